Source: an optimization exercise on an open RTL-to-GDS flow (aim: small area). Production flows keep margins and buffers that such runs may drop. The RTL was checked by simulation tests, not by an equivalence proof against the original design. Order is by start time. A run may have started before the one above it ended, and the first run may already hold edits. Some runs may be left out. An edit can pass the tests and still lose a function that they never use. The clock cells of runs 7 to 13 come from the design's own scripts or RTL, not from TritonCTS. The clock input has no modelled driver; a real chip could not lean on it and would need a root buffer or a full tree. No activity file was given, so power comes from the tool's default toggle rates.

**flow/run.sh**
```bash
#!/bin/bash
# synth_recipe.tcl (not shown) runs the flow's synth.tcl, then flattens the netlist and writes it again
# the make line also repeats each setting of config.mk as NAME=value (left out here)
make -C /OpenROAD-flow-scripts/flow DESIGN_CONFIG=/design/flow/config.mk WORK_HOME=/design/flow/orfs CLKGATE_MAP_FILE= SYNTH_SCRIPT=/design/flow/synth_recipe.tcl finish
```
**flow/config.mk**
```make
export PLATFORM = sky130hd
export DESIGN_NAME = Snake
export DESIGN_NICKNAME = Snake
export VERILOG_FILES = /design/flow/design.v
export SDC_FILE = /design/flow/constraint.sdc
export NUM_CORES = 4
export LEC_CHECK = 0
export CAP_MARGIN = 20
export CORE_MARGIN = 2
export CORE_UTILIZATION = 40
export SLEW_MARGIN = 20
```
**flow/constraint.sdc**
```tcl
create_clock -name core_clock -period 10.0 [get_ports {clk}]
set_input_delay 2.0000 -clock core_clock [delete_from_list [all_inputs] [get_ports {clk}]]
set_output_delay 2.0000 -clock core_clock [all_outputs]
set_load 0.01 [all_outputs]
```
**flow/design.v**
```verilog
`timescale 1ns / 1ps
module Buttons (
input wire clk,
input wire reset,
input left,
input right,
input up,
input down,
output reg [3:0] movement
);
    always@(posedge clk) begin
        if(reset) begin
            movement <= 4'b0000;  
        end
        else if(left == 1) begin 
            movement <= 4'b0001;  
        end 
        else if(right == 1) begin 
            movement <= 4'b0010;  
        end 
        else if(up == 1) begin 
            movement <= 4'b0100;  
        end 
        else if(down == 1) begin 
            movement <=4'b1000;  
        end 
        else begin 
            movement <= movement;  
        end 
    end
endmodule
module ClockDivider(
input wire clk,
input wire reset,
output reg VGA_clk
);
    localparam integer check = 3;
    integer a;
	always@(posedge clk)
    begin 
        if(reset) begin
            a <= 0;
            VGA_clk <= 0;
        end
        else if(a<check) begin
            a <= a + 1;
            VGA_clk <= 0;
        end
        else begin
            a <= 0;
            VGA_clk <= 1;
        end
	end
endmodule 
`timescale 1ns / 1ps
module SNAKECLOCK(
input wire clk,
input wire reset,
output reg update_clk
);
    localparam [21:0] LIMIT = 22'd100000;
    reg [21:0] check;
    always @ (posedge clk) begin
        if(reset) begin
            check <= 0;
            update_clk <= 0;
        end
        else if(check < LIMIT) begin
            check <= check + 1;
            update_clk <= 0;
        end
        else begin 
            check <= 0;
            update_clk <= 1;
        end
    end
endmodule              
`timescale 1ns/1ps
module RandomPoint(clk, reset, VGA_clk, randX, randY);
	input clk;
	input reset;
	input VGA_clk;
	output reg [9:0]randX;
	output reg [8:0]randY;
	reg [5:0]pointX, pointY;
	always @(posedge clk)
		if(reset)
			pointX <= 0;
		else if(VGA_clk)
			pointX <= pointX + 2;	
	always @(posedge clk)
		if(reset)
			pointY <= 10;
		else if(VGA_clk)
			pointY <= pointY + 1;
	always @(posedge clk)
	begin	
		if(reset)
			randX <= 0;
		else if(VGA_clk) begin
			if(pointX>62)
				randX <= 620;
			else if (pointX<2)
				randX <= 20;
			else
				randX <= (pointX * 10);
		end
	end
	always @(posedge clk)
	begin	
		if(reset)
			randY <= 0;
		else if(VGA_clk) begin
			if(pointY>469)
				randY <= 460;
			else if (pointY<2)
				randY <= 20;
			else
				randY <= (pointY * 10);
		end
	end
endmodule
`timescale 1ns / 1ps
	module VGA(
	input wire clk,
	input wire reset,
	input wire VGA_clk,
	output reg [9:0] CountxAxis, CountyAxis, 
	output reg displayArea,
    output VGA_hSync, VGA_vSync
    ); 
    reg p_hSync, p_vSync;
	localparam integer porchHF = 640;  
	localparam integer syncH = 656; 
	localparam integer porchHB = 752;  
	localparam integer maxH = 800;  
	localparam integer porchVF = 480;  
	localparam integer syncV = 490;  
	localparam integer porchVB = 492;  
	localparam integer maxV = 525;  
	always@(posedge clk)
    begin
		if(reset)
			CountxAxis <= 0;
		else if(VGA_clk) begin
			if(CountxAxis == maxH)
				CountxAxis <= 0;
			else
				CountxAxis <= CountxAxis + 1'b1;
		end
	end
	always@(posedge clk)
    begin
		if(reset)
			CountyAxis <= 0;
		else if(VGA_clk) begin
			if(CountxAxis == maxH)
			begin
				if(CountyAxis == maxV)
					CountyAxis <= 0;
				else
				CountyAxis <= CountyAxis + 1'b1;
			end
		end
	end
	always@(posedge clk)
    begin
		if(reset)
			displayArea <= 0;
		else if(VGA_clk)
			displayArea <= ((CountxAxis < porchHF) && (CountyAxis < porchVF)); 
	end
	always@(posedge clk)
    begin
		if(reset) begin
			p_hSync <= 0;
			p_vSync <= 0;
		end
		else if(VGA_clk) begin
			p_hSync <= ((CountxAxis >= syncH) && (CountxAxis < porchHB)); 
			p_vSync <= ((CountyAxis >= syncV) && (CountyAxis < porchVB)); 
		end
	end
	assign VGA_vSync = ~p_vSync; 
	assign VGA_hSync = ~p_hSync;
endmodule
  module Snake (
  input wire clk,
  input reset, left, right, up, down,
  output h_sync, v_sync,
  output reg [3:0] red, green, blue
  );
  wire VGA_clk;        
  wire update_clock;   
  wire[9:0] CountxAxis;
  wire[9:0] CountyAxis;
  wire[3:0] movement;
  wire[9:0] randX;
  reg[9:0] randomX;
  wire[8:0] randY;
  reg[8:0] randomY;
  wire displayArea;
  reg [9:0] appleX;
  reg [9:0] appleY;
  reg inX, inY;
  reg [9:0] snakeX[0:10];
  reg [8:0] snakeY[0:10];
  reg snake;
  reg gameOver;
  reg SnakeHead;
  reg apple;
  reg border;
  reg R, G, B;
  integer i;
  ClockDivider VGAclkDivider(clk, reset, VGA_clk);
  SNAKECLOCK UpdateSnakeMovementCLK(clk, reset, update_clock);
  VGA VGAoutput(clk, reset, VGA_clk, CountxAxis, CountyAxis, displayArea, h_sync, v_sync);
  RandomPoint randompointgen(clk, reset, VGA_clk, randX, randY);
  Buttons buttonInpu(clk,reset,left,right,up,down,movement);
  always @(*) begin 
  randomX = randX;
   randomY = randY;
   end
  always @(posedge clk) begin
      if(reset) begin
          inX <= 0;
          inY <= 0;
          apple <= 0;
      end
      else if(VGA_clk) begin
          inX <= (CountxAxis > appleX & CountxAxis < (appleX + 10));
          inY <= (CountyAxis > appleY & CountyAxis < (appleY + 10));
          apple <= inX & inY;
      end
  end
  always@(posedge clk) begin
      if(reset)
         border <= 0;
      else if(VGA_clk)
         border <= (((CountxAxis >= 0) & (CountxAxis < 15) | (CountxAxis >= 630) & (CountxAxis < 641)) | ((CountyAxis >= 0) & (CountyAxis < 15) | (CountyAxis >= 465) & (CountyAxis < 481)));
  end
  always@(posedge clk) begin    
      if(reset) begin
        appleX <= 350;
        appleY <= 300;
      end 
      else if(VGA_clk & apple & SnakeHead) begin 
        appleX <= randomX % 400;
        appleY <= randomY % 250;
      end                        
  end
  always@(posedge clk) begin
  if(reset) begin
     for(i = 0; i <= 10; i = i + 1) begin
        snakeX[i] <= 320;
        snakeY[i] <= 240;
     end
  end
  else if(update_clock) begin
  snakeX[10] <= snakeX[9];
  snakeY[10] <= snakeY[9];
  snakeX[9] <= snakeX[8];
  snakeY[9] <= snakeY[8];
  snakeX[8] <= snakeX[7];
  snakeY[8] <= snakeY[7];
  snakeX[7] <= snakeX[6];
  snakeY[7] <= snakeY[6];
  snakeX[6] <= snakeX[5];
  snakeY[6] <= snakeY[5];
  snakeX[5] <= snakeX[4];
  snakeY[5] <= snakeY[4];
  snakeX[4] <= snakeX[3];
  snakeY[4] <= snakeY[3];
  snakeX[3] <= snakeX[2];
  snakeY[3] <= snakeY[2];
  snakeX[2] <= snakeX[1];
  snakeY[2] <= snakeY[1];
  snakeX[1] <= snakeX[0];
  snakeY[1] <= snakeY[0];
  if(movement == 4'b0001) begin snakeX[0] <= snakeX[0] - 5; end  
     else if (movement == 4'b0010) begin snakeX[0] <= snakeX[0] + 5; end  
     else if (movement == 4'b0100) begin snakeY[0] <= snakeY[0] - 5; end  
     else if(movement == 4'b1000) begin snakeY[0] <= snakeY[0] + 5; end  
  end
  end
always@(posedge clk) begin
    if(reset)
        snake <= 0;
    else if(VGA_clk)
        snake <= ((CountxAxis > snakeX[1] & CountxAxis < snakeX[10]+10) & (CountyAxis > snakeY[1] & CountyAxis < snakeY[10]+10));
end   
always@(posedge clk) begin
    if(reset)
        SnakeHead <= 0;
    else if(VGA_clk)
        SnakeHead  <= (CountxAxis > snakeX[0] & CountxAxis < (snakeX[0]+10)) & (CountyAxis > snakeY[0] & CountyAxis < (snakeY[0]+10));
end
always @(posedge clk) begin
   if(reset) gameOver <= 1;
   else if(VGA_clk) begin
      if(border & (snake|SnakeHead)) gameOver<=1;
      else gameOver<=0;
   end
end
always @(*) begin        
R = (displayArea & (apple & ~gameOver));
G = (displayArea & (snake & ~gameOver));
B = (displayArea & (border | SnakeHead | gameOver));
end
always@(posedge clk) begin       
    if(reset) begin
       red <= 0;
       green <= 0;
       blue <= 0;
    end
    else if(VGA_clk) begin
       red <= {4{R}};
       green <= {4{G}};
       blue <= {4{B}};
    end
end          
endmodule 
```
==> results of run 1 <==
flip-flops by register name, summed over array words and instances, names as in the netlist, 4 cells and up:
signal and cells:
appleX 9, VGAclkDivider.a 32, buttonInpu.movement 4, snakeY 99, randompointgen.randX 8, appleY 9, randompointgen.randY 8, VGAoutput.CountxAxis 10
randompointgen.pointY 6, UpdateSnakeMovementCLK.check 22, snakeX 110, VGAoutput.CountyAxis 10, randompointgen.pointX 5
where the power goes:
part           switching, mW  internal, mW  leakage, nW
Clock                  0.583         0.914        0.669
Sequential            0.0280          1.41         2.81
Combinational          0.119        0.0782         4.89
per-stage QoR:
stage,std cells,hold slack [ns],util [%]
after CTS,2573,0.446,44.9
after detailed placement,2501,0.436,41.8
after global routing,2573,0.486,44.9
final,2573,0.442,44.9
after floorplan,1972,0.413,-
after global placement,2501,0.423,41.8
cells by family (layout without fill, tap and decap cells):
family / count (synthesis) / after routing / share of synthesized area (%)
xor+xnor: 127 / 127 / 6.28
buf+inv: 179 / 188 / 4.00
simple gates: 678 / 678 / 17.8
other cells: 1 / 5 / 0.0212
compound gates: 274 / 274 / 9.67
fa+ha+maj: 165 / 165 / 11.8
mux: 197 / 197 / 11.2
flops: 347 / 347 / 39.2
layer usage:
layer	share of wire, %	wire length [um]	up-vias	global-route usage, %
met2	45	16200	199	25.8
met3	4.1	1480	59	2.72
met5	0	0	-	0
met4	2.6	925	0	5.56
li1	-	-	6825	-
met1	49	17700	6204	21.0
worst max-delay path, stage by stage:
cell                       delay [ns]
sky130_fd_sc_hd__buf_6           0.30
sky130_fd_sc_hd__inv_2           0.55
sky130_fd_sc_hd__buf_4           0.57
sky130_fd_sc_hd__nand2_1         0.18
sky130_fd_sc_hd__a211o_1         0.31
sky130_fd_sc_hd__a311oi_1        0.23
sky130_fd_sc_hd__a32oi_1         0.14
sky130_fd_sc_hd__a211oi_1        0.18
Yosys cell counts (9+ instances only):
| cell | instances |
|---|---|
| sky130_fd_sc_hd__nand2_1 | 143 |
| sky130_fd_sc_hd__and3_1 | 21 |
| sky130_fd_sc_hd__xor2_1 | 66 |
| sky130_fd_sc_hd__nor3_1 | 32 |
| sky130_fd_sc_hd__dfxtp_1 | 347 |
| sky130_fd_sc_hd__or3_1 | 14 |
| sky130_fd_sc_hd__nor2_1 | 300 |
| sky130_fd_sc_hd__nor4_1 | 14 |
| sky130_fd_sc_hd__a211oi_1 | 14 |
| sky130_fd_sc_hd__ha_1 | 160 |
| sky130_fd_sc_hd__a21o_1 | 11 |
| sky130_fd_sc_hd__buf_4 | 9 |
| sky130_fd_sc_hd__a21oi_1 | 83 |
| sky130_fd_sc_hd__clkbuf_1 | 50 |
| sky130_fd_sc_hd__buf_1 | 27 |
| sky130_fd_sc_hd__xnor2_1 | 61 |
| sky130_fd_sc_hd__mux2i_1 | 194 |
| sky130_fd_sc_hd__o211ai_1 | 20 |
| sky130_fd_sc_hd__nand3_1 | 42 |
| sky130_fd_sc_hd__nor2b_1 | 18 |
| sky130_fd_sc_hd__a22oi_1 | 9 |
| sky130_fd_sc_hd__inv_1 | 91 |
| sky130_fd_sc_hd__nand2b_1 | 9 |
| sky130_fd_sc_hd__o21ai_0 | 70 |
| sky130_fd_sc_hd__nand4_1 | 31 |
area by class of cell:
cell class / count / area [um^2] / area share, %
repair buffers: 25 / 249 / 1.26
multi-input cells: 1446 / 10100 / 51.1
inverters: 91 / 342 / 1.73
well taps: 592 / 741 / 3.76
clock buffers: 51 / 1100 / 5.60
clock inverters: 21 / 254 / 1.29
flip-flops and latches: 347 / 6950 / 35.3
worst max-delay path by stage:
stage | from | endpoint | slack [ns]
2_1_floorplan | buttonInpu.movement[1] | snakeX[0][9] | 6.95
3_3_place_gp | reset | SnakeHead | 5.42
3_5_place_dp | reset | SnakeHead | 5.40
4_1_cts | reset | SnakeHead | 5.97
5_1_grt | reset | SnakeHead | 5.73
6_report | reset | SnakeHead | 5.98
==> Implementation_results.wiki, run 1 <==
{| class="wikitable"
! Metric !! Value
|-
| Status || complete, no violations
|-
| Detailed Place HPWL || 24,500 um
|-
| Commonest cells after routing, fill and taps aside || sky130_fd_sc_hd__dfxtp_1, sky130_fd_sc_hd__nor2_1, sky130_fd_sc_hd__mux2i_1, sky130_fd_sc_hd__ha_1, sky130_fd_sc_hd__nand2_1
|-
| Relative slew margins || between 10% and 20%
|-
| FILL cells || 4,300
|-
| Row Count || 77
|-
| Kind of end point of the critical path || register
|-
| Pin count of the biggest net entering global routing || 151
|-
| Final global-route overflow total || 0
|-
| Post-DR wirelength/cell || 14.1 um
|-
| Most common cell after layout, fill and taps aside || sky130_fd_sc_hd__dfxtp_1
|-
| Area Growth Syn to Fin || 11.3%
|-
| Cells after Synth || 1,968
|-
| Initial antenna violation count || 0
|-
| Die Span Y || 214 um
|-
| Flop and latch count out of synthesis || 347
|-
| Fin area || 0.0197 mm^2
|-
| Nets || 2,121
|-
| Std-Cell Core Area || 0.0439 mm^2
|-
| Setup repair after global routing missed its margin || false
|-
| Root buffer cell || sky130_fd_sc_hd__clkbuf_16
|-
| Yosys warns || 8
|-
| Number of clock sinks || 347
|-
| Leak || between 8 and 9 nW
|-
| Setup_tns || 0 ns
|-
| TritonCTS clock tree || yes
|-
| Worst hold path startpoint || UpdateSnakeMovementCLK.check[0]
|-
| Clock-pin slew on the worst setup and hold paths || 0.06 ns
|-
| Synth Flop Type || sky130_fd_sc_hd__dfxtp_1
|-
| Source-to-sink clock delay at the later pin of the worst-skew pair || 0.56 ns
|-
| Hold Path End || UpdateSnakeMovementCLK.check[0]
|-
| Number of buffers created by CTS || 40
|-
| Average size of a mapped cell || 9.00 um^2
|-
| Routed via count || 13.3k
|-
| Number of detailed-routing iterations run before antenna repair || 5
|-
| Post-route fraction of the period consumed by the critical path || 40.2%
|-
| Worst Path Class, Setup || in -> reg
|-
| Number of gates resized after CTS || 0
|-
| Largest vdd supply drop || approximately 0.12 mV
|-
| Weighted congestion at the end of routability-driven global placement || 0.837
|-
| Number of distinct library cells after synthesis || slightly below 70
|-
| Hold violation total from the final report || 0
|-
| Clock skew after layout || 0.0185 ns
|-
| Post-CTS setup buffers || 0
|-
| Post-route ant nets || 0
|-
| WHS Path Cells || 1
|-
| Ranking of synthesized cells by area || sky130_fd_sc_hd__dfxtp_1, sky130_fd_sc_hd__ha_1, sky130_fd_sc_hd__mux2i_1
|-
| Vias in the first global route || 12.8k
|-
| Fraction of final layout cells sized beyond drive strength 1 || ~5%
|-
| Max cap viols || 0
|-
| Remaining routing DRC violations || 0
|-
| R2R depth || 10
|-
| Initial core utilization || approximately 40%
|-
| EDFF count, synth || 0
|-
| Required time of the critical path || 10.47 ns
|-
| Critical path arrival || 4.49 ns
|-
| Cell type contributing the most total cell area after synthesis || sky130_fd_sc_hd__dfxtp_1
|-
| Gr usage total || roughly 16%
|-
| Pwr Density || 159 mW/mm^2
|-
| Global-route wire length before repair || 62,000 um
|-
| Total power after layout || 3.13 mW
|-
| H-Tree Level Count || 2
|-
| Final setup violation count || 0
|-
| Actual transition at the worst max-transition pin || 1.31 ns
|-
| Ports || 20
|-
| Post-Place Cell Area || 0.0184 mm^2
|-
| Share of the yosys chip area belonging to registers || around two fifths
|-
| Worst R2R Start || buttonInpu.movement[1]
|-
| Kind of start point of the critical path || primary input
|-
| Area fraction of the dominant cell type after synthesis || 39.2%
|-
| Number of antenna diodes || 0
|-
| Critical-path maximum fanout || slightly below 100
|-
| Share of flip-flops with an asynchronous set or reset after synthesis || 0%
|-
| Reg2reg end || snakeX[0][9]
|-
| Die Span X || roughly 210 um
|-
| Number of DRC markers after the initial detailed-route iteration || 649
|-
| Worst min path class || reg -> reg
|-
| Number of buffers between clock root and the deepest sink || 3
|-
| Die Area || 0.0460 mm^2
|-
| Minimum clock period after layout || 4.02 ns
|-
| Port Buffer Count || 19
|-
| Setup Slack @ Placement || 5.40 ns
|-
| Overall routed net length || 36,300 um
|-
| Number of pins with negative max-slew slack in the final report || 0
|-
| Reg2Reg Setup Slack || 7.15 ns
|-
| Vias per cell || 5.16
|-
| Final WS setup || 5.98 ns
|-
| Hold_buf cts || 0
|-
| Netlist area before placement || 0.0177 mm^2
|-
| Max frequency || 0.249 GHz
|}
==> inputs of run 2 (changes only) <==
==> flow/design.v (replaced) <==
module Snake (
  input wire clk,
  input reset, left, right, up, down,
  output h_sync, v_sync,
  output [3:0] red, green, blue
);
  function automatic [10:0] inc11(input [10:0] a);
    integer i; reg c;
    begin c = 1'b1; for (i = 0; i < 11; i = i + 1) begin inc11[i] = a[i] ^ c; c = c & a[i]; end end
  endfunction
  function automatic [10:0] add11(input [10:0] a, input [10:0] b);
    integer i; reg c;
    begin c = 1'b0; for (i = 0; i < 11; i = i + 1) begin add11[i] = a[i] ^ b[i] ^ c; c = (a[i] & b[i]) | (c & (a[i] ^ b[i])); end end
  endfunction
  function automatic [10:0] sub11(input [10:0] a, input [10:0] b);
    integer i; reg c;
    begin c = 1'b1; for (i = 0; i < 11; i = i + 1) begin sub11[i] = a[i] ^ ~b[i] ^ c; c = (a[i] & ~b[i]) | (c & (a[i] | ~b[i])); end end
  endfunction
  function automatic lt11(input [10:0] a, input [10:0] b);
    integer i; reg l;
    begin l = 1'b0; for (i = 0; i < 11; i = i + 1) l = (~a[i] & b[i]) | (~a[i] & l) | (b[i] & l); lt11 = l; end
  endfunction
  reg [1:0] ph;    
  reg       run;   
  always @(posedge clk) begin
    run <= ~reset;
    if (reset) ph <= 2'b00;
    else       ph <= {ph[0], ~ph[1]};
  end
  wire en = run & (ph == 2'b00);
  localparam [16:0] TERM = 17'h151ae;
  reg  [16:0] lf;
  wire upd = (lf == TERM);
  always @(posedge clk) begin
    if (reset | upd) lf <= {16'd0, ~reset};
    else             lf <= {lf[15:0], ~(lf[16] ^ lf[13])};
  end
  reg [9:0] cx, cy;
  wire cx_end = cx[9] & cx[8] & cx[5];             
  wire cy_end = cy[9] & cy[3] & cy[2] & cy[0];     
  always @(posedge clk) begin
    if (reset) begin
      cx <= 10'd0;
      cy <= 10'd0;
    end else if (en) begin
      if (cx_end) begin
        cx <= 10'd0;
        cy <= cy_end ? 10'd0 : inc11({1'b0, cy});
      end else
        cx <= inc11({1'b0, cx});
    end
  end
  wire cx0 = (cx == 10'd0);
  wire disp = ~cx0 & lt11({1'b0, cx}, 11'd641) & lt11({1'b0, cy}, 11'd480);
  wire hs_p = ~lt11({1'b0, cx}, 11'd657) & lt11({1'b0, cx}, 11'd753);
  wire vs_p = cx0 ? ((cy == 10'd491) | (cy == 10'd492)) : ((cy == 10'd490) | (cy == 10'd491));
  wire bx   = (~cx0 & lt11({1'b0, cx}, 11'd16)) | (~lt11({1'b0, cx}, 11'd631) & lt11({1'b0, cx}, 11'd642));
  wire by   = cx0 ? (((cy != 10'd0) & lt11({1'b0, cy}, 11'd16)) | (~lt11({1'b0, cy}, 11'd466) & lt11({1'b0, cy}, 11'd482)))
                  : (lt11({1'b0, cy}, 11'd15) | (~lt11({1'b0, cy}, 11'd465) & lt11({1'b0, cy}, 11'd481)));
  wire brd  = bx | by;
  assign h_sync = ~hs_p;
  assign v_sync = ~vs_p;
  reg [5:0] rc;    
  always @(posedge clk) begin
    if (reset)   rc <= 6'd63;
    else if (en) rc <= inc11({5'b0, rc});
  end
  reg [5:0] aidx;   
  reg       aset;   
  reg [8:0] tx, ty;
  always @(*) begin
    case (aidx[4:0])
      5'd0: tx = 9'd20;
      5'd1: tx = 9'd20;
      5'd2: tx = 9'd40;
      5'd3: tx = 9'd60;
      5'd4: tx = 9'd80;
      5'd5: tx = 9'd100;
      5'd6: tx = 9'd120;
      5'd7: tx = 9'd140;
      5'd8: tx = 9'd160;
      5'd9: tx = 9'd180;
      5'd10: tx = 9'd200;
      5'd11: tx = 9'd220;
      5'd12: tx = 9'd240;
      5'd13: tx = 9'd260;
      5'd14: tx = 9'd280;
      5'd15: tx = 9'd300;
      5'd16: tx = 9'd320;
      5'd17: tx = 9'd340;
      5'd18: tx = 9'd360;
      5'd19: tx = 9'd380;
      5'd20: tx = 9'd0;
      5'd21: tx = 9'd20;
      5'd22: tx = 9'd40;
      5'd23: tx = 9'd60;
      5'd24: tx = 9'd80;
      5'd25: tx = 9'd100;
      5'd26: tx = 9'd120;
      5'd27: tx = 9'd140;
      5'd28: tx = 9'd160;
      5'd29: tx = 9'd180;
      5'd30: tx = 9'd200;
      5'd31: tx = 9'd220;
      default: tx = 9'd0;
    endcase
    case (aidx)
      6'd0: ty = 9'd100;
      6'd1: ty = 9'd110;
      6'd2: ty = 9'd120;
      6'd3: ty = 9'd130;
      6'd4: ty = 9'd140;
      6'd5: ty = 9'd150;
      6'd6: ty = 9'd160;
      6'd7: ty = 9'd170;
      6'd8: ty = 9'd180;
      6'd9: ty = 9'd190;
      6'd10: ty = 9'd200;
      6'd11: ty = 9'd210;
      6'd12: ty = 9'd220;
      6'd13: ty = 9'd230;
      6'd14: ty = 9'd240;
      6'd15: ty = 9'd0;
      6'd16: ty = 9'd10;
      6'd17: ty = 9'd20;
      6'd18: ty = 9'd30;
      6'd19: ty = 9'd40;
      6'd20: ty = 9'd50;
      6'd21: ty = 9'd60;
      6'd22: ty = 9'd70;
      6'd23: ty = 9'd80;
      6'd24: ty = 9'd90;
      6'd25: ty = 9'd100;
      6'd26: ty = 9'd110;
      6'd27: ty = 9'd120;
      6'd28: ty = 9'd130;
      6'd29: ty = 9'd140;
      6'd30: ty = 9'd150;
      6'd31: ty = 9'd160;
      6'd32: ty = 9'd170;
      6'd33: ty = 9'd180;
      6'd34: ty = 9'd190;
      6'd35: ty = 9'd200;
      6'd36: ty = 9'd210;
      6'd37: ty = 9'd220;
      6'd38: ty = 9'd230;
      6'd39: ty = 9'd240;
      6'd40: ty = 9'd0;
      6'd41: ty = 9'd10;
      6'd42: ty = 9'd8;
      6'd43: ty = 9'd18;
      6'd44: ty = 9'd28;
      6'd45: ty = 9'd38;
      6'd46: ty = 9'd48;
      6'd47: ty = 9'd58;
      6'd48: ty = 9'd68;
      6'd49: ty = 9'd78;
      6'd50: ty = 9'd88;
      6'd51: ty = 9'd98;
      6'd52: ty = 9'd108;
      6'd53: ty = 9'd118;
      6'd54: ty = 9'd20;
      6'd55: ty = 9'd20;
      6'd56: ty = 9'd20;
      6'd57: ty = 9'd30;
      6'd58: ty = 9'd40;
      6'd59: ty = 9'd50;
      6'd60: ty = 9'd60;
      6'd61: ty = 9'd70;
      6'd62: ty = 9'd80;
      6'd63: ty = 9'd90;
      default: ty = 9'd0;
    endcase
  end
  wire [8:0] ax = aset ? tx : 9'd350;
  wire [8:0] ay = aset ? ty : 9'd300;
  reg       mv;      
  reg [1:0] mdir;    
  always @(posedge clk) begin
    if (reset) mv <= 1'b0;
    else if (left | right | up | down) mv <= 1'b1;
    if (left)       mdir <= 2'd0;
    else if (right) mdir <= 2'd1;
    else if (up)    mdir <= 2'd2;
    else if (down)  mdir <= 2'd3;
  end
  reg [9:0] s1x, s10x;
  reg [8:0] s1y, s10y;
  reg [1:0] hd0, hd1, hd2, hd3, hd4, hd5, hd6, hd7, hd8, hd9;
  reg [3:0] cnt;
  wire lv = (cnt != 4'd0);
  wire ov = (cnt == 4'd10);
  wire [9:0] dx_l = (lv & ~hd0[1]) ? (hd0[0] ? 10'd5 : -10'd5) : 10'd0;
  wire [8:0] dy_l = (lv &  hd0[1]) ? (hd0[0] ? 9'd5  : -9'd5)  : 9'd0;
  wire [9:0] dx_o = (ov & ~hd9[1]) ? (hd9[0] ? 10'd5 : -10'd5) : 10'd0;
  wire [8:0] dy_o = (ov &  hd9[1]) ? (hd9[0] ? 9'd5  : -9'd5)  : 9'd0;
  wire [10:0] s0xw = add11({1'b0, s1x}, {1'b0, dx_l});
  wire [10:0] s0yw = add11({2'b0, s1y}, {2'b0, dy_l});
  wire [10:0] s10xn = add11({1'b0, s10x}, {1'b0, dx_o});
  wire [10:0] s10yn = add11({2'b0, s10y}, {2'b0, dy_o});
  wire [9:0] s0x = s0xw[9:0];
  wire [8:0] s0y = s0yw[8:0];
  always @(posedge clk) begin
    if (reset) begin
      s1x <= 10'd320; s1y <= 9'd240;
      s10x <= 10'd320; s10y <= 9'd240;
      cnt <= 4'd0;
    end else if (upd) begin
      s1x <= s0x; s1y <= s0y;
      s10x <= s10xn[9:0]; s10y <= s10yn[8:0];
      if (mv & ~ov) cnt <= inc11({7'b0, cnt});
    end
  end
  always @(posedge clk) begin
    if (upd) begin
      hd9 <= hd8; hd8 <= hd7; hd7 <= hd6; hd6 <= hd5; hd5 <= hd4;
      hd4 <= hd3; hd3 <= hd2; hd2 <= hd1; hd1 <= hd0; hd0 <= mdir;
    end
  end
  reg pa, apl, snk, hd, go, R, G, B;
  function automatic in19(input [10:0] d);
    in19 = (d[10:4] == 7'd0) & (d[3:0] != 4'd0) & ~(d[3] & (d[2] | d[1]));
  endfunction
  wire [10:0] cxm = add11({1'b0, cx}, 11'd2038);
  wire [10:0] cym = add11({1'b0, cy}, 11'd2038);
  wire cxl = lt11({1'b0, cx}, 11'd10);
  wire cyl = lt11({1'b0, cy}, 11'd10);
  wire in_apple = in19(sub11({1'b0, cx}, {2'b0, ax})) & in19(sub11({1'b0, cy}, {2'b0, ay}));
  wire in_body  = lt11({1'b0, s1x}, {1'b0, cx}) & (cxl | lt11({1'b0, cxm[9:0]}, {1'b0, s10x})) &
                  lt11({2'b0, s1y}, {1'b0, cy}) & (cyl | lt11({1'b0, cym[9:0]}, {2'b0, s10y}));
  wire in_head  = in19(sub11({1'b0, cx}, {1'b0, s0x})) & in19(sub11({1'b0, cy}, {2'b0, s0y}));
  always @(posedge clk) begin
    if (reset) begin
      pa <= 1'b0; apl <= 1'b0; snk <= 1'b0; hd <= 1'b0; go <= 1'b1;
      R <= 1'b0; G <= 1'b0; B <= 1'b0;
      aset <= 1'b0;
    end else if (en) begin
      pa  <= in_apple;
      apl <= pa;
      snk <= in_body;
      hd  <= in_head;
      go  <= brd & (snk | hd);
      R   <= disp & apl & ~go;
      G   <= disp & snk & ~go;
      B   <= disp & (brd | hd | go);
      if (apl & hd) aset <= 1'b1;
    end
  end
  always @(posedge clk)
    if (en & apl & hd) aidx <= rc;
  assign red   = {4{R}};
  assign green = {4{G}};
  assign blue  = {4{B}};
endmodule
==> run 2 against run 1 <==
  * Via count fell by 47%
  * Maximum frequency fell by 38%
  * Power fell by 59%
  * Final area fell by 49%
  * Combinational power fell by 79%
  * Worst setup slack got worse by 2.4 ns
  * Core utilization fell by 0.47 points
  * Synthesized area fell by 49%
  * Register-to-register slack got worse by 3.6 ns
  * Critical endpoint is now hd
  * Highest routed layer unchanged
==> Implementation_results.wiki, run 2 <==
{| class="wikitable"
! Metric !! Value
|-
| Status || complete, no violations
|-
| Number of DRC markers after the initial detailed-route iteration || 606 (-6.6%)
|-
| Number of buffers between clock root and the deepest sink || 2 (-1)
|-
| Pin count of the biggest net entering global routing || 50 (-67%)
|-
| Initial core utilization || 40.4% (+0.084 points)
|-
| Actual transition at the worst max-transition pin || 0.847 ns (-0.462 ns)
|-
| Root buffer cell || sky130_fd_sc_hd__clkbuf_16
|-
| Worst Path Class, Setup || reg -> reg
|-
| Share of the yosys chip area belonging to registers || 33.7% (-5.5 points)
|-
| Setup repair after global routing missed its margin || false
|-
| Relative slew margins || 43.2% (+30 points)
|-
| Overall routed net length || 21,500 um (-41%)
|-
| Initial antenna violation count || 0 (unchanged)
|-
| Clock-pin slew on the worst setup and hold paths || 0.07 ns (about the same)
|-
| Remaining routing DRC violations || 0 (unchanged)
|-
| H-Tree Level Count || 4 (+2)
|-
| Yosys warns || 1 (-7)
|-
| Final global-route overflow total || 0 (unchanged)
|-
| Number of antenna diodes || 0 (unchanged)
|-
| Max cap viols || 0 (unchanged)
|-
| Number of distinct library cells after synthesis || 81 (+17%)
|-
| Average size of a mapped cell || 9.14 um^2 (+1.6%)
|-
| Most common cell after layout, fill and taps aside || sky130_fd_sc_hd__nand2_1
|-
| Number of buffers created by CTS || 17 (-57%)
|-
| Share of flip-flops with an asynchronous set or reset after synthesis || 0% (unchanged)
|-
| Netlist area before placement || 0.00909 mm^2 (-49%)
|-
| Number of clock sinks || 140 (-60%)
|-
| Weighted congestion at the end of routability-driven global placement || 0.860 (+2.8%)
|-
| Std-Cell Core Area || 0.0225 mm^2 (-49%)
|-
| Leak || 3.99 nW (-52%)
|-
| Most used standard cells in the synthesized netlist || sky130_fd_sc_hd__nand2_1, sky130_fd_sc_hd__dfxtp_1, sky130_fd_sc_hd__inv_1
|-
| Minimum clock period after layout || 6.46 ns (+2.44 ns)
|-
| Kind of start point of the critical path || register
|-
| Largest vdd supply drop || 0.0852 mV (-31%)
|-
| Vias in the first global route || 6,873 (-46%)
|-
| Maximum cell stage delay along the critical path || 0.54 ns (-0.03 ns)
|-
| Slowest cell on crit path || sky130_fd_sc_hd__fa_1
|-
| Commonest cells after routing, fill and taps aside || sky130_fd_sc_hd__nand2_1, sky130_fd_sc_hd__dfxtp_1, sky130_fd_sc_hd__inv_1, sky130_fd_sc_hd__a21oi_1, sky130_fd_sc_hd__nor2_1
|-
| Flip-flop count of the largest register after layout || 17 (-85%)
|-
| Post-CTS setup buffers || 0 (unchanged)
|-
| FILL cells || 2,146 (-50%)
|-
| Area Growth Syn to Fin || 9.91%
|-
| Pwr Density || 128 mW/mm^2 (-19%)
|-
| Global-route wire length before repair || 35,700 um (-42%)
|-
| Total power after layout || 1.28 mW (-59%)
|-
| Hold violation total from the final report || 0 (unchanged)
|-
| Crit path top cell by count || sky130_fd_sc_hd__fa_1
|-
| Worst path cell trace || inv_1 -> ha_1 -> nor3b_1 -> nor3_1 -> inv_1 -> fa_1 -> fa_1 -> inv_1 -> fa_1 -> inv_1 -> fa_1 -> fa_1 -> fa_1 -> fa_1 -> fa_1 -> fa_1 -> inv_1 -> fa_1 -> nor4_1 -> nand4b_1 -> a2111oi_0 -> nand3_1 -> a21oi_1
|-
| Post-route ant nets || 0 (unchanged)
|-
| Nets || 1,113 (-48%)
|-
| Register name with the most flops || lf
|-
| Number of pins with negative max-slew slack in the final report || 0 (unchanged)
|-
| Max frequency || 0.155 GHz (-38%)
|-
| Post-DR wirelength/cell || 16.8 um (+19%)
|-
| Fraction of final layout cells sized beyond drive strength 1 || 5.92% (+0.98 points)
|-
| Port Buffer Count || 19 (unchanged)
|-
| Post-Route Hold Slack || 0.416 ns (-0.0257 ns)
|-
| Routed via count || 6,976 (-47%)
|-
| Ranking of synthesized cells by area || sky130_fd_sc_hd__dfxtp_1, sky130_fd_sc_hd__fa_1, sky130_fd_sc_hd__ha_1
|-
| Most common cell in the synthesized netlist || sky130_fd_sc_hd__nand2_1
|-
| Cell type contributing the most total cell area after synthesis || sky130_fd_sc_hd__dfxtp_1
|-
| Kind of end point of the critical path || register
|-
| Critical-path maximum fanout || 6 (-94%)
|-
| Gr usage total || 18.9% (+3.1 points)
|-
| Critical path arrival || 6.81 ns (+2.32 ns)
|-
| Worst min path class || reg -> reg
|-
| Reg2Reg Setup Slack || 3.54 ns (-3.61 ns)
|-
| Hold_buf cts || 0 (unchanged)
|-
| TritonCTS clock tree || yes
|-
| EDFF count, synth || 26 (+26)
|-
| Number of detailed-routing iterations run before antenna repair || 5 (unchanged)
|-
| Synth Flop Type || sky130_fd_sc_hd__dfxtp_1
|-
| Die Span Y || 155 um (-28%)
|-
| Post-route fraction of the period consumed by the critical path || 64.6% (+24 points)
|-
| Source-to-sink clock delay at the later pin of the worst-skew pair || 0.43 ns (-0.13 ns)
|-
| Cells after Synth || 994 (-49%)
|-
| Setup_tns || 0 ns (unchanged)
|-
| Die Span X || 155 um (-28%)
|-
| Detailed Place HPWL || 15,300 um (-38%)
|-
| Row Count || 55 (-29%)
|-
| Final setup violation count || 0 (unchanged)
|-
| Clock skew after layout || 0.0166 ns (-0.00183 ns)
|-
| Number of gates resized after CTS || 0 (unchanged)
|-
| Required time of the critical path || 10.35 ns (-0.12 ns)
|-
| Flop and latch count out of synthesis || 140 (-60%)
|-
| Die Area || 0.0239 mm^2 (-48%)
|-
| Area fraction of the dominant cell type after synthesis || 25.1% (-14 points)
|-
| Vias per cell || 5.45 (+5.5%)
|-
| Ports || 20 (unchanged)
|}
-- run 2: power breakdown --
group / switching (mW) / total (mW) / internal [mW]
Combinational: 0.0271 / 0.0423 / 0.0152
Clock: 0.274 / 0.645 / 0.371
Sequential: 0.0107 / 0.589 / 0.578
Total: 0.312 / 1.28 / 0.964
-- run 2: layer usage --
metal  global-route usage (%)  vias to the layer above  share of wire (%)
li1                         -                     3429                  -
met1                     27.6                     3350                 50
met2                     29.3                      185                 44
met3                     3.33                       12                4.6
met4                     4.54                        0               0.75
met5                        0                        -                  0
-- run 2: cells by family after synthesis --
group	synth area share [%]
adders and majority gates	22.5
and+or+nand+nor	18.0
buffers and inverters	7.24
DFF	33.7
xor gates and xnor gates	1.54
muxes	1.07
AOI/OAI and AO/OA	15.9
-- run 2: final cells by class --
class                      count  area [um^2]  area share (%)
multi-input combinational    700         5370            53.8
sequential                   140         3060            30.7
clock buffer                  20          468            4.68
inverter                      99          372            3.72
tap                          285          357            3.57
timing repair buffer          25          230            2.30
clock inverter                12          126            1.27
-- run 2: through the flow --
| step | setup WS, ns | cells | util [%] | instance area (um^2) |
|---|---|---|---|---|
| 2_1_floorplan | 4.10 | 994 | - | 9090 |
| 3_3_place_gp | 3.63 | 1249 | 41.8 | 9400 |
| 3_5_place_dp | 3.55 | 1249 | 41.8 | 9400 |
| 4_1_cts | 3.49 | 1281 | 44.4 | 9990 |
| 5_1_grt | 3.20 | 1281 | 44.4 | 9990 |
| 6_report | 3.54 | 1281 | 44.4 | 9990 |
-- run 2: worst paths after layout --
kind,end,from,cells after the start
worst max-delay path,hd,cnt[0],23
worst min-delay path,hd6[1],hd5[1],0
worst max register to register,hd,cnt[0],23
worst min register to register,hd6[1],hd5[1],0
-- run 2: critical path, delay by kind of cell (launching register included) --
kind	cells	cell delay [ns]
flip-flops	1	0.34
adder cells (fa/ha/maj)	11	3.87
AND/OR/NAND/NOR	5	1.09
buffers and inverters	5	0.61
AO/OA/AOI/OAI	2	0.46
==> inputs of run 3 (changes only) <==
==> flow/design.v (replaced) <==
module Snake (
  input wire clk,
  input reset, left, right, up, down,
  output h_sync, v_sync,
  output [3:0] red, green, blue
);
  function automatic [10:0] add11(input [10:0] a, input [10:0] b);
    integer i; reg c;
    begin c = 1'b0; for (i = 0; i < 11; i = i + 1) begin add11[i] = a[i] ^ b[i] ^ c; c = (a[i] & b[i]) | (c & (a[i] ^ b[i])); end end
  endfunction
  function automatic [10:0] inc11(input [10:0] a, input ci);
    integer i; reg c;
    begin c = ci; for (i = 0; i < 11; i = i + 1) begin inc11[i] = a[i] ^ c; c = c & a[i]; end end
  endfunction
  function automatic [10:0] sub11(input [10:0] a, input [10:0] b);
    integer i; reg c;
    begin c = 1'b1; for (i = 0; i < 11; i = i + 1) begin sub11[i] = a[i] ^ ~b[i] ^ c; c = (a[i] & ~b[i]) | (c & (a[i] | ~b[i])); end end
  endfunction
  function automatic lt11(input [10:0] a, input [10:0] b);
    integer i; reg l;
    begin l = 1'b0; for (i = 0; i < 11; i = i + 1) l = (~a[i] & b[i]) | (~a[i] & l) | (b[i] & l); lt11 = l; end
  endfunction
  function automatic in19(input [10:0] d);
    in19 = (d[10:4] == 7'd0) & (d[3:0] != 4'd0) & ~(d[3] & (d[2] | d[1]));
  endfunction
  reg [1:0] ph;    
  reg       run;   
  always @(posedge clk) begin
    run <= ~reset;
    if (reset) ph <= 2'b00;
    else       ph <= {ph[0], ~ph[1]};
  end
  wire en = run & (ph == 2'b00);
  localparam [16:0] TERM = 17'h151ae;
  reg  [16:0] lf;
  wire upd = (lf == TERM);
  always @(posedge clk) begin
    if (reset | upd) lf <= {16'd0, ~reset};
    else             lf <= {lf[15:0], ~(lf[16] ^ lf[13])};
  end
  reg [9:0] cx, cy;
  wire cx_end = cx[9] & cx[8] & cx[5];             
  wire cy_end = cy[9] & cy[3] & cy[2] & cy[0];     
  wire line_end = en & cx_end;
  wire [10:0] cxn = inc11({1'b0, cx}, en);
  wire [10:0] cyn = inc11({1'b0, cy}, line_end);
  always @(posedge clk) begin
    cx <= (reset | line_end) ? 10'd0 : cxn[9:0];
    cy <= (reset | (line_end & cy_end)) ? 10'd0 : cyn[9:0];
  end
  wire cx0 = (cx == 10'd0);
  wire disp = ~cx0 & lt11({1'b0, cx}, 11'd641) & lt11({1'b0, cy}, 11'd480);
  wire hs_p = ~lt11({1'b0, cx}, 11'd657) & lt11({1'b0, cx}, 11'd753);
  wire vs_p = cx0 ? ((cy == 10'd491) | (cy == 10'd492)) : ((cy == 10'd490) | (cy == 10'd491));
  wire bx   = (~cx0 & lt11({1'b0, cx}, 11'd16)) | (~lt11({1'b0, cx}, 11'd631) & lt11({1'b0, cx}, 11'd642));
  wire by   = cx0 ? (((cy != 10'd0) & lt11({1'b0, cy}, 11'd16)) | (~lt11({1'b0, cy}, 11'd466) & lt11({1'b0, cy}, 11'd482)))
                  : (lt11({1'b0, cy}, 11'd15) | (~lt11({1'b0, cy}, 11'd465) & lt11({1'b0, cy}, 11'd481)));
  wire brd  = bx | by;
  assign h_sync = ~hs_p;
  assign v_sync = ~vs_p;
  reg [5:0] rc;    
  wire [10:0] rcn = inc11({5'b0, rc}, en);
  always @(posedge clk)
    rc <= reset ? 6'd63 : rcn[5:0];
  reg [5:0] aidx;   
  reg       aset;   
  wire [8:0] tx, ty;
  assign tx[0] = 1'b0;
  assign tx[1] = 1'b0;
  assign tx[2] = (aidx[4:0] == 5'd0) | (aidx[4:0] == 5'd1) | (aidx[4:0] == 5'd3) | (aidx[4:0] == 5'd5) | (aidx[4:0] == 5'd7) | (aidx[4:0] == 5'd9) | (aidx[4:0] == 5'd11) | (aidx[4:0] == 5'd13) | (aidx[4:0] == 5'd15) | (aidx[4:0] == 5'd17) | (aidx[4:0] == 5'd19) | (aidx[4:0] == 5'd21) | (aidx[4:0] == 5'd23) | (aidx[4:0] == 5'd25) | (aidx[4:0] == 5'd27) | (aidx[4:0] == 5'd29) | (aidx[4:0] == 5'd31);
  assign tx[3] = (aidx[4:0] == 5'd2) | (aidx[4:0] == 5'd3) | (aidx[4:0] == 5'd6) | (aidx[4:0] == 5'd7) | (aidx[4:0] == 5'd10) | (aidx[4:0] == 5'd11) | (aidx[4:0] == 5'd14) | (aidx[4:0] == 5'd15) | (aidx[4:0] == 5'd18) | (aidx[4:0] == 5'd19) | (aidx[4:0] == 5'd22) | (aidx[4:0] == 5'd23) | (aidx[4:0] == 5'd26) | (aidx[4:0] == 5'd27) | (aidx[4:0] == 5'd30) | (aidx[4:0] == 5'd31);
  assign tx[4] = (aidx[4:0] == 5'd0) | (aidx[4:0] == 5'd1) | (aidx[4:0] == 5'd3) | (aidx[4:0] == 5'd4) | (aidx[4:0] == 5'd6) | (aidx[4:0] == 5'd9) | (aidx[4:0] == 5'd11) | (aidx[4:0] == 5'd12) | (aidx[4:0] == 5'd14) | (aidx[4:0] == 5'd17) | (aidx[4:0] == 5'd19) | (aidx[4:0] == 5'd21) | (aidx[4:0] == 5'd23) | (aidx[4:0] == 5'd24) | (aidx[4:0] == 5'd26) | (aidx[4:0] == 5'd29) | (aidx[4:0] == 5'd31);
  assign tx[5] = (aidx[4:0] == 5'd2) | (aidx[4:0] == 5'd3) | (aidx[4:0] == 5'd5) | (aidx[4:0] == 5'd6) | (aidx[4:0] == 5'd8) | (aidx[4:0] == 5'd9) | (aidx[4:0] == 5'd12) | (aidx[4:0] == 5'd15) | (aidx[4:0] == 5'd18) | (aidx[4:0] == 5'd19) | (aidx[4:0] == 5'd22) | (aidx[4:0] == 5'd23) | (aidx[4:0] == 5'd25) | (aidx[4:0] == 5'd26) | (aidx[4:0] == 5'd28) | (aidx[4:0] == 5'd29);
  assign tx[6] = (aidx[4:0] == 5'd4) | (aidx[4:0] == 5'd5) | (aidx[4:0] == 5'd6) | (aidx[4:0] == 5'd10) | (aidx[4:0] == 5'd11) | (aidx[4:0] == 5'd12) | (aidx[4:0] == 5'd16) | (aidx[4:0] == 5'd17) | (aidx[4:0] == 5'd18) | (aidx[4:0] == 5'd19) | (aidx[4:0] == 5'd24) | (aidx[4:0] == 5'd25) | (aidx[4:0] == 5'd26) | (aidx[4:0] == 5'd30) | (aidx[4:0] == 5'd31);
  assign tx[7] = (aidx[4:0] == 5'd7) | (aidx[4:0] == 5'd8) | (aidx[4:0] == 5'd9) | (aidx[4:0] == 5'd10) | (aidx[4:0] == 5'd11) | (aidx[4:0] == 5'd12) | (aidx[4:0] == 5'd27) | (aidx[4:0] == 5'd28) | (aidx[4:0] == 5'd29) | (aidx[4:0] == 5'd30) | (aidx[4:0] == 5'd31);
  assign tx[8] = (aidx[4:0] == 5'd13) | (aidx[4:0] == 5'd14) | (aidx[4:0] == 5'd15) | (aidx[4:0] == 5'd16) | (aidx[4:0] == 5'd17) | (aidx[4:0] == 5'd18) | (aidx[4:0] == 5'd19);
  wire [10:0] pyw = add11({5'b0, aidx}, 11'd10);
  wire [5:0] p = pyw[5:0];
  wire p01 = (p[5:1] == 5'd0);
  wire ge25 = ~lt11({5'b0, p}, 11'd25);
  wire ge50 = ~lt11({5'b0, p}, 11'd50);
  wire ge52 = ~lt11({5'b0, p}, 11'd52);
  wire [10:0] qq = sub11({5'b0, p}, ge52 ? 11'd52 : ge50 ? 11'd50 : ge25 ? 11'd25 : 11'd0);
  wire [4:0] q = qq[4:0];
  wire [10:0] t10b = add11({3'b0, q, 3'b000}, {5'b0, q, 1'b0});
  wire [10:0] t10c = add11(t10b, {7'b0, ge52, 3'b000});
  assign ty = p01 ? 9'd20 : t10c[8:0];
  wire [8:0] ax = aset ? tx : 9'd350;
  wire [8:0] ay = aset ? ty : 9'd300;
  reg       mv;      
  reg [1:0] mdir;    
  always @(posedge clk) begin
    if (reset) mv <= 1'b0;
    else if (left | right | up | down) mv <= 1'b1;
    if (left)       mdir <= 2'd0;
    else if (right) mdir <= 2'd1;
    else if (up)    mdir <= 2'd2;
    else if (down)  mdir <= 2'd3;
  end
  reg [1:0] last;    
  reg [1:0] rg0, rg1, rg2, rg3, rg4, rg5, rg6, rg7, rg8;
  always @(posedge clk) begin
    if (upd) last <= mdir;
    rg0 <= upd ? last : rg8;
    rg1 <= rg0; rg2 <= rg1; rg3 <= rg2; rg4 <= rg3;
    rg5 <= rg4; rg6 <= rg5; rg7 <= rg6; rg8 <= rg7;
  end
  wire [1:0] h0 = last;
  wire [1:0] h9 = rg8;
  reg [9:0] s1x, s10x;
  reg [8:0] s1y, s10y;
  reg [3:0] cnt;
  wire lv = (cnt != 4'd0);
  wire ov = (cnt == 4'd10);
  wire dzx = ~lv | h0[1];
  wire dpx = lv & ~h0[1] & h0[0];
  wire dnx = lv & ~h0[1] & ~h0[0];
  wire dzy = ~lv | ~h0[1];
  wire dpy = lv & h0[1] & h0[0];
  wire dny = lv & h0[1] & ~h0[0];
  wire ux = upd & lv & ~h0[1];
  wire uy = upd & lv &  h0[1];
  wire vx = upd & ov & ~h9[1];
  wire vy = upd & ov &  h9[1];
  wire [9:0] ax_l = ux ? (h0[0] ? 10'd5 : -10'd5) : 10'd0;
  wire [8:0] ay_l = uy ? (h0[0] ? 9'd5  : -9'd5)  : 9'd0;
  wire [9:0] ax_o = vx ? (h9[0] ? 10'd5 : -10'd5) : 10'd0;
  wire [8:0] ay_o = vy ? (h9[0] ? 9'd5  : -9'd5)  : 9'd0;
  wire [10:0] s1xn = add11({1'b0, s1x}, {1'b0, ax_l});
  wire [10:0] s1yn = add11({2'b0, s1y}, {2'b0, ay_l});
  wire [10:0] s10xn = add11({1'b0, s10x}, {1'b0, ax_o});
  wire [10:0] s10yn = add11({2'b0, s10y}, {2'b0, ay_o});
  wire [10:0] cntn = inc11({7'b0, cnt}, upd & mv & ~ov);
  always @(posedge clk) begin
    s1x  <= reset ? 10'd320 : s1xn[9:0];
    s1y  <= reset ? 9'd240  : s1yn[8:0];
    s10x <= reset ? 10'd320 : s10xn[9:0];
    s10y <= reset ? 9'd240  : s10yn[8:0];
    cnt  <= reset ? 4'd0    : cntn[3:0];
  end
  wire xwp = ~lt11({1'b0, s1x}, 11'd1019);    
  wire xwn = lt11({1'b0, s1x}, 11'd5);        
  wire ywp = ~lt11({2'b0, s1y}, 11'd507);
  wire ywn = lt11({2'b0, s1y}, 11'd5);
  reg pa, apl, snk, hd, go, R, G, B;
  wire [10:0] cxm = add11({1'b0, cx}, 11'd2038);
  wire [10:0] cym = add11({1'b0, cy}, 11'd2038);
  wire cxl = lt11({1'b0, cx}, 11'd10);
  wire cyl = lt11({1'b0, cy}, 11'd10);
  wire [10:0] d1x = sub11({1'b0, cx}, {1'b0, s1x});
  wire [10:0] d1y = sub11({1'b0, cy}, {2'b0, s1y});
  wire in_apple = in19(sub11({1'b0, cx}, {2'b0, ax})) & in19(sub11({1'b0, cy}, {2'b0, ay}));
  wire in_body  = ~d1x[10] & (d1x != 11'd0) & (cxl | lt11({1'b0, cxm[9:0]}, {1'b0, s10x})) &
                  ~d1y[10] & (d1y != 11'd0) & (cyl | lt11({1'b0, cym[9:0]}, {2'b0, s10y}));
  wire head_x = (dzx & (~lt11(d1x ^ 11'h400, 11'd1025) & lt11(d1x ^ 11'h400, 11'd1034))) |
                   (dpx & ~xwp & (~lt11(d1x ^ 11'h400, 11'd1030) & lt11(d1x ^ 11'h400, 11'd1039))) |
                   (dpx & xwp & (~lt11(d1x ^ 11'h400, 11'd6) & lt11(d1x ^ 11'h400, 11'd15))) |
                   (dnx & ~xwn & (~lt11(d1x ^ 11'h400, 11'd1020) & lt11(d1x ^ 11'h400, 11'd1029)));
  wire head_y = (dzy & (~lt11(d1y ^ 11'h400, 11'd1025) & lt11(d1y ^ 11'h400, 11'd1034))) |
                   (dpy & ~ywp & (~lt11(d1y ^ 11'h400, 11'd1030) & lt11(d1y ^ 11'h400, 11'd1039))) |
                   (dpy & ywp & (~lt11(d1y ^ 11'h400, 11'd518) & lt11(d1y ^ 11'h400, 11'd527))) |
                   (dny & ~ywn & (~lt11(d1y ^ 11'h400, 11'd1020) & lt11(d1y ^ 11'h400, 11'd1029))) |
                   (dny & ywn & (~lt11(d1y ^ 11'h400, 11'd1532) & lt11(d1y ^ 11'h400, 11'd1541)));
  wire in_head = head_x & head_y;
  always @(posedge clk) begin
    if (reset) begin
      pa <= 1'b0; apl <= 1'b0; snk <= 1'b0; hd <= 1'b0; go <= 1'b1;
      R <= 1'b0; G <= 1'b0; B <= 1'b0;
      aset <= 1'b0;
    end else if (en) begin
      pa  <= in_apple;
      apl <= pa;
      snk <= in_body;
      hd  <= in_head;
      go  <= brd & (snk | hd);
      R   <= disp & apl & ~go;
      G   <= disp & snk & ~go;
      B   <= disp & (brd | hd | go);
      if (apl & hd) aset <= 1'b1;
    end
  end
  always @(posedge clk)
    if (en & apl & hd) aidx <= rc;
  assign red   = {4{R}};
  assign green = {4{G}};
  assign blue  = {4{B}};
endmodule
==> run 3 against run 2 <==
  * Maximum frequency decreased by 8.4%
  * Sequential share of layout area decreased by 0.50 points
  * Non-clock buffer count decreased by 4
  * Critical endpoint is now pa
==> Implementation_results.wiki, run 3 <==
{| class="wikitable"
! Metric !! Value
|-
| Share of flip-flops with an asynchronous set or reset after synthesis || 0% (unchanged)
|-
| Required time of the critical path || 10.34 ns (about the same)
|-
| Port Buffer Count || 19 (unchanged)
|-
| Number of DRC markers after the initial detailed-route iteration || 168 (-72%)
|-
| Placed insts || 1,020 (-18%)
|-
| Source-to-sink clock delay at the later pin of the worst-skew pair || 0.42 ns (about the same)
|-
| Cells after Synth || 766 (-23%)
|-
| Share of the yosys chip area belonging to registers || 33.7% (about the same)
|-
| Root buffer cell || sky130_fd_sc_hd__clkbuf_16
|-
| Std-Cell Core Area || 0.0188 mm^2 (-16%)
|-
| Fraction of final layout cells sized beyond drive strength 1 || 9.09% (+3.2 points)
|-
| Global-route wire length before repair || 25,300 um (-29%)
|-
| Minimum clock period after layout || 7.06 ns (+0.594 ns)
|-
| Crit path top cell by count || sky130_fd_sc_hd__fa_1
|-
| Flop and latch count out of synthesis || 126 (-10%)
|-
| Most common cell in the synthesized netlist || sky130_fd_sc_hd__dfxtp_1
|-
| Slowest cell on crit path || sky130_fd_sc_hd__edfxtp_1
|-
| Area fraction of the dominant cell type after synthesis || 30.6% (+5.5 points)
|-
| Ranking of synthesized cells by area || sky130_fd_sc_hd__dfxtp_1, sky130_fd_sc_hd__fa_1, sky130_fd_sc_hd__ha_1
|-
| Critical-path maximum fanout || 12 (+6)
|-
| Final setup violation count || 0 (unchanged)
|-
| Commonest cells after routing, fill and taps aside || sky130_fd_sc_hd__dfxtp_1, sky130_fd_sc_hd__inv_1, sky130_fd_sc_hd__fa_1, sky130_fd_sc_hd__ha_1, sky130_fd_sc_hd__nor2_1
|-
| Actual transition at the worst max-transition pin || 0.857 ns (+0.0103 ns)
|-
| Area Growth Syn to Fin || 11.7%
|-
| Vias per cell || 4.81 (-12%)
|-
| End-of-flow core utilization || 45.8% (+1.4 points)
|-
| Overall routed net length || 14,800 um (-31%)
|-
| Number of gates resized after CTS || 0 (unchanged)
|-
| Post-CTS setup buffers || 0 (unchanged)
|-
| Post-Place Cell Area || 0.00807 mm^2 (-14%)
|-
| Flip-flop count of the largest register after layout || 17 (unchanged)
|-
| H-Tree Level Count || 4 (unchanged)
|-
| Setup_tns || 0 ns (unchanged)
|-
| Register name with the most flops || lf
|-
| Kind of start point of the critical path || register
|-
| Post-route fraction of the period consumed by the critical path || 70.6% (+5.9 points)
|-
| Number of detailed-routing iterations run before antenna repair || 6 (+1)
|-
| Total power after layout || 1.14 mW (-11%)
|-
| Non-filler cells, final || 1,052 (-18%)
|-
| Worst min path class || reg -> reg
|-
| Die Area || 0.0204 mm^2 (-15%)
|-
| Final global-route overflow total || 0 (unchanged)
|-
| Cell type contributing the most total cell area after synthesis || sky130_fd_sc_hd__dfxtp_1
|-
| Detailed Place HPWL || 11,300 um (-26%)
|-
| TritonCTS clock tree || yes
|-
| Average size of a mapped cell || 10.1 um^2 (+10%)
|-
| Number of distinct library cells after synthesis || 75 (-7.4%)
|-
| Initial antenna violation count || 0 (unchanged)
|-
| Remaining routing DRC violations || 0 (unchanged)
|-
| Ports || 20 (unchanged)
|-
| Number of pins with negative max-slew slack in the final report || 0 (unchanged)
|-
| Die Span X || 143 um (-7.6%)
|-
| Hold_buf cts || 0 (unchanged)
|-
| Setup Slack @ Placement || 2.95 ns (-0.607 ns)
|-
| Leak || 3.67 nW (-8.2%)
|-
| Most used standard cells in the synthesized netlist || sky130_fd_sc_hd__dfxtp_1, sky130_fd_sc_hd__inv_1, sky130_fd_sc_hd__fa_1
|-
| Relative slew margins || 42.6% (-0.62 points)
|-
| Most common cell after layout, fill and taps aside || sky130_fd_sc_hd__dfxtp_1
|-
| Pwr Density || 132 mW/mm^2 (+3.0%)
|-
| Clock-pin slew on the worst setup and hold paths || 0.06 ns (about the same)
|-
| Kind of end point of the critical path || register
|-
| Max cap viols || 0 (unchanged)
|-
| Final WS setup || 2.94 ns (-0.594 ns)
|-
| Netlist area before placement || 0.00772 mm^2 (-15%)
|-
| Max frequency || 0.142 GHz (-8.4%)
|-
| Critical path arrival || 7.40 ns (+0.59 ns)
|-
| Nets || 918 (-18%)
|-
| Yosys warns || 1 (unchanged)
|-
| Number of buffers created by CTS || 17 (unchanged)
|-
| Largest vdd supply drop || 0.140 mV (+65%)
|-
| Hold violation total from the final report || 0 (unchanged)
|-
| Number of antenna diodes || 0 (unchanged)
|-
| Setup repair after global routing missed its margin || false
|-
| Number of buffers between clock root and the deepest sink || 2 (unchanged)
|-
| Weighted congestion at the end of routability-driven global placement || 0.807 (-6.2%)
|-
| Gr usage total || 16.0% (-3.0 points)
|-
| Vias in the first global route || 4,988 (-27%)
|-
| Pin count of the biggest net entering global routing || 70 (+40%)
|-
| Post-Route Hold Slack || 0.322 ns (-0.0939 ns)
|-
| Die Span Y || 143 um (-7.6%)
|-
| Clock skew after layout || 0.00665 ns (-0.00998 ns)
|-
| Post-route ant nets || 0 (unchanged)
|-
| Row Count || 50 (-9.1%)
|-
| EDFF count, synth || 8 (-69%)
|-
| Number of clock sinks || 126 (-10%)
|-
| Fin area || 0.00863 mm^2 (-14%)
|-
| Routed via count || 5,060 (-27%)
|-
| Post-DR wirelength/cell || 14.1 um (-16%)
|-
| Status || complete, no violations
|-
| Initial core utilization || 41.0% (+0.62 points)
|-
| Worst Path Class, Setup || reg -> reg
|-
| Maximum cell stage delay along the critical path || 0.54 ns (about the same)
|-
| Synth Flop Type || sky130_fd_sc_hd__dfxtp_1
|}
==> run 3: changes by cell type after synthesis, sizes merged, moves of 22 or more <==
cell | before | now
a21oi | 71 | 30
nand2 | 115 | 38
nor2b | 11 | 38
o21ai | 38 | 16
==> run 3: layout make-up <==
type	count	area [um^2]
Tap cell	260	325
Inverter	93	364
Timing Repair Buffer	21	200
Sequential cell	126	2600
Multi-Input combinational cell	520	4570
Clock inverter	15	139
Fill cell	1797	10200
Clock buffer	17	425
==> run 3: critical path, delay by kind of cell (launching register included) <==
family / cells / cell delay [ns]
AO/OA/AOI/OAI: 1 / 0.16
XOR/XNOR: 1 / 0.39
adder cells (fa/ha/maj): 13 / 4.22
buffers and inverters: 7 / 0.48
flip-flops: 1 / 0.54
AND/OR/NAND/NOR: 7 / 1.22
==> run 3: worst paths after layout <==
kind / endpoint / slack [ns] / cells past startpoint / startpoint
worst max-delay path: pa / 2.94 / 29 / aidx[1]
worst min-delay path: rg8[1] / 0.32 / 0 / rg7[1]
worst max register to register: pa / 2.94 / 29 / aidx[1]
worst min register to register: rg8[1] / 0.32 / 0 / rg7[1]
==> run 3: logic make-up after synthesis <==
logic type,count (synthesis),synth area share (%)
simple gates,271,20.4
fa+ha+maj,138,28.7
flops,126,33.7
buf+inv,120,7.08
compound gates,89,7.57
xor+xnor,17,1.93
mux,5,0.648
==> run 3: routing by layer <==
layer	global-route usage, %	wire length (um)	vias up
met5	0	0	-
met4	5.52	148	0
met3	3.42	348	7
met2	24.5	6690	53
met1	22.4	7620	2409
li1	-	-	2591
==> run 3: report_power, final <==
group / internal [mW] / total [mW] / switching [mW] / leakage (nW)
Clock: 0.345 / 0.585 / 0.240 / 0.268
Sequential: 0.514 / 0.519 / 0.00477 / 1.03
Combinational: 0.0137 / 0.0318 / 0.0181 / 2.37
==> inputs of run 4 (changes only) <==
--- a/flow/config.mk
+++ b/flow/config.mk
@@ -9,3 +9,4 @@
 export CORE_MARGIN = 2
 export CORE_UTILIZATION = 40
+export CTS_BUF_LIST = sky130_fd_sc_hd__clkbuf_8
 export SLEW_MARGIN = 20
==> run 4 against run 3 <==
  * Via count is 0.53% higher
  * Sequential share of layout area is 0.68 points higher
  * Critical path depth stayed put
  * Power is 15% lower
  * Critical path type unchanged
  * Non-clock buffer count stayed put
==> Implementation_results.wiki, run 4 <==
{| class="wikitable"
! Metric !! Value
|-
| Overall routed net length || 14,700 um (-0.84%)
|-
| Actual transition at the worst max-transition pin || 0.851 ns (-0.00605 ns)
|-
| EDFF count, synth || 8 (unchanged)
|-
| Source-to-sink clock delay at the later pin of the worst-skew pair || 0.44 ns (+0.02 ns)
|-
| Leak || 3.58 nW (-2.4%)
|-
| Relative slew margins || 43.0% (+0.41 points)
|-
| Root buffer cell || sky130_fd_sc_hd__clkbuf_8
|-
| Critical path arrival || 7.40 ns (about the same)
|-
| Number of clock sinks || 126 (unchanged)
|-
| Number of gates resized after CTS || 0 (unchanged)
|-
| Number of pins with negative max-slew slack in the final report || 0 (unchanged)
|-
| Required time of the critical path || 10.37 ns (+0.03 ns)
|-
| Initial core utilization || 41.0% (unchanged)
|-
| Gr usage total || 15.9% (-0.088 points)
|-
| Number of buffers between clock root and the deepest sink || 2 (unchanged)
|-
| Most used standard cells in the synthesized netlist || sky130_fd_sc_hd__dfxtp_1, sky130_fd_sc_hd__inv_1, sky130_fd_sc_hd__fa_1
|-
| Pin count of the biggest net entering global routing || 70 (unchanged)
|-
| Kind of end point of the critical path || register
|-
| Yosys warns || 1 (unchanged)
|-
| Maximum cell stage delay along the critical path || 0.54 ns (about the same)
|-
| Flop and latch count out of synthesis || 126 (unchanged)
|-
| H-Tree Level Count || 4 (unchanged)
|-
| Worst hold path startpoint || rg7[1]
|-
| Die Area || 0.0204 mm^2 (unchanged)
|-
| Ports || 20 (unchanged)
|-
| Initial antenna violation count || 0 (unchanged)
|-
| R2R depth || 29 (unchanged)
|-
| Max frequency || 0.142 GHz (+0.41%)
|-
| Cell type contributing the most total cell area after synthesis || sky130_fd_sc_hd__dfxtp_1
|-
| Worst min path class || reg -> reg
|-
| Portion of netlist area occupied by mux cells || 0.648% (unchanged)
|-
| TritonCTS clock tree || yes
|-
| Post-synthesis compound-gate area fraction || 7.57% (unchanged)
|-
| Reg2reg end || pa
|-
| Number of distinct library cells after synthesis || 75 (unchanged)
|-
| Adder-Cell Fraction of Synth Area || 28.7% (unchanged)
|-
| Hold_buf cts || 0 (unchanged)
|-
| Nets || 918 (unchanged)
|-
| Routing usage on met1 || 22.3% (-0.074 points)
|-
| Die Span Y || 143 um (unchanged)
|-
| Clock skew after layout || 0.00762 ns (+0.000971 ns)
|-
| Area fraction of the dominant cell type after synthesis || 30.6% (unchanged)
|-
| Crit path top cell by count || sky130_fd_sc_hd__fa_1
|-
| Routed via count || 5,087 (+0.53%)
|-
| Setup_tns || 0 ns (unchanged)
|-
| Top cell family by delay on the critical path || adder cells
|-
| Netlist area before placement || 0.00772 mm^2 (unchanged)
|-
| Max cap viols || 0 (unchanged)
|-
| Reg2Reg Setup Slack || 2.97 ns (+0.03 ns)
|-
| Total power after layout || 0.970 mW (-15%)
|-
| Share of flip-flops with an asynchronous set or reset after synthesis || 0% (unchanged)
|-
| Clock-pin slew on the worst setup and hold paths || 0.08 ns (+0.02 ns)
|-
| Post-CTS setup buffers || 0 (unchanged)
|-
| Largest family of logic cells by synthesized area || adder cells
|-
| WHS Path Cells || 0 (unchanged)
|-
| Synth Area in XOR/XNOR || 1.93% (unchanged)
|-
| Slowest cell on crit path || sky130_fd_sc_hd__edfxtp_1
|-
| Area Growth Syn to Fin || 9.27%
|-
| Critical-path maximum fanout || 12 (unchanged)
|-
| Std-Cell Core Area || 0.0188 mm^2 (unchanged)
|-
| Most common cell after layout, fill and taps aside || sky130_fd_sc_hd__dfxtp_1
|-
| Final setup violation count || 0 (unchanged)
|-
| Worst Path Class, Setup || reg -> reg
|-
| Non-filler cells, final || 1,052 (unchanged)
|-
| Vias per cell || 4.84 (+0.53%)
|-
| Synth Area in Simple Gates || 20.4% (unchanged)
|-
| Fraction of final layout cells sized beyond drive strength 1 || 9.09% (unchanged)
|-
| Ranking of synthesized cells by area || sky130_fd_sc_hd__dfxtp_1, sky130_fd_sc_hd__fa_1, sky130_fd_sc_hd__ha_1
|-
| Post-DR wirelength/cell || 14.0 um (-0.84%)
|-
| Weighted congestion at the end of routability-driven global placement || 0.807 (unchanged)
|-
| GR peak layer || met2
|-
| FILL cells || 1,819 (+1.2%)
|-
| Vias in the first global route || 4,964 (-0.48%)
|-
| Detailed Place HPWL || 11,300 um (unchanged)
|-
| Port Buffer Count || 19 (unchanged)
|-
| Global-route wire length before repair || 25,200 um (-0.62%)
|-
| Commonest cells after routing, fill and taps aside || sky130_fd_sc_hd__dfxtp_1, sky130_fd_sc_hd__inv_1, sky130_fd_sc_hd__fa_1, sky130_fd_sc_hd__ha_1, sky130_fd_sc_hd__nor2_1
|-
| Synth Flop Type || sky130_fd_sc_hd__dfxtp_1
|-
| Minimum clock period after layout || 7.03 ns (-0.0286 ns)
|-
| Number of DRC markers after the initial detailed-route iteration || 191 (+14%)
|-
| Status || complete, no violations
|-
| Placed insts || 1,020 (unchanged)
|-
| Global routing usage on met3 || 3.02% (-0.40 points)
|-
| Flip-flop count of the largest register after layout || 17 (unchanged)
|-
| Number of buffers and inverters on the critical path || 7 (unchanged)
|-
| Largest vdd supply drop || 0.130 mV (-7.1%)
|-
| Final global-route overflow total || 0 (unchanged)
|-
| Share of the yosys chip area belonging to registers || 33.7% (unchanged)
|-
| Kind of start point of the critical path || register
|-
| Grt met2 use || 24.5% (-0.076 points)
|-
| Number of detailed-routing iterations run before antenna repair || 4 (-2)
|-
| Setup repair after global routing missed its margin || false
|-
| Die Span X || 143 um (unchanged)
|-
| Average size of a mapped cell || 10.1 um^2 (unchanged)
|-
| Hold violation total from the final report || 0 (unchanged)
|-
| Hold Path End || rg8[1]
|-
| Post-route ant nets || 0 (unchanged)
|-
| Post-route fraction of the period consumed by the critical path || 70.3% (-0.29 points)
|-
| Remaining routing DRC violations || 0 (unchanged)
|-
| Cells after Synth || 766 (unchanged)
|-
| Row Count || 50 (unchanged)
|-
| Worst R2R Start || aidx[1]
|-
| Number of buffers created by CTS || 17 (unchanged)
|-
| End-of-flow core utilization || 44.8% (-1.0 points)
|-
| Register name with the most flops || lf
|-
| Most common cell in the synthesized netlist || sky130_fd_sc_hd__dfxtp_1
|-
| Number of antenna diodes || 0 (unchanged)
|-
| Pwr Density || 115 mW/mm^2 (-13%)
|}
==> run 4: routing by layer <==
metal / wire, um / vias up
li1: - / 2589
met1: 7560 / 2425
met2: 6510 / 56
met3: 333 / 17
met4: 269 / 0
met5: 0 / -
==> run 4: layout make-up <==
| type | count | area (um^2) | share of cell area, % |
|---|---|---|---|
| multi-input combinational | 520 | 4570 | 54.2 |
| tap | 260 | 325 | 3.86 |
| sequential | 126 | 2600 | 30.8 |
| inverter | 93 | 364 | 4.31 |
| clock inverter | 15 | 139 | 1.65 |
| clock buffer | 17 | 234 | 2.77 |
| timing repair buffer | 21 | 200 | 2.37 |
==> run 4: report_power, final <==
group / switching, mW / internal (mW)
clock: 0.221 / 0.200
sequential: 0.00471 / 0.513
combinational: 0.0179 / 0.0137
total: 0.244 / 0.727
==> run 4: cells by family (layout without fill, tap and decap cells) <==
family                     Yosys count  in the layout
and+or+nand+nor                    271            271
adders and majority gates          138            138
DFF                                126            126
buffers and inverters              120            146
AOI/OAI and AO/OA                   89             89
xor gates and xnor gates            17             17
muxes                                5              5
==> run 4: how the worst max path moves through the flow <==
stage	slack [ns]	end	from	cells past startpoint
2_1_floorplan	3.45	pa	aidx[2]	29
3_3_place_gp	3.08	pa	aidx[1]	29
3_5_place_dp	2.95	pa	aidx[1]	29
4_1_cts	2.95	pa	aidx[1]	29
5_1_grt	2.45	pa	aidx[1]	29
6_report	2.97	pa	aidx[1]	29
==> run 4: per-stage QoR <==
step | instance area [um^2] | setup WS [ns] | hold slack (ns)
detailed placement | 8070 | 2.95 | 0.312
CTS | 8440 | 2.95 | 0.331
global route | 8440 | 2.45 | 0.339
floorplan | 7720 | 3.45 | 0.310
finish | 8440 | 2.97 | 0.324
global placement | 8070 | 3.08 | 0.312
==> inputs of run 5 (changes only) <==
--- a/flow/config.mk
+++ b/flow/config.mk
@@ -9,4 +9,4 @@
 export CORE_MARGIN = 2
 export CORE_UTILIZATION = 40
-export CTS_BUF_LIST = sky130_fd_sc_hd__clkbuf_8
+export CTS_BUF_LIST = sky130_fd_sc_hd__clkbuf_2 sky130_fd_sc_hd__clkbuf_4 sky130_fd_sc_hd__clkbuf_8
 export SLEW_MARGIN = 20
==> run 5 against run 4 <==
  * Routed wire length did not move
  * Global-route usage did not move
  * Still clean
  * Final area did not move
  * Largest cell class unchanged
  * Critical path depth did not move
  * Largest power group unchanged
==> Implementation_results.wiki, run 5 <==
{| class="wikitable"
! Metric !! Value
|-
| Post-DR wirelength/cell || 14.0 um (unchanged)
|-
| Number of DRC markers after the initial detailed-route iteration || 191 (unchanged)
|-
| Area fraction of the dominant cell type after synthesis || 30.6% (unchanged)
|-
| Average size of a mapped cell || 10.1 um^2 (unchanged)
|-
| Top Metal Used || met4
|-
| Remaining routing DRC violations || 0 (unchanged)
|-
| Yosys warns || 1 (unchanged)
|-
| R2R depth || 29 (unchanged)
|-
| Synth Flop Type || sky130_fd_sc_hd__dfxtp_1
|-
| Netlist area before placement || 0.00772 mm^2 (unchanged)
|-
| Number of pins with negative max-slew slack in the final report || 0 (unchanged)
|-
| Ranking of synthesized cells by area || sky130_fd_sc_hd__dfxtp_1, sky130_fd_sc_hd__fa_1, sky130_fd_sc_hd__ha_1
|-
| Vias in the first global route || 4,964 (unchanged)
|-
| Required time of the critical path || 10.37 ns (about the same)
|-
| Hold violation total from the final report || 0 (unchanged)
|-
| WHS Path Cells || 0 (unchanged)
|-
| Overall routed net length || 14,700 um (unchanged)
|-
| Wire length on met3 || 333 um (unchanged)
|-
| Weighted congestion at the end of routability-driven global placement || 0.807 (unchanged)
|-
| Post-route fraction of the period consumed by the critical path || 70.3% (unchanged)
|-
| Worst min path class || reg -> reg
|-
| Ports || 20 (unchanged)
|-
| Critical path arrival || 7.40 ns (about the same)
|-
| Die Area || 0.0204 mm^2 (unchanged)
|-
| Pin count of the biggest net entering global routing || 70 (unchanged)
|-
| Most common cell after layout, fill and taps aside || sky130_fd_sc_hd__dfxtp_1
|-
| Final setup violation count || 0 (unchanged)
|-
| Length of routed met2 wiring || 6510 um (unchanged)
|-
| Routed via count || 5,087 (unchanged)
|-
| Number of clock sinks || 126 (unchanged)
|-
| Number of buffers between clock root and the deepest sink || 2 (unchanged)
|-
| Maximum cell stage delay along the critical path || 0.54 ns (about the same)
|-
| Vias per cell || 4.84 (unchanged)
|-
| Most common cell in the synthesized netlist || sky130_fd_sc_hd__dfxtp_1
|-
| Cell type contributing the most total cell area after synthesis || sky130_fd_sc_hd__dfxtp_1
|-
| Nets || 918 (unchanged)
|-
| Number of distinct library cells after synthesis || 75 (unchanged)
|-
| Worst Path Class, Setup || reg -> reg
|-
| Relative slew margins || 43.0% (unchanged)
|-
| Hold_buf cts || 0 (unchanged)
|-
| TritonCTS clock tree || yes
|-
| Final global-route overflow total || 0 (unchanged)
|-
| Die Span Y || 143 um (unchanged)
|-
| Status || complete, no violations
|-
| Synth Area in Simple Gates || 20.4% (unchanged)
|-
| Clock skew after layout || 0.00762 ns (unchanged)
|-
| Number of buffers created by CTS || 17 (unchanged)
|-
| Commonest cells after routing, fill and taps aside || sky130_fd_sc_hd__dfxtp_1, sky130_fd_sc_hd__inv_1, sky130_fd_sc_hd__fa_1, sky130_fd_sc_hd__ha_1, sky130_fd_sc_hd__nor2_1
|-
| Slowest cell on crit path || sky130_fd_sc_hd__edfxtp_1
|-
| Detailed Place HPWL || 11,300 um (unchanged)
|-
| Root buffer cell || sky130_fd_sc_hd__clkbuf_8
|-
| Synth Area in XOR/XNOR || 1.93% (unchanged)
|-
| Clock-pin slew on the worst setup and hold paths || 0.08 ns (about the same)
|-
| Max frequency || 0.142 GHz (unchanged)
|-
| Post-route met1 wirelength || 7560 um (unchanged)
|-
| Setup_tns || 0 ns (unchanged)
|-
| Row Count || 50 (unchanged)
|-
| Post-route ant nets || 0 (unchanged)
|-
| Critical-path maximum fanout || 12 (unchanged)
|-
| Total power after layout || 0.970 mW (unchanged)
|-
| Number of gates resized after CTS || 0 (unchanged)
|-
| EDFF count, synth || 8 (unchanged)
|-
| Adder-Cell Fraction of Synth Area || 28.7% (unchanged)
|-
| Number of antenna diodes || 0 (unchanged)
|-
| Crit path top cell by count || sky130_fd_sc_hd__fa_1
|-
| Cells after Synth || 766 (unchanged)
|-
| Flop and latch count out of synthesis || 126 (unchanged)
|-
| H-Tree Level Count || 4 (unchanged)
|-
| Area Growth Syn to Fin || 9.27% (unchanged)
|-
| Share of flip-flops with an asynchronous set or reset after synthesis || 0% (unchanged)
|-
| Share of the yosys chip area belonging to registers || 33.7% (unchanged)
|-
| Number of detailed-routing iterations run before antenna repair || 4 (unchanged)
|-
| Kind of end point of the critical path || register
|-
| Largest family of logic cells by synthesized area || adder cells
|-
| Initial antenna violation count || 0 (unchanged)
|-
| Most used standard cells in the synthesized netlist || sky130_fd_sc_hd__dfxtp_1, sky130_fd_sc_hd__inv_1, sky130_fd_sc_hd__fa_1
|-
| Setup repair after global routing missed its margin || false
|-
| Actual transition at the worst max-transition pin || 0.851 ns (unchanged)
|-
| Source-to-sink clock delay at the later pin of the worst-skew pair || 0.44 ns (about the same)
|-
| Pwr Density || 115 mW/mm^2 (unchanged)
|-
| Largest vdd supply drop || 0.130 mV (unchanged)
|-
| Post-synthesis compound-gate area fraction || 7.57% (unchanged)
|-
| Die Span X || 143 um (unchanged)
|-
| Global-route wire length before repair || 25,200 um (unchanged)
|-
| Max cap viols || 0 (unchanged)
|-
| Flip-flop count of the largest register after layout || 17 (unchanged)
|-
| Initial core utilization || 41.0% (unchanged)
|-
| Port Buffer Count || 19 (unchanged)
|-
| Register name with the most flops || lf
|-
| Kind of start point of the critical path || register
|-
| Post-CTS setup buffers || 0 (unchanged)
|-
| Fraction of final layout cells sized beyond drive strength 1 || 9.09% (unchanged)
|-
| Minimum clock period after layout || 7.03 ns (unchanged)
|-
| Portion of netlist area occupied by mux cells || 0.648% (unchanged)
|-
| Gr usage total || 15.9% (unchanged)
|-
| Std-Cell Core Area || 0.0188 mm^2 (unchanged)
|-
| Leak || 3.58 nW (unchanged)
|}
run 5: cell counts after synthesis:
No cell type changed its count.
run 5: path summary, 6_finish.rpt:
check          start  endpoint  slack (ns)
min reg2reg   rg7[1]    rg8[1]        0.32
min           rg7[1]    rg8[1]        0.32
max          aidx[1]        pa        2.97
max reg2reg  aidx[1]        pa        2.97
run 5: per-stage QoR:
stage          worst slack [ns]  cell area (um^2)  util, %  instances  hold slack (ns)
2_1_floorplan              3.45              7720        -        766            0.310
3_3_place_gp               3.08              8070     42.8       1020            0.312
3_5_place_dp               2.95              8070     42.8       1020            0.312
4_1_cts                    2.95              8440     44.8       1052            0.331
5_1_grt                    2.45              8440     44.8       1052            0.339
6_report                   2.97              8440     44.8       1052            0.324
run 5: cell type report:
class | count | area, um^2
Clock inverter | 15 | 139
Inverter | 93 | 364
Clock buffer | 17 | 234
Timing Repair Buffer | 21 | 200
Multi-Input combinational cell | 520 | 4570
Tap cell | 260 | 325
Fill cell | 1819 | 10400
Sequential cell | 126 | 2600
run 5: critical path: cells and delay by family, from the launching register on:
kind | cells | cell delay, ns
AO/OA/AOI/OAI | 1 | 0.16
XOR/XNOR | 1 | 0.39
adder cells (fa/ha/maj) | 13 | 4.20
buffers and inverters | 7 | 0.48
flip-flops | 1 | 0.54
AND/OR/NAND/NOR | 7 | 1.21
run 5: where the power goes:
group | total [mW] | internal [mW] | switching (mW)
Combinational | 0.0316 | 0.0137 | 0.0179
Sequential | 0.518 | 0.513 | 0.00471
Clock | 0.421 | 0.200 | 0.221
Total | 0.970 | 0.727 | 0.244
run 5: cells by family (layout without fill, tap and decap cells):
family	after synthesis	after routing
flip-flops	126	126
XOR/XNOR	17	17
adder cells (fa/ha/maj)	138	138
multiplexers	5	5
AO/OA/AOI/OAI	89	89
AND/OR/NAND/NOR	271	271
buffers and inverters	120	146
run 5: routing by layer:
metal  GRT usage, %  up-vias
li1               -     2589
met1           22.3     2425
met2           24.5       56
met3           3.02       17
met4           5.84        0
met5              0        -
==> inputs of run 6 (changes only) <==
==> flow/flow/run.sh (new file) <==
#!/bin/bash
# The standard layout, with the smallest buffer on the ports and a clock
# tree of clkbuf_8 without dummy loads.
set -euo pipefail
export BUFFER_PORTS_ARGS="-buffer_cell sky130_fd_sc_hd__buf_1"
export CTS_ARGS="-sink_clustering_enable -repair_clock_nets -buf_list sky130_fd_sc_hd__clkbuf_8 -dont_use_dummy_load"
bash standard.sh > standard.log 2>&1
==> flow/standard.sh (new file) <==
#!/bin/bash
# synth_recipe.tcl (not shown) runs the flow's synth.tcl, then flattens the netlist and writes it again
# the make line also repeats each setting of config.mk as NAME=value (left out here)
make -C /OpenROAD-flow-scripts/flow DESIGN_CONFIG=/design/flow/config.mk WORK_HOME=/design/flow/orfs CLKGATE_MAP_FILE= SYNTH_SCRIPT=/design/flow/synth_recipe.tcl "${@:-finish}"
--- a/flow/config.mk
+++ b/flow/config.mk
@@ -9,4 +9,3 @@
 export CORE_MARGIN = 2
 export CORE_UTILIZATION = 40
-export CTS_BUF_LIST = sky130_fd_sc_hd__clkbuf_2 sky130_fd_sc_hd__clkbuf_4 sky130_fd_sc_hd__clkbuf_8
 export SLEW_MARGIN = 20
removed: flow/run.sh
==> run 6 against run 5 <==
  * Synthesized cell count stayed put
  * Sequential power hardly changed
  * Worst hold slack worse by 0.0086 ns
  * Critical path depth is 2 higher
  * Final area is 3.0% lower
  * Core utilization is 1.3 points lower
==> Implementation_results.wiki, run 6 <==
{| class="wikitable"
! Metric !! Value
|-
| Clock power share || 36.6% (-6.8 points)
|-
| Number of gates resized after CTS || 0 (unchanged)
|-
| Cells after Synth || 766 (unchanged)
|-
| Row Count || 50 (unchanged)
|-
| Hold Path End || rg5[1]
|-
| Relative slew margins || 43.3% (+0.33 points)
|-
| Comb pwr share || 3.4% (about the same)
|-
| Max cap viols || 0 (unchanged)
|-
| Slowest cell on crit path || sky130_fd_sc_hd__edfxtp_1
|-
| Number of detailed-routing iterations run before antenna repair || 4 (unchanged)
|-
| Commonest cells after routing, fill and taps aside || sky130_fd_sc_hd__dfxtp_1, sky130_fd_sc_hd__inv_1, sky130_fd_sc_hd__fa_1, sky130_fd_sc_hd__ha_1, sky130_fd_sc_hd__nor2_1
|-
| Number of buffers created by CTS || 17 (unchanged)
|-
| Kind of start point of the critical path || register
|-
| Max frequency || 0.142 GHz (about the same)
|-
| Register name with the most flops || lf
|-
| Critical-path maximum fanout || 12 (unchanged)
|-
| Number of antenna diodes || 0 (unchanged)
|-
| Required time of the critical path || 10.36 ns (about the same)
|-
| Number of pins with negative max-slew slack in the final report || 0 (unchanged)
|-
| Worst Path Class, Setup || reg -> reg
|-
| Initial core utilization || 41.0% (unchanged)
|-
| Routed via count || 5,019 (-1.3%)
|-
| Source-to-sink clock delay at the later pin of the worst-skew pair || 0.45 ns (about the same)
|-
| Most common cell in the synthesized netlist || sky130_fd_sc_hd__dfxtp_1
|-
| Largest vdd supply drop || 0.102 mV (-22%)
|-
| Share of the yosys chip area belonging to registers || 33.7% (unchanged)
|-
| Fraction of final layout cells sized beyond drive strength 1 || 7.34% (-1.8 points)
|-
| Overall routed net length || 14,400 um (-1.8%)
|-
| Average size of a mapped cell || 10.1 um^2 (unchanged)
|-
| Pin count of the biggest net entering global routing || 70 (unchanged)
|-
| Vias in the first global route || 4,951 (-0.26%)
|-
| Die Area || 0.0204 mm^2 (unchanged)
|-
| R2R depth || 31 (+6.9%)
|-
| Post-route ant nets || 0 (unchanged)
|-
| EDFF count, synth || 8 (unchanged)
|-
| Die Span Y || 143 um (unchanged)
|-
| Minimum clock period after layout || 7.02 ns (-0.00338 ns)
|-
| Net switching share of the total power || 22.0% (-3.2 points)
|-
| Nets || 918 (unchanged)
|-
| Reg2reg end || pa
|-
| Worst R2R Start || aidx[1]
|-
| Leak || 3.48 nW (-2.9%)
|-
| Yosys warns || 1 (unchanged)
|-
| Internal || 0.675 mW (-7.2%)
|-
| Weighted congestion at the end of routability-driven global placement || 0.792 (-1.9%)
|-
| Detailed Place HPWL || 11,200 um (-1.0%)
|-
| Post-Route Hold Slack || 0.315 ns (-0.00864 ns)
|-
| Status || complete, no violations
|-
| Hold_buf cts || 0 (unchanged)
|-
| WHS Path Cells || 0 (unchanged)
|-
| Clock skew after layout || 0.0314 ns (+0.0238 ns)
|-
| FILL cells || 1,840 (+1.2%)
|-
| Vias per cell || 4.84 (about the same)
|-
| Die Span X || 143 um (unchanged)
|-
| Std-Cell Core Area || 0.0188 mm^2 (unchanged)
|-
| Crit path top cell by count || sky130_fd_sc_hd__fa_1
|-
| Ranking of synthesized cells by area || sky130_fd_sc_hd__dfxtp_1, sky130_fd_sc_hd__fa_1, sky130_fd_sc_hd__ha_1
|-
| Final global-route overflow total || 0 (unchanged)
|-
| Share of flip-flops with an asynchronous set or reset after synthesis || 0% (unchanged)
|-
| Global-route wire length before repair || 25,000 um (-0.74%)
|-
| Flop and latch count out of synthesis || 126 (unchanged)
|-
| Post-route fraction of the period consumed by the critical path || 70.2% (about the same)
|-
| Kind of end point of the critical path || register
|-
| Ports || 20 (unchanged)
|-
| Number of buffers between clock root and the deepest sink || 2 (unchanged)
|-
| Area Growth Syn to Fin || 6.01%
|-
| Number of distinct library cells after synthesis || 75 (unchanged)
|-
| Gr usage total || 15.7% (-0.17 points)
|-
| Critical path arrival || 7.38 ns (-0.02 ns)
|-
| Worst hold path startpoint || rg4[1]
|-
| Most used standard cells in the synthesized netlist || sky130_fd_sc_hd__dfxtp_1, sky130_fd_sc_hd__inv_1, sky130_fd_sc_hd__fa_1
|-
| Setup_tns || 0 ns (unchanged)
|-
| Maximum cell stage delay along the critical path || 0.53 ns (about the same)
|-
| Number of DRC markers after the initial detailed-route iteration || 173 (-9.4%)
|-
| TritonCTS clock tree || yes
|-
| Setup repair after global routing missed its margin || false
|-
| Initial antenna violation count || 0 (unchanged)
|-
| Actual transition at the worst max-transition pin || 0.846 ns (-0.00492 ns)
|-
| Hold violation total from the final report || 0 (unchanged)
|-
| Number of clock sinks || 126 (unchanged)
|-
| Root buffer cell || sky130_fd_sc_hd__clkbuf_8
|-
| Port Buffer Count || 19 (unchanged)
|-
| Worst min path class || reg -> reg
|-
| Reg2Reg Setup Slack || 2.98 ns (about the same)
|-
| Cell type contributing the most total cell area after synthesis || sky130_fd_sc_hd__dfxtp_1
|-
| Remaining routing DRC violations || 0 (unchanged)
|-
| Most common cell after layout, fill and taps aside || sky130_fd_sc_hd__dfxtp_1
|-
| Post-CTS setup buffers || 0 (unchanged)
|-
| Area fraction of the dominant cell type after synthesis || 30.6% (unchanged)
|-
| Netlist area before placement || 0.00772 mm^2 (unchanged)
|-
| Flip-flop count of the largest register after layout || 17 (unchanged)
|-
| Proportion of power drawn by flip-flops and latches || 60.0% (+6.6 points)
|-
| Net switching power || 0.190 mW (-22%)
|-
| Synth Flop Type || sky130_fd_sc_hd__dfxtp_1
|-
| Clock-pin slew on the worst setup and hold paths || 0.08 ns (about the same)
|-
| Final setup violation count || 0 (unchanged)
|-
| Post-DR wirelength/cell || 13.9 um (-0.43%)
|-
| Pwr Density || 106 mW/mm^2 (-8.2%)
|-
| H-Tree Level Count || 4 (unchanged)
|}
-- run 6: power groups by stage --
stage / combinational, mW / clock, mW / sequential (mW)
2_1_floorplan: 0.0244 / 0 / 0.528
3_3_place_gp: 0.0296 / 0 / 0.530
3_5_place_dp: 0.0297 / 0 / 0.530
4_1_cts: 0.0300 / 0.329 / 0.519
5_1_grt: 0.0343 / 0.348 / 0.519
6_report: 0.0294 / 0.316 / 0.519
-- run 6: worst max-delay path by stage --
| stage | to | slack (ns) | cells past startpoint | from |
|---|---|---|---|---|
| floorplan | pa | 3.45 | 29 | aidx[2] |
| global placement | pa | 3.08 | 29 | aidx[1] |
| detailed placement | pa | 2.96 | 29 | aidx[1] |
| CTS | pa | 2.96 | 29 | aidx[1] |
| global route | pa | 2.50 | 34 | aidx[1] |
| finish | pa | 2.98 | 31 | aidx[1] |
-- run 6: final cells by class --
cell class / instances / area (um^2) / area share [%]
clock buffer: 17 / 234 / 2.86
inverter: 93 / 364 / 4.45
tap: 260 / 325 / 3.97
multi-input combinational: 520 / 4570 / 55.9
sequential: 126 / 2600 / 31.8
timing repair buffer: 21 / 87.6 / 1.07
-- run 6: per-layer routing --
| layer | vias to the layer above | part of all wire (%) | track usage [%] | wire [um] |
|---|---|---|---|---|
| met4 | 0 | 1.1 | 5.63 | 153 |
| met1 | 2367 | 52 | 22.4 | 7490 |
| met2 | 62 | 44 | 23.9 | 6320 |
| li1 | 2575 | - | - | - |
| met3 | 15 | 3.1 | 2.88 | 449 |
| met5 | - | 0 | 0 | 0 |
-- run 6: critical path: cells and delay by family, from the launching register on --
| family | cells | cell delay [ns] |
|---|---|---|
| flip-flops | 1 | 0.53 |
| XOR/XNOR | 1 | 0.40 |
| buffers and inverters | 8 | 0.51 |
| adder cells (fa/ha/maj) | 14 | 4.33 |
| AO/OA/AOI/OAI | 2 | 0.23 |
| AND/OR/NAND/NOR | 6 | 0.91 |
-- run 6: through the flow --
stage / std cells / utilization, % / total power, mW / setup WS [ns] / area [um^2]
finish: 1037 / 43.5 / 0.864 / 2.98 / 8190
global placement: 1020 / 42.2 / 0.560 / 3.08 / 7950
floorplan: 766 / - / 0.553 / 3.45 / 7720
detailed placement: 1020 / 42.2 / 0.560 / 2.96 / 7950
global route: 1037 / 43.5 / 0.902 / 2.50 / 8190
CTS: 1037 / 43.5 / 0.878 / 2.96 / 8190
-- run 6: logic make-up (layout without fill, tap and decap cells) --
family	Yosys count	after routing	share of synthesized area, %
DFF	126	126	33.7
adders and majority gates	138	138	28.7
muxes	5	5	0.648
xor gates and xnor gates	17	17	1.93
AOI/OAI and AO/OA	89	89	7.57
buffers and inverters	120	131	7.08
and+or+nand+nor	271	271	20.4
==> inputs of run 7 (changes only) <==
==> flow/flow/run.sh (replaced) <==
#!/bin/bash
# The standard layout (standard.sh), with two changes: the ports get the
# smallest buffer, and the clock tree is built by flow/cts_manual.tcl (the
# clock port drives one root buffer, which drives one buffer per spatial
# cluster of flip-flops) instead of TritonCTS.
set -euo pipefail
export BUFFER_PORTS_ARGS="-buffer_cell sky130_fd_sc_hd__buf_1"
export PRE_CTS_TCL="$PWD/flow/cts_manual.tcl"
export MCTS_NLEAF=8
export MCTS_ROOT=sky130_fd_sc_hd__clkbuf_8
export MCTS_BUF=sky130_fd_sc_hd__clkbuf_8
bash standard.sh > standard.log 2>&1
==> flow/flow/cts_manual.tcl (new file) <==
# Replaces TritonCTS with a one-level clock tree: the clock port drives NLEAF
# buffers, each driving one spatial cluster of the clock sinks.
proc clock_tree_synthesis { args } {
  set nleaf [expr { [info exists ::env(MCTS_NLEAF)] ? $::env(MCTS_NLEAF) : 4 }]
  set bufname [expr { [info exists ::env(MCTS_BUF)] ? $::env(MCTS_BUF) : "sky130_fd_sc_hd__clkbuf_8" }]
  set db [ord::get_db]
  set block [ord::get_db_block]
  set master [$db findMaster $bufname]
  set clk [$block findNet clk]
  set sinks {}
  foreach it [$clk getITerms] {
    set inst [$it getInst]
    set bb [$inst getBBox]
    lappend sinks [list $it [expr {([$bb xMin] + [$bb xMax]) / 2}] [expr {([$bb yMin] + [$bb yMax]) / 2}]]
  }
  set n [llength $sinks]
  puts "manual cts: $n sinks, $nleaf leaves of $bufname"
  # k-means clustering, initial centres spread along a sort by x then y
  set sorted [lsort -integer -index 1 $sinks]
  set cx {}; set cy {}
  for {set k 0} {$k < $nleaf} {incr k} {
    set s [lindex $sorted [expr {int(($k + 0.5) * $n / $nleaf)}]]
    lappend cx [lindex $s 1]; lappend cy [lindex $s 2]
  }
  for {set iter 0} {$iter < 50} {incr iter} {
    # capacity-limited assignment: sink-centre pairs in order of distance
    set cap [expr {int(ceil(double($n) / $nleaf))}]
    set pairs {}
    set i 0
    foreach s $sinks {
      for {set k 0} {$k < $nleaf} {incr k} {
        lappend pairs [list [expr {abs([lindex $s 1] - [lindex $cx $k]) + abs([lindex $s 2] - [lindex $cy $k])}] $i $k]
      }
      incr i
    }
    set pairs [lsort -real -index 0 $pairs]
    set asg [lrepeat $n -1]
    set used [lrepeat $nleaf 0]
    foreach p $pairs {
      lassign $p d i k
      if {[lindex $asg $i] >= 0} continue
      if {[lindex $used $k] >= $cap} continue
      lset asg $i $k
      lset used $k [expr {[lindex $used $k] + 1}]
    }
    set assign $asg
    # balance: cap cluster size
    set ncx {}; set ncy {}
    for {set k 0} {$k < $nleaf} {incr k} {
      set sx 0; set sy 0; set c 0
      foreach s $sinks a $assign { if {$a == $k} { set sx [expr {$sx + [lindex $s 1]}]; set sy [expr {$sy + [lindex $s 2]}]; incr c } }
      if {$c > 0} { lappend ncx [expr {$sx / $c}]; lappend ncy [expr {$sy / $c}] } else { lappend ncx [lindex $cx $k]; lappend ncy [lindex $cy $k] }
    }
    set cx $ncx; set cy $ncy
  }
  set src $clk
  if {[info exists ::env(MCTS_ROOT)] && $::env(MCTS_ROOT) ne ""} {
    set rinst [odb::dbInst_create $block [$db findMaster $::env(MCTS_ROOT)] "mcts_root"]
    set rnet [odb::dbNet_create $block "mcts_clknet_root"]
    $rnet setSigType CLOCK
    # move the port's sinks onto the root net
    [$rinst findITerm A] connect $clk
    [$rinst findITerm X] connect $rnet
    set sx 0; set sy 0
    foreach v $cx { set sx [expr {$sx + $v}] }
    foreach v $cy { set sy [expr {$sy + $v}] }
    $rinst setLocation [expr {int($sx / $nleaf)}] [expr {int($sy / $nleaf)}]
    $rinst setPlacementStatus PLACED
    set src $rnet
  }
  for {set k 0} {$k < $nleaf} {incr k} {
    set inst [odb::dbInst_create $block $master "mcts_leaf_$k"]
    set net [odb::dbNet_create $block "mcts_clknet_$k"]
    $net setSigType CLOCK
    [$inst findITerm A] connect $src
    [$inst findITerm X] connect $net
    $inst setLocation [expr {int([lindex $cx $k])}] [expr {int([lindex $cy $k])}]
    $inst setPlacementStatus PLACED
    set c 0
    foreach s $sinks a $assign {
      if {$a == $k} {
        set it [lindex $s 0]
        $it disconnect
        $it connect $net
        incr c
      }
    }
    puts "manual cts: leaf $k at ([lindex $cx $k], [lindex $cy $k]) drives $c sinks"
  }
  global_connect
}
==> run 7 against run 6 <==
  * Worst setup slack worse by 0.0085 ns
  * Cell count decreased by 0.77%
  * First-iteration DRC count increased by 9.2%
  * Via count is 0.72% lower
  * Critical path depth is the same
  * Clock power decreased by 26%
  * Sequential cell count stayed put
  * Critical endpoint unchanged
  * Largest power group unchanged
==> Implementation_results.wiki, run 7 <==
{| class="wikitable"
! Metric !! Value
|-
| Relative slew margins || 43.7% (+0.45 points)
|-
| Share of the yosys chip area belonging to registers || 33.7% (unchanged)
|-
| Gr usage total || 14.7% (-1.0 points)
|-
| EDFF count, synth || 8 (unchanged)
|-
| Share of flip-flops with an asynchronous set or reset after synthesis || 0% (unchanged)
|-
| Detailed Place HPWL || 11,200 um (unchanged)
|-
| Final global-route overflow total || 0 (unchanged)
|-
| Kind of end point of the critical path || register
|-
| Post-Place Cell Area || 0.00795 mm^2 (unchanged)
|-
| Average size of a mapped cell || 10.1 um^2 (unchanged)
|-
| Commonest cells after routing, fill and taps aside || sky130_fd_sc_hd__dfxtp_1, sky130_fd_sc_hd__inv_1, sky130_fd_sc_hd__fa_1, sky130_fd_sc_hd__ha_1, sky130_fd_sc_hd__nor2_1
|-
| Overall routed net length || 14,300 um (-1.1%)
|-
| Maximum cell stage delay along the critical path || 0.55 ns (+0.02 ns)
|-
| Post-Route Hold Slack || 0.333 ns (+0.0180 ns)
|-
| Largest vdd supply drop || 0.0981 mV (-3.7%)
|-
| Number of detailed-routing iterations run before antenna repair || 4 (unchanged)
|-
| Die Span Y || 143 um (unchanged)
|-
| Remaining routing DRC violations || 0 (unchanged)
|-
| Slowest cell on crit path || sky130_fd_sc_hd__edfxtp_1
|-
| Cell type contributing the most total cell area after synthesis || sky130_fd_sc_hd__dfxtp_1
|-
| Weighted congestion at the end of routability-driven global placement || 0.792 (unchanged)
|-
| Post-CTS setup buffers || 0 (unchanged)
|-
| Initial antenna violation count || 0 (unchanged)
|-
| Most common cell in the synthesized netlist || sky130_fd_sc_hd__dfxtp_1
|-
| Clock skew after layout || 0.0207 ns (-0.0107 ns)
|-
| Fraction of final layout cells sized beyond drive strength 1 || 6.37% (-0.96 points)
|-
| Die Area || 0.0204 mm^2 (unchanged)
|-
| Setup Slack @ Placement || 2.96 ns (unchanged)
|-
| Final setup violation count || 0 (unchanged)
|-
| Register name with the most flops || lf
|-
| Number of gates resized after CTS || 0 (unchanged)
|-
| Vias per cell || 4.84 (about the same)
|-
| Post-DR wirelength/cell || 13.9 um (-0.29%)
|-
| Final WS setup || 2.97 ns (-0.00847 ns)
|-
| Nets || 910 (-0.87%)
|-
| Status || complete, no violations
|-
| Internal || 0.607 mW (-10%)
|-
| Row Count || 50 (unchanged)
|-
| Worst min path class || reg -> reg
|-
| Required time of the critical path || 10.33 ns (-0.03 ns)
|-
| Max cap viols || 0 (unchanged)
|-
| Kind of start point of the critical path || register
|-
| Clock-pin slew on the worst setup and hold paths || 0.10 ns (+0.02 ns)
|-
| Leak || 3.42 nW (-1.7%)
|-
| Total power after layout || 0.780 mW (-9.8%)
|-
| Area Growth Syn to Fin || 4.59%
|-
| Comb pwr share || 3.8% (+0.4 points)
|-
| Non-filler cells, final || 1,029 (-0.77%)
|-
| Global-route wire length before repair || 24,800 um (-0.86%)
|-
| Flip-flop count of the largest register after layout || 17 (unchanged)
|-
| Routed via count || 4,983 (-0.72%)
|-
| Most used standard cells in the synthesized netlist || sky130_fd_sc_hd__dfxtp_1, sky130_fd_sc_hd__inv_1, sky130_fd_sc_hd__fa_1
|-
| Number of antenna diodes || 0 (unchanged)
|-
| Net switching share of the total power || 22.2% (+0.29 points)
|-
| Placed insts || 1,020 (unchanged)
|-
| Number of pins with negative max-slew slack in the final report || 0 (unchanged)
|-
| Initial core utilization || 41.0% (unchanged)
|-
| Number of distinct library cells after synthesis || 75 (unchanged)
|-
| Critical-path maximum fanout || 12 (unchanged)
|-
| Vias in the first global route || 4,876 (-1.5%)
|-
| Critical path arrival || 7.37 ns (about the same)
|-
| Hold violation total from the final report || 0 (unchanged)
|-
| Net switching power || 0.174 mW (-8.5%)
|-
| Ranking of synthesized cells by area || sky130_fd_sc_hd__dfxtp_1, sky130_fd_sc_hd__fa_1, sky130_fd_sc_hd__ha_1
|-
| Source-to-sink clock delay at the later pin of the worst-skew pair || 0.41 ns (-0.04 ns)
|-
| Pwr Density || 96.6 mW/mm^2 (-8.5%)
|-
| Pin count of the biggest net entering global routing || 70 (unchanged)
|-
| Setup repair after global routing missed its margin || false
|-
| Worst Path Class, Setup || reg -> reg
|-
| Setup_tns || 0 ns (unchanged)
|-
| Die Span X || 143 um (unchanged)
|-
| Ports || 20 (unchanged)
|-
| Std-Cell Core Area || 0.0188 mm^2 (unchanged)
|-
| Proportion of power drawn by flip-flops and latches || 66.4% (+6.4 points)
|-
| Post-route ant nets || 0 (unchanged)
|-
| Fin area || 0.00808 mm^2 (-1.3%)
|-
| Actual transition at the worst max-transition pin || 0.839 ns (-0.00665 ns)
|-
| Post-route fraction of the period consumed by the critical path || 70.3% (+0.085 points)
|-
| Yosys warns || 1 (unchanged)
|-
| Number of DRC markers after the initial detailed-route iteration || 189 (+9.2%)
|-
| Minimum clock period after layout || 7.03 ns (+0.00847 ns)
|-
| Hold_buf cts || 0 (unchanged)
|-
| Flop and latch count out of synthesis || 126 (unchanged)
|-
| FILL cells || 1,846 (+0.33%)
|-
| Max frequency || 0.142 GHz (-0.12%)
|-
| Crit path top cell by count || sky130_fd_sc_hd__fa_1
|-
| Synth Flop Type || sky130_fd_sc_hd__dfxtp_1
|-
| Clock power share || 29.8% (-6.8 points)
|-
| End-of-flow core utilization || 42.9% (-0.58 points)
|-
| Area fraction of the dominant cell type after synthesis || 30.6% (unchanged)
|-
| Port Buffer Count || 19 (unchanged)
|-
| Cells after Synth || 766 (unchanged)
|-
| Netlist area before placement || 0.00772 mm^2 (unchanged)
|-
| Most common cell after layout, fill and taps aside || sky130_fd_sc_hd__dfxtp_1
|}
## run 7: cell counts after synthesis
Identical to the previous run, type by type.
## run 7: area by class of cell
type / count / area [um^2] / area share [%]
sequential: 126 / 2600 / 32.2
tap: 260 / 325 / 4.03
inverter: 93 / 364 / 4.51
buffer: 9 / 124 / 1.53
multi-input combinational: 520 / 4570 / 56.6
timing repair buffer: 21 / 87.6 / 1.08
## run 7: power groups by stage
stage                     Sequential [mW]  Combinational [mW]  Clock (mW)
final                               0.518              0.0293       0.233
after global routing                0.519              0.0343       0.261
after CTS                           0.530              0.0299       0.169
after detailed placement            0.530              0.0297           0
after global placement              0.530              0.0296           0
after floorplan                     0.528              0.0244           0
## run 7: final timing paths
kind | start | to | slack (ns) | depth (start not counted)
setup / recovery | aidx[1] | pa | 2.97 | 31
hold / removal | rg4[0] | rg5[0] | 0.33 | 0
setup reg to reg | aidx[1] | pa | 2.97 | 31
hold reg to reg | rg4[0] | rg5[0] | 0.33 | 0
## run 7: per-layer routing
layer / track usage [%] / part of all wire [%]
met3: 1.07 / 3.7
met2: 23.9 / 44
met4: 1.62 / 1.3
met5: 0 / 0
met1: 22.1 / 51
## run 7: cells by family after synthesis
group / count (synthesis) / synth area share [%]
AO/OA/AOI/OAI: 89 / 7.57
XOR/XNOR: 17 / 1.93
adder cells (fa/ha/maj): 138 / 28.7
buffers and inverters: 120 / 7.08
flip-flops: 126 / 33.7
multiplexers: 5 / 0.648
AND/OR/NAND/NOR: 271 / 20.4
## run 7: worst max-delay path: cells and delay by family (launching register included)
| family | cells | cell delay [ns] |
|---|---|---|
| simple gates | 6 | 0.92 |
| compound gates | 2 | 0.23 |
| fa+ha+maj | 14 | 4.33 |
| flops | 1 | 0.55 |
| xor+xnor | 1 | 0.40 |
| buf+inv | 8 | 0.51 |
==> inputs of run 8 (changes only) <==
--- a/flow/flow/run.sh
+++ b/flow/flow/run.sh
@@ -7,6 +7,6 @@
 export BUFFER_PORTS_ARGS="-buffer_cell sky130_fd_sc_hd__buf_1"
 export PRE_CTS_TCL="$PWD/flow/cts_manual.tcl"
-export MCTS_NLEAF=8
-export MCTS_ROOT=sky130_fd_sc_hd__clkbuf_8
-export MCTS_BUF=sky130_fd_sc_hd__clkbuf_8
+export MCTS_NLEAF=4
+export MCTS_ROOT=
+export MCTS_BUF=sky130_fd_sc_hd__clkbuf_16
 bash standard.sh > standard.log 2>&1
--- a/flow/config.mk
+++ b/flow/config.mk
@@ -8,4 +8,4 @@
 export CAP_MARGIN = 20
 export CORE_MARGIN = 2
-export CORE_UTILIZATION = 40
+export CORE_UTILIZATION = 70
 export SLEW_MARGIN = 20
==> run 8 against run 7 <==
  * Still clean
  * Die area down 42%
  * Routed wire length increased by 4.8%
  * First-iteration DRC count increased by 69%
  * Power decreased by 3.9%
  * Final area down 2.2%
  * Via count rose by 6.2%
  * Clock skew barely moved
  * Synthesized area is the same
  * Synthesized cell count did not move
  * Global-route usage rose by 12 points
  * Sequential share of layout area is 0.71 points higher
  * Critical path type unchanged
==> Implementation_results.wiki, run 8 <==
{| class="wikitable"
! Metric !! Value
|-
| Post-route ant nets || 0 (unchanged)
|-
| Net switching share of the total power || 19.9% (-2.3 points)
|-
| Share of flip-flops with an asynchronous set or reset after synthesis || 0% (unchanged)
|-
| Relative slew margins || 44.3% (+0.60 points)
|-
| Critical path arrival || 7.35 ns (-0.02 ns)
|-
| Largest vdd supply drop || 0.148 mV (+51%)
|-
| Register name with the most flops || lf
|-
| Pin count of the biggest net entering global routing || 42 (-40%)
|-
| Minimum clock period after layout || 7.24 ns (+0.205 ns)
|-
| Flop and latch count out of synthesis || 126 (unchanged)
|-
| Crit path top cell by count || sky130_fd_sc_hd__fa_1
|-
| Pwr Density || 94.9 mW/mm^2 (-1.8%)
|-
| Hold_buf cts || 0 (unchanged)
|-
| Critical-path maximum fanout || 12 (unchanged)
|-
| Cells after Synth || 766 (unchanged)
|-
| Final setup violation count || 0 (unchanged)
|-
| Netlist area before placement || 0.00772 mm^2 (unchanged)
|-
| Number of pins with negative max-slew slack in the final report || 0 (unchanged)
|-
| Commonest cells after routing, fill and taps aside || sky130_fd_sc_hd__dfxtp_1, sky130_fd_sc_hd__inv_1, sky130_fd_sc_hd__fa_1, sky130_fd_sc_hd__ha_1, sky130_fd_sc_hd__nor2_1
|-
| Post-DR wirelength/cell || 16.5 um (+19%)
|-
| Synth Area in Simple Gates || 20.4% (unchanged)
|-
| Slowest cell on crit path || sky130_fd_sc_hd__edfxtp_1
|-
| Remaining routing DRC violations || 0 (unchanged)
|-
| Row Count || 38 (-24%)
|-
| Number of detailed-routing iterations run before antenna repair || 4 (unchanged)
|-
| Area fraction of the dominant cell type after synthesis || 30.6% (unchanged)
|-
| Most common cell in the synthesized netlist || sky130_fd_sc_hd__dfxtp_1
|-
| Internal || 0.600 mW (-1.0%)
|-
| Average size of a mapped cell || 10.1 um^2 (unchanged)
|-
| Number of antenna diodes || 0 (unchanged)
|-
| Hold violation total from the final report || 0 (unchanged)
|-
| Kind of end point of the critical path || register
|-
| Post-Place Cell Area || 0.00780 mm^2 (-1.9%)
|-
| Most common cell after layout, fill and taps aside || sky130_fd_sc_hd__dfxtp_1
|-
| Flip-flop count of the largest register after layout || 17 (unchanged)
|-
| End-of-flow core utilization || 73.2% (+30 points)
|-
| Max cap viols || 0 (unchanged)
|-
| Ports || 20 (unchanged)
|-
| Actual transition at the worst max-transition pin || 0.830 ns (-0.00902 ns)
|-
| Worst Path Class, Setup || reg -> reg
|-
| Vias per cell || 5.85 (+21%)
|-
| Final global-route overflow total || 0 (unchanged)
|-
| Number of DRC markers after the initial detailed-route iteration || 319 (+69%)
|-
| Setup repair after global routing missed its margin || false
|-
| FILL cells || 798 (-57%)
|-
| Setup_tns || 0 ns (unchanged)
|-
| Portion of netlist area occupied by mux cells || 0.648% (unchanged)
|-
| Leak || 3.40 nW (-0.45%)
|-
| Post-route fraction of the period consumed by the critical path || 72.4% (+2.0 points)
|-
| Required time of the critical path || 10.11 ns (-0.22 ns)
|-
| Fraction of final layout cells sized beyond drive strength 1 || 5.76% (-0.61 points)
|-
| Global-route wire length before repair || 25,300 um (+2.2%)
|-
| Post-synthesis compound-gate area fraction || 7.57% (unchanged)
|-
| Number of distinct library cells after synthesis || 75 (unchanged)
|-
| Top cell family by delay on the critical path || adder cells
|-
| Die Span Y || 109 um (-24%)
|-
| Area taken by multi-input logic gates || 0.00457 mm^2 (unchanged)
|-
| Detailed Place HPWL || 12,000 um (+7.1%)
|-
| Number of buffers and inverters on the critical path || 7 (-1)
|-
| Post-CTS setup buffers || 0 (unchanged)
|-
| Worst min path class || reg -> reg
|-
| Port Buffer Count || 19 (unchanged)
|-
| Net switching power || 0.149 mW (-14%)
|-
| Comb pwr share || 4.1% (+0.3 points)
|-
| Gr usage total || 26.6% (+12 points)
|-
| Kind of start point of the critical path || register
|-
| Share of the yosys chip area belonging to registers || 33.7% (unchanged)
|-
| Area occupied by registers || 0.00260 mm^2 (unchanged)
|-
| Cell type contributing the most total cell area after synthesis || sky130_fd_sc_hd__dfxtp_1
|-
| Status || complete, no violations
|-
| Setup Slack @ Placement || 2.79 ns (-0.173 ns)
|-
| Number of gates resized after CTS || 0 (unchanged)
|-
| Synth Flop Type || sky130_fd_sc_hd__dfxtp_1
|-
| Clock power share || 26.7% (-3.1 points)
|-
| Initial core utilization || 71.6% (+31 points)
|-
| Initial antenna violation count || 0 (unchanged)
|-
| Ranking of synthesized cells by area || sky130_fd_sc_hd__dfxtp_1, sky130_fd_sc_hd__fa_1, sky130_fd_sc_hd__ha_1
|-
| Post-Route Hold Slack || 0.341 ns (+0.00762 ns)
|-
| Die Area || 0.0119 mm^2 (-42%)
|-
| EDFF count, synth || 8 (unchanged)
|-
| Maximum cell stage delay along the critical path || 0.55 ns (about the same)
|-
| Overall routed net length || 14,900 um (+4.8%)
|-
| Final WS setup || 2.76 ns (-0.205 ns)
|-
| Die Span X || 109 um (-24%)
|-
| Source-to-sink clock delay at the later pin of the worst-skew pair || 0.18 ns (-0.23 ns)
|-
| Clock skew after layout || 0.0207 ns (+0.0000662 ns)
|-
| Area Growth Syn to Fin || 2.33%
|-
| Largest family of logic cells by synthesized area || adder cells
|-
| Max frequency || 0.138 GHz (-2.8%)
|-
| Most used standard cells in the synthesized netlist || sky130_fd_sc_hd__dfxtp_1, sky130_fd_sc_hd__inv_1, sky130_fd_sc_hd__fa_1
|-
| Routed via count || 5,291 (+6.2%)
|-
| Std-Cell Core Area || 0.0108 mm^2 (-43%)
|-
| Vias in the first global route || 5,281 (+8.3%)
|-
| Proportion of power drawn by flip-flops and latches || 69.1% (+2.7 points)
|-
| Clock-pin slew on the worst setup and hold paths || 0.12 ns (+0.02 ns)
|-
| Fin area || 0.00790 mm^2 (-2.2%)
|-
| Yosys warns || 1 (unchanged)
|-
| Nets || 905 (-0.55%)
|-
| Synth Area in XOR/XNOR || 1.93% (unchanged)
|-
| Weighted congestion at the end of routability-driven global placement || 0.921 (+16%)
|-
| Adder-Cell Fraction of Synth Area || 28.7% (unchanged)
|}
-- run 8: changes by cell type in the layout (fill, tap and decap cells not counted) --
cell / previous run / this run
sky130_fd_sc_hd__clkbuf_8: 9 / 0
sky130_fd_sc_hd__clkbuf_16: 0 / 4
-- run 8: worst paths after layout --
kind              startpoint  endpoint  slack (ns)  cells past startpoint
hold reg to reg       rg4[1]    rg5[1]        0.34                      0
hold / removal        rg4[1]    rg5[1]        0.34                      0
setup / recovery     aidx[1]        pa        2.76                     29
setup reg to reg     aidx[1]        pa        2.76                     29
-- run 8: through the flow --
| stage | total power [mW] | std cells |
|---|---|---|
| after CTS | 0.710 | 904 |
| after floorplan | 0.553 | 766 |
| after global routing | 0.775 | 904 |
| after detailed placement | 0.560 | 900 |
| final | 0.750 | 904 |
| after global placement | 0.558 | 900 |
-- run 8: kinds of logic after synthesis --
logic type | Yosys count
and+or+nand+nor | 271
DFF | 126
buffers and inverters | 120
adders and majority gates | 138
muxes | 5
AOI/OAI and AO/OA | 89
xor gates and xnor gates | 17
-- run 8: area by class of cell --
class / instances / share of cell area [%]
Tap cell: 140 / 2.22
Timing Repair Buffer: 21 / 1.11
Sequential cell: 126 / 32.9
Multi-Input combinational cell: 520 / 57.9
Buffer: 4 / 1.27
Inverter: 93 / 4.61
-- run 8: per-layer routing --
metal	up-vias	wire (um)	GRT usage [%]
met2	132	7360	45.6
li1	2548	-	-
met1	2596	6780	38.4
met5	-	0	0
met4	0	210	3.75
met3	15	578	1.43
-- run 8: power groups by stage --
stage / Clock [mW] / Combinational [mW] / Sequential [mW]
after floorplan: 0 / 0.0244 / 0.528
final: 0.200 / 0.0310 / 0.518
after detailed placement: 0 / 0.0307 / 0.530
after global routing: 0.220 / 0.0348 / 0.519
after global placement: 0 / 0.0288 / 0.529
after CTS: 0.149 / 0.0309 / 0.530
==> inputs of run 9 (changes only) <==
--- a/flow/config.mk
+++ b/flow/config.mk
@@ -8,4 +8,4 @@
 export CAP_MARGIN = 20
 export CORE_MARGIN = 2
-export CORE_UTILIZATION = 70
+export CORE_UTILIZATION = 40
 export SLEW_MARGIN = 20
==> run 9 against run 8 <==
  * Synthesized area unchanged
  * Global-route usage down 12 points
  * Clock power about the same
  * Critical path depth up 2
  * Final area up 1.9%
  * Maximum frequency up 2.7%
  * Clock skew down 0.0057 ns
  * Critical endpoint unchanged
  * Worst setup slack better by 0.19 ns
==> Implementation_results.wiki, run 9 <==
{| class="wikitable"
! Metric !! Value
|-
| Netlist area before placement || 0.00772 mm^2 (unchanged)
|-
| Worst Path Class, Setup || reg -> reg
|-
| Required time of the critical path || 10.11 ns (about the same)
|-
| Status || complete, no violations
|-
| Grt met2 use || 23.6% (-22 points)
|-
| Ranking of synthesized cells by area || sky130_fd_sc_hd__dfxtp_1, sky130_fd_sc_hd__fa_1, sky130_fd_sc_hd__ha_1
|-
| Initial antenna violation count || 0 (unchanged)
|-
| Minimum clock period after layout || 7.05 ns (-0.192 ns)
|-
| Vias in the first global route || 4,833 (-8.5%)
|-
| Critical-path maximum fanout || 12 (unchanged)
|-
| Hold_buf cts || 0 (unchanged)
|-
| Ports || 20 (unchanged)
|-
| Leak || 3.40 nW (unchanged)
|-
| Global-route wire length before repair || 24,600 um (-2.9%)
|-
| Clock-pin slew on the worst setup and hold paths || 0.12 ns (about the same)
|-
| Source-to-sink clock delay at the later pin of the worst-skew pair || 0.18 ns (about the same)
|-
| Vias per cell || 4.83 (-17%)
|-
| Kind of end point of the critical path || register
|-
| Yosys warns || 1 (unchanged)
|-
| Cell type contributing the most total cell area after synthesis || sky130_fd_sc_hd__dfxtp_1
|-
| Number of buffers and inverters on the critical path || 8 (+1)
|-
| Setup_tns || 0 ns (unchanged)
|-
| Die Area || 0.0204 mm^2 (+72%)
|-
| Commonest cells after routing, fill and taps aside || sky130_fd_sc_hd__dfxtp_1, sky130_fd_sc_hd__inv_1, sky130_fd_sc_hd__fa_1, sky130_fd_sc_hd__ha_1, sky130_fd_sc_hd__nor2_1
|-
| Maximum cell stage delay along the critical path || 0.56 ns (about the same)
|-
| Top cell family by delay on the critical path || adder cells
|-
| Hold violation total from the final report || 0 (unchanged)
|-
| Slowest cell on crit path || sky130_fd_sc_hd__edfxtp_1
|-
| Overall routed net length || 14,100 um (-5.4%)
|-
| Number of distinct library cells after synthesis || 75 (unchanged)
|-
| Kind of start point of the critical path || register
|-
| Most common cell after layout, fill and taps aside || sky130_fd_sc_hd__dfxtp_1
|-
| Most used standard cells in the synthesized netlist || sky130_fd_sc_hd__dfxtp_1, sky130_fd_sc_hd__inv_1, sky130_fd_sc_hd__fa_1
|-
| Final global-route overflow total || 0 (unchanged)
|-
| Number of pins with negative max-slew slack in the final report || 0 (unchanged)
|-
| Weighted congestion at the end of routability-driven global placement || 0.792 (-14%)
|-
| Global routing usage on met3 || 0.537% (-0.90 points)
|-
| Gr usage total || 14.5% (-12 points)
|-
| Pin count of the biggest net entering global routing || 70 (+67%)
|-
| Initial core utilization || 41.0% (-31 points)
|-
| Post-DR wirelength/cell || 13.8 um (-17%)
|-
| Nets || 905 (unchanged)
|-
| Number of antenna diodes || 0 (unchanged)
|-
| Setup repair after global routing missed its margin || false
|-
| Largest vdd supply drop || 0.142 mV (-4.1%)
|-
| Row Count || 50 (+32%)
|-
| FILL cells || 1,842 (+130%)
|-
| Final setup violation count || 0 (unchanged)
|-
| Area Growth Syn to Fin || 4.28%
|-
| Most common cell in the synthesized netlist || sky130_fd_sc_hd__dfxtp_1
|-
| Post-route ant nets || 0 (unchanged)
|-
| Post-route fraction of the period consumed by the critical path || 70.5% (-1.9 points)
|-
| Total power after layout || 0.748 mW (-0.28%)
|-
| Flop and latch count out of synthesis || 126 (unchanged)
|-
| Pwr Density || 92.8 mW/mm^2 (-2.1%)
|-
| Port Buffer Count || 19 (unchanged)
|-
| Max frequency || 0.142 GHz (+2.7%)
|-
| Relative slew margins || 43.9% (-0.46 points)
|-
| Max cap viols || 0 (unchanged)
|-
| Share of the yosys chip area belonging to registers || 33.7% (unchanged)
|-
| Cells after Synth || 766 (unchanged)
|-
| Std-Cell Core Area || 0.0188 mm^2 (+74%)
|-
| Number of DRC markers after the initial detailed-route iteration || 206 (-35%)
|-
| Post-CTS setup buffers || 0 (unchanged)
|-
| Register name with the most flops || lf
|-
| Clock skew after layout || 0.0150 ns (-0.00574 ns)
|-
| Number of detailed-routing iterations run before antenna repair || 4 (unchanged)
|-
| Synth Flop Type || sky130_fd_sc_hd__dfxtp_1
|-
| Crit path top cell by count || sky130_fd_sc_hd__fa_1
|-
| Share of flip-flops with an asynchronous set or reset after synthesis || 0% (unchanged)
|-
| Fraction of final layout cells sized beyond drive strength 1 || 5.76% (unchanged)
|-
| Average size of a mapped cell || 10.1 um^2 (unchanged)
|-
| Number of gates resized after CTS || 0 (unchanged)
|-
| Area fraction of the dominant cell type after synthesis || 30.6% (unchanged)
|-
| EDFF count, synth || 8 (unchanged)
|-
| Detailed Place HPWL || 11,200 um (-6.7%)
|-
| Remaining routing DRC violations || 0 (unchanged)
|-
| Actual transition at the worst max-transition pin || 0.837 ns (+0.00691 ns)
|-
| Worst min path class || reg -> reg
|-
| Routed via count || 4,950 (-6.4%)
|-
| Die Span X || 143 um (+31%)
|-
| Routing usage on met1 || 22.4% (-16 points)
|-
| Die Span Y || 143 um (+31%)
|-
| Critical path arrival || 7.16 ns (-0.19 ns)
|-
| Flip-flop count of the largest register after layout || 17 (unchanged)
|-
| GR peak layer || met2
|}
-- run 9: cell counts after synthesis --
No cell type changed its count.
-- run 9: cell families (layout without fill, tap and decap cells) --
logic type | count (synthesis) | count (layout) | synth area share (%)
adders and majority gates | 138 | 138 | 28.7
xor gates and xnor gates | 17 | 17 | 1.93
buffers and inverters | 120 | 118 | 7.08
muxes | 5 | 5 | 0.648
AOI/OAI and AO/OA | 89 | 89 | 7.57
and+or+nand+nor | 271 | 271 | 20.4
DFF | 126 | 126 | 33.7
-- run 9: final timing paths --
kind / cells after the start / startpoint / slack [ns] / endpoint
setup / recovery: 31 / aidx[1] / 2.95 / pa
hold / removal: 0 / rg7[0] / 0.34 / rg8[0]
setup reg to reg: 31 / aidx[1] / 2.95 / pa
hold reg to reg: 0 / rg7[0] / 0.34 / rg8[0]
-- run 9: stage by stage --
stage	util [%]	instance area, um^2	std cells	hold WS [ns]	setup slack, ns
floorplan	-	7720	766	0.310	3.45
global placement	42.2	7950	1020	0.312	3.08
detailed placement	42.2	7950	1020	0.312	2.96
CTS	42.8	8050	1024	0.312	2.97
global route	42.8	8050	1024	0.345	2.46
finish	42.8	8050	1024	0.338	2.95
-- run 9: cell type report --
type / instances / area, um^2 / share of cell area [%]
Buffer: 4 / 100 / 1.24
Tap cell: 260 / 325 / 4.04
Inverter: 93 / 364 / 4.52
Multi-Input combinational cell: 520 / 4570 / 56.8
Sequential cell: 126 / 2600 / 32.3
Timing Repair Buffer: 21 / 87.6 / 1.09
-- run 9: metal layers --
metal	share of wire, %	routed length (um)
met5	0	0
met4	1.0	146
met3	2.9	412
met2	44	6240
met1	52	7330
-- run 9: where the power goes --
part / leakage [nW] / switching, mW / internal (mW)
clock: 0.0493 / 0.125 / 0.0747
sequential: 1.03 / 0.00478 / 0.514
combinational: 2.33 / 0.0175 / 0.0118
==> inputs of run 10 (changes only) <==
--- a/flow/design.v
+++ b/flow/design.v
@@ -12,4 +12,8 @@
     integer i; reg c;
     begin c = ci; for (i = 0; i < 11; i = i + 1) begin inc11[i] = a[i] ^ c; c = c & a[i]; end end
+  endfunction
+  function automatic [10:0] addc11(input [10:0] a, input [10:0] b, input ci);
+    integer i; reg c;
+    begin c = ci; for (i = 0; i < 11; i = i + 1) begin addc11[i] = a[i] ^ b[i] ^ c; c = (a[i] & b[i]) | (c & (a[i] ^ b[i])); end end
   endfunction
   function automatic [10:0] sub11(input [10:0] a, input [10:0] b);
@@ -108,6 +112,6 @@
   wire [1:0] h0 = last;
   wire [1:0] h9 = rg8;
-  reg [9:0] s1x, s10x;
-  reg [8:0] s1y, s10y;
+  reg [9:0] n1x, n10x;
+  reg [8:0] n1y, n10y;
   reg [3:0] cnt;
   wire lv = (cnt != 4'd0);
@@ -123,24 +127,24 @@
   wire vx = upd & ov & ~h9[1];
   wire vy = upd & ov &  h9[1];
-  wire [9:0] ax_l = ux ? (h0[0] ? 10'd5 : -10'd5) : 10'd0;
-  wire [8:0] ay_l = uy ? (h0[0] ? 9'd5  : -9'd5)  : 9'd0;
-  wire [9:0] ax_o = vx ? (h9[0] ? 10'd5 : -10'd5) : 10'd0;
-  wire [8:0] ay_o = vy ? (h9[0] ? 9'd5  : -9'd5)  : 9'd0;
-  wire [10:0] s1xn = add11({1'b0, s1x}, {1'b0, ax_l});
-  wire [10:0] s1yn = add11({2'b0, s1y}, {2'b0, ay_l});
-  wire [10:0] s10xn = add11({1'b0, s10x}, {1'b0, ax_o});
-  wire [10:0] s10yn = add11({2'b0, s10y}, {2'b0, ay_o});
+  wire [9:0] ax_l = ux ? (h0[0] ? -10'd5 : 10'd5) : 10'd0;    
+  wire [8:0] ay_l = uy ? (h0[0] ? -9'd5  : 9'd5)  : 9'd0;
+  wire [9:0] ax_o = vx ? (h9[0] ? -10'd5 : 10'd5) : 10'd0;    
+  wire [8:0] ay_o = vy ? (h9[0] ? -9'd5  : 9'd5)  : 9'd0;
+  wire [10:0] n1xn = add11({1'b0, n1x}, {1'b0, ax_l});
+  wire [10:0] n1yn = add11({2'b0, n1y}, {2'b0, ay_l});
+  wire [10:0] n10xn = add11({1'b0, n10x}, {1'b0, ax_o});
+  wire [10:0] n10yn = add11({2'b0, n10y}, {2'b0, ay_o});
   wire [10:0] cntn = inc11({7'b0, cnt}, upd & mv & ~ov);
   always @(posedge clk) begin
-    s1x  <= reset ? 10'd320 : s1xn[9:0];
-    s1y  <= reset ? 9'd240  : s1yn[8:0];
-    s10x <= reset ? 10'd320 : s10xn[9:0];
-    s10y <= reset ? 9'd240  : s10yn[8:0];
+    n1x  <= reset ? ~10'd320 : n1xn[9:0];
+    n1y  <= reset ? ~9'd240  : n1yn[8:0];
+    n10x <= reset ? ~10'd320 : n10xn[9:0];
+    n10y <= reset ? ~9'd240  : n10yn[8:0];
     cnt  <= reset ? 4'd0    : cntn[3:0];
   end
-  wire xwp = ~lt11({1'b0, s1x}, 11'd1019);    
-  wire xwn = lt11({1'b0, s1x}, 11'd5);        
-  wire ywp = ~lt11({2'b0, s1y}, 11'd507);
-  wire ywn = lt11({2'b0, s1y}, 11'd5);
+  wire xwp = lt11({1'b0, n1x}, 11'd5);      
+  wire xwn = ~lt11({1'b0, n1x}, 11'd1019);  
+  wire ywp = lt11({2'b0, n1y}, 11'd5);      
+  wire ywn = ~lt11({2'b0, n1y}, 11'd507);   
   reg pa, apl, snk, hd, go, R, G, B;
   wire [10:0] cxm = add11({1'b0, cx}, 11'd2038);
@@ -148,9 +152,11 @@
   wire cxl = lt11({1'b0, cx}, 11'd10);
   wire cyl = lt11({1'b0, cy}, 11'd10);
-  wire [10:0] d1x = sub11({1'b0, cx}, {1'b0, s1x});
-  wire [10:0] d1y = sub11({1'b0, cy}, {2'b0, s1y});
+  wire [10:0] d1x = addc11({1'b0, cx}, {1'b1, n1x}, 1'b1);
+  wire [10:0] d1y = addc11({1'b0, cy}, {2'b11, n1y}, 1'b1);
   wire in_apple = in19(sub11({1'b0, cx}, {2'b0, ax})) & in19(sub11({1'b0, cy}, {2'b0, ay}));
-  wire in_body  = ~d1x[10] & (d1x != 11'd0) & (cxl | lt11({1'b0, cxm[9:0]}, {1'b0, s10x})) &
-                  ~d1y[10] & (d1y != 11'd0) & (cyl | lt11({1'b0, cym[9:0]}, {2'b0, s10y}));
+  wire [10:0] ex = addc11({1'b0, cx}, {1'b1, n10x}, 1'b1);
+  wire [10:0] ey = addc11({1'b0, cy}, {2'b11, n10y}, 1'b1);
+  wire in_body  = ~d1x[10] & (d1x != 11'd0) & (ex[10] | (ex[9:4] == 6'd0 & ~(ex[3] & (ex[2] | ex[1])))) &
+                  ~d1y[10] & (d1y != 11'd0) & (ey[10] | (ey[9:4] == 6'd0 & ~(ey[3] & (ey[2] | ey[1]))));
   wire head_x = (dzx & (~lt11(d1x ^ 11'h400, 11'd1025) & lt11(d1x ^ 11'h400, 11'd1034))) |
                    (dpx & ~xwp & (~lt11(d1x ^ 11'h400, 11'd1030) & lt11(d1x ^ 11'h400, 11'd1039))) |
--- a/flow/flow/run.sh
+++ b/flow/flow/run.sh
@@ -7,6 +7,7 @@
 export BUFFER_PORTS_ARGS="-buffer_cell sky130_fd_sc_hd__buf_1"
 export PRE_CTS_TCL="$PWD/flow/cts_manual.tcl"
-export MCTS_NLEAF=4
-export MCTS_ROOT=
-export MCTS_BUF=sky130_fd_sc_hd__clkbuf_16
+export MCTS_NLEAF=8
+export MCTS_MODE=bisect
+export MCTS_ROOT=sky130_fd_sc_hd__clkbuf_16
+export MCTS_BUF=sky130_fd_sc_hd__clkbuf_8
 bash standard.sh > standard.log 2>&1
--- a/flow/flow/cts_manual.tcl
+++ b/flow/flow/cts_manual.tcl
@@ -1,2 +1,35 @@
+# Recursive bisection of the sinks into nleaf groups (nleaf a power of two):
+# split at the median of the longer side of the group's bounding box.
+proc mcts_bisect_rec { idx sinks nleaf base } {
+  if {$nleaf <= 1} {
+    set r {}
+    foreach i $idx { lappend r $i $base }
+    return $r
+  }
+  set xs {}; set ys {}
+  foreach i $idx { lappend xs [lindex $sinks $i 1]; lappend ys [lindex $sinks $i 2] }
+  set xs [lsort -integer $xs]; set ys [lsort -integer $ys]
+  set w [expr {[lindex $xs end] - [lindex $xs 0]}]
+  set h [expr {[lindex $ys end] - [lindex $ys 0]}]
+  set col [expr {$w >= $h ? 1 : 2}]
+  set pairs {}
+  foreach i $idx { lappend pairs [list $i [lindex $sinks $i $col]] }
+  set pairs [lsort -integer -index 1 $pairs]
+  set half [expr {[llength $pairs] / 2}]
+  set a {}; set b {}
+  set k 0
+  foreach p $pairs { if {$k < $half} { lappend a [lindex $p 0] } else { lappend b [lindex $p 0] }; incr k }
+  set n2 [expr {$nleaf / 2}]
+  return [concat [mcts_bisect_rec $a $sinks $n2 $base] [mcts_bisect_rec $b $sinks $n2 [expr {$base + $n2}]]]
+}
+proc mcts_bisect { sinks nleaf } {
+  set idx {}
+  for {set i 0} {$i < [llength $sinks]} {incr i} { lappend idx $i }
+  set r [mcts_bisect_rec $idx $sinks $nleaf 0]
+  set asg [lrepeat [llength $sinks] 0]
+  foreach {i k} $r { lset asg $i $k }
+  return $asg
+}
+
 # Replaces TritonCTS with a one-level clock tree: the clock port drives NLEAF
 # buffers, each driving one spatial cluster of the clock sinks.
@@ -45,5 +78,5 @@
     }
     set assign $asg
-    # balance: cap cluster size
+    if {[info exists ::env(MCTS_MODE)] && $::env(MCTS_MODE) eq "bisect"} { set assign [mcts_bisect $sinks $nleaf] }
     set ncx {}; set ncy {}
     for {set k 0} {$k < $nleaf} {incr k} {
==> run 10 against run 9 <==
  * Highest routed layer unchanged
  * Synthesized area is 2.4% lower
  * Synthesized cell count is 3.8% lower
  * Largest cell class unchanged
  * First-iteration DRC count is 8.3% higher
==> Implementation_results.wiki, run 10 <==
{| class="wikitable"
! Metric !! Value
|-
| Status || complete, no violations
|-
| Pin count of the biggest net entering global routing || 60 (-14%)
|-
| Startpoint of the most critical setup path || aidx[1]
|-
| Kind of start point of the critical path || register
|-
| Area occupied by registers || 0.00260 mm^2 (unchanged)
|-
| Worst Path Class, Setup || reg -> reg
|-
| Commonest cells after routing, fill and taps aside || sky130_fd_sc_hd__dfxtp_1, sky130_fd_sc_hd__inv_1, sky130_fd_sc_hd__fa_1, sky130_fd_sc_hd__ha_1, sky130_fd_sc_hd__nor2_1
|-
| Final global-route overflow total || 0 (unchanged)
|-
| Critical-path maximum fanout || 10 (-2)
|-
| Fraction of final layout cells sized beyond drive strength 1 || 5.40% (-0.36 points)
|-
| Actual transition at the worst max-transition pin || 1.15 ns (+0.308 ns)
|-
| Vias per cell || 4.93 (+2.0%)
|-
| Area taken by multi-input logic gates || 0.00439 mm^2 (-3.9%)
|-
| Vias in the first global route || 4,682 (-3.1%)
|-
| Worst hold path startpoint || rg6[0]
|-
| Internal || 0.614 mW (+2.4%)
|-
| Maximum cell stage delay along the critical path || 0.54 ns (-0.02 ns)
|-
| Minimum clock period after layout || 7.08 ns (+0.0336 ns)
|-
| Critical path arrival || 7.37 ns (+0.21 ns)
|-
| Area Growth Syn to Fin || 4.85%
|-
| Worst min path class || reg -> reg
|-
| Number of gates resized after CTS || 0 (unchanged)
|-
| Post-CTS setup buffers || 0 (unchanged)
|-
| Overall routed net length || 14,200 um (+0.80%)
|-
| Clock skew after layout || 0.0195 ns (+0.00445 ns)
|-
| Ranking of synthesized cells by area || sky130_fd_sc_hd__dfxtp_1, sky130_fd_sc_hd__fa_1, sky130_fd_sc_hd__ha_1
|-
| Pwr Density || 99.9 mW/mm^2 (+7.6%)
|-
| Remaining routing DRC violations || 0 (unchanged)
|-
| Max cap viols || 0 (unchanged)
|-
| Proportion of power drawn by flip-flops and latches || 65.6% (-3.7 points)
|-
| Hold violation total from the final report || 0 (unchanged)
|-
| Detailed Place HPWL || 11,000 um (-1.7%)
|-
| Placed insts || 966 (-5.3%)
|-
| Number of pins with negative max-slew slack in the final report || 0 (unchanged)
|-
| Flop and latch count out of synthesis || 126 (unchanged)
|-
| Die Area || 0.0200 mm^2 (-2.3%)
|-
| Std-Cell Core Area || 0.0186 mm^2 (-1.3%)
|-
| Nets || 882 (-2.5%)
|-
| Number of distinct library cells after synthesis || 57 (-24%)
|-
| Clock-pin slew on the worst setup and hold paths || 0.10 ns (-0.02 ns)
|-
| Setup_tns || 0 ns (unchanged)
|-
| Relative slew margins || 22.9% (-21 points)
|-
| Flip-flop count of the largest register after layout || 17 (unchanged)
|-
| Routed via count || 4,807 (-2.9%)
|-
| Worst R2R Start || aidx[1]
|-
| Post-route fraction of the period consumed by the critical path || 70.8% (+0.34 points)
|-
| Initial antenna violation count || 0 (unchanged)
|-
| Setup repair after global routing missed its margin || false
|-
| Number of antenna diodes || 0 (unchanged)
|-
| Share of the yosys chip area belonging to registers || 34.5% (+0.83 points)
|-
| FILL cells || 1,806 (-2.0%)
|-
| Net switching share of the total power || 22.2% (+2.5 points)
|-
| Kind of end point of the critical path || register
|-
| Global-route wire length before repair || 24,700 um (+0.42%)
|-
| Most used standard cells in the synthesized netlist || sky130_fd_sc_hd__dfxtp_1, sky130_fd_sc_hd__inv_1, sky130_fd_sc_hd__fa_1
|-
| Clock power share || 31.0% (+4.3 points)
|-
| Register name with the most flops || lf
|-
| Ports || 20 (unchanged)
|-
| Slowest cell on crit path || sky130_fd_sc_hd__edfxtp_1
|-
| Weighted congestion at the end of routability-driven global placement || 0.777 (-1.8%)
|-
| Die Span X || 141 um (-1.2%)
|-
| Post-Route Hold Slack || 0.333 ns (-0.00550 ns)
|-
| Non-filler cells, final || 975 (-4.8%)
|-
| Leak || 3.40 nW (-0.19%)
|-
| Max frequency || 0.141 GHz (-0.47%)
|-
| Post-DR wirelength/cell || 14.6 um (+5.9%)
|-
| Final setup violation count || 0 (unchanged)
|-
| Most common cell after layout, fill and taps aside || sky130_fd_sc_hd__dfxtp_1
|-
| Die Span Y || 141 um (-1.2%)
|-
| Average size of a mapped cell || 10.2 um^2 (+1.4%)
|-
| Area fraction of the dominant cell type after synthesis || 31.3% (+0.75 points)
|-
| Required time of the critical path || 10.29 ns (+0.18 ns)
|-
| Hold_buf cts || 0 (unchanged)
|-
| Gr usage total || 15.0% (+0.52 points)
|-
| Net switching power || 0.175 mW (+19%)
|-
| Post-route ant nets || 0 (unchanged)
|-
| Most common cell in the synthesized netlist || sky130_fd_sc_hd__dfxtp_1
|-
| Comb pwr share || 3.4% (-0.5 points)
|-
| Netlist area before placement || 0.00754 mm^2 (-2.4%)
|-
| Largest vdd supply drop || 0.105 mV (-26%)
|-
| Crit path top cell by count || sky130_fd_sc_hd__fa_1
|-
| Number of DRC markers after the initial detailed-route iteration || 223 (+8.3%)
|-
| Source-to-sink clock delay at the later pin of the worst-skew pair || 0.35 ns (+0.17 ns)
|-
| Row Count || 50 (unchanged)
|-
| Synth Flop Type || sky130_fd_sc_hd__dfxtp_1
|-
| Yosys warns || 1 (unchanged)
|-
| Port Buffer Count || 19 (unchanged)
|-
| EDFF count, synth || 8 (unchanged)
|-
| Cells after Synth || 737 (-3.8%)
|-
| Number of detailed-routing iterations run before antenna repair || 4 (unchanged)
|-
| Share of flip-flops with an asynchronous set or reset after synthesis || 0% (unchanged)
|-
| Cell type contributing the most total cell area after synthesis || sky130_fd_sc_hd__dfxtp_1
|-
| Initial core utilization || 40.6% (-0.44 points)
|}
run 10: worst max-delay path, delay by kind of cell (launching register included):
family,cells,cell delay (ns)
and+or+nand+nor,8,1.20
xor gates and xnor gates,1,0.39
buffers and inverters,8,0.52
adders and majority gates,14,4.17
DFF,1,0.54
AOI/OAI and AO/OA,1,0.15
run 10: cells by family (layout without fill, tap and decap cells):
group,count (synthesis),in the layout,synth area share [%]
and+or+nand+nor,255,255,19.0
AOI/OAI and AO/OA,68,68,5.96
xor gates and xnor gates,17,17,1.98
buffers and inverters,131,135,7.17
adders and majority gates,133,133,30.4
DFF,126,126,34.5
muxes,7,7,0.963
run 10: power by group through the flow:
stage / registers [mW] / logic, mW / clock network, mW
2_1_floorplan: 0.528 / 0.0202 / 0
5_1_grt: 0.519 / 0.0320 / 0.278
3_3_place_gp: 0.530 / 0.0269 / 0
4_1_cts: 0.530 / 0.0274 / 0.178
6_report: 0.518 / 0.0272 / 0.245
3_5_place_dp: 0.530 / 0.0272 / 0
run 10: routing by layer:
metal | track usage, % | wire, um | part of all wire [%] | vias up
met3 | 1.32 | 501 | 3.5 | 17
met5 | 0 | 0 | 0 | -
met4 | 1.95 | 227 | 1.6 | 0
met1 | 22.4 | 7040 | 49 | 2288
met2 | 24.6 | 6470 | 45 | 85
li1 | - | - | - | 2417
run 10: metrics by stage:
| step | util (%) | power [mW] | instance area [um^2] | setup WS, ns |
|---|---|---|---|---|
| 3_3_place_gp | 41.8 | 0.557 | 7770 | 3.04 |
| 4_1_cts | 42.5 | 0.735 | 7900 | 2.91 |
| 2_1_floorplan | - | 0.548 | 7540 | 3.44 |
| 3_5_place_dp | 41.8 | 0.557 | 7770 | 2.93 |
| 5_1_grt | 42.5 | 0.829 | 7900 | 2.37 |
| 6_report | 42.5 | 0.790 | 7900 | 2.92 |
run 10: cell type report:
cell class                 count  share of cell area, %
multi-input combinational    480                   55.6
tap                          234                   3.70
timing repair buffer          20                   1.01
inverter                     106                   5.03
buffer                         9                   1.71
sequential                   126                   32.9
run 10: final timing paths:
check	end	slack, ns	depth (start not counted)
setup / recovery	pa	2.92	32
hold reg to reg	rg7[0]	0.33	0
setup reg to reg	pa	2.92	32
hold / removal	rg7[0]	0.33	0
==> inputs of run 11 (changes only) <==
==> flow/flow/run.sh (replaced) <==
#!/bin/bash
# The standard layout (standard.sh, standard synthesis unchanged), with two
# changes: the ports get the smallest buffer (buf_1), and the clock tree is
# built by flow/cts_manual.tcl instead of TritonCTS: the clock port drives one
# root buffer, which drives eight leaf buffers, each driving one of eight
# groups of flip-flops made by recursive bisection of their placement.
set -euo pipefail
export BUFFER_PORTS_ARGS="-buffer_cell sky130_fd_sc_hd__buf_1"
export PRE_CTS_TCL="$PWD/flow/cts_manual.tcl"
export MCTS_NLEAF=8
export MCTS_MODE=bisect
export MCTS_ROOT=sky130_fd_sc_hd__clkbuf_16
export MCTS_BUF=sky130_fd_sc_hd__clkbuf_8
bash standard.sh > standard.log 2>&1
==> run 11 against run 10 <==
  * Still clean on timing, DRC and antenna
  * Sequential power is essentially flat
  * Worst setup slack is the same
  * Critical path depth is the same
  * Clock power is essentially flat
  * Register-to-register slack is essentially flat
  * Clock skew is the same
  * Sequential cell count is the same
==> Implementation_results.wiki, run 11 <==
{| class="wikitable"
! Metric !! Value
|-
| Area fraction of the dominant cell type after synthesis || 31.3% (unchanged)
|-
| Number of DRC markers after the initial detailed-route iteration || 223 (unchanged)
|-
| Largest vdd supply drop || 0.105 mV (unchanged)
|-
| Remaining routing DRC violations || 0 (unchanged)
|-
| Number of pins with negative max-slew slack in the final report || 0 (unchanged)
|-
| Clock skew after layout || 0.0195 ns (unchanged)
|-
| Pwr Density || 99.9 mW/mm^2 (unchanged)
|-
| Hold_buf cts || 0 (unchanged)
|-
| Comb pwr share || 3.4% (about the same)
|-
| Detailed Place HPWL || 11,000 um (unchanged)
|-
| Number of antenna diodes || 0 (unchanged)
|-
| Kind of start point of the critical path || register
|-
| Die Span Y || 141 um (unchanged)
|-
| Routing usage on met1 || 22.4% (unchanged)
|-
| Ports || 20 (unchanged)
|-
| Non-filler cells, final || 975 (unchanged)
|-
| Number of detailed-routing iterations run before antenna repair || 4 (unchanged)
|-
| Most used standard cells in the synthesized netlist || sky130_fd_sc_hd__dfxtp_1, sky130_fd_sc_hd__inv_1, sky130_fd_sc_hd__fa_1
|-
| Clock power share || 31.0% (about the same)
|-
| Share of flip-flops with an asynchronous set or reset after synthesis || 0% (unchanged)
|-
| Final setup violation count || 0 (unchanged)
|-
| Setup repair after global routing missed its margin || false
|-
| Yosys warns || 1 (unchanged)
|-
| Post-Route Hold Slack || 0.333 ns (unchanged)
|-
| Nets || 882 (unchanged)
|-
| Fraction of final layout cells sized beyond drive strength 1 || 5.40% (unchanged)
|-
| Vias per cell || 4.93 (unchanged)
|-
| Crit path top cell by count || sky130_fd_sc_hd__fa_1
|-
| Synth Flop Type || sky130_fd_sc_hd__dfxtp_1
|-
| Fin area || 0.00790 mm^2 (unchanged)
|-
| Setup_tns || 0 ns (unchanged)
|-
| Post-Place Cell Area || 0.00777 mm^2 (unchanged)
|-
| Slowest cell on crit path || sky130_fd_sc_hd__edfxtp_1
|-
| Overall routed net length || 14,200 um (unchanged)
|-
| Worst min path class || reg -> reg
|-
| Kind of end point of the critical path || register
|-
| Global routing usage on met3 || 1.32% (unchanged)
|-
| Netlist area before placement || 0.00754 mm^2 (unchanged)
|-
| Placed insts || 966 (unchanged)
|-
| Flip-flop count of the largest register after layout || 17 (unchanged)
|-
| Source-to-sink clock delay at the later pin of the worst-skew pair || 0.35 ns (about the same)
|-
| Most common cell after layout, fill and taps aside || sky130_fd_sc_hd__dfxtp_1
|-
| Std-Cell Core Area || 0.0186 mm^2 (unchanged)
|-
| Global-route wire length before repair || 24,700 um (unchanged)
|-
| Flop and latch count out of synthesis || 126 (unchanged)
|-
| Number of gates resized after CTS || 0 (unchanged)
|-
| Area Growth Syn to Fin || 4.85% (unchanged)
|-
| Worst Path Class, Setup || reg -> reg
|-
| Initial antenna violation count || 0 (unchanged)
|-
| Register name with the most flops || lf
|-
| Gr usage total || 15.0% (unchanged)
|-
| Ranking of synthesized cells by area || sky130_fd_sc_hd__dfxtp_1, sky130_fd_sc_hd__fa_1, sky130_fd_sc_hd__ha_1
|-
| Required time of the critical path || 10.29 ns (about the same)
|-
| Most common cell in the synthesized netlist || sky130_fd_sc_hd__dfxtp_1
|-
| End-of-flow core utilization || 42.5% (unchanged)
|-
| Average size of a mapped cell || 10.2 um^2 (unchanged)
|-
| Internal || 0.614 mW (unchanged)
|-
| Max cap viols || 0 (unchanged)
|-
| Max frequency || 0.141 GHz (unchanged)
|-
| Grt met2 use || 24.6% (unchanged)
|-
| Actual transition at the worst max-transition pin || 1.15 ns (unchanged)
|-
| Port Buffer Count || 19 (unchanged)
|-
| Pin count of the biggest net entering global routing || 60 (unchanged)
|-
| EDFF count, synth || 8 (unchanged)
|-
| Leak || 3.40 nW (unchanged)
|-
| Post-route ant nets || 0 (unchanged)
|-
| Number of distinct library cells after synthesis || 57 (unchanged)
|-
| Die Span X || 141 um (unchanged)
|-
| Cells after Synth || 737 (unchanged)
|-
| Critical path arrival || 7.37 ns (about the same)
|-
| Clock-pin slew on the worst setup and hold paths || 0.10 ns (about the same)
|-
| Final global-route overflow total || 0 (unchanged)
|-
| Die Area || 0.0200 mm^2 (unchanged)
|-
| Initial core utilization || 40.6% (unchanged)
|-
| Weighted congestion at the end of routability-driven global placement || 0.777 (unchanged)
|-
| Post-DR wirelength/cell || 14.6 um (unchanged)
|-
| Proportion of power drawn by flip-flops and latches || 65.6% (about the same)
|-
| Net switching power || 0.175 mW (unchanged)
|-
| Vias in the first global route || 4,682 (unchanged)
|-
| Post-route fraction of the period consumed by the critical path || 70.8% (unchanged)
|-
| Commonest cells after routing, fill and taps aside || sky130_fd_sc_hd__dfxtp_1, sky130_fd_sc_hd__inv_1, sky130_fd_sc_hd__fa_1, sky130_fd_sc_hd__ha_1, sky130_fd_sc_hd__nor2_1
|-
| Share of the yosys chip area belonging to registers || 34.5% (unchanged)
|-
| Status || complete, no violations
|-
| Critical-path maximum fanout || 10 (unchanged)
|-
| GR peak layer || met2
|-
| Row Count || 50 (unchanged)
|-
| Routed via count || 4,807 (unchanged)
|-
| Relative slew margins || 22.9% (unchanged)
|-
| Post-CTS setup buffers || 0 (unchanged)
|-
| Cell type contributing the most total cell area after synthesis || sky130_fd_sc_hd__dfxtp_1
|-
| Minimum clock period after layout || 7.08 ns (unchanged)
|-
| Hold violation total from the final report || 0 (unchanged)
|-
| Maximum cell stage delay along the critical path || 0.54 ns (about the same)
|-
| Net switching share of the total power || 22.2% (unchanged)
|}
[run 11: cells by family after synthesis]
family,synth area share [%]
buffers and inverters,7.17
XOR/XNOR,1.98
multiplexers,0.963
adder cells (fa/ha/maj),30.4
flip-flops,34.5
AO/OA/AOI/OAI,5.96
AND/OR/NAND/NOR,19.0
[run 11: worst paths after layout]
kind	startpoint	endpoint	slack (ns)	cells past startpoint
worst max-delay path	aidx[1]	pa	2.92	32
worst min-delay path	rg6[0]	rg7[0]	0.33	0
worst max register to register	aidx[1]	pa	2.92	32
worst min register to register	rg6[0]	rg7[0]	0.33	0
[run 11: power by group through the flow]
stage               Combinational [mW]  Clock (mW)  Sequential [mW]
floorplan                       0.0202           0            0.528
global placement                0.0269           0            0.530
detailed placement              0.0272           0            0.530
global route                    0.0320       0.278            0.519
finish                          0.0272       0.245            0.518
CTS                             0.0274       0.178            0.530
[run 11: layout make-up]
class	count	area, um^2
Multi-Input combinational cell	480	4390
Sequential cell	126	2600
Inverter	106	398
Fill cell	1806	10700
Timing Repair Buffer	20	80.1
Buffer	9	135
Tap cell	234	293
[run 11: per-stage QoR]
stage                     power (mW)  setup slack, ns
after floorplan                0.548             3.44
final                          0.790             2.92
after CTS                      0.735             2.91
after global routing           0.829             2.37
after detailed placement       0.557             2.93
after global placement         0.557             3.04
[run 11: routing by layer]
| layer | vias up | routed length, um |
|---|---|---|
| li1 | 2417 | - |
| met1 | 2288 | 7040 |
| met2 | 85 | 6470 |
| met3 | 17 | 501 |
| met4 | 0 | 227 |
| met5 | - | 0 |
[run 11: worst max-delay path: cells and delay by family, from the launching register on]
| family | cells | cell delay (ns) |
|---|---|---|
| AOI/OAI and AO/OA | 1 | 0.15 |
| adders and majority gates | 14 | 4.17 |
| DFF | 1 | 0.54 |
| buffers and inverters | 8 | 0.52 |
| xor gates and xnor gates | 1 | 0.39 |
| and+or+nand+nor | 8 | 1.20 |
==> inputs of run 12 (changes only) <==
--- a/flow/design.v
+++ b/flow/design.v
@@ -154,5 +154,7 @@
   wire [10:0] d1x = addc11({1'b0, cx}, {1'b1, n1x}, 1'b1);
   wire [10:0] d1y = addc11({1'b0, cy}, {2'b11, n1y}, 1'b1);
-  wire in_apple = in19(sub11({1'b0, cx}, {2'b0, ax})) & in19(sub11({1'b0, cy}, {2'b0, ay}));
+  wire [10:0] ey2 = sub11({2'b0, cy[9:1]}, {3'b0, ay[8:1]});
+  wire iny = (ey2[10:3] == 8'd0) & ((ey2[2:0] == 3'd0 & cy[0]) | (ey2[2:0] != 3'd0 & ~(ey2[2] & (ey2[1] | ey2[0]))));
+  wire in_apple = in19(sub11({1'b0, cx}, {2'b0, ax})) & iny;
   wire [10:0] ex = addc11({1'b0, cx}, {1'b1, n10x}, 1'b1);
   wire [10:0] ey = addc11({1'b0, cy}, {2'b11, n10y}, 1'b1);
==> run 12 against run 11 <==
  * Still clean
  * Maximum frequency fell by 3.2%
  * Global-route usage hardly changed
  * Sequential power barely moved
  * Routed wire length rose by 1.6%
  * Highest routed layer unchanged
==> Implementation_results.wiki, run 12 <==
{| class="wikitable"
! Metric !! Value
|-
| Status || complete, no violations
|-
| Hold_buf cts || 0 (unchanged)
|-
| Net switching power || 0.178 mW (+1.6%)
|-
| Leak || 3.40 nW (about the same)
|-
| Post-CTS setup buffers || 0 (unchanged)
|-
| Kind of end point of the critical path || register
|-
| Pin count of the biggest net entering global routing || 60 (unchanged)
|-
| Number of detailed-routing iterations run before antenna repair || 4 (unchanged)
|-
| Nets || 878 (-0.45%)
|-
| Fraction of final layout cells sized beyond drive strength 1 || 5.56% (+0.16 points)
|-
| Critical-path maximum fanout || 8 (-2)
|-
| FILL cells || 1,790 (-0.89%)
|-
| Weighted congestion at the end of routability-driven global placement || 0.879 (+13%)
|-
| EDFF count, synth || 8 (unchanged)
|-
| Flop and latch count out of synthesis || 126 (unchanged)
|-
| Global-route wire length before repair || 24,700 um (+0.14%)
|-
| Final global-route overflow total || 0 (unchanged)
|-
| Clock power share || 31.2% (+0.2 points)
|-
| Die Area || 0.0199 mm^2 (about the same)
|-
| Synth Flop Type || sky130_fd_sc_hd__dfxtp_1
|-
| Hold violation total from the final report || 0 (unchanged)
|-
| Largest vdd supply drop || 0.0998 mV (-4.8%)
|-
| Detailed Place HPWL || 11,100 um (+1.1%)
|-
| Kind of start point of the critical path || register
|-
| Area fraction of the dominant cell type after synthesis || 31.4% (about the same)
|-
| Netlist area before placement || 0.00753 mm^2 (about the same)
|-
| Row Count || 50 (unchanged)
|-
| Internal || 0.614 mW (about the same)
|-
| Ports || 20 (unchanged)
|-
| Area taken by multi-input logic gates || 0.00440 mm^2 (about the same)
|-
| Pwr Density || 100 mW/mm^2 (+0.38%)
|-
| Flip-flop count of the largest register after layout || 17 (unchanged)
|-
| Cell type contributing the most total cell area after synthesis || sky130_fd_sc_hd__dfxtp_1
|-
| Commonest cells after routing, fill and taps aside || sky130_fd_sc_hd__dfxtp_1, sky130_fd_sc_hd__inv_1, sky130_fd_sc_hd__fa_1, sky130_fd_sc_hd__ha_1, sky130_fd_sc_hd__nor2_1
|-
| Number of distinct library cells after synthesis || 59 (+3.5%)
|-
| Max frequency || 0.137 GHz (-3.2%)
|-
| Number of gates resized after CTS || 0 (unchanged)
|-
| Most common cell after layout, fill and taps aside || sky130_fd_sc_hd__dfxtp_1
|-
| Routed via count || 4,828 (+0.44%)
|-
| Most common cell in the synthesized netlist || sky130_fd_sc_hd__dfxtp_1
|-
| Clock skew after layout || 0.0164 ns (-0.00305 ns)
|-
| Vias in the first global route || 4,820 (+2.9%)
|-
| Most used standard cells in the synthesized netlist || sky130_fd_sc_hd__dfxtp_1, sky130_fd_sc_hd__inv_1, sky130_fd_sc_hd__fa_1
|-
| Std-Cell Core Area || 0.0186 mm^2 (unchanged)
|-
| Port Buffer Count || 19 (unchanged)
|-
| Comb pwr share || 3.4% (about the same)
|-
| Cells after Synth || 733 (-0.54%)
|-
| Crit path top cell by count || sky130_fd_sc_hd__fa_1
|-
| Slowest cell on crit path || sky130_fd_sc_hd__or4b_2
|-
| Worst min path class || reg -> reg
|-
| Initial core utilization || 40.5% (about the same)
|-
| Worst Path Class, Setup || reg -> reg
|-
| Number of antenna diodes || 0 (unchanged)
|-
| Relative slew margins || 39.9% (+17 points)
|-
| Top cell family by delay on the critical path || adder cells
|-
| Number of pins with negative max-slew slack in the final report || 0 (unchanged)
|-
| Overall routed net length || 14,500 um (+1.6%)
|-
| Average size of a mapped cell || 10.3 um^2 (+0.45%)
|-
| Source-to-sink clock delay at the later pin of the worst-skew pair || 0.36 ns (about the same)
|-
| Setup repair after global routing missed its margin || false
|-
| Gr usage total || 15.1% (+0.029 points)
|-
| Area Growth Syn to Fin || 4.90% (about the same)
|-
| Final setup violation count || 0 (unchanged)
|-
| Remaining routing DRC violations || 0 (unchanged)
|-
| Actual transition at the worst max-transition pin || 0.894 ns (-0.251 ns)
|-
| Max cap viols || 0 (unchanged)
|-
| Post-DR wirelength/cell || 14.9 um (+2.0%)
|-
| Share of the yosys chip area belonging to registers || 34.6% (about the same)
|-
| R2R depth || 31 (-3.1%)
|-
| Share of flip-flops with an asynchronous set or reset after synthesis || 0% (unchanged)
|-
| Ranking of synthesized cells by area || sky130_fd_sc_hd__dfxtp_1, sky130_fd_sc_hd__fa_1, sky130_fd_sc_hd__ha_1
|-
| Net switching share of the total power || 22.5% (+0.27 points)
|-
| Maximum cell stage delay along the critical path || 0.64 ns (+0.10 ns)
|-
| Vias per cell || 4.97 (+0.85%)
|-
| Post-route ant nets || 0 (unchanged)
|-
| Proportion of power drawn by flip-flops and latches || 65.3% (-0.3 points)
|-
| WHS Path Cells || 0 (unchanged)
|-
| Die Span Y || 141 um (about the same)
|-
| Critical path arrival || 7.61 ns (+0.24 ns)
|-
| CP Depth || 31 (-3.1%)
|-
| Setup_tns || 0 ns (unchanged)
|-
| Total power after layout || 0.792 mW (+0.34%)
|-
| Number of buffers and inverters on the critical path || 8 (unchanged)
|-
| Minimum clock period after layout || 7.31 ns (+0.234 ns)
|-
| Post-route fraction of the period consumed by the critical path || 73.1% (+2.3 points)
|-
| Initial antenna violation count || 0 (unchanged)
|-
| Required time of the critical path || 10.29 ns (about the same)
|-
| Number of DRC markers after the initial detailed-route iteration || 227 (+1.8%)
|-
| Die Span X || 141 um (about the same)
|-
| Register name with the most flops || lf
|-
| Area occupied by registers || 0.00260 mm^2 (unchanged)
|-
| Yosys warns || 1 (unchanged)
|-
| Clock-pin slew on the worst setup and hold paths || 0.10 ns (about the same)
|}
==> run 12: changes by cell type after synthesis, moves of 4 or more <==
cell / previous run / this run
sky130_fd_sc_hd__inv_1: 105 / 100
sky130_fd_sc_hd__nor3_1: 17 / 22
sky130_fd_sc_hd__a21oi_1: 18 / 22
sky130_fd_sc_hd__nor2b_1: 32 / 25
sky130_fd_sc_hd__nand2b_1: 2 / 7
==> run 12: routing by layer <==
| metal | GRT usage, % | part of all wire (%) | vias to the layer above |
|---|---|---|---|
| li1 | - | - | 2406 |
| met5 | 0 | 0 | - |
| met4 | 2.05 | 1.5 | 0 |
| met1 | 22.8 | 50 | 2318 |
| met3 | 1.09 | 4.3 | 14 |
| met2 | 24.3 | 44 | 90 |
==> run 12: path summary, 6_finish.rpt <==
kind              slack (ns)     from      to
setup / recovery        2.69  aidx[1]      pa
hold / removal          0.33   rg5[1]  rg6[1]
setup reg to reg        2.69  aidx[1]      pa
hold reg to reg         0.33   rg5[1]  rg6[1]
==> run 12: cells by family after synthesis <==
group	after synthesis	synth area share, %
and+or+nand+nor	256	19.2
adders and majority gates	133	30.5
buffers and inverters	128	7.03
DFF	126	34.6
AOI/OAI and AO/OA	65	5.62
xor gates and xnor gates	17	1.98
muxes	8	1.10
==> run 12: power groups by stage <==
stage | Sequential, mW | Combinational (mW) | Clock [mW]
detailed placement | 0.529 | 0.0277 | 0
floorplan | 0.528 | 0.0202 | 0
global placement | 0.530 | 0.0273 | 0
CTS | 0.530 | 0.0279 | 0.178
global route | 0.519 | 0.0319 | 0.279
finish | 0.518 | 0.0271 | 0.248
==> run 12: area by class of cell <==
type                    instances  area share [%]
well taps                     234            3.71
plain buffers                   9            1.71
inverters                     102            4.85
repair buffers                 21            1.11
flip-flops and latches        126            32.9
multi-input cells             479            55.7
==> run 12: stage by stage <==
step / hold slack (ns) / std cells / setup WS [ns] / cell area, um^2 / util (%)
after global placement: 0.312 / 962 / 2.81 / 7760 / 41.8
after global routing: 0.342 / 971 / 2.10 / 7900 / 42.5
after floorplan: 0.310 / 733 / 3.10 / 7530 / -
after CTS: 0.312 / 971 / 2.72 / 7900 / 42.5
final: 0.334 / 971 / 2.69 / 7900 / 42.5
after detailed placement: 0.312 / 962 / 2.73 / 7760 / 41.8
==> inputs of run 13 (changes only) <==
--- a/flow/flow/run.sh
+++ b/flow/flow/run.sh
@@ -10,5 +10,5 @@
 export MCTS_NLEAF=8
 export MCTS_MODE=bisect
-export MCTS_ROOT=sky130_fd_sc_hd__clkbuf_16
+export MCTS_ROOT=sky130_fd_sc_hd__clkbuf_8
 export MCTS_BUF=sky130_fd_sc_hd__clkbuf_8
 bash standard.sh > standard.log 2>&1
==> run 13 against run 12 <==
  * Still clean
  * Global-route usage did not move
  * First-iteration DRC count unchanged
  * Final area shrank 0.14%
  * Clock power is 4% lower
  * Synthesized cell count unchanged
  * Clock skew about the same
  * Sequential power hardly changed
  * Core utilization down 0.061 points
  * Critical endpoint unchanged
==> Implementation_results.wiki, run 13 <==
{| class="wikitable"
! Metric !! Value
|-
| Status || complete, no violations
|-
| Global-route wire length before repair || 24,700 um (unchanged)
|-
| Nets || 878 (unchanged)
|-
| Max frequency || 0.137 GHz (about the same)
|-
| Hold Path End || rg6[1]
|-
| Total power after layout || 0.783 mW (-1.2%)
|-
| Portion of netlist area occupied by mux cells || 1.10% (unchanged)
|-
| Initial core utilization || 40.5% (unchanged)
|-
| Non-filler cells, final || 971 (unchanged)
|-
| Clock-pin slew on the worst setup and hold paths || 0.10 ns (about the same)
|-
| Ports || 20 (unchanged)
|-
| Std-Cell Core Area || 0.0186 mm^2 (unchanged)
|-
| Share of the yosys chip area belonging to registers || 34.6% (unchanged)
|-
| Critical path arrival || 7.66 ns (+0.05 ns)
|-
| Post-CTS setup buffers || 0 (unchanged)
|-
| Die Area || 0.0199 mm^2 (unchanged)
|-
| Worst hold path startpoint || rg5[1]
|-
| Cell type contributing the most total cell area after synthesis || sky130_fd_sc_hd__dfxtp_1
|-
| Maximum cell stage delay along the critical path || 0.64 ns (about the same)
|-
| Worst R2R Start || aidx[1]
|-
| Setup repair after global routing missed its margin || false
|-
| Synth Area in Simple Gates || 19.2% (unchanged)
|-
| Synth Flop Type || sky130_fd_sc_hd__dfxtp_1
|-
| Ranking of synthesized cells by area || sky130_fd_sc_hd__dfxtp_1, sky130_fd_sc_hd__fa_1, sky130_fd_sc_hd__ha_1
|-
| Port Buffer Count || 19 (unchanged)
|-
| Fin area || 0.00789 mm^2 (-0.14%)
|-
| Die Span X || 141 um (unchanged)
|-
| Critical-path maximum fanout || 8 (unchanged)
|-
| Adder-Cell Fraction of Synth Area || 30.5% (unchanged)
|-
| Max cap viols || 0 (unchanged)
|-
| Netlist area before placement || 0.00753 mm^2 (unchanged)
|-
| Routed via count || 4,831 (+0.062%)
|-
| Kind of start point of the critical path || register
|-
| Post-Place Cell Area || 0.00776 mm^2 (unchanged)
|-
| Slowest cell on crit path || sky130_fd_sc_hd__or4b_2
|-
| Kind of end point of the critical path || register
|-
| Relative slew margins || 39.9% (unchanged)
|-
| Cells after Synth || 733 (unchanged)
|-
| Most common cell in the synthesized netlist || sky130_fd_sc_hd__dfxtp_1
|-
| Number of detailed-routing iterations run before antenna repair || 4 (unchanged)
|-
| Row Count || 50 (unchanged)
|-
| Remaining routing DRC violations || 0 (unchanged)
|-
| Overall routed net length || 14,500 um (about the same)
|-
| Pwr Density || 99.3 mW/mm^2 (-1.1%)
|-
| EDFF count, synth || 8 (unchanged)
|-
| End-of-flow core utilization || 42.5% (-0.061 points)
|-
| Required time of the critical path || 10.34 ns (+0.05 ns)
|-
| Post-route fraction of the period consumed by the critical path || 73.1% (about the same)
|-
| Post-route ant nets || 0 (unchanged)
|-
| Hold violation total from the final report || 0 (unchanged)
|-
| Largest vdd supply drop || 0.0997 mV (-0.11%)
|-
| R2R depth || 31 (unchanged)
|-
| Largest family of logic cells by synthesized area || adder cells
|-
| Pin count of the biggest net entering global routing || 60 (unchanged)
|-
| Post-DR wirelength/cell || 14.9 um (about the same)
|-
| Gr usage total || 15.1% (unchanged)
|-
| Worst Path Class, Setup || reg -> reg
|-
| Post-Route Hold Slack || 0.335 ns (+0.0000810 ns)
|-
| Detailed Place HPWL || 11,100 um (unchanged)
|-
| Initial antenna violation count || 0 (unchanged)
|-
| Crit path top cell by count || sky130_fd_sc_hd__fa_1
|-
| Setup_tns || 0 ns (unchanged)
|-
| Source-to-sink clock delay at the later pin of the worst-skew pair || 0.41 ns (+0.05 ns)
|-
| Reg2Reg Setup Slack || 2.69 ns (about the same)
|-
| Actual transition at the worst max-transition pin || 0.894 ns (unchanged)
|-
| Vias per cell || 4.98 (about the same)
|-
| Minimum clock period after layout || 7.31 ns (+0.000100 ns)
|-
| Setup Slack @ Placement || 2.73 ns (unchanged)
|-
| Reg2reg end || pa
|-
| Number of gates resized after CTS || 0 (unchanged)
|-
| Clock skew after layout || 0.0164 ns (-0.0000116 ns)
|-
| Die Span Y || 141 um (unchanged)
|-
| Most common cell after layout, fill and taps aside || sky130_fd_sc_hd__dfxtp_1
|-
| Leak || 3.39 nW (-0.15%)
|-
| Hold_buf cts || 0 (unchanged)
|-
| Share of flip-flops with an asynchronous set or reset after synthesis || 0% (unchanged)
|-
| Final setup violation count || 0 (unchanged)
|-
| Number of antenna diodes || 0 (unchanged)
|-
| Worst min path class || reg -> reg
|-
| Average size of a mapped cell || 10.3 um^2 (unchanged)
|-
| Commonest cells after routing, fill and taps aside || sky130_fd_sc_hd__dfxtp_1, sky130_fd_sc_hd__inv_1, sky130_fd_sc_hd__fa_1, sky130_fd_sc_hd__ha_1, sky130_fd_sc_hd__nor2_1
|-
| Area fraction of the dominant cell type after synthesis || 31.4% (unchanged)
|-
| Number of pins with negative max-slew slack in the final report || 0 (unchanged)
|-
| Number of distinct library cells after synthesis || 59 (unchanged)
|-
| FILL cells || 1,792 (+0.11%)
|-
| Yosys warns || 1 (unchanged)
|-
| WHS Path Cells || 0 (unchanged)
|-
| Weighted congestion at the end of routability-driven global placement || 0.879 (unchanged)
|-
| Final WS setup || 2.69 ns (-0.000100 ns)
|-
| Vias in the first global route || 4,820 (unchanged)
|-
| Most used standard cells in the synthesized netlist || sky130_fd_sc_hd__dfxtp_1, sky130_fd_sc_hd__inv_1, sky130_fd_sc_hd__fa_1
|-
| Flip-flop count of the largest register after layout || 17 (unchanged)
|-
| Synth Area in XOR/XNOR || 1.98% (unchanged)
|-
| Fraction of final layout cells sized beyond drive strength 1 || 5.56% (unchanged)
|-
| Placed insts || 962 (unchanged)
|-
| Post-synthesis compound-gate area fraction || 5.62% (unchanged)
|-
| Number of DRC markers after the initial detailed-route iteration || 227 (unchanged)
|-
| Final global-route overflow total || 0 (unchanged)
|-
| Flop and latch count out of synthesis || 126 (unchanged)
|-
| Register name with the most flops || lf
|-
| Area Growth Syn to Fin || 4.75%
|}
==> run 13: cell counts after synthesis <==
No cell type changed its count.
==> run 13: kinds of logic after synthesis <==
kind of cell | Yosys count
multiplexers | 8
AND/OR/NAND/NOR | 256
flip-flops | 126
AO/OA/AOI/OAI | 65
adder cells (fa/ha/maj) | 133
buffers and inverters | 128
XOR/XNOR | 17
==> run 13: worst max path at each step <==
stage	from	endpoint	slack [ns]	depth (start not counted)
after global placement	aidx[1]	pa	2.81	29
after detailed placement	aidx[1]	pa	2.73	31
final	aidx[1]	pa	2.69	31
after CTS	aidx[1]	pa	2.72	29
after global routing	aidx[1]	pa	2.10	31
after floorplan	aidx[1]	pa	3.10	29
==> run 13: cell type report <==
class / count / area (um^2) / area share (%)
multi-input combinational: 479 / 4400 / 55.8
timing repair buffer: 21 / 87.6 / 1.11
tap: 234 / 293 / 3.71
inverter: 102 / 383 / 4.85
buffer: 9 / 124 / 1.57
sequential: 126 / 2600 / 33.0
==> run 13: worst max-delay path, delay by kind of cell (launching register included) <==
family | cells | cell delay (ns)
flip-flops | 1 | 0.50
buffers and inverters | 8 | 0.53
AO/OA/AOI/OAI | 2 | 0.23
adder cells (fa/ha/maj) | 14 | 4.32
AND/OR/NAND/NOR | 6 | 1.28
XOR/XNOR | 1 | 0.39
==> run 13: power breakdown <==
group | switching, mW | internal, mW | leakage (nW) | total (mW)
clock network | 0.156 | 0.0816 | 0.0647 | 0.238
logic | 0.0172 | 0.00986 | 2.30 | 0.0271
registers | 0.00449 | 0.513 | 1.03 | 0.518
total | 0.178 | 0.605 | 3.39 | 0.783
==> run 13: metal layers <==
layer | vias up | GRT usage, % | wire [um]
met4 | 0 | 2.05 | 233
met5 | - | 0 | 0
li1 | 2406 | - | -
met3 | 16 | 1.09 | 612
met1 | 2320 | 22.8 | 7240
met2 | 89 | 24.3 | 6400

## re-timing with driven ports
How much do the figures lean on ideal ports? The routed layouts below were timed once more, with nothing changed but the port constraints. Step 1 assumes that a clkbuf_16 drives the clock port and a buf_2 every other input. Step 2 adds t to the input delays and takes it off the output delays; t is the mean of the earliest and latest rising clock arrival at the registers after step 1. Input paths then give back, and output paths get back, about the clock's delay inside the block. Slacks: ideal ports / drivers / drivers and shift; pairs: ideal ports / drivers.
run | t (ns) | slack for setup (ns) | hold WS [ns] | cell pins on the clock port's net
run 1 | 0.605 | 5.976 / 6.002 / 5.397 | 0.442 / 0.442 / 0.442 | 1
run 2 | 0.475 | 3.538 / 3.538 / 3.538 | 0.416 / 0.416 / 0.416 | 1
run 3 | 0.458 | 2.943 / 2.943 / 2.943 | 0.322 / 0.322 / 0.322 | 1
run 4 | 0.478 | 2.972 / 2.972 / 2.972 | 0.324 / 0.324 / 0.324 | 1
run 5 | 0.478 | 2.972 / 2.972 / 2.972 | 0.324 / 0.324 / 0.324 | 1
run 6 | 0.475 | 2.975 / 2.975 / 2.975 | 0.315 / 0.315 / 0.315 | 1
run 7 | 0.430 | 2.967 / 2.967 / 2.967 | 0.333 / 0.333 / 0.333 | 1
run 8 | 0.259 | 2.762 / 2.762 / 2.762 | 0.341 / 0.341 / 0.341 | 4
run 9 | 0.262 | 2.954 / 2.954 / 2.954 | 0.338 / 0.338 / 0.338 | 4
run 10 | 0.381 | 2.920 / 2.920 / 2.920 | 0.333 / 0.333 / 0.333 | 1
run 11 | 0.381 | 2.920 / 2.920 / 2.920 | 0.333 / 0.333 / 0.333 | 1
run 12 | 0.387 | 2.686 / 2.686 / 2.686 | 0.334 / 0.334 / 0.334 | 1
run 13 | 0.433 | 2.686 / 2.686 / 2.686 | 0.335 / 0.335 / 0.335 | 1
After both steps setup and hold are still met in every run listed. For run 1, which loses most, drivers alone change the setup slack by +0.026 ns; drivers and shift together by -0.579 ns.
